From an optimization exercise on the open Yosys and OpenROAD flow, aimed at small area; shortcuts taken in it are not production practice.
In this exercise RTL edits were held to simulation tests only and were not proved equivalent to the original.
The runs stand in the order in which they began. Some may have run side by side, so a run need not build on the results above it, and the first need not be the original design.
Some runs may be left out. An edit can pass the tests and still lose a function that they never use.
The flow treats the clock pin as an ideal source, which a real chip does not have.

==> flow/config.mk <==
export PLATFORM = sky130hd
export DESIGN_NAME = cipher
export DESIGN_NICKNAME = cipher
export VERILOG_FILES = /design/flow/design.v
export SDC_FILE = /design/flow/constraint.sdc
export NUM_CORES = 4
export LEC_CHECK = 0
export CAP_MARGIN = 20
export CORE_MARGIN = 2
export CORE_UTILIZATION = 40
export SLEW_MARGIN = 20
==> flow/constraint.sdc <==
create_clock -name core_clock -period 5.0 [get_ports {clock}]
set_input_delay 1.0000 -clock core_clock [delete_from_list [all_inputs] [get_ports {clock}]]
set_output_delay 1.0000 -clock core_clock [all_outputs]
set_load 0.01 [all_outputs]
==> flow/design.v <==
module rcloss #(
    parameter FEEDBACK = 0,
    parameter KEYLEN = 64, 
    parameter FRAMENUMLEN = 22,
    parameter REGLEN = 0,
    parameter SYNCBITPOS = 0
)(
    input [KEYLEN + FRAMENUMLEN - 1:0] seq,
    input clock,
    input reset,
    input majority,
    output reg exposed,
    output reg sync
);
    integer counter;
    reg[REGLEN - 1:0] register;
    always @ (posedge clock) begin
        if (reset) begin
            if (counter == KEYLEN + FRAMENUMLEN) begin
                register = {REGLEN {1'b0}};
                counter = 0;
            end
            register[0] = register[0] ^ seq[counter];
            counter = counter + 1;
            register = {register[REGLEN - 2:0], ^(register & FEEDBACK)};
        end else begin
            counter = KEYLEN + FRAMENUMLEN;
            if (majority == register[SYNCBITPOS]) begin
                register = {register[REGLEN - 2:0], ^(register & FEEDBACK)};
            end
        end
        exposed = register[REGLEN - 1];
        sync = register[SYNCBITPOS];
    end
endmodule
module cipher #(
    parameter REG1LEN = 19,
    parameter REG2LEN = 22,
    parameter REG3LEN = 23,
    parameter MASK1 = 19'h07200,
    parameter MASK2 = 22'h300000,
    parameter MASK3 = 23'h700100,
    parameter SYNCBIT1 = 8,
    parameter SYNCBIT2 = 10,
    parameter SYNCBIT3 = 10,
    parameter FRAMENUMLEN = 22,
    parameter KEYLEN = 64,
    parameter CHUNKLEN = 114,
    parameter COUNTERLEN = 32
) (
    input in,
    input [FRAMENUMLEN + KEYLEN - 1:0] seq,
    input clock,
    input control,
    input reset,
    output out
);
    wire F;
    wire gamma;
    wire outR1;
    wire outR2;
    wire outR3;
    wire syncR1;
    wire syncR2;
    wire syncR3;
    rcloss #(.FEEDBACK(MASK1), .REGLEN(REG1LEN), .SYNCBITPOS(SYNCBIT1)) loss1 (
        .seq(seq),
        .clock(clock),
        .reset(reset),
        .majority(F),
        .exposed(outR1),
        .sync(syncR1)
    );
    rcloss #(.FEEDBACK(MASK2), .REGLEN(REG2LEN), .SYNCBITPOS(SYNCBIT2)) loss2 (
        .seq(seq),
        .clock(clock),
        .reset(reset),
        .majority(F),
        .exposed(outR2),
        .sync(syncR2)
    );
    rcloss #(.FEEDBACK(MASK3), .REGLEN(REG3LEN), .SYNCBITPOS(SYNCBIT3)) loss3 (
        .seq(seq),
        .clock(clock),
        .reset(reset),
        .majority(F),
        .exposed(outR3),
        .sync(syncR3)
    );
    assign gamma = outR1 ^ outR2 ^ outR3;
    assign F = syncR1 & syncR2 | syncR1 & syncR3 | syncR2 & syncR3;
    assign out = (control && !reset) ? in ^ gamma : 0;
endmodule
==> flow/run.sh <==
#!/bin/bash
# synth_recipe.tcl (not shown) runs the flow's synth.tcl, then flattens the netlist and writes it again
# the make line also repeats each setting of config.mk as NAME=value (left out here)
make -C /OpenROAD-flow-scripts/flow DESIGN_CONFIG=/design/flow/config.mk WORK_HOME=/design/flow/orfs CLKGATE_MAP_FILE= SYNTH_SCRIPT=/design/flow/synth_recipe.tcl finish
==> flow_summary.ini, run 1 <==
[cts]
clockRootBuffer = clkbuf_16
cts_tree = yes
clk_pin_slew_worst_paths_ns = 0.07
ctsHoldBuffers = 0
ctsResizeCount = 0
cts_setup_buffers = 0
cts_sinks = 160
htree_levels = 4
numCtsBuffers = 17
cts_buffer_depth = 2
clock_latency_ns = 0.44

[layout]
n_antenna_cell = 0
drive_gt1_share_pct = 10.2
fin_util_pct = 47.1
multi_input_area_um2 = 5770
stdcell_count = 1478
regArea_um2 = 3840
fillers = 2402
fin_nets = 1231
area_delta_synth_final_pct = 16.8

[worst_setup_path]
endpoint_kind = flop
crit_path_start = loss1.counter[23]
reg2reg_slack_ns = 1.21
cp-start-kind = flop
cp.arrival_ns = 3.97
crit_end = loss1.register[1]
timing.rr.start = loss1.counter[23]
critPathMaxFanout = 12
critPathRequiredTime_ns = 5.18
r2r-end = loss1.register[1]
reg2reg_depth = 9
critical_path_class = reg2reg

[logic_synthesis]
synth.cell_area_um2 = 10100
postSynth.asyncResetShare_pct = 0
synth_seq_cells = 160
synth_common_cells = dfxtp_1 (96), nand2_1 (96), nor2_1 (96), and2_1 (70), edfxtp_1 (64)
synth_cell_type_count = 85
synthCells = 1073
synth.top_cells.by_area = dfxtp_1 (19%), edfxtp_1 (19%), mux4_2 (6.3%)
postSynthAreaPerCell_um2 = 9.39
synth_nets = 1169
synth_edf_count = 64
yosysTopAreaCell = dfxtp_1
yosysWarnings = 3
synthFlopType = dfxtp_1
ys_seq_area_share_pct = 38.2
synth.top_cell.area_share_pct = 19.1

[sta]
final.setup.tns_ns = 0
max_slew_margin_pct = 37.7
fin_crit_ns = 3.79
setup_viol = 0
hold_violations = 0
worstMarginPinSlew_ns = 0.933
fin_crit_sh_pct = 75.7
fmax_mhz = 264
fin_skew_ns = 0.0153
rsz0062_at_grt = false
slew_viol_final = 0

[die]
die-width_um = 163
core_area_um2 = 25000
die-area_um2 = 26500
start_util_pct = 40.3
io_pins = 91
num_rows = 58
dieHeight_um = 163

[placement]
place_inst = 1446
io_buffers = 90
gp_congestion = 0.934
dp_hpwl_um = 21600

[worst_hold_path]
hold_class = reg2reg

[detailed_routing]
drtIter0Drc = 682
wl_per_cell_um = 20.4
drt-total-wl_um = 30100
viasPerCell = 5.94
drc = 0
routed-via-count = 8781
antenna_left = 0
drt-pass1-iter-count = 5

[global_routing]
antenna_found_initial = 0
grt_max_degree = 50
gr-total-overflow = 0
grt_pass1_vias = 8231
grt.total_usage_pct = 23.1
grt_pass1_wl_um = 47100

[job]
drv_cap = 0

[status]
outcome = complete, no violations
cells in the final DEF (no fill, tap or decap), types with 9 or more instances in the layout:
cell type        count
xor2_1              45
edfxtp_1            64
o211ai_1            12
a21oi_1             40
clkbuf_16           17
a211oi_1            15
inv_1               24
nand4_1             11
nor3_1              13
mux2i_1             20
and3_1              34
nor4_1              20
and2_1              70
a2111oi_0           10
mux4_2              28
xnor2_1             36
nand3_1             42
or3_1               24
dfxtp_1             95
nor2_1              96
a31oi_1              9
mux2_2              11
clkdlybuf4s50_1     90
buf_4               19
nand2_1             96
o21ai_0             40
cells by family (layout without fill, tap and decap cells):
logic type | count (synthesis) | count (layout) | synth area share, %
compound gates | 218 | 218 | 15.5
flops | 160 | 160 | 38.2
mux | 62 | 62 | 10.2
xor+xnor | 81 | 81 | 7.04
simple gates | 453 | 453 | 23.6
fa+ha+maj | 7 | 7 | 0.845
buf+inv | 92 | 167 | 4.56
state kept, by name (all words and copies together), names as in the netlist:
| name | cells |
|---|---|
| loss2.counter | 32 |
| loss3.register | 23 |
| loss2.register | 22 |
| loss1.register | 19 |
| loss1.counter | 32 |
| loss3.counter | 32 |
per-stage QoR:
step | setup WS, ns | cell area (um2) | hold WS [ns]
finish | 1.21 | 11800 | 0.503
global placement | 1.38 | 11200 | 0.482
detailed placement | 1.34 | 11200 | 0.491
CTS | 1.29 | 11800 | 0.501
floorplan | 1.79 | 10100 | 0.466
global route | 1.05 | 11800 | 0.530
worst min path at each step:
stage | cells past startpoint | slack, ns | startpoint | to
floorplan | 2 | 0.47 | loss3.counter[10] | loss3.counter[10]
global placement | 2 | 0.48 | loss2.counter[31] | loss2.counter[31]
detailed placement | 2 | 0.49 | loss1.counter[19] | loss1.counter[19]
CTS | 2 | 0.50 | loss2.counter[31] | loss2.counter[31]
global route | 2 | 0.53 | loss3.counter[10] | loss3.counter[10]
finish | 2 | 0.50 | loss1.counter[19] | loss1.counter[19]
critical path, cell delays in order (launching register included):
cell	delay [ns]
dfxtp_1	0.35
nor4_1	0.54
nand3_1	0.58
o31ai_4	0.73
a2111oi_0	0.22
a211o_2	0.34
a211oi_1	0.23
a2bb2o_4	0.25
a41oi_1	0.20
o21ai_1	0.08
routing by layer:
layer | vias to the layer above | GRT usage, % | wire length, um
li1 | 4093 | - | -
met1 | 4266 | 32.8 | 13700
met2 | 366 | 34.9 | 13200
met3 | 56 | 4.07 | 2220
met4 | 0 | 9.41 | 979
met5 | - | 0 | 0
area by class of cell:
class / instances / share of cell area [%]
tap: 330 / 3.51
multi-input combinational: 821 / 49.0
timing repair buffer: 109 / 8.87
inverter: 26 / 0.830
clock inverter: 15 / 1.47
clock buffer: 17 / 3.62
sequential: 160 / 32.7
Power of run 1 is not shown: the default activity estimate is doubtful for this run.
==> inputs of run 2 (changes only) <==
==> flow/design.v (replaced) <==
module rcloss #(
    parameter REGLEN = 19,
    parameter FEEDBACK = 0,
    parameter SYNCBITPOS = 0
) (
    input clock,
    input load,        
    input first,
    input keybit,      
    input majority,
    output exposed,
    output sync
);
    reg [REGLEN - 1:0] register;
    wire sh = (majority == register[SYNCBITPOS]);
    wire a = load ? ~first : sh;
    wire b = ~load & ~sh;
    wire [REGLEN - 1:0] shifted = {register[REGLEN - 2:1], register[0] & ~(load & first), ^(register & FEEDBACK)};
    wire [REGLEN - 1:0] inj = {{(REGLEN - 2){1'b0}}, keybit, 1'b0};
    always @(posedge clock)
        register <= (({REGLEN {a}} & shifted) | ({REGLEN {b}} & register)) ^ inj;
    assign exposed = register[REGLEN - 1];
    assign sync = register[SYNCBITPOS];
endmodule
module cipher (
    input in,
    input [85:0] seq,
    input clock,
    input control,
    input reset,
    output out
);
    reg [6:0] counter;
    always @(posedge clock)
        counter <= reset ? counter + 7'd1 : 7'd0;
    wire first = (counter == 7'd0);
    wire keybit = reset & seq[counter];
    wire F;
    wire outR1, outR2, outR3;
    wire syncR1, syncR2, syncR3;
    rcloss #(.REGLEN(19), .FEEDBACK(19'h07200), .SYNCBITPOS(8)) loss1 (
        .clock(clock), .load(reset), .first(first), .keybit(keybit),
        .majority(F), .exposed(outR1), .sync(syncR1));
    rcloss #(.REGLEN(22), .FEEDBACK(22'h300000), .SYNCBITPOS(10)) loss2 (
        .clock(clock), .load(reset), .first(first), .keybit(keybit),
        .majority(F), .exposed(outR2), .sync(syncR2));
    rcloss #(.REGLEN(23), .FEEDBACK(23'h700100), .SYNCBITPOS(10)) loss3 (
        .clock(clock), .load(reset), .first(first), .keybit(keybit),
        .majority(F), .exposed(outR3), .sync(syncR3));
    assign F = syncR1 & syncR2 | syncR1 & syncR3 | syncR2 & syncR3;
    assign out = (control && !reset) ? in ^ outR1 ^ outR2 ^ outR3 : 1'b0;
endmodule
==> run 2 against run 1 <==
- design area down 63%
- synthesized cell count down 74%
- global-route usage down 5.2 points
- hold slack worse by 0.034 ns
- core utilization up 9.6 points
- clock skew down 0.0064 ns
- die area down 67%
- maximum frequency up 10%
- critical path depth down 4
- first-iteration DRC count down 85%
- critical endpoint is now out
- highest routed layer unchanged
==> flow_summary.ini, run 2 <==
[job]
drv_cap = 0

[global_routing]
grt_pass1_wl_um = 12300
antenna_found_initial = 0
grt_max_degree = 26
gr-total-overflow = 0
grt_pass1_vias = 2613
grt.total_usage_pct = 17.9

[worst_setup_path]
critical_path_class = in2out
timing.rr.start = counter[0]
endpoint_kind = primary output
critPathRequiredTime_ns = 4.00
cp.arrival_ns = 2.43
cp_cell_sequence = clkdlybuf4s50_1 -> xnor2_1 -> xnor2_1 -> and3_1 -> clkdlybuf4s50_1
cp_slowest_cell = clkdlybuf4s50_1
critPathMaxFanout = 1
crit_path_start = in
cp_slowest_stage_delay_ns = 0.53
cp-start-kind = primary input

[logic_synthesis]
ys_seq_area_share_pct = 43.9
yosysTopAreaCell = dfxtp_1
synth.top_cell.area_share_pct = 43.9
postSynthAreaPerCell_um2 = 11.6
synthCells = 279
synth.cell_area_um2 = 3240
synth_edf_count = 0
yosysWarnings = 4
synth_nets = 371
synth_cell_type_count = 41
synth_seq_cells = 71
synth.top_cells.by_area = dfxtp_1 (44%), a22o_1 (16%), mux4_1 (6.5%)
synth_common_cells = dfxtp_1 (71), a22o_1 (60), nor2_1 (16), clkbuf_1 (14)
synthFlopType = dfxtp_1
synth_most_common_cell = dfxtp_1
postSynth.asyncResetShare_pct = 0

[die]
dieHeight_um = 94.0
start_util_pct = 41.7
core_area_um2 = 7770
die-width_um = 94.0
die-area_um2 = 8830
num_rows = 32
io_pins = 91

[sta]
max_slew_margin_pct = 37.6
whs_ns = 0.469
fin_skew_ns = 0.00890
rsz0062_at_grt = false
worstMarginPinSlew_ns = 0.934
final.setup.tns_ns = 0
setup_ws_ns = 1.57
fmax_mhz = 292
setup_viol = 0
fin_crit_ns = 3.43
fin_crit_sh_pct = 68.5
hold_violations = 0
slew_viol_final = 0

[detailed_routing]
routed-via-count = 2500
antenna_left = 0
drc = 0
drt-pass1-iter-count = 4
wl_per_cell_um = 15.4
drtIter0Drc = 101
drt-total-wl_um = 7260
viasPerCell = 5.32

[layout]
n_antenna_cell = 0
area_delta_synth_final_pct = 36.1
fin_nets = 456
final_cell_mix = clkdlybuf4s50_1 (90), dfxtp_1 (71), a22o_1 (60)
regMostFlops = loss3.register
drive_gt1_share_pct = 10.3
fillers = 673
largest_reg_flops = 23
final_common_cell = clkdlybuf4s50_1

[cts]
cts_sinks = 71
ctsResizeCount = 0
clk_pin_slew_worst_paths_ns = 0.08
cts_buffer_depth = 2
htree_levels = 3
numCtsBuffers = 9
cts_setup_buffers = 0
ctsHoldBuffers = 0
clock_latency_ns = 0.33
clockRootBuffer = clkbuf_8
cts_tree = yes

[placement]
dp_hpwl_um = 5340
dp_slack_ns = 1.55
io_buffers = 90
gp_congestion = 0.748

[worst_hold_path]
hold_start = loss3.register[12]
hold_class = reg2reg

[status]
outcome = complete, no violations
## run 2: cells by family (layout without fill, tap and decap cells)
| logic type | after synthesis | in the layout | share of synthesized area [%] |
|---|---|---|---|
| AND/OR/NAND/NOR | 47 | 47 | 8.04 |
| multiplexers | 30 | 30 | 16.9 |
| buffers and inverters | 29 | 118 | 4.64 |
| AO/OA/AOI/OAI | 82 | 82 | 20.9 |
| flip-flops | 71 | 71 | 43.9 |
| adder cells (fa/ha/maj) | 2 | 2 | 0.773 |
| XOR/XNOR | 18 | 18 | 4.87 |
## run 2: layout make-up
type | count | area, um2 | area share [%]
Clock buffer | 11 | 151 | 3.44
Clock inverter | 4 | 55.1 | 1.25
Inverter | 5 | 18.8 | 0.426
Multi-Input combinational cell | 179 | 1670 | 37.8
Sequential cell | 71 | 1420 | 32.3
Tap cell | 102 | 128 | 2.90
Timing Repair Buffer | 98 | 965 | 21.9
## run 2: through the flow
| stage | cell area, um2 | instances | utilization, % |
|---|---|---|---|
| 2_1_floorplan | 3240 | 279 | - |
| 3_3_place_gp | 4190 | 454 | 53.9 |
| 3_5_place_dp | 4200 | 455 | 54.0 |
| 4_1_cts | 4400 | 470 | 56.7 |
| 5_1_grt | 4400 | 470 | 56.7 |
| 6_report | 4400 | 470 | 56.7 |
## run 2: worst paths after layout
path	endpoint	slack (ns)	depth (start not counted)
setup / recovery	out	1.57	5
hold / removal	loss3.register[13]	0.47	1
setup reg to reg	loss1.register[1]	2.34	9
hold reg to reg	loss3.register[13]	0.47	1
## run 2: worst max-delay path, delay by kind of cell
family	cells	cell delay [ns]
xor+xnor	2	0.26
buf+inv	2	1.00
simple gates	1	0.17
## run 2: per-layer routing
layer / wire [um] / GRT usage [%] / part of all wire [%] / vias to the layer above
met4: 107 / 5.43 / 1.5 / 0
met1: 3210 / 22.9 / 44 / 1170
met2: 3590 / 29.4 / 49 / 66
met5: 0 / 0 / 0 / -
li1: - / - / - / 1253
met3: 355 / 4.90 / 4.9 / 11
Power of run 2 is not shown: the default activity estimate is doubtful for this run.
==> inputs of run 3 (changes only) <==
==> flow/flow/run.sh (new file) <==
#!/bin/bash
# Own layout flow: the standard layout, with an area-oriented ABC mapping
# in synthesis and the ports buffered with the smallest buffer.
set -euo pipefail
W=$(pwd)
export MY_WORK=$W
export MY_ABC_SCRIPT=$W/flow/abc.script
bash standard.sh SYNTH_SCRIPT=$W/flow/synth.tcl \
  "BUFFER_PORTS_ARGS=-buffer_cell sky130_fd_sc_hd__buf_1" finish > $W/make_finish.log 2>&1
==> flow/flow/abc.script (new file) <==
strash
&get -n
&dch -f
&nf -R 1000
&put
topo
==> flow/flow/synth.tcl (new file) <==
# The standard flow's synthesis script, with the technology mapping of the logic done by
# a different ABC script (flow/abc.script, area-oriented). The registers and
# everything else are as synth_recipe.tcl makes them.
proc abc {args} {
  set out {}
  set skip 0
  foreach a $args {
    if {$skip} { set skip 0; continue }
    if {$a eq "-script"} {
      lappend out -script $::env(MY_ABC_SCRIPT)
      set skip 1
      continue
    }
    lappend out $a
  }
  yosys abc {*}$out
}
source $::env(MY_WORK)/synth_recipe.tcl
==> flow/standard.sh (new file) <==
#!/bin/bash
# synth_recipe.tcl (not shown) runs the flow's synth.tcl, then flattens the netlist and writes it again
# the make line also repeats each setting of config.mk as NAME=value (left out here)
make -C /OpenROAD-flow-scripts/flow DESIGN_CONFIG=/design/flow/config.mk WORK_HOME=/design/flow/orfs CLKGATE_MAP_FILE= SYNTH_SCRIPT=/design/flow/synth_recipe.tcl "${@:-finish}"
--- a/flow/config.mk
+++ b/flow/config.mk
@@ -7,2 +7,3 @@
 export LEC_CHECK = 0
+export ABC_AREA = 1
 export CAP_MARGIN = 20
removed: flow/run.sh
==> run 3 against run 2 <==
- non-clock buffer count down 1
- critical path depth up 5
- synthesized cell count down 19%
- sequential share of layout area up 5.7 points
- final cell count down 7.0%
- clock skew down 0.0029 ns
- core utilization down 5.1 points
- wire length down 18%
==> flow_summary.ini, run 3 <==
[status]
outcome = complete, no violations

[logic_synthesis]
synth_common_cells = dfxtp_1 (71), a22o_1 (61), mux4_2 (26), nor2_1 (13), xnor2_1 (11)
synth_most_common_cell = dfxtp_1
synthFlopType = dfxtp_1
synth.top_cells.by_area = dfxtp_1 (48%), mux4_2 (20%), a22o_1 (18%)
synth_seq_cells = 71
yosysWarnings = 4
synth_cell_type_count = 22
synth_nets = 317
postSynth.asyncResetShare_pct = 0
yosysTopAreaCell = dfxtp_1
synth_edf_count = 0
postSynthAreaPerCell_um2 = 13.3
synth.cell_area_um2 = 2980
synth.top_cell.area_share_pct = 47.7
synthCells = 225
ys_seq_area_share_pct = 47.7

[worst_hold_path]
hold_class = reg2reg
hold_depth = 1
hold_start = loss1.register[17]
holdPathEnd = loss1.register[18]

[die]
core_area_um2 = 7250
dieHeight_um = 90.4
die-width_um = 90.4
num_rows = 31
die-area_um2 = 8160
io_pins = 91
start_util_pct = 41.1

[sta]
fmax_mhz = 329
setup_ws_ns = 1.96
fin_crit_ns = 3.04
final.setup.tns_ns = 0
slew_viol_final = 0
rsz0062_at_grt = false
hold_violations = 0
worstMarginPinSlew_ns = 0.986
max_slew_margin_pct = 34.2
fin_skew_ns = 0.00601
fin_crit_sh_pct = 60.7
setup_viol = 0

[detailed_routing]
drt-total-wl_um = 5960
routed-via-count = 2295
drc = 0
antenna_left = 0
drt-pass1-iter-count = 4
viasPerCell = 5.25
wl_per_cell_um = 13.6
drtIter0Drc = 74

[global_routing]
grt_max_degree = 26
grt_pass1_vias = 2276
gr-total-overflow = 0
grt.total_usage_pct = 15.3
grt_pass1_wl_um = 10200
antenna_found_initial = 0

[cts]
cts_buffer_depth = 2
cts_setup_buffers = 0
ctsResizeCount = 0
clockRootBuffer = clkbuf_8
numCtsBuffers = 9
cts_sinks = 71
cts_tree = yes
clk_pin_slew_worst_paths_ns = 0.08
clock_latency_ns = 0.34
ctsHoldBuffers = 0
htree_levels = 3

[worst_setup_path]
cp.arrival_ns = 3.25
reg2reg_depth = 10
reg2reg_slack_ns = 1.96
r2r-end = loss3.register[1]
endpoint_kind = flop
cp-start-kind = flop
critPathRequiredTime_ns = 5.22
critical_path_class = reg2reg
timing.rr.start = counter[0]
critPathMaxFanout = 17

[layout]
largest_reg_flops = 23
final_common_cell = buf_1
fin_nets = 425
n_antenna_cell = 0
regMostFlops = loss3.register
area_delta_synth_final_pct = 25.5
final_cell_mix = buf_1 (90), dfxtp_1 (71), a22o_1 (61)
fillers = 678
drive_gt1_share_pct = 15.7

[placement]
dp_slack_ns = 1.82
io_buffers = 90
dp_hpwl_um = 4210
gp_congestion = 0.782

[job]
drv_cap = 0
## run 3: critical path, cell delays in order, from the launching register on
cell,delay (ns)
dfxtp_1,0.91
buf_4,0.32
mux4_2,0.51
mux4_2,0.47
mux2i_1,0.14
nor2_1,0.05
a21oi_1,0.11
nor2_1,0.05
a21oi_1,0.11
nor2b_1,0.10
xnor2_1,0.13
## run 3: cells by family (layout without fill, tap and decap cells)
logic type	count (synthesis)	in the layout	share of synthesized area, %
compound gates	72	72	20.2
xor+xnor	15	15	4.40
fa+ha+maj	2	2	0.839
buf+inv	2	115	0.252
flops	71	71	47.7
mux	31	31	21.4
simple gates	32	32	5.33
## run 3: layout make-up
type / instances / area, um2 / area share, %
tap: 99 / 124 / 3.31
clock inverter: 6 / 92.6 / 2.47
inverter: 2 / 7.51 / 0.200
clock buffer: 10 / 138 / 3.68
multi-input combinational: 152 / 1570 / 42.0
timing repair buffer: 97 / 390 / 10.4
sequential: 71 / 1420 / 38.0
## run 3: per-stage QoR
step	util (%)	area [um2]	std cells	hold slack, ns
finish	51.6	3740	437	0.471
global route	51.6	3740	437	0.488
CTS	51.6	3740	437	0.475
detailed placement	48.4	3510	421	0.455
global placement	48.4	3510	421	0.453
floorplan	-	2980	225	0.443
## run 3: how the worst max path moves through the flow
| stage | startpoint | slack (ns) | to |
|---|---|---|---|
| after floorplan | reset | 1.52 | loss3.register[1] |
| after global placement | reset | 1.85 | loss1.register[1] |
| after detailed placement | reset | 1.82 | loss1.register[1] |
| after CTS | counter[0] | 1.91 | loss3.register[1] |
| after global routing | counter[0] | 1.62 | loss3.register[1] |
| final | counter[0] | 1.96 | loss3.register[1] |
## run 3: metal layers
metal  share of wire (%)  routed length [um]  track usage (%)
met5                   0                   0                0
met4                 1.4                  85             6.67
met3                 5.0                 297             3.51
met2                  46                2750             24.2
met1                  47                2830             20.2
Power of run 3 is not shown: the default activity estimate is doubtful for this run.
==> inputs of run 4 (changes only) <==
--- a/flow/flow/run.sh
+++ b/flow/flow/run.sh
@@ -8,2 +8,2 @@
 bash standard.sh SYNTH_SCRIPT=$W/flow/synth.tcl \
-  "BUFFER_PORTS_ARGS=-buffer_cell sky130_fd_sc_hd__buf_1" finish > $W/make_finish.log 2>&1
+  "BUFFER_PORTS_ARGS=-buffer_cell sky130_fd_sc_hd__buf_1" "CTS_ARGS=-sink_clustering_enable -repair_clock_nets -dont_use_dummy_load -buf_list sky130_fd_sc_hd__clkbuf_4" finish > $W/make_finish.log 2>&1
==> run 4 against run 3 <==
- still clean
- setup slack better by 0.012 ns
- die area unchanged
- core utilization down 2.2 points
- critical path depth unchanged
- count of clock-buffer cells in the layout down 1
- wire length down 1.2%
- via count down 1.4%
- sequential share of layout area up 1.7 points
- critical path type unchanged
- critical endpoint unchanged
==> flow_summary.ini, run 4 <==
[sta]
final.setup.tns_ns = 0
fin_crit_sh_pct = 60.5
slew_viol_final = 0
hold_violations = 0
setup_viol = 0
fin_skew_ns = 0.0391
fin_crit_ns = 3.03
fmax_mhz = 331
max_slew_margin_pct = 33.8
rsz0062_at_grt = false
worstMarginPinSlew_ns = 0.992

[placement]
io_buffers = 90
gp_congestion = 0.782
place_inst = 421
place_area_um2 = 3510
dp_hpwl_um = 4210

[logic_synthesis]
synth_most_common_cell = dfxtp_1
yosysWarnings = 4
synth_nets = 317
synth.top_cells.by_area = dfxtp_1 (48%), mux4_2 (20%), a22o_1 (18%)
postSynthAreaPerCell_um2 = 13.3
yosysTopAreaCell = dfxtp_1
synthCells = 225
postSynth.asyncResetShare_pct = 0
synth.cell_area_um2 = 2980
synth.top_cell.area_share_pct = 47.7
synth_cell_type_count = 22
synth_edf_count = 0
synth_common_cells = dfxtp_1 (71), a22o_1 (61), mux4_2 (26), nor2_1 (13), xnor2_1 (11)
synthFlopType = dfxtp_1
ys_seq_area_share_pct = 47.7
synth_seq_cells = 71

[status]
outcome = complete, no violations

[worst_setup_path]
endpoint_kind = flop
critPathRequiredTime_ns = 5.26
cp.arrival_ns = 3.28
critPathMaxFanout = 17
cp_cell_sequence = buf_4 -> mux4_2 -> mux4_2 -> mux2i_1 -> nor2_1 -> a21oi_1 -> nor2_1 -> a21oi_1 -> nor2b_1 -> xnor2_1
cp-start-kind = flop
cp_slowest_stage_delay_ns = 0.91
cp_slowest_cell = dfxtp_1
critical_path_class = reg2reg
path_delay_family = multiplexers
reg2reg_slack_ns = 1.97
crit_buf_inv = 1

[global_routing]
gr-max-usage-layer = met2
grt_max_degree = 26
grt_pass1_wl_um = 10100
antenna_found_initial = 0
grt_use_met1_pct = 20.0
gr-total-overflow = 0
grt_use_met2_pct = 23.9
grt_use_met3_pct = 3.26
grt.total_usage_pct = 15.1
grt_pass1_vias = 2269

[cts]
numCtsBuffers = 9
cts_tree = yes
cts_sinks = 71
ctsResizeCount = 0
ctsHoldBuffers = 0
cts_buffer_depth = 2
htree_levels = 3
clk_pin_slew_worst_paths_ns = 0.12
clockRootBuffer = clkbuf_4
cts_setup_buffers = 0
clock_latency_ns = 0.40

[layout]
final_common_cell = buf_1
final_cell_area_um2 = 3580
fin_util_pct = 49.4
regMostFlops = loss3.register
stdcell_count = 430
n_antenna_cell = 0
multi_input_area_um2 = 1570
fin_nets = 425
fillers = 689
regArea_um2 = 1420
largest_reg_flops = 23
drive_gt1_share_pct = 13.9
area_delta_synth_final_pct = 20.1
final_cell_mix = buf_1 (90), dfxtp_1 (71), a22o_1 (61)

[detailed_routing]
drc = 0
antenna_left = 0
viasPerCell = 5.27
routed-via-count = 2264
drt-pass1-iter-count = 6
drtIter0Drc = 54
wl_per_cell_um = 13.7
drt-total-wl_um = 5890

[die]
dieHeight_um = 90.4
io_pins = 91
die-area_um2 = 8160
start_util_pct = 41.1
die-width_um = 90.4
num_rows = 31
core_area_um2 = 7250

[job]
drv_cap = 0

[worst_hold_path]
hold_class = reg2reg
-- run 4: path summary, 6_finish.rpt --
| check | from | to | cells after the start |
|---|---|---|---|
| min | loss1.register[7] | loss1.register[8] | 1 |
| min reg2reg | loss1.register[7] | loss1.register[8] | 1 |
| max | counter[0] | loss3.register[1] | 10 |
| max reg2reg | counter[0] | loss3.register[1] | 10 |
-- run 4: through the flow --
| step | worst slack, ns | hold WS [ns] |
|---|---|---|
| 2_1_floorplan | 1.52 | 0.443 |
| 3_3_place_gp | 1.85 | 0.453 |
| 3_5_place_dp | 1.82 | 0.455 |
| 4_1_cts | 1.92 | 0.458 |
| 5_1_grt | 1.61 | 0.482 |
| 6_report | 1.97 | 0.454 |
-- run 4: logic make-up after synthesis --
logic type	share of synthesized area [%]
muxes	21.4
DFF	47.7
buffers and inverters	0.252
xor gates and xnor gates	4.40
and+or+nand+nor	5.33
AOI/OAI and AO/OA	20.2
adders and majority gates	0.839
-- run 4: final cells by class --
class / count / area share (%)
multi-input cells: 152 / 43.9
flip-flops and latches: 71 / 39.7
repair buffers: 97 / 10.9
clock buffers: 9 / 1.89
inverters: 2 / 0.210
well taps: 99 / 3.46
-- run 4: metal layers --
metal / up-vias / part of all wire, %
li1: 1126 / -
met1: 1062 / 48
met3: 7 / 4.9
met4: 0 / 1.4
met2: 69 / 46
met5: - / 0
Power of run 4 is not shown: the default activity estimate is doubtful for this run.
==> inputs of run 5 (changes only) <==
==> flow/flow/run.sh (replaced) <==
#!/bin/bash
# Own layout flow: the standard layout, with an area-oriented ABC mapping
# in synthesis and the ports buffered with the smallest buffer.
set -euo pipefail
W=$(pwd)
export MY_WORK=$W
export MY_ABC_SCRIPT=$W/flow/abc.script
bash standard.sh SYNTH_SCRIPT=$W/flow/synth.tcl \
  "BUFFER_PORTS_ARGS=-buffer_cell sky130_fd_sc_hd__buf_1" "CTS_ARGS=-sink_clustering_enable -repair_clock_nets -dont_use_dummy_load -buf_list sky130_fd_sc_hd__clkbuf_4 -sink_clustering_size 24 -sink_clustering_max_diameter 200" finish > $W/make_finish.log 2>&1
==> run 5 against run 4 <==
- still clean on timing, DRC and antenna
- critical path depth did not move
- maximum frequency is the same
- count of clock-buffer cells in the layout unchanged
- area after synthesis stayed put
- clock skew unchanged
- core utilization stayed put
- global-route usage stayed put
- critical path type unchanged
- critical endpoint unchanged
==> flow_summary.ini, run 5 <==
[status]
outcome = complete, no violations

[detailed_routing]
antenna_left = 0
drt-pass1-iter-count = 6
routed-via-count = 2264
drc = 0
viasPerCell = 5.27
drtIter0Drc = 54
drt-total-wl_um = 5890
wl_per_cell_um = 13.7

[cts]
clock_latency_ns = 0.40
numCtsBuffers = 9
ctsHoldBuffers = 0
cts_setup_buffers = 0
ctsResizeCount = 0
cts_sinks = 71
cts_buffer_depth = 2
cts_tree = yes
clockRootBuffer = clkbuf_4
htree_levels = 3
clk_pin_slew_worst_paths_ns = 0.12

[logic_synthesis]
postSynthAreaPerCell_um2 = 13.3
synth_common_cells = dfxtp_1 (71), a22o_1 (61), mux4_2 (26), nor2_1 (13), xnor2_1 (11)
yosysTopAreaCell = dfxtp_1
synth.top_cells.by_area = dfxtp_1 (48%), mux4_2 (20%), a22o_1 (18%)
yosysWarnings = 4
synth_edf_count = 0
synth_seq_cells = 71
synth_nets = 317
postSynth.asyncResetShare_pct = 0
ys_seq_area_share_pct = 47.7
synth.top_cell.area_share_pct = 47.7
synth.cell_area_um2 = 2980
synth_cell_type_count = 22
synthCells = 225
synth_most_common_cell = dfxtp_1
synthFlopType = dfxtp_1

[worst_setup_path]
critPathMaxFanout = 17
critical_path_class = reg2reg
cp.arrival_ns = 3.28
critPathRequiredTime_ns = 5.26
cp-start-kind = flop
endpoint_kind = flop

[die]
dieHeight_um = 90.4
die-area_um2 = 8160
die-width_um = 90.4
io_pins = 91
start_util_pct = 41.1
num_rows = 31
core_area_um2 = 7250

[global_routing]
grt_pass1_vias = 2269
grt_max_degree = 26
gr-total-overflow = 0
grt_pass1_wl_um = 10100
grt.total_usage_pct = 15.1
antenna_found_initial = 0

[layout]
regMostFlops = loss3.register
largest_reg_flops = 23
fin_nets = 425
area_delta_synth_final_pct = 20.1
n_antenna_cell = 0
final_cell_mix = buf_1 (90), dfxtp_1 (71), a22o_1 (61)
final_common_cell = buf_1
drive_gt1_share_pct = 13.9

[placement]
dp_hpwl_um = 4210
dp_slack_ns = 1.82
io_buffers = 90
gp_congestion = 0.782

[job]
drv_cap = 0

[sta]
fin_crit_ns = 3.03
max_slew_margin_pct = 33.8
whs_ns = 0.454
final.setup.tns_ns = 0
setup_ws_ns = 1.97
fin_crit_sh_pct = 60.5
fin_skew_ns = 0.0391
fmax_mhz = 331
worstMarginPinSlew_ns = 0.992
setup_viol = 0
rsz0062_at_grt = false
slew_viol_final = 0
hold_violations = 0

[worst_hold_path]
hold_class = reg2reg
-- run 5: cell counts after synthesis --
Identical to the previous run, type by type.
-- run 5: worst max-delay path, cell delays in order, from the launching register on --
cell     delay, ns
dfxtp_1       0.91
buf_4         0.32
mux4_2        0.50
mux4_2        0.47
mux2i_1       0.15
nor2_1        0.05
a21oi_1       0.11
nor2_1        0.05
a21oi_1       0.11
nor2b_1       0.10
xnor2_1       0.13
-- run 5: worst paths after layout --
| check | start | endpoint | slack, ns | cells after the start |
|---|---|---|---|---|
| max | counter[0] | loss3.register[1] | 1.97 | 10 |
| min | loss1.register[7] | loss1.register[8] | 0.45 | 1 |
| max reg2reg | counter[0] | loss3.register[1] | 1.97 | 10 |
| min reg2reg | loss1.register[7] | loss1.register[8] | 0.45 | 1 |
-- run 5: logic make-up (layout without fill, tap and decap cells) --
family	count (synthesis)	after routing	share of synthesized area, %
compound gates	72	72	20.2
flops	71	71	47.7
simple gates	32	32	5.33
mux	31	31	21.4
xor+xnor	15	15	4.40
fa+ha+maj	2	2	0.839
buf+inv	2	108	0.252
-- run 5: layout make-up --
| type | instances | area (um2) |
|---|---|---|
| clock buffers | 9 | 67.6 |
| multi-input cells | 152 | 1570 |
| repair buffers | 97 | 390 |
| flip-flops and latches | 71 | 1420 |
| fillers | 689 | 3670 |
| well taps | 99 | 124 |
| inverters | 2 | 7.51 |
-- run 5: metrics by stage --
step                std cells  instance area, um2  util, %
finish                    430                3580     49.4
global route              430                3580     49.4
CTS                       430                3580     49.4
detailed placement        421                3510     48.4
global placement          421                3510     48.4
floorplan                 225                2980        -
-- run 5: per-layer routing --
| layer | vias up | wire length [um] | GRT usage (%) |
|---|---|---|---|
| met1 | 1062 | 2820 | 20.0 |
| met2 | 69 | 2700 | 23.9 |
| met5 | - | 0 | 0 |
| li1 | 1126 | - | - |
| met3 | 7 | 286 | 3.26 |
| met4 | 0 | 83 | 6.67 |
Power of run 5 is not shown: the default activity estimate is doubtful for this run.
==> inputs of run 6 (changes only) <==
==> flow/flow/run.sh (replaced) <==
#!/bin/bash
# Own layout flow: the standard layout, with an area-oriented ABC mapping
# in synthesis and the ports buffered with the smallest buffer.
set -euo pipefail
W=$(pwd)
export MY_WORK=$W
export MY_ABC_SCRIPT=$W/flow/abc.script
bash standard.sh SYNTH_SCRIPT=$W/flow/synth.tcl \
  "BUFFER_PORTS_ARGS=-buffer_cell sky130_fd_sc_hd__buf_1" "CTS_ARGS=-sink_clustering_enable -repair_clock_nets -dont_use_dummy_load -buf_list sky130_fd_sc_hd__clkbuf_4 -sink_clustering_size 18 -sink_clustering_max_diameter 300 -root_buf sky130_fd_sc_hd__clkbuf_4" finish > $W/make_finish.log 2>&1
==> run 6 against run 5 <==
- count of clock-buffer cells in the layout is the same
- register-to-register slack is essentially flat
- non-clock buffer count did not move
- largest cell class unchanged
- highest routed layer unchanged
==> flow_summary.ini, run 6 <==
[status]
outcome = complete, no violations

[global_routing]
antenna_found_initial = 0
gr-total-overflow = 0
grt_pass1_vias = 2269
grt_max_degree = 26
grt.total_usage_pct = 15.1
grt_pass1_wl_um = 10100

[worst_setup_path]
endpoint_kind = flop
critPathMaxFanout = 17
cp-start-kind = flop
critPathRequiredTime_ns = 5.26
critical_path_class = reg2reg
cp.arrival_ns = 3.28

[cts]
clock_latency_ns = 0.40
clockRootBuffer = clkbuf_4
numCtsBuffers = 9
cts_tree = yes
cts_buffer_depth = 2
cts_setup_buffers = 0
htree_levels = 3
ctsResizeCount = 0
ctsHoldBuffers = 0
clk_pin_slew_worst_paths_ns = 0.12
cts_sinks = 71

[job]
drv_cap = 0

[layout]
final_cell_mix = buf_1 (90), dfxtp_1 (71), a22o_1 (61)
stdcell_count = 430
final_common_cell = buf_1
largest_reg_flops = 23
fin_nets = 425
multi_input_area_um2 = 1570
fillers = 689
drive_gt1_share_pct = 13.9
area_delta_synth_final_pct = 20.1
n_antenna_cell = 0
regArea_um2 = 1420
regMostFlops = loss3.register

[sta]
fmax_mhz = 331
fin_crit_sh_pct = 60.5
hold_violations = 0
final.setup.tns_ns = 0
max_slew_margin_pct = 33.8
worstMarginPinSlew_ns = 0.992
fin_skew_ns = 0.0391
rsz0062_at_grt = false
fin_crit_ns = 3.03
slew_viol_final = 0
setup_viol = 0

[placement]
dp_hpwl_um = 4210
gp_congestion = 0.782
place_inst = 421
io_buffers = 90

[logic_synthesis]
ys_seq_area_share_pct = 47.7
yosysTopAreaCell = dfxtp_1
postSynthAreaPerCell_um2 = 13.3
postSynth.asyncResetShare_pct = 0
synth_edf_count = 0
synth_nets = 317
synth.top_cells.by_area = dfxtp_1 (48%), mux4_2 (20%), a22o_1 (18%)
synth_common_cells = dfxtp_1 (71), a22o_1 (61), mux4_2 (26), nor2_1 (13), xnor2_1 (11)
synth.top_cell.area_share_pct = 47.7
synth.cell_area_um2 = 2980
yosysWarnings = 4
synth_cell_type_count = 22
synth_most_common_cell = dfxtp_1
synthFlopType = dfxtp_1
synth_seq_cells = 71
synthCells = 225

[die]
die-area_um2 = 8160
io_pins = 91
dieHeight_um = 90.4
die-width_um = 90.4
core_area_um2 = 7250
start_util_pct = 41.1
num_rows = 31

[worst_hold_path]
hold_class = reg2reg

[detailed_routing]
drt-total-wl_um = 5890
drc = 0
drt-pass1-iter-count = 6
drtIter0Drc = 54
routed-via-count = 2264
wl_per_cell_um = 13.7
antenna_left = 0
viasPerCell = 5.27
==> run 6: cell counts after synthesis <==
No cell type changed its count.
==> run 6: kinds of logic (layout without fill, tap and decap cells) <==
kind of cell    after synthesis  after routing  share of synthesized area (%)
flops                        71             71                           47.7
fa+ha+maj                     2              2                          0.839
compound gates               72             72                           20.2
mux                          31             31                           21.4
buf+inv                       2            108                          0.252
xor+xnor                     15             15                           4.40
simple gates                 32             32                           5.33
==> run 6: cell type report <==
type	count	area share, %
clock buffers	9	1.89
inverters	2	0.210
multi-input cells	152	43.9
flip-flops and latches	71	39.7
well taps	99	3.46
repair buffers	97	10.9
==> run 6: routing by layer <==
| layer | global-route usage (%) | vias to the layer above | routed length [um] |
|---|---|---|---|
| li1 | - | 1126 | - |
| met1 | 20.0 | 1062 | 2820 |
| met2 | 23.9 | 69 | 2700 |
| met3 | 3.26 | 7 | 286 |
| met4 | 6.67 | 0 | 83 |
| met5 | 0 | - | 0 |
==> run 6: metrics by stage <==
step                setup WS [ns]  hold WS, ns  cell area (um2)  util (%)
detailed placement           1.82        0.455             3510      48.4
global route                 1.61        0.482             3580      49.4
floorplan                    1.52        0.443             2980         -
finish                       1.97        0.454             3580      49.4
CTS                          1.92        0.458             3580      49.4
global placement             1.85        0.453             3510      48.4
==> run 6: worst max-delay path, stage by stage, from the launching register on <==
cell,delay [ns]
dfxtp_1,0.91
buf_4,0.32
mux4_2,0.50
mux4_2,0.47
mux2i_1,0.15
nor2_1,0.05
a21oi_1,0.11
nor2_1,0.05
a21oi_1,0.11
nor2b_1,0.10
xnor2_1,0.13
==> run 6: path summary, 6_finish.rpt <==
path	from	to	slack, ns	cells after the start
worst min-delay path	loss1.register[7]	loss1.register[8]	0.45	1
worst max-delay path	counter[0]	loss3.register[1]	1.97	10
worst min register to register	loss1.register[7]	loss1.register[8]	0.45	1
worst max register to register	counter[0]	loss3.register[1]	1.97	10
Power of run 6 is not shown: the default activity estimate is doubtful for this run.
==> inputs of run 7 (changes only) <==
==> flow/flow/run.sh (replaced) <==
#!/bin/bash
# Own layout flow: the standard layout, with an area-oriented ABC mapping
# in synthesis and the ports buffered with the smallest buffer.
set -euo pipefail
W=$(pwd)
export MY_WORK=$W
export MY_ABC_SCRIPT=$W/flow/abc.script
bash standard.sh SYNTH_SCRIPT=$W/flow/synth.tcl \
  "BUFFER_PORTS_ARGS=-buffer_cell sky130_fd_sc_hd__buf_1" "CTS_ARGS=-sink_clustering_enable -repair_clock_nets -dont_use_dummy_load -buf_list sky130_fd_sc_hd__clkbuf_4" finish > $W/make_finish.log 2>&1
--- a/flow/config.mk
+++ b/flow/config.mk
@@ -8,5 +8,5 @@
 export ABC_AREA = 1
-export CAP_MARGIN = 20
+export CAP_MARGIN = 0
 export CORE_MARGIN = 2
 export CORE_UTILIZATION = 40
-export SLEW_MARGIN = 20
+export SLEW_MARGIN = 0
==> run 7 against run 6 <==
- still clean
- wire length increased by 0.10%
- setup slack improved by 0.00092 ns
- sequential share of layout area about the same
- count of clock-buffer cells in the layout unchanged
- critical path type unchanged
- critical endpoint unchanged
- highest routed layer unchanged
==> flow_summary.ini, run 7 <==
[die]
num_rows = 31
start_util_pct = 41.1
die-area_um2 = 8160
core_area_um2 = 7250
io_pins = 91
dieHeight_um = 90.4
die-width_um = 90.4

[logic_synthesis]
synth_edf_count = 0
synth_cell_type_count = 22
synth_common_cells = dfxtp_1 (71), a22o_1 (61), mux4_2 (26), nor2_1 (13), xnor2_1 (11)
synth.top_cell.area_share_pct = 47.7
yosysWarnings = 4
synthCells = 225
postSynthAreaPerCell_um2 = 13.3
synth_seq_cells = 71
ys_seq_area_share_pct = 47.7
yosysTopAreaCell = dfxtp_1
synthFlopType = dfxtp_1
synth_nets = 317
synth_most_common_cell = dfxtp_1
synth.top_cells.by_area = dfxtp_1 (48%), mux4_2 (20%), a22o_1 (18%)
postSynth.asyncResetShare_pct = 0
synth.cell_area_um2 = 2980

[layout]
regArea_um2 = 1420
largest_reg_flops = 23
n_antenna_cell = 0
fillers = 690
drive_gt1_share_pct = 13.6
final_common_cell = buf_1
multi_input_area_um2 = 1570
final_cell_mix = buf_1 (90), dfxtp_1 (71), a22o_1 (61)
area_delta_synth_final_pct = 20.0
regMostFlops = loss3.register
fin_nets = 425

[placement]
gp_congestion = 0.782
io_buffers = 90
dp_hpwl_um = 4210

[job]
drv_cap = 0

[worst_hold_path]
hold_class = reg2reg
hold_depth = 1
hold_start = loss1.register[7]
holdPathEnd = loss1.register[8]

[cts]
cts_buffer_depth = 2
ctsResizeCount = 0
ctsHoldBuffers = 0
numCtsBuffers = 9
clock_latency_ns = 0.40
clockRootBuffer = clkbuf_4
htree_levels = 3
cts_sinks = 71
clk_pin_slew_worst_paths_ns = 0.12
cts_tree = yes
cts_setup_buffers = 0

[sta]
worstMarginPinSlew_ns = 1.16
fin_crit_sh_pct = 60.5
fin_crit_ns = 3.02
rsz0062_at_grt = false
fmax_mhz = 331
setup_viol = 0
final.setup.tns_ns = 0
hold_violations = 0
max_slew_margin_pct = 22.1
slew_viol_final = 0
fin_skew_ns = 0.0391

[worst_setup_path]
r2r-end = loss3.register[1]
reg2reg_slack_ns = 1.98
critPathMaxFanout = 17
critPathRequiredTime_ns = 5.26
cp-start-kind = flop
timing.rr.start = counter[0]
critical_path_class = reg2reg
reg2reg_depth = 10
endpoint_kind = flop
cp.arrival_ns = 3.28

[global_routing]
grt.total_usage_pct = 15.1
grt_pass1_vias = 2269
grt_max_degree = 26
gr-total-overflow = 0
antenna_found_initial = 0
grt_pass1_wl_um = 10100

[detailed_routing]
drtIter0Drc = 63
routed-via-count = 2275
wl_per_cell_um = 13.7
viasPerCell = 5.29
antenna_left = 0
drt-total-wl_um = 5900
drc = 0
drt-pass1-iter-count = 6

[status]
outcome = complete, no violations
## run 7: final cells by class
type / count / share of cell area (%)
Sequential cell: 71 / 39.7
Clock buffer: 9 / 1.89
Tap cell: 99 / 3.46
Inverter: 2 / 0.210
Timing Repair Buffer: 97 / 10.9
Multi-Input combinational cell: 152 / 43.8
## run 7: per-layer routing
metal / GRT usage, % / vias up / wire length (um)
li1: - / 1125 / -
met1: 20.0 / 1065 / 2810
met2: 23.9 / 74 / 2690
met3: 3.26 / 11 / 292
met4: 6.67 / 0 / 108
met5: 0 / - / 0
## run 7: logic make-up (layout without fill, tap and decap cells)
kind of cell | after synthesis | after routing | synth area share [%]
fa+ha+maj | 2 | 2 | 0.839
xor+xnor | 15 | 15 | 4.40
buf+inv | 2 | 108 | 0.252
compound gates | 72 | 72 | 20.2
flops | 71 | 71 | 47.7
simple gates | 32 | 32 | 5.33
mux | 31 | 31 | 21.4
## run 7: worst max path at each step
stage	startpoint	endpoint	slack, ns	depth (start not counted)
6_report	counter[0]	loss3.register[1]	1.98	10
3_3_place_gp	reset	loss1.register[1]	1.85	6
3_5_place_dp	reset	loss1.register[1]	1.82	6
2_1_floorplan	reset	loss3.register[1]	1.52	4
5_1_grt	counter[0]	loss3.register[1]	1.61	10
4_1_cts	counter[0]	loss3.register[1]	1.92	9
## run 7: critical path: stages (launching register included)
cell and delay [ns]:
dfxtp_1 0.91, buf_4 0.32, mux4_2 0.50, mux4_2 0.47, mux2i_1 0.15, nor2_1 0.05
a21oi_1 0.11, nor2_1 0.05, a21oi_1 0.11, nor2b_1 0.10, xnor2_1 0.13
## run 7: through the flow
| stage | std cells | setup slack [ns] | utilization (%) | cell area [um2] | hold slack, ns |
|---|---|---|---|---|---|
| 6_report | 430 | 1.98 | 49.4 | 3580 | 0.453 |
| 5_1_grt | 430 | 1.61 | 49.4 | 3580 | 0.482 |
| 4_1_cts | 430 | 1.92 | 49.4 | 3580 | 0.458 |
| 3_5_place_dp | 421 | 1.82 | 48.4 | 3510 | 0.455 |
| 3_3_place_gp | 421 | 1.85 | 48.4 | 3510 | 0.453 |
| 2_1_floorplan | 225 | 1.52 | - | 2980 | 0.443 |
Power of run 7 is not shown: the default activity estimate is doubtful for this run.
==> inputs of run 8 (changes only) <==
--- a/flow/design.v
+++ b/flow/design.v
@@ -32,7 +32,21 @@
 );
-    reg [6:0] counter;
+    reg [2:0] lo;
+    reg [4:0] hi;
     always @(posedge clock)
-        counter <= reset ? counter + 7'd1 : 7'd0;
-    wire first = (counter == 7'd0);
-    wire keybit = reset & seq[counter];
+        if (reset) begin
+            lo <= {lo[1:0], lo[2]};
+            hi <= hi + {4'd0, lo[2]};
+        end else begin
+            lo <= 3'b001;
+            hi <= 5'd0;
+        end
+    wire first = lo[0] & (hi == 5'd0);
+    wire [87:0] seqx = {2'b00, seq};
+    reg [28:0] group;
+    integer j;
+    always @* begin
+        for (j = 0; j < 29; j = j + 1)
+            group[j] = seqx[3 * j] & lo[0] | seqx[3 * j + 1] & lo[1] | seqx[3 * j + 2] & lo[2];
+    end
+    wire keybit = reset & group[hi];
     wire F;
--- a/flow/config.mk
+++ b/flow/config.mk
@@ -8,5 +8,6 @@
 export ABC_AREA = 1
-export CAP_MARGIN = 0
+export CAP_MARGIN = 20
 export CORE_MARGIN = 2
-export CORE_UTILIZATION = 40
-export SLEW_MARGIN = 0
+export CORE_UTILIZATION = 75
+export PLACE_DENSITY = 0.85
+export SLEW_MARGIN = 20
==> run 8 against run 7 <==
- sequential share of layout area grew 3.4 points
- via count grew 18%
- critical path depth decreased by 4
- register-to-register slack improved by 0.33 ns
- core utilization is 43 points higher
- die area fell by 48%
- count of clock-buffer cells in the layout stayed put
- first-iteration DRC count grew to 5.8 times the previous value
- design area is 6.7% lower
- global-route usage up 22 points
==> flow_summary.ini, run 8 <==
[layout]
regArea_um2 = 1440
area_delta_synth_final_pct = 18.5
final_cell_area_um2 = 3340
multi_input_area_um2 = 1400
n_antenna_cell = 0
final_common_cell = buf_1
drive_gt1_share_pct = 7.12
fin_nets = 431
largest_reg_flops = 23
final_cell_mix = buf_1 (90), dfxtp_1 (72), a22o_1 (61)
regMostFlops = loss3.register
fillers = 122

[sta]
rsz0062_at_grt = false
hold_violations = 0
fin_crit_ns = 3.05
max_slew_margin_pct = 30.8
slew_viol_final = 0
fin_crit_sh_pct = 61.0
worstMarginPinSlew_ns = 1.04
final.setup.tns_ns = 0
setup_viol = 0
fmax_mhz = 328
fin_skew_ns = 0.0336

[logic_synthesis]
ys_seq_area_share_pct = 51.1
synth_edf_count = 0
yosysTopAreaCell = dfxtp_1
postSynth.asyncResetShare_pct = 0
synthFlopType = dfxtp_1
yosysWarnings = 4
synth_most_common_cell = dfxtp_1
synth_common_cells = dfxtp_1 (72), a22o_1 (61), a222oi_1 (26), a21oi_1 (8), nor2_1 (8)
postSynthAreaPerCell_um2 = 12.1
synth.top_cells.by_area = dfxtp_1 (51%), a22o_1 (19%), a222oi_1 (9.2%)
synth_nets = 325
synthCells = 233
synth.top_cell.area_share_pct = 51.1
synth_cell_type_count = 23
synth_seq_cells = 72
synth.cell_area_um2 = 2820

[global_routing]
grt.total_usage_pct = 37.3
gr-total-overflow = 0
antenna_found_initial = 0
grt_max_degree = 31
grt_pass1_vias = 2595
grt_pass1_wl_um = 11900

[detailed_routing]
viasPerCell = 6.99
drtIter0Drc = 365
dr.max_layer_used = met4
wl_per_cell_um = 19.9
dr_wl_met2_um = 3910
drt-total-wl_um = 7650
drc = 0
drt-pass1-iter-count = 15
wl_met3_um = 662
routed-via-count = 2693
antenna_left = 0
wl_met1_um = 2820

[cts]
ctsResizeCount = 0
cts_setup_buffers = 0
cts_buffer_depth = 2
clk_pin_slew_worst_paths_ns = 0.11
numCtsBuffers = 9
cts_tree = yes
cts_sinks = 72
ctsHoldBuffers = 0
clockRootBuffer = clkbuf_4
htree_levels = 3
clock_latency_ns = 0.40

[worst_hold_path]
hold_class = reg2reg

[placement]
dp_hpwl_um = 5240
io_buffers = 90
gp_congestion = 0.813
place_area_um2 = 3270

[die]
die-width_um = 65.3
dieHeight_um = 65.3
start_util_pct = 77.6
num_rows = 22
core_area_um2 = 3630
die-area_um2 = 4270
io_pins = 91

[worst_setup_path]
critPathRequiredTime_ns = 4.00
cp-start-kind = primary input
critPathMaxFanout = 2
endpoint_kind = primary output
cp.arrival_ns = 2.05
critical_path_class = in2out

[job]
drv_cap = 0

[status]
outcome = complete, no violations
run 8: cell count changes in the layout (fill, tap and decap cells not counted), moves of 3 or more:
cell      delta
xnor2_1      -4
a22oi_1      +3
nor2_1       -6
a222oi_1    +26
nor2b_1      -3
nand2_1      +3
a21oi_1      +4
mux4_2      -20
run 8: final cells by class:
cell class	count	area share, %
tap	48	1.80
multi-input combinational	161	41.8
clock buffer	9	2.02
timing repair buffer	95	11.2
sequential	72	43.1
run 8: stage by stage:
stage                     util, %  cells  hold slack (ns)  setup slack [ns]
after floorplan                 -    233            0.443              1.52
after global placement       90.0    376            0.449              1.96
after detailed placement     90.0    376            0.457              1.86
after CTS                    91.9    385            0.469              2.00
after global routing         91.9    385            0.478              1.93
final                        91.9    385            0.466              1.95
run 8: path summary, 6_finish.rpt:
path | to | cells after the start | from | slack [ns]
max | out | 6 | in | 1.95
min | loss2.register[17] | 1 | loss2.register[16] | 0.47
min reg2reg | loss2.register[17] | 1 | loss2.register[16] | 0.47
max reg2reg | loss3.register[1] | 6 | lo[0] | 2.31
run 8: kinds of logic (layout without fill, tap and decap cells):
kind of cell               Yosys count  in the layout  share of synthesized area [%]
adders and majority gates            2              2                          0.887
and+or+nand+nor                     29             29                           5.06
muxes                               10             10                           6.21
DFF                                 72             72                           51.1
AOI/OAI and AO/OA                  107            107                           32.7
xor gates and xnor gates            13             13                           4.04
buffers and inverters                0            104                              0
run 8: routing by layer:
| metal | vias up | track usage, % |
|---|---|---|
| li1 | 1205 | - |
| met1 | 1273 | 41.3 |
| met2 | 187 | 64.7 |
| met3 | 28 | 12.3 |
| met4 | 0 | 17.2 |
| met5 | - | 0 |
run 8: worst max-delay path: stages:
cell,delay (ns)
buf_1,0.08
xnor2_1,0.13
xnor2_1,0.25
o21ai_0,0.12
a211oi_1,0.29
buf_1,0.19
Power of run 8 is not shown: the default activity estimate is doubtful for this run.
==> inputs of run 9 (changes only) <==
--- a/flow/config.mk
+++ b/flow/config.mk
@@ -10,4 +10,3 @@
 export CORE_MARGIN = 2
-export CORE_UTILIZATION = 75
-export PLACE_DENSITY = 0.85
+export CORE_UTILIZATION = 65
 export SLEW_MARGIN = 20
==> run 9 against run 8 <==
- still clean on timing, DRC and antenna
- maximum frequency rose by 2.8%
- critical path depth unchanged
- core utilization shrank 10 points
- final cell count increased by 0.52%
- count of clock-buffer cells in the layout unchanged
- register-to-register slack worse by 0.02 ns
- sequential share of layout area is the same
- hold slack lost 0.0027 ns
- wire length decreased by 19%
- critical path type unchanged
- largest cell class unchanged
==> flow_summary.ini, run 9 <==
[status]
outcome = complete, no violations

[logic_synthesis]
synthAdderAreaFrac_pct = 0.887
ys_seq_area_share_pct = 51.1
postSynthAreaPerCell_um2 = 12.1
synth_simple_gate_area_share_pct = 5.06
yosysWarnings = 4
yosysTopAreaCell = dfxtp_1
synthFlopType = dfxtp_1
synth_common_cells = dfxtp_1 (72), a22o_1 (61), a222oi_1 (26), a21oi_1 (8), nor2_1 (8)
synth.top_cell.area_share_pct = 51.1
synth_seq_cells = 72
synth-xor-area-share_pct = 4.04
synth.cell_area_um2 = 2820
synth.top_cells.by_area = dfxtp_1 (51%), a22o_1 (19%), a222oi_1 (9.2%)
synth_compound_area_share_pct = 32.7
synthMuxAreaShare_pct = 6.21
synth_edf_count = 0
synth_most_common_cell = dfxtp_1
synth_top_family_by_area = compound AO/OA/AOI/OAI gates
postSynth.asyncResetShare_pct = 0
synth_cell_type_count = 23
synth_nets = 325
synthCells = 233

[cts]
clock_latency_ns = 0.39
cts_buffer_depth = 2
cts_tree = yes
ctsHoldBuffers = 0
cts_setup_buffers = 0
clk_pin_slew_worst_paths_ns = 0.09
numCtsBuffers = 9
cts_sinks = 72
ctsResizeCount = 0
clockRootBuffer = clkbuf_4
htree_levels = 3

[placement]
dp_hpwl_um = 4220
io_buffers = 90
gp_congestion = 0.860

[layout]
final_common_cell = buf_1
drive_gt1_share_pct = 6.82
regMostFlops = loss3.register
final_cell_mix = buf_1 (90), dfxtp_1 (72), a22o_1 (61)
fin_nets = 431
area_delta_synth_final_pct = 18.5
n_antenna_cell = 0
largest_reg_flops = 23

[sta]
fin_crit_ns = 2.96
fmax_mhz = 337
final.setup.tns_ns = 0
rsz0062_at_grt = false
fin_skew_ns = 0.0353
worstMarginPinSlew_ns = 1.08
slew_viol_final = 0
max_slew_margin_pct = 27.8
fin_crit_sh_pct = 59.3
setup_viol = 0
hold_violations = 0

[worst_setup_path]
critPathRequiredTime_ns = 4.00
endpoint_kind = primary output
critPathMaxFanout = 2
reg2reg_slack_ns = 2.29
cp.arrival_ns = 1.96
critical_path_class = in2out
cp-start-kind = primary input

[detailed_routing]
antenna_left = 0
wl_per_cell_um = 16.0
routed-via-count = 2475
drc = 0
drtIter0Drc = 248
drt-total-wl_um = 6180
drt-pass1-iter-count = 9
viasPerCell = 6.40

[die]
core_area_um2 = 4090
die-width_um = 69.9
start_util_pct = 69.0
die-area_um2 = 4880
num_rows = 23
dieHeight_um = 69.9
io_pins = 91

[global_routing]
grt.total_usage_pct = 26.0
gr-total-overflow = 0
grt_pass1_vias = 2291
grt_pass1_wl_um = 10200
grt_max_degree = 31
antenna_found_initial = 0

[job]
drv_cap = 0

[worst_hold_path]
hold_class = reg2reg
[run 9: cell count changes in the layout (fill, tap and decap cells not counted)]
| cell | previous run | this run |
|---|---|---|
| nor2_2 | 1 | 0 |
| nor2_1 | 7 | 8 |
[run 9: final cells by class]
| cell class | instances | area, um2 |
|---|---|---|
| clock buffer | 9 | 67.6 |
| fill | 281 | 746 |
| multi-input combinational | 161 | 1390 |
| sequential | 72 | 1440 |
| tap | 50 | 62.6 |
| timing repair buffer | 95 | 375 |
[run 9: layer usage]
layer	global-route usage, %	wire (um)	vias to the layer above	part of all wire, %
met5	0	0	-	0
met4	8.97	55	0	0.89
met3	8.37	426	6	6.9
met2	38.0	2860	94	46
met1	36.5	2830	1165	46
li1	-	-	1210	-
[run 9: through the flow]
step	std cells	hold slack (ns)	setup slack (ns)	area, um2	utilization, %
after floorplan	233	0.443	1.52	2820	-
after global placement	378	0.447	2.00	3270	80.1
after detailed placement	378	0.453	1.88	3270	80.1
after CTS	387	0.455	2.04	3340	81.8
after global routing	387	0.482	1.95	3340	81.8
final	387	0.463	2.04	3340	81.8
[run 9: worst paths after layout]
check,from,endpoint,depth (start not counted)
worst max-delay path,in,out,6
worst max register to register,lo[0],loss1.register[1],6
worst min-delay path,loss1.register[4],loss1.register[5],1
worst min register to register,loss1.register[4],loss1.register[5],1
[run 9: worst max-delay path: stages]
cell and delay (ns):
buf_1 0.08, xnor2_1 0.17, xnor2_1 0.18, o21ai_0 0.11, a211oi_1 0.24, buf_1 0.19
[run 9: cell families (layout without fill, tap and decap cells)]
kind of cell,Yosys count,count (layout)
compound gates,107,107
xor+xnor,13,13
fa+ha+maj,2,2
buf+inv,0,104
flops,72,72
mux,10,10
simple gates,29,29
Power of run 9 is not shown: the default activity estimate is doubtful for this run.
==> inputs of run 10 (changes only) <==
--- a/flow/design.v
+++ b/flow/design.v
@@ -34,18 +34,41 @@
     reg [4:0] hi;
-    always @(posedge clock)
-        if (reset) begin
-            lo <= {lo[1:0], lo[2]};
-            hi <= hi + {4'd0, lo[2]};
-        end else begin
-            lo <= 3'b001;
-            hi <= 5'd0;
-        end
-    wire first = lo[0] & (hi == 5'd0);
-    wire [87:0] seqx = {2'b00, seq};
-    reg [28:0] group;
-    integer j;
-    always @* begin
-        for (j = 0; j < 29; j = j + 1)
-            group[j] = seqx[3 * j] & lo[0] | seqx[3 * j + 1] & lo[1] | seqx[3 * j + 2] & lo[2];
+    always @(posedge clock) begin
+        lo <= reset ? {lo[1:0], lo[2]} : 3'b001;
+        hi <= reset ? {hi[3:0], ~(hi[4] ^ hi[2])} : 5'd0;
     end
+    wire first = lo[0] & ~|hi;
+    wire [2:0] sel = lo;
+    wire [31:0] group;
+    assign group[0] = seq[0] & sel[0] | seq[31] & sel[1] | seq[62] & sel[2];
+    assign group[1] = seq[63] & sel[0] | seq[1] & sel[1] | seq[32] & sel[2];
+    assign group[2] = seq[42] & sel[0] | seq[73] & sel[1] | seq[11] & sel[2];
+    assign group[3] = seq[33] & sel[0] | seq[64] & sel[1] | seq[2] & sel[2];
+    assign group[4] = seq[39] & sel[0] | seq[70] & sel[1] | seq[8] & sel[2];
+    assign group[5] = seq[12] & sel[0] | seq[43] & sel[1] | seq[74] & sel[2];
+    assign group[6] = seq[27] & sel[0] | seq[58] & sel[1];
+    assign group[7] = seq[3] & sel[0] | seq[34] & sel[1] | seq[65] & sel[2];
+    assign group[8] = seq[9] & sel[0] | seq[40] & sel[1] | seq[71] & sel[2];
+    assign group[9] = seq[25] & sel[1] | seq[56] & sel[2];
+    assign group[10] = seq[75] & sel[0] | seq[13] & sel[1] | seq[44] & sel[2];
+    assign group[11] = seq[15] & sel[0] | seq[46] & sel[1] | seq[77] & sel[2];
+    assign group[12] = seq[28] & sel[1] | seq[59] & sel[2];
+    assign group[13] = seq[84] & sel[0] | seq[22] & sel[1] | seq[53] & sel[2];
+    assign group[14] = seq[66] & sel[0] | seq[4] & sel[1] | seq[35] & sel[2];
+    assign group[15] = seq[48] & sel[0] | seq[79] & sel[1] | seq[17] & sel[2];
+    assign group[16] = seq[30] & sel[0] | seq[61] & sel[1];
+    assign group[17] = seq[72] & sel[0] | seq[10] & sel[1] | seq[41] & sel[2];
+    assign group[18] = seq[69] & sel[0] | seq[7] & sel[1] | seq[38] & sel[2];
+    assign group[19] = seq[57] & sel[0] | seq[26] & sel[2];
+    assign group[20] = seq[24] & sel[0] | seq[55] & sel[1];
+    assign group[21] = seq[45] & sel[0] | seq[76] & sel[1] | seq[14] & sel[2];
+    assign group[22] = seq[21] & sel[0] | seq[52] & sel[1] | seq[83] & sel[2];
+    assign group[23] = seq[78] & sel[0] | seq[16] & sel[1] | seq[47] & sel[2];
+    assign group[24] = seq[60] & sel[0] | seq[29] & sel[2];
+    assign group[25] = seq[6] & sel[0] | seq[37] & sel[1] | seq[68] & sel[2];
+    assign group[26] = seq[54] & sel[0] | seq[85] & sel[1] | seq[23] & sel[2];
+    assign group[27] = seq[51] & sel[0] | seq[82] & sel[1] | seq[20] & sel[2];
+    assign group[28] = seq[36] & sel[0] | seq[67] & sel[1] | seq[5] & sel[2];
+    assign group[29] = seq[81] & sel[0] | seq[19] & sel[1] | seq[50] & sel[2];
+    assign group[30] = seq[18] & sel[0] | seq[49] & sel[1] | seq[80] & sel[2];
+    assign group[31] = group[30];
     wire keybit = reset & group[hi];
==> run 10 against run 9 <==
- still clean on timing, DRC and antenna
- global-route usage grew 0.72 points
- flip-flop and latch count is the same
- core utilization shrank 0.41 points
- sequential share of layout area grew 0.52 points
- area after synthesis shrank 1.5%
- setup slack lost 0.11 ns
- count of clock-buffer cells in the layout is the same
- critical path type unchanged
==> flow_summary.ini, run 10 <==
[cts]
ctsHoldBuffers = 0
cts_setup_buffers = 0
htree_levels = 3
ctsResizeCount = 0
clockRootBuffer = clkbuf_4
numCtsBuffers = 9
cts_sinks = 72
clk_pin_slew_worst_paths_ns = 0.09
clock_latency_ns = 0.40
cts_tree = yes
cts_buffer_depth = 2

[logic_synthesis]
synth_common_cells = dfxtp_1 (72), a22o_1 (61), a222oi_1 (24), a22oi_1 (10)
postSynth.asyncResetShare_pct = 0
postSynthAreaPerCell_um2 = 12.6
synthFlopType = dfxtp_1
ys_seq_area_share_pct = 51.9
synth_most_common_cell = dfxtp_1
synth_edf_count = 0
synthCells = 221
synth_seq_cells = 72
synth_cell_type_count = 20
synth.cell_area_um2 = 2780
yosysTopAreaCell = dfxtp_1
synth.top_cells.by_area = dfxtp_1 (52%), a22o_1 (19%), a222oi_1 (8.6%)
synth.top_cell.area_share_pct = 51.9
synth_nets = 311
yosysWarnings = 4

[sta]
final.setup.tns_ns = 0
hold_violations = 0
fin_crit_ns = 3.08
max_slew_margin_pct = 35.1
fin_skew_ns = 0.0491
slew_viol_final = 0
rsz0062_at_grt = false
fin_crit_sh_pct = 61.5
worstMarginPinSlew_ns = 0.972
setup_viol = 0
fmax_mhz = 325

[global_routing]
grt.total_usage_pct = 26.7
grt_use_met1_pct = 34.4
grt_max_degree = 31
gr-max-usage-layer = met2
gr-total-overflow = 0
antenna_found_initial = 0
grt_use_met3_pct = 8.58
grt_pass1_vias = 2303
grt_use_met2_pct = 41.7
grt_pass1_wl_um = 10300

[worst_hold_path]
hold_class = reg2reg

[layout]
final_cell_mix = buf_1 (90), dfxtp_1 (72), a22o_1 (61)
regMostFlops = loss3.register
area_delta_synth_final_pct = 18.8
fin_nets = 417
final_common_cell = buf_1
regArea_um2 = 1440
n_antenna_cell = 0
fillers = 280
multi_input_area_um2 = 1350
largest_reg_flops = 23
drive_gt1_share_pct = 8.31

[detailed_routing]
drc = 0
antenna_left = 0
drt-pass1-iter-count = 5
drt-total-wl_um = 6070
routed-via-count = 2403
viasPerCell = 6.41
wl_per_cell_um = 16.2
drtIter0Drc = 222

[worst_setup_path]
cp.arrival_ns = 2.08
critical_path_class = in2out
critPathRequiredTime_ns = 4.00
critPathMaxFanout = 2
endpoint_kind = primary output
cp-start-kind = primary input

[die]
die-area_um2 = 4810
start_util_pct = 68.5
core_area_um2 = 4060
num_rows = 23
io_pins = 91
dieHeight_um = 69.4
die-width_um = 69.4

[status]
outcome = complete, no violations

[placement]
io_buffers = 90
gp_congestion = 0.722
dp_hpwl_um = 4370

[job]
drv_cap = 0
-- run 10: final cells by class --
class | count | area share (%)
Inverter | 1 | 0.114
Multi-Input combinational cell | 148 | 40.9
Sequential cell | 72 | 43.7
Timing Repair Buffer | 95 | 11.4
Tap cell | 50 | 1.90
Clock buffer | 9 | 2.05
-- run 10: worst paths after layout --
check | depth (start not counted) | slack (ns) | start | to
worst max register to register | 7 | 2.05 | lo[0] | loss2.register[1]
worst min register to register | 1 | 0.45 | loss3.register[4] | loss3.register[5]
worst min-delay path | 1 | 0.45 | loss3.register[4] | loss3.register[5]
worst max-delay path | 6 | 1.92 | in | out
-- run 10: per-layer routing --
layer  vias up  part of all wire [%]
met2       100                    48
met5         -                     0
met4         0                   2.4
met3        17                   6.1
met1      1118                    44
li1       1168                     -
-- run 10: logic make-up (layout without fill, tap and decap cells) --
logic type      count (synthesis)  after routing  share of synthesized area (%)
xor+xnor                       12             12                           3.78
flops                          72             72                           51.9
compound gates                102            102                           32.1
simple gates                   24             24                           4.41
mux                            10             10                           7.66
buf+inv                         1            105                          0.135
-- run 10: critical path: stages --
cell	delay, ns
buf_1	0.08
xnor2_1	0.24
xnor2_1	0.17
o21ai_0	0.10
a211oi_1	0.29
buf_1	0.19
-- run 10: stage by stage --
stage	std cells	area (um2)	utilization (%)	worst slack (ns)	hold slack, ns
6_report	375	3300	81.3	1.92	0.446
5_1_grt	375	3300	81.3	1.87	0.464
3_5_place_dp	366	3230	79.6	1.86	0.454
4_1_cts	375	3300	81.3	1.95	0.453
3_3_place_gp	366	3230	79.6	1.95	0.447
2_1_floorplan	221	2780	-	1.52	0.443
Power of run 10 is not shown: the default activity estimate is doubtful for this run.
==> inputs of run 11 (changes only) <==
==> flow/flow/run.sh (replaced) <==
#!/bin/bash
# Own layout flow: the standard layout, with an area-oriented ABC mapping
# in synthesis and the ports buffered with the smallest buffer.
set -euo pipefail
W=$(pwd)
export MY_WORK=$W
export MY_ABC_SCRIPT=$W/flow/abc.script
bash standard.sh SYNTH_SCRIPT=$W/flow/synth.tcl \
  "BUFFER_PORTS_ARGS=-buffer_cell sky130_fd_sc_hd__buf_1" "CTS_ARGS=-sink_clustering_enable -repair_clock_nets -dont_use_dummy_load -buf_list {sky130_fd_sc_hd__clkbuf_2 sky130_fd_sc_hd__clkbuf_4}" finish > $W/make_finish.log 2>&1
==> run 11 against run 10 <==
- setup slack unchanged
- critical endpoint unchanged
- design area is the same
- largest cell class unchanged
- register-to-register slack about the same
- synthesized cell count unchanged
==> flow_summary.ini, run 11 <==
[worst_setup_path]
critPathMaxFanout = 2
critPathRequiredTime_ns = 4.00
reg2reg_slack_ns = 2.05
cp_cell_sequence = buf_1 -> xnor2_1 -> xnor2_1 -> o21ai_0 -> a211oi_1 -> buf_1
critical_path_class = in2out
reg2reg_depth = 7
crit_buf_inv = 2
timing.rr.start = lo[0]
r2r-end = loss2.register[1]
cp_slowest_cell = a211oi_1
cp-start-kind = primary input
cp_slowest_stage_delay_ns = 0.29
endpoint_kind = primary output
cp.arrival_ns = 2.08
path_delay_family = XOR/XNOR gates

[logic_synthesis]
synth_common_cells = dfxtp_1 (72), a22o_1 (61), a222oi_1 (24), a22oi_1 (10)
synth_nets = 311
synth_cell_type_count = 20
synth.top_cell.area_share_pct = 51.9
synth_edf_count = 0
synthCells = 221
synth_most_common_cell = dfxtp_1
ys_seq_area_share_pct = 51.9
postSynth.asyncResetShare_pct = 0
yosysWarnings = 4
synth.top_cells.by_area = dfxtp_1 (52%), a22o_1 (19%), a222oi_1 (8.6%)
synthFlopType = dfxtp_1
synth_seq_cells = 72
yosysTopAreaCell = dfxtp_1
synth.cell_area_um2 = 2780
postSynthAreaPerCell_um2 = 12.6

[sta]
fin_crit_sh_pct = 61.5
hold_violations = 0
slew_viol_final = 0
worstMarginPinSlew_ns = 0.972
setup_viol = 0
fmax_mhz = 325
rsz0062_at_grt = false
final.setup.tns_ns = 0
fin_skew_ns = 0.0491
fin_crit_ns = 3.08
max_slew_margin_pct = 35.1

[global_routing]
grt_pass1_vias = 2303
grt.total_usage_pct = 26.7
gr-total-overflow = 0
antenna_found_initial = 0
grt_pass1_wl_um = 10300
grt_max_degree = 31

[die]
dieHeight_um = 69.4
core_area_um2 = 4060
start_util_pct = 68.5
io_pins = 91
die-width_um = 69.4
die-area_um2 = 4810
num_rows = 23

[cts]
cts_tree = yes
htree_levels = 3
clock_latency_ns = 0.40
ctsHoldBuffers = 0
numCtsBuffers = 9
cts_setup_buffers = 0
ctsResizeCount = 0
cts_sinks = 72
cts_buffer_depth = 2
clockRootBuffer = clkbuf_4
clk_pin_slew_worst_paths_ns = 0.09

[worst_hold_path]
hold_depth = 1
holdPathEnd = loss3.register[5]
hold_class = reg2reg
hold_start = loss3.register[4]

[detailed_routing]
drt-pass1-iter-count = 5
wl_per_cell_um = 16.2
viasPerCell = 6.41
antenna_left = 0
routed-via-count = 2403
drc = 0
drt-total-wl_um = 6070
drtIter0Drc = 222

[job]
drv_cap = 0

[layout]
final_common_cell = buf_1
final_cell_mix = buf_1 (90), dfxtp_1 (72), a22o_1 (61)
regMostFlops = loss3.register
n_antenna_cell = 0
largest_reg_flops = 23
drive_gt1_share_pct = 8.31
fin_nets = 417
fillers = 280
fin_util_pct = 81.3
area_delta_synth_final_pct = 18.8

[placement]
dp_hpwl_um = 4370
io_buffers = 90
gp_congestion = 0.722

[status]
outcome = complete, no violations
## run 11: cell counts in the layout (fill, tap and decap cells not counted)
No cell type changed its count.
## run 11: final cells by class
| class | instances | area, um2 | share of cell area, % |
|---|---|---|---|
| inverter | 1 | 3.75 | 0.114 |
| sequential | 72 | 1440 | 43.7 |
| tap | 50 | 62.6 | 1.90 |
| multi-input combinational | 148 | 1350 | 40.9 |
| clock buffer | 9 | 67.6 | 2.05 |
| timing repair buffer | 95 | 375 | 11.4 |
## run 11: worst max path at each step
stage / startpoint / to / slack (ns) / cells past startpoint
after floorplan: reset / loss3.register[1] / 1.52 / 4
after global placement: in / out / 1.95 / 6
after detailed placement: reset / loss1.register[1] / 1.86 / 6
after CTS: in / out / 1.95 / 6
after global routing: in / out / 1.87 / 6
final: in / out / 1.92 / 6
## run 11: cell families after synthesis
group	share of synthesized area, %
AOI/OAI and AO/OA	32.1
xor gates and xnor gates	3.78
buffers and inverters	0.135
DFF	51.9
muxes	7.66
and+or+nand+nor	4.41
## run 11: stage by stage
step	hold WS [ns]	setup WS (ns)	area [um2]	instances
6_report	0.446	1.92	3300	375
5_1_grt	0.464	1.87	3300	375
4_1_cts	0.453	1.95	3300	375
3_5_place_dp	0.454	1.86	3230	366
3_3_place_gp	0.447	1.95	3230	366
2_1_floorplan	0.443	1.52	2780	221
## run 11: worst register-to-register path, stage by stage, from the launching register on
cell and delay (ns):
dfxtp_1 0.94, a22oi_1 0.28, mux4_2 0.52, mux4_2 0.47
nand2_1 0.08, nand2_1 0.05, a21oi_1 0.36, xnor2_1 0.14
## run 11: per-layer routing
layer	vias up	part of all wire (%)	track usage (%)
li1	1168	-	-
met1	1118	44	34.4
met2	100	48	41.7
met4	0	2.4	11.1
met3	17	6.1	8.58
met5	-	0	0
Power of run 11 is not shown: the default activity estimate is doubtful for this run.
==> inputs of run 12 (changes only) <==
==> flow/flow/run.sh (replaced) <==
#!/bin/bash
# Own layout flow: the standard layout, with an area-oriented ABC mapping
# in synthesis and the ports buffered with the smallest buffer.
set -euo pipefail
W=$(pwd)
export MY_WORK=$W
export MY_ABC_SCRIPT=$W/flow/abc.script
bash standard.sh SYNTH_SCRIPT=$W/flow/synth.tcl \
  "BUFFER_PORTS_ARGS=-buffer_cell sky130_fd_sc_hd__buf_1" "CTS_ARGS=-sink_clustering_enable -repair_clock_nets -dont_use_dummy_load -buf_list sky130_fd_sc_hd__clkbuf_4" finish > $W/make_finish.log 2>&1
==> flow/flow/abc.script (replaced) <==
strash
&get -n
&dch -f
&nf -R 1000
&put
topo
stime -c
buffer -c
upsize -c
dnsize -c
==> run 12 against run 11 <==
- sequential share of layout area decreased by 0.18 points
- critical path depth unchanged
- flip-flop and latch count unchanged
- final cell count increased by 0.53%
- design area increased by 0.42%
- highest routed layer unchanged
==> flow_summary.ini, run 12 <==
[layout]
regArea_um2 = 1440
multi_input_area_um2 = 1360
n_antenna_cell = 0
fillers = 303
largest_reg_flops = 23
area_delta_synth_final_pct = 14.1
fin_nets = 417
final_common_cell = buf_1
final_cell_mix = buf_1 (90), dfxtp_1 (72), a22o_1 (61)
regMostFlops = loss3.register
drive_gt1_share_pct = 8.62

[sta]
fin_crit_ns = 2.98
hold_violations = 0
rsz0062_at_grt = false
final.setup.tns_ns = 0
worstMarginPinSlew_ns = 1.01
setup_viol = 0
max_slew_margin_pct = 32.7
slew_viol_final = 0
fmax_mhz = 335
fin_skew_ns = 0.0245
fin_crit_sh_pct = 59.7

[detailed_routing]
routed-via-count = 2465
wl_per_cell_um = 16.6
dr_wl_met2_um = 2860
dr.max_layer_used = met4
drt-pass1-iter-count = 9
drc = 0
drt-total-wl_um = 6250
antenna_left = 0
viasPerCell = 6.54
drtIter0Drc = 282
wl_met3_um = 429
wl_met1_um = 2860

[cts]
cts_sinks = 72
clock_latency_ns = 0.41
numCtsBuffers = 9
cts_buffer_depth = 2
clk_pin_slew_worst_paths_ns = 0.11
ctsHoldBuffers = 0
cts_tree = yes
cts_setup_buffers = 0
ctsResizeCount = 0
clockRootBuffer = clkbuf_4
htree_levels = 3

[global_routing]
antenna_found_initial = 0
grt_pass1_vias = 2318
gr-total-overflow = 0
grt_pass1_wl_um = 10300
grt.total_usage_pct = 25.8
grt_max_degree = 31

[die]
die-width_um = 70.8
die-area_um2 = 5020
start_util_pct = 67.2
core_area_um2 = 4320
dieHeight_um = 70.8
io_pins = 91
num_rows = 24

[placement]
dp_hpwl_um = 4430
io_buffers = 90
gp_congestion = 0.835

[job]
drv_cap = 0

[logic_synthesis]
synth_edf_count = 0
synth.top_cell.area_share_pct = 49.6
yosysWarnings = 4
ys_seq_area_share_pct = 49.6
postSynth.asyncResetShare_pct = 0
synthFlopType = dfxtp_1
synth_most_common_cell = dfxtp_1
synthCells = 244
synth.top_cells.by_area = dfxtp_1 (50%), a22o_1 (18%), a222oi_1 (8.3%)
synth_cell_type_count = 25
yosysTopAreaCell = dfxtp_1
synth.cell_area_um2 = 2900
postSynthAreaPerCell_um2 = 11.9
synth_nets = 334
synth_common_cells = dfxtp_1 (72), a22o_1 (61), a222oi_1 (24), clkbuf_1 (13), a22oi_1 (10)
synth_seq_cells = 72

[worst_hold_path]
hold_class = reg2reg

[worst_setup_path]
endpoint_kind = primary output
critPathRequiredTime_ns = 4.00
critical_path_class = in2out
cp-start-kind = primary input
cp.arrival_ns = 1.98
critPathMaxFanout = 2

[status]
outcome = complete, no violations
==> run 12: changes by cell type in the layout (fill, tap and decap cells not counted) <==
cell      previous run  this run
clkinv_1             1         0
o21ai_1              0         2
a21oi_1              2         1
a21oi_4              0         1
and2_0               7         0
inv_1                0         1
o21ai_0              2         0
and2_1               0         7
==> run 12: critical path, cell delays in order <==
cell and delay, ns:
buf_1 0.08, xnor2_1 0.14, xnor2_1 0.26, o21ai_1 0.09, a211oi_1 0.23, buf_1 0.18
==> run 12: cells by family after synthesis <==
logic type                after synthesis  synth area share, %
and+or+nand+nor                        24                 4.22
xor gates and xnor gates               12                 3.62
muxes                                  10                 7.32
AOI/OAI and AO/OA                     102                 31.1
buffers and inverters                  24                 4.09
DFF                                    72                 49.6
==> run 12: final timing paths <==
check | startpoint | to | slack (ns) | depth (start not counted)
worst min register to register | loss3.register[16] | loss3.register[17] | 0.47 | 1
worst max-delay path | in | out | 2.02 | 6
worst min-delay path | loss3.register[16] | loss3.register[17] | 0.47 | 1
worst max register to register | lo[0] | loss1.register[1] | 2.13 | 7
==> run 12: final cells by class <==
class | instances | area share [%]
sequential | 72 | 43.5
multi-input combinational | 148 | 41.1
timing repair buffer | 95 | 11.3
clock buffer | 9 | 2.04
tap | 52 | 1.96
inverter | 1 | 0.113
==> run 12: routing by layer <==
metal	up-vias	track usage, %
li1	1163	-
met1	1187	33.6
met2	100	40.0
met3	15	10.8
met4	0	7.34
met5	-	0
==> run 12: stage by stage <==
| step | utilization, % | setup slack (ns) | hold slack [ns] | area (um2) | std cells |
|---|---|---|---|---|---|
| 3_3_place_gp | 75.0 | 1.96 | 0.450 | 3240 | 368 |
| 5_1_grt | 76.6 | 1.89 | 0.497 | 3310 | 377 |
| 4_1_cts | 76.6 | 2.02 | 0.471 | 3310 | 377 |
| 3_5_place_dp | 75.0 | 1.92 | 0.455 | 3240 | 368 |
| 6_report | 76.6 | 2.02 | 0.467 | 3310 | 377 |
| 2_1_floorplan | - | 2.28 | 0.443 | 2900 | 244 |
Power of run 12 is not shown: the default activity estimate is doubtful for this run.
==> inputs of run 13 (changes only) <==
==> flow/flow/run.sh (replaced) <==
#!/bin/bash
# Own layout flow: the standard layout, with an area-oriented ABC mapping
# in synthesis and the ports buffered with the smallest buffer.
set -euo pipefail
W=$(pwd)
export MY_WORK=$W
export MY_ABC_SCRIPT=$W/flow/abc.script
bash standard.sh SYNTH_SCRIPT=$W/flow/synth.tcl \
  "BUFFER_PORTS_ARGS=-buffer_cell sky130_fd_sc_hd__buf_1" "CTS_ARGS=-sink_clustering_enable -repair_clock_nets -dont_use_dummy_load -buf_list sky130_fd_sc_hd__clkbuf_8 -sink_clustering_size 36 -sink_clustering_max_diameter 300" finish > $W/make_finish.log 2>&1
==> flow/flow/abc.script (replaced) <==
strash
&get -n
&dch -f
&nf -R 1000
&put
topo
==> run 13 against run 12 <==
- design area is 1.3% higher
- core utilization up 6.1 points
- largest cell class unchanged
- critical endpoint unchanged
- wire length is 0.96% higher
- critical path type unchanged
- register-to-register slack worse by 0.10 ns
- hold slack got worse by 0.0088 ns
- count of clock-buffer cells in the layout is the same
- final cell count down 0.53%
- critical path depth stayed put
- non-clock buffer count unchanged
==> flow_summary.ini, run 13 <==
[worst_setup_path]
critPathMaxFanout = 2
crit_path_start = in
cp-start-kind = primary input
cp.arrival_ns = 2.09
critPathRequiredTime_ns = 4.00
timing.rr.start = lo[0]
reg2reg_depth = 7
r2r-end = loss2.register[1]
endpoint_kind = primary output
reg2reg_slack_ns = 2.03
crit_end = out
critical_path_class = in2out

[die]
io_pins = 91
num_rows = 23
die-width_um = 69.4
start_util_pct = 68.5
die-area_um2 = 4810
dieHeight_um = 69.4
core_area_um2 = 4060

[global_routing]
antenna_found_initial = 0
gr-max-usage-layer = met2
grt.total_usage_pct = 27.7
grt_pass1_wl_um = 10700
grt_use_met3_pct = 7.70
gr-total-overflow = 0
grt_pass1_vias = 2334
grt_use_met1_pct = 34.9
grt_use_met2_pct = 43.9
grt_max_degree = 31

[sta]
fmax_mhz = 324
rsz0062_at_grt = false
setup_viol = 0
slew_viol_final = 0
fin_crit_ns = 3.09
worstMarginPinSlew_ns = 0.973
whs_ns = 0.458
max_slew_margin_pct = 35.0
final.setup.tns_ns = 0
fin_crit_sh_pct = 61.8
hold_violations = 0
fin_skew_ns = 0.0246

[cts]
clock_latency_ns = 0.33
clockRootBuffer = clkbuf_8
cts_buffer_depth = 2
cts_sinks = 72
cts_setup_buffers = 0
htree_levels = 3
numCtsBuffers = 9
ctsResizeCount = 0
cts_tree = yes
clk_pin_slew_worst_paths_ns = 0.06
ctsHoldBuffers = 0

[logic_synthesis]
synth_cell_type_count = 20
synth_seq_cells = 72
synthCells = 221
synthFlopType = dfxtp_1
yosysTopAreaCell = dfxtp_1
synth_most_common_cell = dfxtp_1
synth_common_cells = dfxtp_1 (72), a22o_1 (61), a222oi_1 (24), a22oi_1 (10)
synth.top_cells.by_area = dfxtp_1 (52%), a22o_1 (19%), a222oi_1 (8.6%)
synth_edf_count = 0
postSynthAreaPerCell_um2 = 12.6
synth_nets = 311
postSynth.asyncResetShare_pct = 0
synth.top_cell.area_share_pct = 51.9
ys_seq_area_share_pct = 51.9
yosysWarnings = 4
synth.cell_area_um2 = 2780

[placement]
gp_congestion = 0.722
io_buffers = 90
dp_hpwl_um = 4370

[layout]
largest_reg_flops = 23
fillers = 266
area_delta_synth_final_pct = 20.9
regMostFlops = loss3.register
final_common_cell = buf_1
final_cell_mix = buf_1 (90), dfxtp_1 (72), a22o_1 (61)
drive_gt1_share_pct = 8.31
regArea_um2 = 1440
multi_input_area_um2 = 1350
fin_util_pct = 82.7
fin_nets = 417
n_antenna_cell = 0

[detailed_routing]
drt-total-wl_um = 6310
antenna_left = 0
drt-pass1-iter-count = 7
drtIter0Drc = 219
drc = 0
routed-via-count = 2394
wl_per_cell_um = 16.8
viasPerCell = 6.38

[worst_hold_path]
hold_class = reg2reg

[job]
drv_cap = 0

[status]
outcome = complete, no violations
-- run 13: how the worst min path moves through the flow --
stage	startpoint	to	slack (ns)	cells past startpoint
after floorplan	loss1.register[10]	loss1.register[11]	0.44	1
after global placement	loss3.register[1]	loss3.register[2]	0.45	1
after detailed placement	loss2.register[4]	loss2.register[5]	0.45	1
after CTS	loss3.register[14]	loss3.register[15]	0.46	1
after global routing	loss3.register[1]	loss3.register[2]	0.47	1
final	loss3.register[4]	loss3.register[5]	0.46	1
-- run 13: per-stage QoR --
stage	area, um2	setup slack, ns	instances
after floorplan	2780	1.52	221
after global placement	3230	1.95	366
after detailed placement	3230	1.86	366
after CTS	3350	1.95	375
after global routing	3360	1.87	375
final	3360	1.91	375
-- run 13: per-layer routing --
metal | vias to the layer above | part of all wire [%] | routed length (um)
li1 | 1160 | - | -
met1 | 1118 | 43 | 2700
met3 | 18 | 5.6 | 350
met2 | 98 | 49 | 3110
met4 | 0 | 2.3 | 147
met5 | - | 0 | 0
-- run 13: kinds of logic after synthesis --
| kind of cell | synth area share (%) |
|---|---|
| simple gates | 4.41 |
| xor+xnor | 3.78 |
| buf+inv | 0.135 |
| flops | 51.9 |
| compound gates | 32.1 |
| mux | 7.66 |
-- run 13: area by class of cell --
class	count	share of cell area (%)
timing repair buffer	95	11.2
tap	50	1.86
inverter	1	0.112
multi-input combinational	148	40.2
clock buffer	9	3.69
sequential	72	42.9
-- run 13: critical path, stage by stage --
cell      delay, ns
buf_1          0.08
xnor2_1        0.24
xnor2_1        0.17
o21ai_0        0.10
a211oi_1       0.31
buf_1          0.19
Power of run 13 is not shown: the default activity estimate is doubtful for this run.
==> inputs of run 14 (changes only) <==
==> flow/flow/run.sh (replaced) <==
#!/bin/bash
# Own layout flow: the standard layout, with an area-oriented ABC mapping
# in synthesis and the ports buffered with the smallest buffer.
set -euo pipefail
W=$(pwd)
export MY_WORK=$W
export MY_ABC_SCRIPT=$W/flow/abc.script
bash standard.sh SYNTH_SCRIPT=$W/flow/synth.tcl \
  "BUFFER_PORTS_ARGS=-buffer_cell sky130_fd_sc_hd__buf_1" "CTS_ARGS=-sink_clustering_enable -repair_clock_nets -dont_use_dummy_load -buf_list sky130_fd_sc_hd__clkbuf_16 -sink_clustering_size 36 -sink_clustering_max_diameter 300" finish > $W/make_finish.log 2>&1
==> run 14 against run 13 <==
- area after synthesis did not move
- critical path depth did not move
- synthesized cell count did not move
- critical endpoint unchanged
==> flow_summary.ini, run 14 <==
[cts]
clock_latency_ns = 0.33
numCtsBuffers = 9
ctsResizeCount = 0
cts_tree = yes
clk_pin_slew_worst_paths_ns = 0.05
htree_levels = 3
ctsHoldBuffers = 0
cts_buffer_depth = 2
clockRootBuffer = clkbuf_16
cts_setup_buffers = 0
cts_sinks = 72

[sta]
rsz0062_at_grt = false
final.setup.tns_ns = 0
max_slew_margin_pct = 35.4
setup_viol = 0
fin_skew_ns = 0.0197
fmax_mhz = 325
worstMarginPinSlew_ns = 0.968
slew_viol_final = 0
hold_violations = 0
fin_crit_ns = 3.07
fin_crit_sh_pct = 61.5

[layout]
multi_input_area_um2 = 1350
fin_util_pct = 85.2
regMostFlops = loss3.register
largest_reg_flops = 23
drive_gt1_share_pct = 8.31
n_antenna_cell = 0
regArea_um2 = 1440
area_delta_synth_final_pct = 24.5
final_common_cell = buf_1
fillers = 230
fin_nets = 417
final_cell_mix = buf_1 (90), dfxtp_1 (72), a22o_1 (61)

[logic_synthesis]
synth.top_cells.by_area = dfxtp_1 (52%), a22o_1 (19%), a222oi_1 (8.6%)
synthFlopType = dfxtp_1
synthCells = 221
synth.cell_area_um2 = 2780
postSynthAreaPerCell_um2 = 12.6
yosysWarnings = 4
yosysTopAreaCell = dfxtp_1
synth_seq_cells = 72
synth_cell_type_count = 20
postSynth.asyncResetShare_pct = 0
synth.top_cell.area_share_pct = 51.9
synth_nets = 311
synth_edf_count = 0
synth_common_cells = dfxtp_1 (72), a22o_1 (61), a222oi_1 (24), a22oi_1 (10)
synth_most_common_cell = dfxtp_1
ys_seq_area_share_pct = 51.9

[detailed_routing]
drt-pass1-iter-count = 5
antenna_left = 0
drtIter0Drc = 349
drt-total-wl_um = 7250
viasPerCell = 6.64
drc = 0
wl_per_cell_um = 19.3
routed-via-count = 2490

[die]
num_rows = 23
die-width_um = 69.4
core_area_um2 = 4060
io_pins = 91
start_util_pct = 68.5
dieHeight_um = 69.4
die-area_um2 = 4810

[worst_setup_path]
critical_path_class = in2out
endpoint_kind = primary output
cp-start-kind = primary input
cp_cell_sequence = buf_1 -> xnor2_1 -> xnor2_1 -> o21ai_0 -> a211oi_1 -> buf_1
critPathRequiredTime_ns = 4.00
critPathMaxFanout = 2
crit_buf_inv = 2
cp_slowest_cell = a211oi_1
cp_slowest_stage_delay_ns = 0.30
path_delay_family = XOR/XNOR gates
cp.arrival_ns = 2.07

[placement]
io_buffers = 90
dp_hpwl_um = 4370
gp_congestion = 0.722

[global_routing]
grt_pass1_wl_um = 11900
grt_pass1_vias = 2468
grt.total_usage_pct = 31.5
grt_max_degree = 31
gr-total-overflow = 0
antenna_found_initial = 0

[job]
drv_cap = 0

[worst_hold_path]
hold_class = reg2reg

[status]
outcome = complete, no violations
run 14: cells by family (layout without fill, tap and decap cells):
logic type / count (synthesis) / after routing / share of synthesized area, %
AOI/OAI and AO/OA: 102 / 102 / 32.1
muxes: 10 / 10 / 7.66
and+or+nand+nor: 24 / 24 / 4.41
DFF: 72 / 72 / 51.9
xor gates and xnor gates: 12 / 12 / 3.78
buffers and inverters: 1 / 105 / 0.135
run 14: metrics by stage:
| step | hold WS [ns] | setup slack, ns | instance area, um2 | std cells |
|---|---|---|---|---|
| 2_1_floorplan | 0.443 | 1.52 | 2780 | 221 |
| 3_3_place_gp | 0.447 | 1.95 | 3230 | 366 |
| 3_5_place_dp | 0.454 | 1.86 | 3230 | 366 |
| 4_1_cts | 0.469 | 1.94 | 3460 | 375 |
| 5_1_grt | 0.490 | 1.76 | 3460 | 375 |
| 6_report | 0.467 | 1.93 | 3460 | 375 |
run 14: per-layer routing:
layer,global-route usage [%],vias to the layer above,part of all wire (%)
met5,0,-,0
met4,15.5,0,4.1
met3,9.16,33,7.1
met2,52.8,137,50
met1,36.8,1161,39
li1,-,1159,-
run 14: final cells by class:
cell class	instances	area share (%)
tap	50	1.81
multi-input combinational	148	39.0
timing repair buffer	95	10.9
sequential	72	41.7
inverter	1	0.109
clock buffer	9	6.51
run 14: worst paths after layout:
check,startpoint,end,slack (ns),cells past startpoint
max,in,out,1.93,6
min,loss3.register[16],loss3.register[17],0.47,1
max reg2reg,lo[0],loss2.register[1],1.93,7
min reg2reg,loss3.register[16],loss3.register[17],0.47,1
Power of run 14 is not shown: the default activity estimate is doubtful for this run.
==> inputs of run 15 (changes only) <==
--- a/flow/design.v
+++ b/flow/design.v
@@ -3,3 +3,4 @@
     parameter FEEDBACK = 0,
-    parameter SYNCBITPOS = 0
+    parameter SYNCBITPOS = 0,
+    parameter INVERT = 0
 ) (
@@ -13,3 +14,4 @@
 );
-    reg [REGLEN - 1:0] register;
+    reg [REGLEN - 1:0] stored;
+    wire [REGLEN - 1:0] register = stored ^ INVERT;
     wire sh = (majority == register[SYNCBITPOS]);
@@ -20,3 +22,3 @@
     always @(posedge clock)
-        register <= (({REGLEN {a}} & shifted) | ({REGLEN {b}} & register)) ^ inj;
+        stored <= ((({REGLEN {a}} & shifted) | ({REGLEN {b}} & register)) ^ inj) ^ INVERT;
     assign exposed = register[REGLEN - 1];
@@ -77,9 +79,9 @@
     wire syncR1, syncR2, syncR3;
-    rcloss #(.REGLEN(19), .FEEDBACK(19'h07200), .SYNCBITPOS(8)) loss1 (
+    rcloss #(.REGLEN(19), .FEEDBACK(19'h07200), .SYNCBITPOS(8), .INVERT(19'h7FC00)) loss1 (
         .clock(clock), .load(reset), .first(first), .keybit(keybit),
         .majority(F), .exposed(outR1), .sync(syncR1));
-    rcloss #(.REGLEN(22), .FEEDBACK(22'h300000), .SYNCBITPOS(10)) loss2 (
+    rcloss #(.REGLEN(22), .FEEDBACK(22'h300000), .SYNCBITPOS(10), .INVERT(22'h3FF800)) loss2 (
         .clock(clock), .load(reset), .first(first), .keybit(keybit),
         .majority(F), .exposed(outR2), .sync(syncR2));
-    rcloss #(.REGLEN(23), .FEEDBACK(23'h700100), .SYNCBITPOS(10)) loss3 (
+    rcloss #(.REGLEN(23), .FEEDBACK(23'h700100), .SYNCBITPOS(10), .INVERT(23'h7FF800)) loss3 (
         .clock(clock), .load(reset), .first(first), .keybit(keybit),
==> flow/flow/run.sh (replaced) <==
#!/bin/bash
# Own layout flow: the standard layout, with an area-oriented ABC mapping
# in synthesis and the ports buffered with the smallest buffer.
set -euo pipefail
W=$(pwd)
export MY_WORK=$W
export MY_ABC_SCRIPT=$W/flow/abc.script
bash standard.sh SYNTH_SCRIPT=$W/flow/synth.tcl \
  "BUFFER_PORTS_ARGS=-buffer_cell sky130_fd_sc_hd__buf_1" "CTS_ARGS=-sink_clustering_enable -repair_clock_nets -dont_use_dummy_load -buf_list sky130_fd_sc_hd__clkbuf_4" finish > $W/make_finish.log 2>&1
==> run 15 against run 14 <==
- first-iteration DRC count is 52% lower
- area after synthesis is 1.4% higher
- still clean
- design area is 4.7% lower
- die area is 1.3% higher
- non-clock buffer count is 5 lower
- highest routed layer unchanged
- global-route usage is 4.7 points lower
==> flow_summary.ini, run 15 <==
[cts]
clockRootBuffer = clkbuf_4
ctsResizeCount = 0
ctsHoldBuffers = 0
clock_latency_ns = 0.40
cts_sinks = 72
clk_pin_slew_worst_paths_ns = 0.09
cts_setup_buffers = 0
cts_tree = yes
cts_buffer_depth = 2
numCtsBuffers = 9
htree_levels = 3

[logic_synthesis]
yosysTopAreaCell = dfxtp_1
synthFlopType = dfxtp_1
synth.cell_area_um2 = 2820
synthCells = 236
synth_nets = 326
synth_seq_cells = 72
ys_seq_area_share_pct = 51.2
synth.top_cell.area_share_pct = 51.2
synth_most_common_cell = dfxtp_1
postSynth.asyncResetShare_pct = 0
synth_edf_count = 0
postSynthAreaPerCell_um2 = 11.9
synth.top_cells.by_area = dfxtp_1 (51%), o22a_1 (9.0%), a222oi_1 (8.5%)
synth_common_cells = dfxtp_1 (72), o22a_1 (29), a22o_1 (26), a222oi_1 (24)
yosysWarnings = 4
synth_cell_type_count = 21

[placement]
gp_congestion = 0.797
io_buffers = 90
dp_hpwl_um = 4450

[global_routing]
grt_max_degree = 31
gr-total-overflow = 0
grt.total_usage_pct = 26.8
antenna_found_initial = 0
grt_pass1_vias = 2422
grt_pass1_wl_um = 10400

[layout]
fin_nets = 427
area_delta_synth_final_pct = 17.0
final_common_cell = buf_1
drive_gt1_share_pct = 5.97
regMostFlops = loss3.stored
n_antenna_cell = 0
largest_reg_flops = 23
final_cell_mix = buf_1 (90), dfxtp_1 (72), o22a_1 (29)

[detailed_routing]
drtIter0Drc = 169
viasPerCell = 6.44
drt-total-wl_um = 6030
drt-pass1-iter-count = 7
drc = 0
wl_per_cell_um = 15.7
routed-via-count = 2479
antenna_left = 0

[sta]
whs_ns = 0.432
setup_viol = 0
fin_crit_sh_pct = 58.7
final.setup.tns_ns = 0
slew_viol_final = 0
fin_crit_ns = 2.93
hold_violations = 0
worstMarginPinSlew_ns = 1.01
fin_skew_ns = 0.0424
max_slew_margin_pct = 32.9
rsz0062_at_grt = false
fmax_mhz = 341

[worst_setup_path]
critPathMaxFanout = 2
r2r-end = loss3.stored[1]
critPathRequiredTime_ns = 4.00
cp-start-kind = primary input
timing.rr.start = lo[1]
reg2reg_depth = 6
crit_path_start = in
reg2reg_slack_ns = 2.15
critical_path_class = in2out
endpoint_kind = primary output
crit_end = out
cp.arrival_ns = 1.93

[die]
start_util_pct = 68.9
dieHeight_um = 69.8
die-width_um = 69.8
num_rows = 23
io_pins = 91
die-area_um2 = 4880
core_area_um2 = 4090

[worst_hold_path]
hold_class = reg2reg
hold_start = loss3.stored[12]

[job]
drv_cap = 0

[status]
outcome = complete, no violations
## run 15: changes by cell type in the layout (fill, tap and decap cells not counted), sizes merged, moves of 3 or more
cell | previous run | this run
o21ai | 2 | 5
buf | 95 | 90
nand2 | 3 | 11
xor2 | 3 | 6
o22a | 0 | 29
a22o | 61 | 26
xnor2 | 9 | 6
nor2 | 6 | 11
## run 15: stage by stage
stage          worst slack (ns)  util [%]  area (um2)  cells
2_1_floorplan              2.35         -        2820    236
3_3_place_gp               1.97      78.7        3220    376
3_5_place_dp               1.87      78.7        3220    376
4_1_cts                    2.08      80.4        3280    385
5_1_grt                    1.94      80.6        3290    385
6_report                   2.07      80.6        3290    385
## run 15: cell type report
class	count	area (um2)
multi-input combinational	164	1390
timing repair buffer	90	338
clock buffer	9	67.6
sequential	72	1440
fill	279	792
tap	50	62.6
## run 15: cell families after synthesis
family	after synthesis	synth area share [%]
simple gates	42	7.11
mux	10	7.55
compound gates	100	30.4
flops	72	51.2
xor+xnor	12	3.73
## run 15: critical path, cell delays in order
cell and delay (ns):
buf_1 0.09, xor2_1 0.18, xnor2_1 0.18, nor2_1 0.07, nor3_1 0.23, buf_1 0.18
## run 15: how the worst min path moves through the flow
| stage | slack, ns | end | cells after the start |
|---|---|---|---|
| 2_1_floorplan | 0.43 | loss1.stored[0] | 2 |
| 3_3_place_gp | 0.44 | loss2.stored[0] | 2 |
| 3_5_place_dp | 0.45 | loss3.stored[0] | 2 |
| 4_1_cts | 0.44 | loss3.stored[13] | 1 |
| 5_1_grt | 0.45 | loss3.stored[13] | 1 |
| 6_report | 0.43 | loss3.stored[13] | 1 |
## run 15: routing by layer
metal,GRT usage (%),vias to the layer above,part of all wire (%)
met3,8.28,16,5.2
met5,0,-,0
met2,42.1,96,49
li1,-,1194,-
met4,14.3,0,2.2
met1,33.0,1173,44
Power of run 15 is not shown: the default activity estimate is doubtful for this run.
==> inputs of run 16 (changes only) <==
==> flow/design.v (replaced) <==
module rcloss #(
    parameter REGLEN = 19,
    parameter FEEDBACK = 0,
    parameter SYNCBITPOS = 0
) (
    input clock,
    input load,        
    input first,
    input keybit,      
    input majority,
    output exposed,
    output sync
);
    reg [REGLEN - 1:0] register;
    wire sh = (majority == register[SYNCBITPOS]);
    wire a = load ? ~first : sh;
    wire b = ~load & ~sh;
    wire [REGLEN - 1:0] shifted = {register[REGLEN - 2:1], register[0] & ~(load & first), ^(register & FEEDBACK)};
    wire [REGLEN - 1:0] inj = {{(REGLEN - 2){1'b0}}, keybit, 1'b0};
    always @(posedge clock)
        register <= (({REGLEN {a}} & shifted) | ({REGLEN {b}} & register)) ^ inj;
    assign exposed = register[REGLEN - 1];
    assign sync = register[SYNCBITPOS];
endmodule
module cipher (
    input in,
    input [85:0] seq,
    input clock,
    input control,
    input reset,
    output out
);
    reg [1:0] lo;
    reg [4:0] hi;
    always @(posedge clock) begin
        lo <= reset ? {lo[0], ~(lo[0] | lo[1])} : 2'b00;
        hi <= reset ? {hi[3:0], ~(hi[4] ^ hi[2])} : 5'd0;
    end
    wire first = ~|{lo, hi};
    wire [2:0] sel = {lo[1], lo[0], ~(lo[0] | lo[1])};
    wire [30:0] ngroup;
    keygroups groups (.seq(seq), .sel(sel), .ngroup(ngroup));
    wire [31:0] ngroupx = {ngroup[30], ngroup};
    wire keybit = reset & ~ngroupx[hi];
    wire F;
    wire outR1, outR2, outR3;
    wire syncR1, syncR2, syncR3;
    rcloss #(.REGLEN(19), .FEEDBACK(19'h07200), .SYNCBITPOS(8)) loss1 (
        .clock(clock), .load(reset), .first(first), .keybit(keybit),
        .majority(F), .exposed(outR1), .sync(syncR1));
    rcloss #(.REGLEN(22), .FEEDBACK(22'h300000), .SYNCBITPOS(10)) loss2 (
        .clock(clock), .load(reset), .first(first), .keybit(keybit),
        .majority(F), .exposed(outR2), .sync(syncR2));
    rcloss #(.REGLEN(23), .FEEDBACK(23'h700100), .SYNCBITPOS(10)) loss3 (
        .clock(clock), .load(reset), .first(first), .keybit(keybit),
        .majority(F), .exposed(outR3), .sync(syncR3));
    assign F = syncR1 & syncR2 | syncR1 & syncR3 | syncR2 & syncR3;
    assign out = (control && !reset) ? in ^ outR1 ^ outR2 ^ outR3 : 1'b0;
endmodule
module keygroups (
    input [85:0] seq,
    input [2:0] sel,
    output [30:0] ngroup
);
    assign ngroup[0] = ~(seq[0] & sel[0] | seq[31] & sel[1] | seq[62] & sel[2]);
    assign ngroup[1] = ~(seq[63] & sel[0] | seq[1] & sel[1] | seq[32] & sel[2]);
    assign ngroup[2] = ~(seq[42] & sel[0] | seq[73] & sel[1] | seq[11] & sel[2]);
    assign ngroup[3] = ~(seq[33] & sel[0] | seq[64] & sel[1] | seq[2] & sel[2]);
    assign ngroup[4] = ~(seq[39] & sel[0] | seq[70] & sel[1] | seq[8] & sel[2]);
    assign ngroup[5] = ~(seq[12] & sel[0] | seq[43] & sel[1] | seq[74] & sel[2]);
    assign ngroup[6] = ~(seq[27] & sel[0] | seq[58] & sel[1]);
    assign ngroup[7] = ~(seq[3] & sel[0] | seq[34] & sel[1] | seq[65] & sel[2]);
    assign ngroup[8] = ~(seq[9] & sel[0] | seq[40] & sel[1] | seq[71] & sel[2]);
    assign ngroup[9] = ~(seq[25] & sel[1] | seq[56] & sel[2]);
    assign ngroup[10] = ~(seq[75] & sel[0] | seq[13] & sel[1] | seq[44] & sel[2]);
    assign ngroup[11] = ~(seq[15] & sel[0] | seq[46] & sel[1] | seq[77] & sel[2]);
    assign ngroup[12] = ~(seq[28] & sel[1] | seq[59] & sel[2]);
    assign ngroup[13] = ~(seq[84] & sel[0] | seq[22] & sel[1] | seq[53] & sel[2]);
    assign ngroup[14] = ~(seq[66] & sel[0] | seq[4] & sel[1] | seq[35] & sel[2]);
    assign ngroup[15] = ~(seq[48] & sel[0] | seq[79] & sel[1] | seq[17] & sel[2]);
    assign ngroup[16] = ~(seq[30] & sel[0] | seq[61] & sel[1]);
    assign ngroup[17] = ~(seq[72] & sel[0] | seq[10] & sel[1] | seq[41] & sel[2]);
    assign ngroup[18] = ~(seq[69] & sel[0] | seq[7] & sel[1] | seq[38] & sel[2]);
    assign ngroup[19] = ~(seq[57] & sel[0] | seq[26] & sel[2]);
    assign ngroup[20] = ~(seq[24] & sel[0] | seq[55] & sel[1]);
    assign ngroup[21] = ~(seq[45] & sel[0] | seq[76] & sel[1] | seq[14] & sel[2]);
    assign ngroup[22] = ~(seq[21] & sel[0] | seq[52] & sel[1] | seq[83] & sel[2]);
    assign ngroup[23] = ~(seq[78] & sel[0] | seq[16] & sel[1] | seq[47] & sel[2]);
    assign ngroup[24] = ~(seq[60] & sel[0] | seq[29] & sel[2]);
    assign ngroup[25] = ~(seq[6] & sel[0] | seq[37] & sel[1] | seq[68] & sel[2]);
    assign ngroup[26] = ~(seq[54] & sel[0] | seq[85] & sel[1] | seq[23] & sel[2]);
    assign ngroup[27] = ~(seq[51] & sel[0] | seq[82] & sel[1] | seq[20] & sel[2]);
    assign ngroup[28] = ~(seq[36] & sel[0] | seq[67] & sel[1] | seq[5] & sel[2]);
    assign ngroup[29] = ~(seq[81] & sel[0] | seq[19] & sel[1] | seq[50] & sel[2]);
    assign ngroup[30] = ~(seq[18] & sel[0] | seq[49] & sel[1] | seq[80] & sel[2]);
endmodule
--- a/flow/config.mk
+++ b/flow/config.mk
@@ -12 +12,2 @@
 export SLEW_MARGIN = 20
+export SYNTH_HIERARCHICAL = 1
==> run 16 against run 15 <==
- still clean on timing, DRC and antenna
- critical endpoint is now loss2.register[1]
- design area shrank 0.42%
- sequential share of layout area shrank 0.43 points
- critical path type is now reg2reg
- hold slack gained 0.015 ns
- final cell count shrank 2.9%
- maximum frequency shrank 14%
==> flow_summary.ini, run 16 <==
[die]
core_area_um2 = 4030
start_util_pct = 68.4
die-area_um2 = 4780
num_rows = 23
io_pins = 91
dieHeight_um = 69.1
die-width_um = 69.1

[logic_synthesis]
synth_nets = 308
yosysTopAreaCell = dfxtp_1
ys_seq_area_share_pct = 51.5
synth_common_cells = dfxtp_1 (71), a22o_1 (61), a222oi_1 (24), xnor2_1 (12), a22oi_1 (10)
synth.top_cells.by_area = dfxtp_1 (52%), a22o_1 (19%), a222oi_1 (8.7%)
synth.top_cell.area_share_pct = 51.5
synth_cell_type_count = 18
postSynth.asyncResetShare_pct = 0
yosysWarnings = 10
synth_seq_cells = 71
synthCells = 218
postSynthAreaPerCell_um2 = 12.6
synth.cell_area_um2 = 2760
synth_most_common_cell = dfxtp_1
synthFlopType = dfxtp_1
synth_edf_count = 0

[worst_hold_path]
holdPathEnd = loss2.register[2]
hold_start = loss2.register[1]
hold_class = reg2reg
hold_depth = 1

[sta]
setup_viol = 0
slew_viol_final = 0
final.setup.tns_ns = 0
fin_skew_ns = 0.0444
worstMarginPinSlew_ns = 1.01
fin_crit_ns = 3.42
hold_violations = 0
rsz0062_at_grt = false
fmax_mhz = 293
max_slew_margin_pct = 32.4
fin_crit_sh_pct = 68.4

[job]
drv_cap = 0

[worst_setup_path]
endpoint_kind = flop
cp-start-kind = flop
reg2reg_slack_ns = 1.58
critPathMaxFanout = 29
critical_path_class = reg2reg
reg2reg_depth = 9
critPathRequiredTime_ns = 5.23
cp.arrival_ns = 3.65
timing.rr.start = lo[1]
r2r-end = loss2.register[1]

[detailed_routing]
drt-pass1-iter-count = 10
drtIter0Drc = 245
viasPerCell = 6.39
routed-via-count = 2388
drt-total-wl_um = 6030
drc = 0
antenna_left = 0
wl_per_cell_um = 16.1

[global_routing]
grt_use_met3_pct = 8.92
grt_use_met1_pct = 34.8
grt.total_usage_pct = 26.7
gr-max-usage-layer = met2
grt_pass1_vias = 2341
grt_max_degree = 32
grt_pass1_wl_um = 10400
grt_use_met2_pct = 41.3
gr-total-overflow = 0
antenna_found_initial = 0

[cts]
numCtsBuffers = 9
ctsHoldBuffers = 0
clock_latency_ns = 0.40
cts_buffer_depth = 2
clk_pin_slew_worst_paths_ns = 0.10
cts_setup_buffers = 0
htree_levels = 3
cts_sinks = 71
clockRootBuffer = clkbuf_4
cts_tree = yes
ctsResizeCount = 0

[placement]
dp_hpwl_um = 4250
gp_congestion = 0.787
io_buffers = 90

[layout]
drive_gt1_share_pct = 8.02
fin_nets = 416
regMostFlops = loss3.register
n_antenna_cell = 0
largest_reg_flops = 23
area_delta_synth_final_pct = 19.0
final_cell_mix = buf_1 (90), dfxtp_1 (71), a22o_1 (61)
final_common_cell = buf_1

[status]
outcome = complete, no violations
## run 16: cell count changes after synthesis, sizes merged, moves of 3 or more
cell   previous run  this run
o22a             29         0
o21ai             5         2
xor2              6         3
nand2            11         4
nor2             11         5
nor3              4         0
xnor2             6        12
a22o             26        61
## run 16: per-stage QoR
step / hold slack, ns / instance area [um2] / setup WS [ns] / std cells / util (%)
CTS: 0.450 / 3280 / 1.33 / 374 / 81.4
global route: 0.475 / 3280 / 1.33 / 374 / 81.4
detailed placement: 0.458 / 3210 / 1.32 / 365 / 79.7
floorplan: 0.443 / 2760 / 1.68 / 218 / -
global placement: 0.450 / 3210 / 1.46 / 365 / 79.7
finish: 0.447 / 3280 / 1.58 / 374 / 81.4
## run 16: modules after synthesis, one instance, submodules excluded, a selection
| module | times used | cells inside | flip-flops and latches | cell area (um2) |
|---|---|---|---|---|
| cipher | 1 | 40 | 7 | 487 |
| keygroups | 1 | 31 | 0 | 293 |
## run 16: how the worst max path moves through the flow
stage	from	endpoint	slack [ns]	cells after the start
6_report	lo[1]	loss2.register[1]	1.58	9
5_1_grt	lo[1]	loss2.register[1]	1.33	9
4_1_cts	lo[1]	loss2.register[1]	1.33	9
3_5_place_dp	lo[0]	loss2.register[1]	1.32	9
3_3_place_gp	lo[0]	loss1.register[1]	1.46	9
2_1_floorplan	lo[0]	loss1.register[1]	1.68	8
## run 16: logic make-up after synthesis
kind of cell    after synthesis  synth area share (%)
compound gates              103                  32.4
flops                        71                  51.5
simple gates                 17                  3.04
xor+xnor                     15                  4.76
mux                          10                  7.71
buf+inv                       1                 0.136
fa+ha+maj                     1                 0.363
## run 16: critical path: stages (launching register included)
cell and delay (ns):
dfxtp_1 0.61, nor2_2 0.71, buf_4 0.30, a22oi_1 0.11
mux4_2 0.49, mux4_2 0.46, nand2_1 0.08, nand2_1 0.05
a21oi_1 0.34, xnor2_1 0.13
## run 16: layer usage
metal | up-vias | wire (um)
met5 | - | 0
met4 | 0 | 27
met3 | 4 | 347
met2 | 98 | 2960
met1 | 1130 | 2700
li1 | 1156 | -
## run 16: final cells by class
| class | instances | area [um2] |
|---|---|---|
| clock buffer | 9 | 67.6 |
| sequential | 71 | 1420 |
| multi-input combinational | 146 | 1340 |
| inverter | 1 | 3.75 |
| tap | 50 | 62.6 |
| timing repair buffer | 97 | 390 |
| fill | 262 | 748 |
Power of run 16 is not shown: the default activity estimate is doubtful for this run.
==> inputs of run 17 (changes only) <==
==> flow/flow/run.sh (replaced) <==
#!/bin/bash
# Own layout flow: the standard layout, with an area-oriented ABC mapping
# in synthesis and the ports buffered with the smallest buffer.
set -euo pipefail
W=$(pwd)
export MY_WORK=$W
export MY_ABC_SCRIPT=$W/flow/abc.script
# The platform's don't-use cells, and the larger buffers, so that repair
# buffers high-fanout nets with small ones.
PLATFORM_DONT_USE=$(make -s -C "$FLOW_HOME" DESIGN_CONFIG=$W/config.mk WORK_HOME=$W/orfs print-DONT_USE_CELLS 2>/dev/null | sed -n 's/^DONT_USE_CELLS: //p')
[[ "$PLATFORM_DONT_USE" == *lpflow* ]] || { echo "no platform don't-use list"; exit 1; }
EXTRA_DONT_USE="sky130_fd_sc_hd__buf_4 sky130_fd_sc_hd__buf_6 sky130_fd_sc_hd__buf_8 sky130_fd_sc_hd__buf_12 sky130_fd_sc_hd__buf_16 sky130_fd_sc_hd__bufbuf_8 sky130_fd_sc_hd__bufbuf_16"
echo "platform dont-use: $PLATFORM_DONT_USE" > $W/dont_use.log
bash standard.sh SYNTH_SCRIPT=$W/flow/synth.tcl \
  "BUFFER_PORTS_ARGS=-buffer_cell sky130_fd_sc_hd__buf_1" "CTS_ARGS=-sink_clustering_enable -repair_clock_nets -dont_use_dummy_load -buf_list sky130_fd_sc_hd__clkbuf_4 -root_buf sky130_fd_sc_hd__clkbuf_8" "DONT_USE_CELLS=$PLATFORM_DONT_USE $EXTRA_DONT_USE" finish > $W/make_finish.log 2>&1
==> run 17 against run 16 <==
- still clean on timing, DRC and antenna
- first-iteration DRC count fell by 7.8%
- flip-flop and latch count did not move
- final cell count did not move
- wire length rose by 3.4%
==> flow_summary.ini, run 17 <==
[detailed_routing]
wl_per_cell_um = 16.7
drc = 0
routed-via-count = 2445
antenna_left = 0
viasPerCell = 6.54
drtIter0Drc = 226
drt-pass1-iter-count = 8
drt-total-wl_um = 6230

[logic_synthesis]
synth_simple_gate_area_share_pct = 3.04
synth.top_cell.area_share_pct = 51.5
postSynthAreaPerCell_um2 = 12.6
synthFlopType = dfxtp_1
synth-xor-area-share_pct = 4.76
synth_cell_type_count = 18
synth.cell_area_um2 = 2760
synth_most_common_cell = dfxtp_1
synth_common_cells = dfxtp_1 (71), a22o_1 (61), a222oi_1 (24), xnor2_1 (12), a22oi_1 (10)
synthCells = 218
postSynth.asyncResetShare_pct = 0
ys_seq_area_share_pct = 51.5
synth.top_cells.by_area = dfxtp_1 (52%), a22o_1 (19%), a222oi_1 (8.7%)
synthAdderAreaFrac_pct = 0.363
synthMuxAreaShare_pct = 7.71
yosysTopAreaCell = dfxtp_1
synth_edf_count = 0
synth_top_family_by_area = compound AO/OA/AOI/OAI gates
yosysWarnings = 10
synth_nets = 308
synth_seq_cells = 71
synth_compound_area_share_pct = 32.4

[placement]
dp_hpwl_um = 4360
io_buffers = 90
dp_slack_ns = 1.60
gp_congestion = 0.804

[cts]
htree_levels = 3
ctsHoldBuffers = 0
clk_pin_slew_worst_paths_ns = 0.06
cts_tree = yes
numCtsBuffers = 9
cts_buffer_depth = 2
ctsResizeCount = 0
clockRootBuffer = clkbuf_8
cts_setup_buffers = 0
cts_sinks = 71
clock_latency_ns = 0.34

[die]
die-area_um2 = 4780
io_pins = 91
dieHeight_um = 69.1
num_rows = 23
die-width_um = 69.1
core_area_um2 = 4030
start_util_pct = 68.4

[worst_setup_path]
timing.rr.start = lo[0]
cp-start-kind = flop
critPathMaxFanout = 31
r2r-end = loss3.register[1]
path_delay_family = multiplexers
crit_path_start = lo[0]
cp_slowest_stage_delay_ns = 0.61
crit_buf_inv = 1
cp.arrival_ns = 3.70
cp_slowest_cell = dfxtp_1
reg2reg_depth = 9
critical_path_class = reg2reg
cp_cell_sequence = nor2_1 -> buf_2 -> a222oi_1 -> mux4_2 -> mux4_2 -> nand2_1 -> nand2_1 -> a21oi_1 -> xnor2_1
path_depth = 9
reg2reg_slack_ns = 1.48
critPathRequiredTime_ns = 5.18
crit_end = loss3.register[1]
endpoint_kind = flop

[sta]
rsz0062_at_grt = false
hold_violations = 0
fin_crit_sh_pct = 70.3
slew_viol_final = 0
fin_skew_ns = 0.0337
worstMarginPinSlew_ns = 0.998
max_slew_margin_pct = 33.4
final.setup.tns_ns = 0
fin_crit_ns = 3.52
fmax_mhz = 284
setup_ws_ns = 1.48
setup_viol = 0

[global_routing]
grt_max_degree = 32
grt.total_usage_pct = 27.2
grt_pass1_vias = 2377
gr-total-overflow = 0
antenna_found_initial = 0
grt_pass1_wl_um = 10600

[layout]
final_cell_mix = buf_1 (96), dfxtp_1 (71), a22o_1 (61)
n_antenna_cell = 0
drive_gt1_share_pct = 5.86
regMostFlops = loss3.register
largest_reg_flops = 23
fin_nets = 416
fin_util_pct = 82.1
final_common_cell = buf_1
area_delta_synth_final_pct = 20.0

[worst_hold_path]
hold_class = reg2reg

[status]
outcome = complete, no violations

[job]
drv_cap = 0
[run 17: cell counts after synthesis]
No cell type changed its count.
[run 17: worst min-delay path by stage]
stage / startpoint / to / slack (ns) / cells past startpoint
2_1_floorplan: loss1.register[10] / loss1.register[11] / 0.44 / 1
3_3_place_gp: loss1.register[11] / loss1.register[12] / 0.45 / 1
3_5_place_dp: loss3.register[17] / loss3.register[18] / 0.46 / 1
4_1_cts: loss2.register[1] / loss2.register[2] / 0.46 / 1
5_1_grt: loss3.register[4] / loss3.register[5] / 0.48 / 1
6_report: loss3.register[4] / loss3.register[5] / 0.47 / 1
[run 17: metrics by stage]
| stage | hold slack (ns) | cell area, um2 | std cells |
|---|---|---|---|
| after floorplan | 0.443 | 2760 | 218 |
| after global routing | 0.478 | 3310 | 374 |
| after detailed placement | 0.457 | 3190 | 365 |
| after CTS | 0.458 | 3310 | 374 |
| final | 0.466 | 3310 | 374 |
| after global placement | 0.447 | 3190 | 365 |
[run 17: cells by family (layout without fill, tap and decap cells)]
logic type | after synthesis | count (layout)
xor+xnor | 15 | 15
fa+ha+maj | 1 | 1
flops | 71 | 71
mux | 10 | 10
simple gates | 17 | 17
compound gates | 103 | 103
buf+inv | 1 | 107
[run 17: final cells by class]
class / instances / area [um2]
flip-flops and latches: 71 / 1420
multi-input cells: 146 / 1330
fillers: 258 / 719
repair buffers: 97 / 365
clock buffers: 9 / 124
well taps: 50 / 62.6
inverters: 1 / 3.75
[run 17: Yosys stat by module (local to each module, per instance), excerpt]
module / times used / cell area (um2) / flops+latches
keygroups: 1 / 293 / 0
cipher: 1 / 487 / 7
[run 17: per-layer routing]
| metal | global-route usage, % | routed length [um] | up-vias |
|---|---|---|---|
| met5 | 0 | 0 | - |
| met1 | 35.9 | 2700 | 1164 |
| li1 | - | - | 1149 |
| met4 | 13.1 | 157 | 0 |
| met2 | 41.3 | 2970 | 115 |
| met3 | 7.60 | 404 | 17 |
Power of run 17 is not shown: the default activity estimate is doubtful for this run.
==> inputs of run 18 (changes only) <==
--- a/flow/flow/run.sh
+++ b/flow/flow/run.sh
@@ -14,2 +14,2 @@
 bash standard.sh SYNTH_SCRIPT=$W/flow/synth.tcl \
-  "BUFFER_PORTS_ARGS=-buffer_cell sky130_fd_sc_hd__buf_1" "CTS_ARGS=-sink_clustering_enable -repair_clock_nets -dont_use_dummy_load -buf_list sky130_fd_sc_hd__clkbuf_4 -root_buf sky130_fd_sc_hd__clkbuf_8" "DONT_USE_CELLS=$PLATFORM_DONT_USE $EXTRA_DONT_USE" finish > $W/make_finish.log 2>&1
+  "BUFFER_PORTS_ARGS=-buffer_cell sky130_fd_sc_hd__buf_1" "CTS_ARGS=-sink_clustering_enable -repair_clock_nets -dont_use_dummy_load -buf_list sky130_fd_sc_hd__clkbuf_4 -root_buf sky130_fd_sc_hd__clkbuf_16" "DONT_USE_CELLS=$PLATFORM_DONT_USE $EXTRA_DONT_USE" finish > $W/make_finish.log 2>&1
==> run 18 against run 17 <==
- still clean on timing, DRC and antenna
- sequential share of layout area decreased by 1.3 points
- hold slack worse by 0.0016 ns
- first-iteration DRC count up 23%
- core utilization up 2.5 points
- flip-flop and latch count did not move
- count of clock-buffer cells in the layout did not move
- area after synthesis did not move
- critical path type unchanged
==> flow_summary.ini, run 18 <==
[status]
outcome = complete, no violations

[cts]
cts_setup_buffers = 0
htree_levels = 3
ctsResizeCount = 0
clk_pin_slew_worst_paths_ns = 0.05
numCtsBuffers = 9
clock_latency_ns = 0.33
cts_buffer_depth = 2
clockRootBuffer = clkbuf_16
ctsHoldBuffers = 0
cts_sinks = 71
cts_tree = yes

[die]
io_pins = 91
dieHeight_um = 69.1
core_area_um2 = 4030
die-width_um = 69.1
start_util_pct = 68.4
die-area_um2 = 4780
num_rows = 23

[logic_synthesis]
synth_cell_type_count = 18
synth_seq_cells = 71
synth_compound_area_share_pct = 32.4
postSynth.asyncResetShare_pct = 0
synth-xor-area-share_pct = 4.76
synthFlopType = dfxtp_1
synthAdderAreaFrac_pct = 0.363
yosysWarnings = 10
synth_most_common_cell = dfxtp_1
synth_edf_count = 0
synthMuxAreaShare_pct = 7.71
synth.top_cells.by_area = dfxtp_1 (52%), a22o_1 (19%), a222oi_1 (8.7%)
synth_simple_gate_area_share_pct = 3.04
postSynthAreaPerCell_um2 = 12.6
synthCells = 218
synth.cell_area_um2 = 2760
synth_common_cells = dfxtp_1 (71), a22o_1 (61), a222oi_1 (24), xnor2_1 (12), a22oi_1 (10)
ys_seq_area_share_pct = 51.5
synth.top_cell.area_share_pct = 51.5
synth_top_family_by_area = compound AO/OA/AOI/OAI gates
yosysTopAreaCell = dfxtp_1
synth_nets = 308

[layout]
fin_nets = 416
largest_reg_flops = 23
final_common_cell = buf_1
area_delta_synth_final_pct = 23.7
final_cell_mix = buf_1 (96), dfxtp_1 (71), a22o_1 (61)
stdcell_count = 374
regMostFlops = loss3.register
drive_gt1_share_pct = 5.86
n_antenna_cell = 0

[sta]
worstMarginPinSlew_ns = 1.00
rsz0062_at_grt = false
fin_crit_ns = 3.60
final.setup.tns_ns = 0
fmax_mhz = 278
max_slew_margin_pct = 33.2
setup_viol = 0
hold_violations = 0
slew_viol_final = 0
fin_crit_sh_pct = 72.1
fin_skew_ns = 0.0218

[detailed_routing]
drt-total-wl_um = 6930
viasPerCell = 6.75
drt-pass1-iter-count = 6
wl_per_cell_um = 18.5
antenna_left = 0
routed-via-count = 2526
drtIter0Drc = 278
drc = 0

[worst_setup_path]
critical_path_class = reg2reg
reg2reg_depth = 9
critPathRequiredTime_ns = 5.18
r2r-end = loss2.register[1]
endpoint_kind = flop
critPathMaxFanout = 31
timing.rr.start = lo[0]
cp.arrival_ns = 3.78
cp-start-kind = flop
reg2reg_slack_ns = 1.40

[global_routing]
gr-total-overflow = 0
grt_max_degree = 32
grt_pass1_vias = 2546
grt_pass1_wl_um = 11800
grt.total_usage_pct = 31.0
antenna_found_initial = 0

[placement]
place_inst = 365
gp_congestion = 0.804
dp_hpwl_um = 4360
io_buffers = 90

[worst_hold_path]
hold_class = reg2reg
hold_depth = 1
holdPathEnd = loss3.register[12]
hold_start = loss3.register[11]

[job]
drv_cap = 0
[run 18: cell counts after synthesis]
Identical to the previous run, type by type.
[run 18: worst max path at each step]
stage | startpoint | to | slack, ns | cells past startpoint
final | lo[0] | loss2.register[1] | 1.40 | 9
after CTS | lo[0] | loss2.register[1] | 1.49 | 9
after global placement | lo[1] | loss2.register[1] | 1.73 | 9
after detailed placement | lo[0] | loss2.register[1] | 1.60 | 9
after floorplan | lo[0] | loss1.register[1] | 1.68 | 8
after global routing | lo[0] | loss2.register[1] | 1.21 | 9
[run 18: kinds of logic after synthesis]
| logic type | count (synthesis) |
|---|---|
| buffers and inverters | 1 |
| adders and majority gates | 1 |
| muxes | 10 |
| xor gates and xnor gates | 15 |
| and+or+nand+nor | 17 |
| DFF | 71 |
| AOI/OAI and AO/OA | 103 |
[run 18: modules after synthesis (local to each module, per instance), excerpt]
module     cells inside  flip-flops and latches
cipher               40                       7
keygroups            31                       0
[run 18: worst max-delay path, cell delays in order, from the launching register on]
cell and delay [ns]:
dfxtp_1 0.61, nor2_1 0.54, buf_2 0.45, a222oi_1 0.18
mux4_2 0.51, mux4_2 0.45, nand2_1 0.08, nand2_1 0.05
a21oi_1 0.42, xnor2_1 0.16
[run 18: through the flow]
step                setup WS, ns  utilization (%)  instance area, um2  hold WS, ns
floorplan                   1.68                -                2760        0.443
global placement            1.73             79.1                3190        0.447
detailed placement          1.60             79.1                3190        0.457
CTS                         1.49             84.7                3410        0.469
global route                1.21             84.7                3410        0.489
finish                      1.40             84.7                3410        0.465
[run 18: per-layer routing]
metal  global-route usage (%)  routed length, um  up-vias  part of all wire, %
met4                     13.5                248        0                  3.6
met2                     50.3               3400      124                   49
met5                        0                  0        -                    0
li1                         -                  -     1158                    -
met3                     9.06                438       23                  6.3
met1                     38.3               2840     1221                   41
[run 18: final cells by class]
cell class | instances | area [um2]
sequential | 71 | 1420
multi-input combinational | 146 | 1330
fill | 237 | 618
timing repair buffer | 97 | 365
clock buffer | 9 | 225
tap | 50 | 62.6
inverter | 1 | 3.75
Power of run 18 is not shown: the default activity estimate is doubtful for this run.
==> inputs of run 19 (changes only) <==
--- a/flow/flow/run.sh
+++ b/flow/flow/run.sh
@@ -7,2 +7,3 @@
 export MY_ABC_SCRIPT=$W/flow/abc.script
+export MY_CLOCK_PORT=clock
 # The platform's don't-use cells, and the larger buffers, so that repair
@@ -14,2 +15,2 @@
 bash standard.sh SYNTH_SCRIPT=$W/flow/synth.tcl \
-  "BUFFER_PORTS_ARGS=-buffer_cell sky130_fd_sc_hd__buf_1" "CTS_ARGS=-sink_clustering_enable -repair_clock_nets -dont_use_dummy_load -buf_list sky130_fd_sc_hd__clkbuf_4 -root_buf sky130_fd_sc_hd__clkbuf_16" "DONT_USE_CELLS=$PLATFORM_DONT_USE $EXTRA_DONT_USE" finish > $W/make_finish.log 2>&1
+  "BUFFER_PORTS_ARGS=-buffer_cell sky130_fd_sc_hd__buf_1" "CTS_ARGS=-sink_clustering_enable -repair_clock_nets -dont_use_dummy_load -buf_list sky130_fd_sc_hd__clkbuf_4" "DONT_USE_CELLS=$PLATFORM_DONT_USE $EXTRA_DONT_USE" "POST_CTS_TCL=$W/flow/post_cts.tcl" finish > $W/make_finish.log 2>&1
==> flow/flow/post_cts.tcl (new file) <==
# After clock tree synthesis: upsize the clock tree's root buffer (the one the
# clock port drives) to clkbuf_8, and every leaf buffer that drives more than
# 11 flip-flops, so that all flip-flop clock pins stay well inside the slew
# limit.
set block [ord::get_db_block]
set clk_net [$block findNet $::env(MY_CLOCK_PORT)]
set changed 0
proc upsize {inst why} {
  puts "Upsizing clock buffer [$inst getName] ($why) to sky130_fd_sc_hd__clkbuf_8"
  replace_cell [$inst getName] sky130_fd_sc_hd__clkbuf_8
}
foreach it [$clk_net getITerms] {
  set root [$it getInst]
  if {[[$root getMaster] getName] ne "sky130_fd_sc_hd__clkbuf_4"} { continue }
  upsize $root root
  incr changed
  foreach rit [$root getITerms] {
    if {![$rit isOutputSignal]} { continue }
    foreach lit [[$rit getNet] getITerms] {
      set leaf [$lit getInst]
      if {$leaf eq $root} { continue }
      if {[[$leaf getMaster] getName] ne "sky130_fd_sc_hd__clkbuf_4"} { continue }
      foreach oit [$leaf getITerms] {
        if {![$oit isOutputSignal]} { continue }
        set sinks [expr {[llength [[$oit getNet] getITerms]] - 1}]
        if {$sinks > 11} {
          upsize $leaf "$sinks sinks"
          incr changed
        }
      }
    }
  }
}
if {$changed} {
  detailed_placement
  check_placement -verbose
  estimate_parasitics -placement
}
==> run 19 against run 18 <==
- setup slack better by 0.15 ns
- final cell count is the same
- critical path depth is the same
- first-iteration DRC count decreased by 6.8%
- core utilization shrank 3.6 points
- via count shrank 3.6%
- clock skew is 0.0072 ns higher
- hold slack got worse by 0.0014 ns
- area after synthesis stayed put
- critical path type unchanged
- critical endpoint is now loss3.register[1]
==> flow_summary.ini, run 19 <==
[sta]
worstMarginPinSlew_ns = 0.988
fin_crit_sh_pct = 69.1
max_slew_margin_pct = 34.0
setup_viol = 0
slew_viol_final = 0
whs_ns = 0.463
hold_violations = 0
fin_crit_ns = 3.46
rsz0062_at_grt = false
final.setup.tns_ns = 0
fin_skew_ns = 0.0290
fmax_mhz = 289

[logic_synthesis]
synth_cell_type_count = 18
postSynthAreaPerCell_um2 = 12.6
synth_common_cells = dfxtp_1 (71), a22o_1 (61), a222oi_1 (24), xnor2_1 (12), a22oi_1 (10)
synth.top_cells.by_area = dfxtp_1 (52%), a22o_1 (19%), a222oi_1 (8.7%)
synthCells = 218
synthFlopType = dfxtp_1
yosysWarnings = 10
yosysTopAreaCell = dfxtp_1
synth_nets = 308
synth.top_cell.area_share_pct = 51.5
synth_most_common_cell = dfxtp_1
postSynth.asyncResetShare_pct = 0
ys_seq_area_share_pct = 51.5
synth_seq_cells = 71
synth.cell_area_um2 = 2760
synth_edf_count = 0

[cts]
cts_tree = yes
clock_latency_ns = 0.34
clk_pin_slew_worst_paths_ns = 0.10
cts_sinks = 71

[die]
num_rows = 23
start_util_pct = 68.4
io_pins = 91
die-area_um2 = 4780
dieHeight_um = 69.1
die-width_um = 69.1
core_area_um2 = 4030

[detailed_routing]
drt-pass1-iter-count = 8
wl_per_cell_um = 16.5
antenna_left = 0
drt-total-wl_um = 6180
viasPerCell = 6.51
drc = 0
routed-via-count = 2435
drtIter0Drc = 259

[placement]
place_inst = 365
io_buffers = 90
gp_congestion = 0.804
dp_hpwl_um = 4360

[global_routing]
grt_pass1_wl_um = 10500
gr-total-overflow = 0
grt.total_usage_pct = 27.2
grt_pass1_vias = 2389
antenna_found_initial = 0
grt_max_degree = 32

[status]
outcome = complete, no violations

[worst_setup_path]
critPathRequiredTime_ns = 5.19
critPathMaxFanout = 31
critical_path_class = reg2reg
cp.arrival_ns = 3.65
cp-start-kind = flop
endpoint_kind = flop

[layout]
n_antenna_cell = 0
largest_reg_flops = 23
area_delta_synth_final_pct = 18.4
final_common_cell = buf_1
drive_gt1_share_pct = 5.86
stdcell_count = 374
final_cell_mix = buf_1 (96), dfxtp_1 (71), a22o_1 (61)
fin_nets = 416
regMostFlops = loss3.register

[job]
drv_cap = 0

[worst_hold_path]
hold_class = reg2reg
==> run 19: cell count changes in the layout (fill, tap and decap cells not counted) <==
cell / change
clkbuf_4: +7
clkbuf_16: -9
clkbuf_8: +2
==> run 19: critical path, stage by stage (launching register included) <==
cell,delay (ns)
dfxtp_1,0.62
nor2_1,0.54
buf_2,0.45
a222oi_1,0.19
mux4_2,0.49
mux4_2,0.46
nand2_1,0.08
nand2_1,0.05
a21oi_1,0.33
xnor2_1,0.11
==> run 19: metal layers <==
layer | track usage (%) | wire, um | vias to the layer above | part of all wire, %
met5 | 0 | 0 | - | 0
met4 | 13.1 | 127 | 0 | 2.1
met3 | 7.16 | 380 | 13 | 6.2
met2 | 41.6 | 2950 | 119 | 48
met1 | 35.9 | 2730 | 1151 | 44
li1 | - | - | 1152 | -
==> run 19: kinds of logic after synthesis <==
logic type	after synthesis	synth area share, %
compound gates	103	32.4
xor+xnor	15	4.76
fa+ha+maj	1	0.363
buf+inv	1	0.136
flops	71	51.5
mux	10	7.71
simple gates	17	3.04
==> run 19: stage by stage <==
step	instance area (um2)	util, %	setup WS [ns]
after global placement	3190	79.1	1.73
final	3270	81.1	1.54
after detailed placement	3190	79.1	1.60
after global routing	3270	81.1	1.28
after floorplan	2760	-	1.68
==> run 19: worst paths after layout <==
| path | start | end | cells after the start | slack, ns |
|---|---|---|---|---|
| max reg2reg | lo[0] | loss3.register[1] | 9 | 1.54 |
| min | loss2.register[16] | loss2.register[17] | 1 | 0.46 |
| min reg2reg | loss2.register[16] | loss2.register[17] | 1 | 0.46 |
| max | lo[0] | loss3.register[1] | 9 | 1.54 |
==> run 19: Yosys stat by module (local to each module, per instance), excerpt <==
module / cell area, um2 / copies in the design / flip-flops and latches / cells inside
keygroups: 293 / 1 / 0 / 31
cipher: 487 / 1 / 7 / 40
==> run 19: area by class of cell <==
type / instances / area [um2]
clock buffer: 9 / 80.1
multi-input combinational: 146 / 1330
fill: 270 / 763
tap: 50 / 62.6
sequential: 71 / 1420
inverter: 1 / 3.75
timing repair buffer: 97 / 365
Power of run 19 is not shown: the default activity estimate is doubtful for this run.
==> inputs of run 20 (changes only) <==
==> flow/flow/run.sh (replaced) <==
#!/bin/bash
# Own layout flow: the standard layout (standard.sh), with
#  - an area-oriented ABC mapping in synthesis (flow/synth.tcl, flow/abc.script);
#    the registers are the standard synthesis's;
#  - the ports buffered with the smallest buffer (buf_1);
#  - clock tree buffers clkbuf_4 without dummy loads, the root and any leaf
#    with more than 11 flip-flops upsized to clkbuf_8 (flow/post_cts.tcl);
#  - the larger buf_* cells kept out of repair, so that it buffers
#    high-fanout nets with small buffers.
# make's whole output goes to make_finish.log; ORFS keeps each step's log
# under orfs/logs/.
set -euo pipefail
W=$(pwd)
export MY_WORK=$W
export MY_ABC_SCRIPT=$W/flow/abc.script
export MY_CLOCK_PORT=clock
PLATFORM_DONT_USE=$(make -s -C "$FLOW_HOME" DESIGN_CONFIG=$W/config.mk WORK_HOME=$W/orfs print-DONT_USE_CELLS 2>/dev/null | sed -n 's/^DONT_USE_CELLS: //p')
[[ "$PLATFORM_DONT_USE" == *lpflow* ]] || { echo "no platform don't-use list"; exit 1; }
EXTRA_DONT_USE="sky130_fd_sc_hd__buf_4 sky130_fd_sc_hd__buf_6 sky130_fd_sc_hd__buf_8 sky130_fd_sc_hd__buf_12 sky130_fd_sc_hd__buf_16 sky130_fd_sc_hd__bufbuf_8 sky130_fd_sc_hd__bufbuf_16"
echo "platform dont-use: $PLATFORM_DONT_USE" > $W/dont_use.log
bash standard.sh SYNTH_SCRIPT=$W/flow/synth.tcl \
  "BUFFER_PORTS_ARGS=-buffer_cell sky130_fd_sc_hd__buf_1" \
  "CTS_ARGS=-sink_clustering_enable -repair_clock_nets -dont_use_dummy_load -buf_list sky130_fd_sc_hd__clkbuf_4" \
  "DONT_USE_CELLS=$PLATFORM_DONT_USE $EXTRA_DONT_USE" \
  "POST_CTS_TCL=$W/flow/post_cts.tcl" \
  finish > $W/make_finish.log 2>&1
==> run 20 against run 19 <==
- wire length did not move
- highest routed layer unchanged
- maximum frequency did not move
- area after synthesis did not move
- register-to-register slack barely moved
- setup slack did not move
- global-route usage did not move
- via count did not move
- final cell count did not move
- critical path depth did not move
- non-clock buffer count did not move
- critical path type unchanged
==> flow_summary.ini, run 20 <==
[placement]
io_buffers = 90
gp_congestion = 0.804
dp_hpwl_um = 4360
place_area_um2 = 3190

[logic_synthesis]
ys_seq_area_share_pct = 51.5
postSynth.asyncResetShare_pct = 0
synth_common_cells = dfxtp_1 (71), a22o_1 (61), a222oi_1 (24), xnor2_1 (12), a22oi_1 (10)
synthFlopType = dfxtp_1
yosysWarnings = 10
synth_seq_cells = 71
synth.cell_area_um2 = 2760
synth.top_cell.area_share_pct = 51.5
synth_most_common_cell = dfxtp_1
yosysTopAreaCell = dfxtp_1
synthCells = 218
synth.top_cells.by_area = dfxtp_1 (52%), a22o_1 (19%), a222oi_1 (8.7%)
synth_cell_type_count = 18
postSynthAreaPerCell_um2 = 12.6
synth_nets = 308
synth_edf_count = 0

[die]
die-area_um2 = 4780
core_area_um2 = 4030
dieHeight_um = 69.1
io_pins = 91
start_util_pct = 68.4
die-width_um = 69.1
num_rows = 23

[worst_setup_path]
cp_cell_sequence = nor2_1 -> buf_2 -> a222oi_1 -> mux4_2 -> mux4_2 -> nand2_1 -> nand2_1 -> a21oi_1 -> xnor2_1
cp-start-kind = flop
endpoint_kind = flop
cp_slowest_cell = dfxtp_1
critPathMaxFanout = 31
reg2reg_slack_ns = 1.54
path_delay_family = multiplexers
crit_buf_inv = 1
critical_path_class = reg2reg
critPathRequiredTime_ns = 5.19
cp_slowest_stage_delay_ns = 0.62
cp.arrival_ns = 3.65

[layout]
final_common_cell = buf_1
multi_input_area_um2 = 1330
largest_reg_flops = 23
final_cell_area_um2 = 3270
fin_nets = 416
area_delta_synth_final_pct = 18.4
regArea_um2 = 1420
fin_util_pct = 81.1
n_antenna_cell = 0
regMostFlops = loss3.register
drive_gt1_share_pct = 5.86
fillers = 270
final_cell_mix = buf_1 (96), dfxtp_1 (71), a22o_1 (61)

[detailed_routing]
routed-via-count = 2435
drt-total-wl_um = 6180
drtIter0Drc = 259
viasPerCell = 6.51
drc = 0
wl_per_cell_um = 16.5
antenna_left = 0
drt-pass1-iter-count = 8

[sta]
rsz0062_at_grt = false
max_slew_margin_pct = 34.0
setup_viol = 0
fmax_mhz = 289
fin_skew_ns = 0.0290
final.setup.tns_ns = 0
fin_crit_ns = 3.46
fin_crit_sh_pct = 69.1
hold_violations = 0
worstMarginPinSlew_ns = 0.988
slew_viol_final = 0

[cts]
cts_sinks = 71
cts_tree = yes
clock_latency_ns = 0.34
clk_pin_slew_worst_paths_ns = 0.10

[global_routing]
grt.total_usage_pct = 27.2
grt_max_degree = 32
gr-total-overflow = 0
antenna_found_initial = 0
grt_use_met3_pct = 7.16
gr-max-usage-layer = met2
grt_pass1_vias = 2389
grt_pass1_wl_um = 10500
grt_use_met2_pct = 41.6
grt_use_met1_pct = 35.9

[job]
drv_cap = 0

[status]
outcome = complete, no violations

[worst_hold_path]
hold_class = reg2reg
-- run 20: cell counts in the layout (fill, tap and decap cells not counted) --
Identical to the previous run, type by type.
-- run 20: metrics by stage --
step,instances,setup slack (ns),hold WS [ns]
after floorplan,218,1.68,0.443
after global placement,365,1.73,0.447
after detailed placement,365,1.60,0.457
after global routing,374,1.28,0.481
final,374,1.54,0.463
-- run 20: kinds of logic (layout without fill, tap and decap cells) --
family,count (synthesis),in the layout,share of synthesized area (%)
simple gates,17,17,3.04
buf+inv,1,107,0.136
compound gates,103,103,32.4
fa+ha+maj,1,1,0.363
xor+xnor,15,15,4.76
flops,71,71,51.5
mux,10,10,7.71
-- run 20: path summary, 6_finish.rpt --
path                 startpoint            endpoint  cells past startpoint
max reg2reg               lo[0]   loss3.register[1]                      9
min reg2reg  loss2.register[16]  loss2.register[17]                      1
min          loss2.register[16]  loss2.register[17]                      1
max                       lo[0]   loss3.register[1]                      9
-- run 20: modules after synthesis (local to each module, per instance), a selection --
module	cells	flops+latches
cipher	40	7
keygroups	31	0
-- run 20: area by class of cell --
type	instances	share of cell area [%]
Clock buffer	9	2.45
Tap cell	50	1.92
Inverter	1	0.115
Timing Repair Buffer	97	11.2
Multi-Input combinational cell	146	40.8
Sequential cell	71	43.5
-- run 20: layer usage --
layer  up-vias  routed length (um)
met4         0                 127
met3        13                 380
li1       1152                   -
met5         -                   0
met1      1151                2730
met2       119                2950
Power of run 20 is not shown: the default activity estimate is doubtful for this run.
==> inputs of run 21 (changes only) <==
--- a/flow/flow/post_cts.tcl
+++ b/flow/flow/post_cts.tcl
@@ -28,2 +28,6 @@
           incr changed
+        } elseif {$sinks <= 6} {
+          puts "Downsizing clock buffer [$leaf getName] ($sinks sinks) to sky130_fd_sc_hd__clkbuf_2"
+          replace_cell [$leaf getName] sky130_fd_sc_hd__clkbuf_2
+          incr changed
         }
==> run 21 against run 20 <==
- first-iteration DRC count is 1.9% higher
- global-route usage stayed put
- wire length hardly changed
- via count is 0.37% lower
- area after synthesis stayed put
- sequential share of layout area hardly changed
- register-to-register slack hardly changed
- final cell count stayed put
- count of clock-buffer cells in the layout stayed put
- clock skew is 0.0066 ns higher
- critical path type unchanged
==> flow_summary.ini, run 21 <==
[logic_synthesis]
yosysWarnings = 10
postSynthAreaPerCell_um2 = 12.6
synthCells = 218
synth.top_cells.by_area = dfxtp_1 (52%), a22o_1 (19%), a222oi_1 (8.7%)
synth_cell_type_count = 18
synth_compound_area_share_pct = 32.4
yosysTopAreaCell = dfxtp_1
synthAdderAreaFrac_pct = 0.363
synth.cell_area_um2 = 2760
synth_edf_count = 0
synthMuxAreaShare_pct = 7.71
synth-xor-area-share_pct = 4.76
synth_nets = 308
synth_most_common_cell = dfxtp_1
synth_simple_gate_area_share_pct = 3.04
synth_common_cells = dfxtp_1 (71), a22o_1 (61), a222oi_1 (24), xnor2_1 (12), a22oi_1 (10)
synth_top_family_by_area = compound AO/OA/AOI/OAI gates
ys_seq_area_share_pct = 51.5
synth.top_cell.area_share_pct = 51.5
synth_seq_cells = 71
synthFlopType = dfxtp_1
postSynth.asyncResetShare_pct = 0

[layout]
fin_nets = 416
stdcell_count = 374
largest_reg_flops = 23
final_cell_mix = buf_1 (96), dfxtp_1 (71), a22o_1 (61)
regMostFlops = loss3.register
area_delta_synth_final_pct = 18.3
drive_gt1_share_pct = 5.86
fin_util_pct = 81.0
n_antenna_cell = 0
final_common_cell = buf_1

[die]
die-width_um = 69.1
die-area_um2 = 4780
num_rows = 23
core_area_um2 = 4030
io_pins = 91
dieHeight_um = 69.1
start_util_pct = 68.4

[sta]
fin_skew_ns = 0.0355
fmax_mhz = 290
fin_crit_sh_pct = 69.0
rsz0062_at_grt = false
setup_ws_ns = 1.55
worstMarginPinSlew_ns = 0.993
slew_viol_final = 0
setup_viol = 0
max_slew_margin_pct = 33.7
hold_violations = 0
fin_crit_ns = 3.45
final.setup.tns_ns = 0

[placement]
place_inst = 365
dp_hpwl_um = 4360
gp_congestion = 0.804
io_buffers = 90
dp_slack_ns = 1.60

[worst_setup_path]
cp-start-kind = flop
critPathRequiredTime_ns = 5.19
r2r-end = loss3.register[1]
timing.rr.start = lo[0]
cp.arrival_ns = 3.64
critPathMaxFanout = 31
crit_end = loss3.register[1]
endpoint_kind = flop
crit_path_start = lo[0]
reg2reg_depth = 9
critical_path_class = reg2reg
reg2reg_slack_ns = 1.55

[job]
drv_cap = 0

[detailed_routing]
routed-via-count = 2426
drt-total-wl_um = 6180
viasPerCell = 6.49
drtIter0Drc = 264
wl_per_cell_um = 16.5
antenna_left = 0
drc = 0
drt-pass1-iter-count = 7

[cts]
cts_sinks = 71
clock_latency_ns = 0.34
clk_pin_slew_worst_paths_ns = 0.10
cts_tree = yes

[status]
outcome = complete, no violations

[global_routing]
grt.total_usage_pct = 27.2
grt_max_degree = 32
grt_pass1_vias = 2389
antenna_found_initial = 0
grt_pass1_wl_um = 10500
gr-total-overflow = 0

[worst_hold_path]
hold_class = reg2reg
[run 21: logic make-up after synthesis]
kind of cell | after synthesis
compound gates | 103
flops | 71
simple gates | 17
xor+xnor | 15
mux | 10
buf+inv | 1
fa+ha+maj | 1
[run 21: critical path, cell delays in order (launching register included)]
cell	delay, ns
dfxtp_1	0.62
nor2_1	0.53
buf_2	0.45
a222oi_1	0.18
mux4_2	0.51
mux4_2	0.45
nand2_1	0.08
nand2_1	0.05
a21oi_1	0.33
xnor2_1	0.11
[run 21: how the worst min path moves through the flow]
stage,start,end,slack [ns],cells past startpoint
2_1_floorplan,loss1.register[10],loss1.register[11],0.44,1
3_3_place_gp,loss1.register[11],loss1.register[12],0.45,1
3_5_place_dp,loss3.register[17],loss3.register[18],0.46,1
5_1_grt,loss2.register[16],loss2.register[17],0.49,1
6_report,loss2.register[16],loss2.register[17],0.46,1
[run 21: metal layers]
metal / global-route usage (%) / routed length [um] / vias to the layer above
li1: - / - / 1151
met1: 35.9 / 2740 / 1153
met2: 41.6 / 2930 / 110
met3: 7.16 / 382 / 12
met4: 13.1 / 129 / 0
met5: 0 / 0 / -
[run 21: per-module statistics from Yosys (local to each module, per instance), a selection]
module | flops+latches | cells | area (um2) | times used
cipher | 7 | 40 | 487 | 1
keygroups | 0 | 31 | 293 | 1
[run 21: cell type report]
cell class                 instances  area, um2
inverter                           1       3.75
sequential                        71       1420
timing repair buffer              97        365
multi-input combinational        146       1330
clock buffer                       9       77.6
fill                             270        766
tap                               50       62.6
[run 21: per-stage QoR]
step,instance area (um2),hold slack [ns]
2_1_floorplan,2760,0.443
3_5_place_dp,3190,0.457
5_1_grt,3260,0.488
3_3_place_gp,3190,0.447
6_report,3260,0.463
Power of run 21 is not shown: the default activity estimate is doubtful for this run.

==> port drivers added, routing unchanged <==
Ports are ideal in the flow. The routed layouts listed here were re-timed in OpenROAD.
Step 1 (the two cells are an assumption about what drives the block):
set clk [get_ports {clock}]
set_driving_cell -lib_cell sky130_fd_sc_hd__clkbuf_16 $clk
set_driving_cell -lib_cell sky130_fd_sc_hd__buf_2 [delete_from_list [all_inputs] $clk]
Step 2 times the ports against the registers' clock, not the clock port: input delays grow and output delays shrink by t, the midpoint of the rising clock arrivals with the driver on.
Slacks: ideal / step 1 / step 2; pairs: ideal / step 1.
run	t, ns	setup slack, ns	hold slack, ns	worst setup path at the end
run 1	0.480	1.214 / 1.214 / 1.214	0.503 / 0.503 / 0.503	register to register
run 2	0.358	1.573 / 1.549 / 1.535	0.469 / 0.469 / 0.469	input to register
run 3	0.360	1.963 / 1.963 / 1.963	0.471 / 0.471 / 0.471	register to register
run 4	0.407	1.975 / 1.975 / 1.975	0.454 / 0.454 / 0.454	register to register
run 5	0.407	1.975 / 1.975 / 1.975	0.454 / 0.454 / 0.454	register to register
run 6	0.407	1.975 / 1.975 / 1.975	0.454 / 0.454 / 0.454	register to register
run 7	0.406	1.976 / 1.976 / 1.782	0.453 / 0.453 / 0.453	input to register
run 8	0.412	1.952 / 1.928 / 1.928	0.466 / 0.466 / 0.466	input to output
run 9	0.395	2.036 / 2.011 / 1.845	0.463 / 0.463 / 0.463	input to register
run 10	0.397	1.925 / 1.906 / 1.906	0.446 / 0.446 / 0.446	input to output
run 11	0.397	1.925 / 1.906 / 1.906	0.446 / 0.446 / 0.446	input to output
run 12	0.417	2.016 / 1.997 / 1.997	0.467 / 0.467 / 0.467	input to output
run 13	0.349	1.912 / 1.892 / 1.892	0.458 / 0.458 / 0.458	input to output
run 14	0.349	1.925 / 1.906 / 1.906	0.467 / 0.467 / 0.467	input to output
run 15	0.403	2.066 / 2.042 / 1.964	0.432 / 0.432 / 0.432	input to register
run 16	0.399	1.582 / 1.582 / 1.582	0.447 / 0.447 / 0.447	register to register
run 17	0.354	1.483 / 1.483 / 1.483	0.466 / 0.466 / 0.466	register to register
run 18	0.350	1.397 / 1.397 / 1.397	0.465 / 0.465 / 0.465	register to register
run 19	0.353	1.543 / 1.543 / 1.543	0.463 / 0.463 / 0.463	register to register
run 20	0.353	1.543 / 1.543 / 1.543	0.463 / 0.463 / 0.463	register to register
run 21	0.350	1.549 / 1.549 / 1.549	0.463 / 0.463 / 0.463	register to register
After both steps setup and hold are still met in every run listed. The setup slack of run 7, which loses most, moves by 0.000 ns with the drivers and by -0.194 ns with both steps.
